Source: an optimization exercise on an open RTL-to-GDS flow (aim: a short achievable clock period and few clock cycles). Production flows keep margins and buffers that such runs may drop.
RTL that was checked went through simulation tests only; none was proved equivalent to the original.
The runs stand in the order in which they began. Some may have run side by side, so a run need not build on the results above it, and the first need not be the original design.
The series may have gaps, and a smaller design here may also do less where the tests do not look.
Only the layout flow was run in run 2; the RTL was not checked for function there.
Power figures rest on the tool's default switching activity, not on a simulated workload.

File: design/flow/run.sh
#!/bin/bash
# synth_recipe.tcl (not shown) runs the flow's synth.tcl, then flattens the netlist and writes it again
# the make line also repeats each setting of config.mk as NAME=value (left out here)
make -C /OpenROAD-flow-scripts/flow DESIGN_CONFIG=/design/flow/config.mk WORK_HOME=/design/flow/orfs CLKGATE_MAP_FILE= SYNTH_SCRIPT=/design/flow/synth_recipe.tcl finish
File: design/flow/config.mk
export PLATFORM = sky130hd
export DESIGN_NAME = cpu_top
export DESIGN_NICKNAME = cpu_top
export VERILOG_FILES = /design/flow/design.v
export SDC_FILE = /design/flow/constraint.sdc
export NUM_CORES = 4
export LEC_CHECK = 0
export CAP_MARGIN = 20
export CORE_MARGIN = 2
export CORE_UTILIZATION = 30
export PLACE_DENSITY = 0.45
export SLEW_MARGIN = 20
File: design/flow/constraint.sdc
create_clock -name core_clock -period 12.0 [get_ports {clk}]
set_input_delay 2.4000 -clock core_clock [delete_from_list [all_inputs] [get_ports {clk}]]
set_output_delay 2.4000 -clock core_clock [all_outputs]
set_load 0.01 [all_outputs]
File: design/flow/design.v
`timescale 1ns / 1ps
module adder(
    input [31:0] data_a_i,
    input [31:0] data_b_i,
    output [31:0] data_o
    );
assign data_o = data_a_i + data_b_i;
endmodule
`timescale 1ns / 1ps
module mux2(
    input [31:0] data_a_i,
    input [31:0] data_b_i,
    output [31:0] data_o,
    input sel_i
    );
assign data_o = (~sel_i) ? data_a_i : data_b_i;
endmodule
`timescale 1ns / 1ps
module mux4(
    input [31:0] data_a_i,
    input [31:0] data_b_i,
    input [31:0] data_c_i,
    input [31:0] data_d_i,
    output [31:0] data_o,
    input [1:0] sel_i
    );
assign data_o = (sel_i == 2'b00) ? data_a_i : ((sel_i == 2'b01) ? data_b_i : ((sel_i == 2'b10) ? data_c_i : data_d_i));
endmodule
`timescale 1ns / 1ps
module register #( parameter WIDTH = 32 )
    (
    input clk,
    input rst_n,
    input wr,
    input [WIDTH - 1:0] data_i,
    output reg [WIDTH - 1:0] data_o
    );
always @(posedge clk) begin
    if (~rst_n) begin
        data_o <= {WIDTH{1'b0}};
    end else begin
        if (wr) begin
            data_o <= data_i;
        end else begin
            data_o <= data_o;
        end
    end   
end
endmodule
`timescale 1ns / 1ps
module reg_file(
    input clk,
    input rst_n,
    input [4:0] rs1_addr_i,
    input [4:0] rs2_addr_i,
    input [4:0] rd_addr_i,
    input [31:0] rd_data_i,
    input rd_wr_en_i,
    output [31:0] r1_data_o,
    output [31:0] r2_data_o
    );
reg [31:0] regs[31:0];  
integer i;
assign r1_data_o = (rd_wr_en_i && rd_addr_i != 0 && rd_addr_i == rs1_addr_i) ? rd_data_i : regs[rs1_addr_i];
assign r2_data_o = (rd_wr_en_i && rd_addr_i != 0 && rd_addr_i == rs2_addr_i) ? rd_data_i : regs[rs2_addr_i];
always @(posedge clk or negedge rst_n) begin
    if (~rst_n) begin
        for (i = 0; i < 32; i = i + 1) begin
            regs[i] <= 0;   
        end 
    end else begin
        if (rd_wr_en_i == 1 && rd_addr_i != 0) begin  
            regs[rd_addr_i] <= rd_data_i;
        end else begin
            for (i = 0; i < 32; i = i + 1) begin
                regs[i] <= regs[i];   
            end 
        end
    end
end 
endmodule
`timescale 1ns / 1ps
module imm_gen(
    input [31:0] inst_i,
    input [4:0] type_i,
    output reg signed [31:0] imm_val_o
    );
wire [31:0] I = inst_i;
always @*
begin
    casex (type_i)  
        5'b1xxxx:  
            imm_val_o = {{21{I[31]}},I[30:20]};   
        5'b01xxx:  
            imm_val_o = {{21{I[31]}},I[30:25],I[11:7]}; 
        5'b001xx:  
            imm_val_o = {{20{I[31]}},I[7],I[30:25],I[11:8],1'b0}; 
        5'b0001x:  
            imm_val_o = {{12{I[31]}},I[19:12],I[20],I[30:21],1'b0}; 
        5'b00001:  
            imm_val_o = {I[31:12],12'b0}; 
        default:
            imm_val_o = 32'd0;
    endcase
end
endmodule
`timescale 1ns / 1ps
module main_ctrl(
    input [6:0] opcode_i,
    input [2:0] funct3_i,
    input [6:0] funct7_i,
    input stall_i,
    output reg mem_read_o,
    output reg mem_to_reg_o,
    output reg mem_sign_extend_o,
    output reg [1:0] mem_trim_o,
    output [1:0] alu_op_o,
    output [4:0] imm_gen_type_o,
    output reg [3:0] mem_write_o,
    output reg [1:0] alu_a_src_o,
    output reg [1:0] alu_b_src_o,
    output reg unc_branch_o,
    output reg pc_adder_src_o,
    output reg reg_write_o
    );
wire R_TYPE        = ( opcode_i == 7'b0110011      );     
wire I_TYPE_LOAD   = ( opcode_i == 7'b0000011 );
wire I_TYPE_ARITH  = ( opcode_i == 7'b0010011);
wire I_TYPE_JUMP   = ( opcode_i == 7'b1100111 );
wire I_TYPE_CSR    = ( opcode_i == 7'b1110011  );
wire S_TYPE        = ( opcode_i == 7'b0100011      );
wire B_TYPE        = ( opcode_i == 7'b1100011      );
wire J_TYPE        = ( opcode_i == 7'b1101111      );
wire U_TYPE_LOAD   = ( opcode_i == 7'b0110111 );
wire U_TYPE_AUIPC  = ( opcode_i == 7'b0010111);
wire I_TYPE = I_TYPE_LOAD || I_TYPE_ARITH || I_TYPE_JUMP || I_TYPE_CSR;
wire U_TYPE = U_TYPE_LOAD || U_TYPE_AUIPC;
wire B_TYPE_BEQ = ( funct3_i == 'b000);
wire B_TYPE_BNQ = ( funct3_i == 'b001);
wire B_TYPE_BLT = ( funct3_i == 'b100);
wire B_TYPE_BGE = ( funct3_i == 'b101);
wire B_TYPE_BLTU = ( funct3_i == 'b110);
wire B_TYPE_BGEU = ( funct3_i == 'b111);
reg alu_op1;
reg alu_op0;
assign imm_gen_type_o = {I_TYPE,S_TYPE,B_TYPE,J_TYPE,U_TYPE};
assign alu_op_o = {alu_op1,alu_op0};
always @*
begin
    if (stall_i) begin
        mem_read_o     = 1'b0;
        mem_to_reg_o   = 1'b0;
        alu_op1        = 1'b0;
        alu_op0        = 1'b0;
        mem_write_o    = 4'b0;
        alu_a_src_o    = 2'b00;
        alu_b_src_o    = 2'b00;
        unc_branch_o   = 1'b0;
        pc_adder_src_o = 1'b0;
        reg_write_o    = 1'b0;    
        mem_sign_extend_o = 1'b0; 
        mem_trim_o     = 2'b00;  
    end else begin
        case (opcode_i)
            7'b0110011 :  
            begin
                mem_read_o     = 1'b0;
                mem_to_reg_o   = 1'b0;
                alu_op1        = 1'b1;
                alu_op0        = 1'b0;
                mem_write_o    = 4'b0;
                alu_a_src_o    = 2'b00;  
                alu_b_src_o    = 2'b00;  
                unc_branch_o   = 1'b0;
                pc_adder_src_o = 1'b0;
                reg_write_o    = 1'b1;    
                mem_sign_extend_o = 1'b0;
                mem_trim_o     = 2'b00;        
            end
            7'b0000011 :  
            begin
                mem_read_o     = 1'b1;
                mem_to_reg_o   = 1'b1;
                alu_op1        = 1'b0;
                alu_op0        = 1'b0;
                mem_write_o    = 4'b0;
                alu_a_src_o    = 2'b00;  
                alu_b_src_o    = 2'b01;  
                unc_branch_o   = 1'b0;
                pc_adder_src_o = 1'b0;
                reg_write_o    = 1'b1; 
                if (funct3_i[1]) begin  
                    mem_sign_extend_o = 1'b1; 
                    mem_trim_o        = 2'b00;                     
                end else begin
                    if (funct3_i[2]) begin  
                        mem_sign_extend_o = 1'b0; 
                    end else begin  
                        mem_sign_extend_o = 1'b1; 
                    end                
                    if (funct3_i[0]) begin  
                        mem_trim_o  = 2'b01; 
                    end else begin  
                        mem_trim_o  = 2'b10;                       
                    end
                end                          
            end
            7'b0010011 :  
            begin
                mem_read_o     = 1'b0;
                mem_to_reg_o   = 1'b0;
                alu_op1        = 1'b1;
                alu_op0        = 1'b1;
                mem_write_o    = 4'b0;
                alu_a_src_o    = 2'b00;  
                alu_b_src_o    = 2'b01;  
                unc_branch_o   = 1'b0;
                pc_adder_src_o = 1'b0;
                reg_write_o    = 1'b1;  
                mem_sign_extend_o = 1'b0; 
                mem_trim_o     = 2'b00;         
            end        
            7'b0100011 :  
            begin
                mem_read_o     = 1'b0;
                mem_to_reg_o   = 1'b0;
                alu_op1        = 1'b0;
                alu_op0        = 1'b0;
                if (funct3_i[1] == 1'b1) begin  
                    mem_write_o = 4'b1111; 
                end else if (funct3_i[0] == 1'b1) begin   
                    mem_write_o = 4'b0011; 
                end else begin 
                    mem_write_o = 4'b0001;  
                end                
                alu_a_src_o    = 2'b00;  
                alu_b_src_o    = 2'b01;  
                unc_branch_o   = 1'b0;
                pc_adder_src_o = 1'b0;
                reg_write_o    = 1'b0;
                mem_sign_extend_o = 1'b0; 
                mem_trim_o     = 2'b00; 
            end
            7'b1100011 :  
            begin
                mem_read_o     = 1'b0;
                mem_to_reg_o   = 1'b0;
                alu_op1        = 1'b0;
                alu_op0        = 1'b1;
                mem_write_o    = 4'b0;
                alu_a_src_o    = 2'b00;  
                alu_b_src_o    = 2'b00;  
                unc_branch_o   = 1'b0;
                pc_adder_src_o = 1'b0;
                reg_write_o    = 1'b0;
                mem_sign_extend_o = 1'b0;
                mem_trim_o     = 2'b00; 
            end
            7'b1101111 :  
            begin
                mem_read_o     = 1'b0;
                mem_to_reg_o   = 1'b0;
                alu_op1        = 1'b0;
                alu_op0        = 1'b0;
                mem_write_o    = 4'b0;
                alu_a_src_o    = 2'b01;  
                alu_b_src_o    = 2'b10;  
                unc_branch_o   = 1'b1;
                pc_adder_src_o = 1'b0;
                reg_write_o    = 1'b1;  
                mem_sign_extend_o = 1'b0;
                mem_trim_o     = 2'b00;                        
            end 
            7'b1100111 :  
            begin
                mem_read_o     = 1'b0;
                mem_to_reg_o   = 1'b0;
                alu_op1        = 1'b0;
                alu_op0        = 1'b0;
                mem_write_o    = 4'b0;
                alu_a_src_o    = 2'b01;  
                alu_b_src_o    = 2'b10;  
                unc_branch_o   = 1'b1;
                pc_adder_src_o = 1'b1;
                reg_write_o    = 1'b1;
                mem_sign_extend_o = 1'b0; 
                mem_trim_o     = 2'b0;                               
            end 
            7'b0110111 :  
            begin
                mem_read_o     = 1'b0;
                mem_to_reg_o   = 1'b0;
                alu_op1        = 1'b0;
                alu_op0        = 1'b0;
                mem_write_o    = 4'b0;
                alu_a_src_o    = 2'b10;  
                alu_b_src_o    = 2'b01;  
                unc_branch_o   = 1'b0;
                pc_adder_src_o = 1'b0;
                reg_write_o    = 1'b1;
                mem_sign_extend_o = 1'b0; 
                mem_trim_o     = 2'b00;                               
            end  
            7'b0010111 :  
            begin
                mem_read_o     = 1'b0;
                mem_to_reg_o   = 1'b0;
                alu_op1        = 1'b0;
                alu_op0        = 1'b0;
                mem_write_o    = 4'b0;
                alu_a_src_o    = 2'b01;  
                alu_b_src_o    = 2'b01;  
                unc_branch_o   = 1'b0;
                pc_adder_src_o = 1'b0;
                reg_write_o    = 1'b1;  
                mem_sign_extend_o = 1'b0;      
                mem_trim_o     = 2'b00;                        
            end                                                       
            default:
            begin
                mem_read_o     = 1'b0;
                mem_to_reg_o   = 1'b0;
                alu_op1        = 1'b0;
                alu_op0        = 1'b0;
                mem_write_o    = 4'b0;
                alu_a_src_o    = 2'b00;
                alu_b_src_o    = 2'b00;
                unc_branch_o   = 1'b0;
                pc_adder_src_o = 1'b0;
                reg_write_o    = 1'b0;  
                mem_sign_extend_o = 1'b0; 
                mem_trim_o     = 2'b00; 
            end
        endcase
    end
end
endmodule
`timescale 1ns / 1ps
module alu_ctrl(
    input [2:0] funct3_i,
    input [6:0] funct7_i,
    input [1:0] alu_op_i,
    output reg [3:0] alu_ctrl_o
    );
always @*
begin
    casex (alu_op_i)
        2'b00: alu_ctrl_o = 4'b0010;  
        2'b01:  
            begin
                case(funct3_i)
                    3'b000: alu_ctrl_o = 4'b1010;  
                    3'b001: alu_ctrl_o = 4'b1011;  
                    3'b100: alu_ctrl_o = 4'b1100;  
                    3'b101: alu_ctrl_o = 4'b1101;  
                    3'b110: alu_ctrl_o = 4'b1110;  
                    3'b111: alu_ctrl_o = 4'b1111;  
                    default: alu_ctrl_o = 4'b0000;
                endcase
            end
        2'b10:  
            case(funct7_i[5])
                1'b0:
                    case(funct3_i)
                        3'b000: alu_ctrl_o =    4'b0010;  
                        3'b001: alu_ctrl_o =    4'b0100;  
                        3'b010: alu_ctrl_o =    4'b1000;  
                        3'b011: alu_ctrl_o =    4'b1001;  
                        3'b100: alu_ctrl_o =    4'b0011;  
                        3'b101: alu_ctrl_o =    4'b0101;  
                        3'b110: alu_ctrl_o =    4'b0001;  
                        3'b111: alu_ctrl_o =    4'b0000;  
                        default: alu_ctrl_o =   4'b0000; 
                    endcase
                7'b1:
                    case(funct3_i[2])
                        1'b0: alu_ctrl_o =    4'b0110;  
                        1'b1: alu_ctrl_o =    4'b0111;  
                        default: alu_ctrl_o =   4'b0000; 
                    endcase
                default: alu_ctrl_o =   4'b0000;                    
            endcase
        2'b11:  
                case(funct3_i)
                    3'b000: alu_ctrl_o =    4'b0010;  
                    3'b001: alu_ctrl_o =    4'b0100;  
                    3'b010: alu_ctrl_o =    4'b1000;  
                    3'b011: alu_ctrl_o =    4'b1001;  
                    3'b100: alu_ctrl_o =    4'b0011;  
                    3'b101: 
                    begin
                        case(funct7_i[5])
                            1'b0: alu_ctrl_o =    4'b0101;  
                            1'b1: alu_ctrl_o =    4'b0111;  
                            default: alu_ctrl_o =   4'b0000; 
                        endcase     
                    end
                    3'b110: alu_ctrl_o =    4'b0001;  
                    3'b111: alu_ctrl_o =    4'b0000;  
                    default: alu_ctrl_o =   4'b0000; 
                endcase
        default: alu_ctrl_o =   4'b0000;
    endcase
end
endmodule
`timescale 1ns / 1ps
module alu(
    input [31:0] op_a_i,
    input [31:0] op_b_i,
    input [3:0] op_code_i,
    output reg [31:0] result_o,
    output reg branch_o
    );
wire signed [31:0] op_a_signed = op_a_i;
wire signed [31:0] op_b_signed = op_b_i;
always @*
begin
    case (op_code_i)
        4'b0101: begin
            result_o = op_a_i >> op_b_i[4:0]; branch_o = 1'b0; end   
        4'b0100: begin
            result_o = op_a_i << op_b_i[4:0]; branch_o = 1'b0; end   
        4'b0011: begin
            result_o = op_a_i ^ op_b_i; branch_o = 1'b0; end    
        4'b0000: begin
            result_o = op_a_i & op_b_i; branch_o = 1'b0; end           
        4'b0001: begin
            result_o = op_a_i | op_b_i; branch_o = 1'b0; end   
        4'b0010: begin
            result_o = op_a_i + op_b_i; branch_o = 1'b0; end   
        4'b0110: begin
            result_o = op_a_i - op_b_i; branch_o = 1'b0; end   
        4'b0111: begin
            result_o = op_a_signed >>> op_b_i[4:0]; branch_o = 1'b0; end   
        4'b1000: begin
            result_o = (op_a_signed < op_b_signed ? 32'b1 : 32'b0); branch_o = 1'b0; end    
        4'b1001: begin
            result_o = (op_a_i < op_b_i ? 32'b1 : 32'b0); branch_o = 1'b0; end     
        4'b1010: begin
            result_o = 32'b0; branch_o = (op_a_i == op_b_i) ? 1 : 0; end   
        4'b1011: begin
            result_o = 32'b0; branch_o = (op_a_i != op_b_i) ? 1 : 0; end           
        4'b1100: begin
            result_o = 32'b0; branch_o = (op_a_signed < op_b_signed) ? 1 : 0; end           
        4'b1101: begin
            result_o = 32'b0; branch_o = (op_a_signed >= op_b_signed) ? 1 : 0; end           
        4'b1110: begin
            result_o = 32'b0; branch_o = (op_a_i < op_b_i) ? 1 : 0; end           
        4'b1111: begin 
            result_o = 32'b0; branch_o = (op_a_i >= op_b_i) ? 1 : 0; end                 
        default: begin
            result_o = 32'd0; branch_o = 1'b0; end
    endcase
end
endmodule
`timescale 1ns / 1ps
module forwarding_unit(
    input [4:0] ID_EX_REG_RS1_ADD,
    input [4:0] ID_EX_REG_RS2_ADD,
    input [4:0] EX_MEM_REG_RD_ADD,
    input [4:0] MEM_WB_REG_RD_ADD,
    input EX_MEM_REG_WB_CTRL_RegWrite,
    input MEM_WB_REG_WB_CTRL_RegWrite,
    output [1:0] ForwardA,
    output [1:0] ForwardB
    );
assign ForwardA = (EX_MEM_REG_WB_CTRL_RegWrite && EX_MEM_REG_RD_ADD != 5'b0 && EX_MEM_REG_RD_ADD == ID_EX_REG_RS1_ADD) ? 2'b10 : 
                  ((MEM_WB_REG_WB_CTRL_RegWrite && MEM_WB_REG_RD_ADD != 5'b0 && MEM_WB_REG_RD_ADD == ID_EX_REG_RS1_ADD) ? 2'b01 : 2'b00);
assign ForwardB = (EX_MEM_REG_WB_CTRL_RegWrite && EX_MEM_REG_RD_ADD != 5'b0 && EX_MEM_REG_RD_ADD == ID_EX_REG_RS2_ADD) ? 2'b10 : 
                  ((MEM_WB_REG_WB_CTRL_RegWrite && MEM_WB_REG_RD_ADD != 5'b0 && MEM_WB_REG_RD_ADD == ID_EX_REG_RS2_ADD) ? 2'b01 : 2'b00);
endmodule
`timescale 1ns / 1ps
module hazard_detection_unit(
    input ID_EX_REG_MEM_CTRL_MemRead,
    input [4:0] ID_EX_REG_RD_ADD,
    input [4:0] IF_ID_REG_RS1_ADD,
    input [4:0] IF_ID_REG_RS2_ADD,
    output stall
    );
assign stall = (ID_EX_REG_MEM_CTRL_MemRead && (ID_EX_REG_RD_ADD == IF_ID_REG_RS1_ADD || ID_EX_REG_RD_ADD == IF_ID_REG_RS2_ADD)) ? 1'b1 : 1'b0;
endmodule
`timescale 1ns / 1ps
module sign_trim_ctrl(
    input sign_extend_i,
    input [1:0] trim_i,
    input [31:0] data_i,
    output [31:0] data_o
    );
wire [31:0] data_byte = {{24{data_i[7] && sign_extend_i}}, (data_i[7:0])};
wire [31:0] data_half = {{16{data_i[15] && sign_extend_i}}, (data_i[15:0])};
wire [31:0] data_word = data_i;
assign data_o = (trim_i == 2'b00) ? data_word : ((trim_i == 2'b01) ? data_half : ((trim_i == 2'b10) ? data_byte : data_word));
endmodule
`timescale 1ns / 1ps
module if_stage(
    input clk,
    input rst_n,
    input id_stage_stall,
    input ex_stage_flush,
    input ex_stage_branch,
    input [31:0] ex_stage_branch_address,
    input [31:0] inst_mem_data_i,
    output [31:0] inst_mem_addr_o,
    output reg [31:0] if_id_reg_pc,
    output reg [31:0] if_id_reg_inst
    );
wire        mux_pc_in_sel = ex_stage_branch;
wire [31:0] mux_pc_in_a;   
wire [31:0] mux_pc_in_b = ex_stage_branch_address; 
wire [31:0] pc_in;
wire [31:0] pc_out;
wire        pc_wr = ~id_stage_stall;
assign inst_mem_addr_o = pc_out;
always @(posedge clk, negedge rst_n)
begin
    if (~rst_n) begin
        if_id_reg_pc <= 32'b0;
        if_id_reg_inst <= 32'b0;        
    end else begin
        if (id_stage_stall) begin
            if_id_reg_pc <= if_id_reg_pc;
            if_id_reg_inst <= if_id_reg_inst;
        end else if (ex_stage_flush) begin
            if_id_reg_pc <= pc_out;
            if_id_reg_inst <= 32'h00000013;         
        end else begin
            if_id_reg_pc <= pc_out;
            if_id_reg_inst <= inst_mem_data_i;        
        end
    end
end
register #(.WIDTH(32)) pc_ins
(
	.clk(clk),
	.rst_n(rst_n),
	.data_i(pc_in),
	.data_o(pc_out),
	.wr(pc_wr)
);
mux2 mux2_pc_in(
   .data_a_i(mux_pc_in_a),
   .data_b_i(mux_pc_in_b),
   .data_o(pc_in),
   .sel_i(mux_pc_in_sel)
); 
adder adder_mux_pc_in_a(
    .data_a_i(pc_out),
    .data_b_i(32'd4),
    .data_o(mux_pc_in_a)
    );  
endmodule
`timescale 1ns / 1ps
module id_stage(
    input clk,
    input rst_n,
    input [31:0] if_id_reg_pc,
    input [31:0] if_id_reg_inst,
    output reg [31:0] id_ex_reg_rs1_data,
    output reg [31:0] id_ex_reg_rs2_data,
    output reg [31:0] id_ex_reg_imm_out,
    output reg [31:0] id_ex_reg_pc,
    output reg [4:0]  id_ex_reg_rs1_adr,
    output reg [4:0]  id_ex_reg_rs2_adr,
    output reg [4:0]  id_ex_reg_rd_adr,
    output reg [6:0]  id_ex_reg_funct7,
    output reg [2:0]  id_ex_reg_funct3,
    output reg        id_ex_reg_wb_ctrl_RegWrite,
    output reg        id_ex_reg_wb_ctrl_MemtoReg,
    output reg        id_ex_reg_wb_ctrl_MemSign,
    output reg [1:0]  id_ex_reg_wb_ctrl_MemTrim,
    output reg        id_ex_reg_mem_ctrl_MemRead,    
    output reg [3:0]  id_ex_reg_mem_ctrl_MemWrite,
    output reg [1:0]  id_ex_reg_ex_ctrl_ALU_A_Src,
    output reg [1:0]  id_ex_reg_ex_ctrl_ALU_B_Src,
    output reg [1:0]  id_ex_reg_ex_ctrl_ALUOp,
    output reg        id_ex_reg_ex_ctrl_uncBranch,
    output reg        id_ex_reg_ex_ctrl_PCAdderSrc,
    output            id_stage_stall,
    input             ex_stage_flush,
    input             wb_stage_wb_ctrl_RegWrite,
    input      [4:0]  wb_stage_rd_adr,
    input      [31:0] wb_stage_reg_file_wr_data
    );
wire [31:0] inst = ex_stage_flush ? 32'h00000013 : if_id_reg_inst;
wire [6:0] OPCODE   = inst[6:0];
wire [6:0] FUNCT7   = inst[31:25];
wire [2:0] FUNCT3   = inst[14:12];
wire [4:0] RS1_ADR   = inst[19:15];
wire [4:0] RS2_ADR   = inst[24:20];
wire [4:0] RD_ADR   = inst[11:7];
wire [4:0]  reg_file_rs1_addr_in = RS1_ADR; 
wire [4:0]  reg_file_rs2_addr_in = RS2_ADR;
wire [4:0]  reg_file_rd_addr_in  = wb_stage_rd_adr;
wire [31:0] reg_file_rd_in = wb_stage_reg_file_wr_data;
wire        reg_file_rd_wr_en_in = wb_stage_wb_ctrl_RegWrite;
wire [31:0] reg_file_rs1_out;
wire [31:0] reg_file_rs2_out;
wire [31:0] imm_gen_inst_in = inst;
wire [4:0]  imm_gen_type; 
wire [31:0] imm_out;
wire        main_ctrl_RegWrite;
wire        main_ctrl_MemtoReg;
wire        main_ctrl_MemSign;
wire [1:0]  main_ctrl_MemTrim;
wire        main_ctrl_MemRead;
wire [3:0]  main_ctrl_MemWrite;
wire [1:0]  main_ctrl_ALU_A_Src;
wire [1:0]  main_ctrl_ALU_B_Src;
wire [1:0]  main_ctrl_ALUOp;
wire        main_ctrl_uncBranch; 
wire        main_ctrl_PCAdderSrc; 
wire        hazard_stall_out;
assign id_stage_stall = hazard_stall_out;
always @(posedge clk, negedge rst_n)
begin
    if (~rst_n) begin
        id_ex_reg_rs1_data <= 32'b0;
        id_ex_reg_rs2_data <= 32'b0;
        id_ex_reg_imm_out <= 32'b0;
        id_ex_reg_pc <= 32'b0;
        id_ex_reg_rs1_adr <= 5'b0;
        id_ex_reg_rs2_adr <= 5'b0;
        id_ex_reg_rd_adr <= 5'b0;
        id_ex_reg_funct7 <= 7'b0;
        id_ex_reg_funct3 <= 3'b0;
        id_ex_reg_wb_ctrl_RegWrite <= 1'b0;
        id_ex_reg_wb_ctrl_MemtoReg <= 1'b0;
        id_ex_reg_wb_ctrl_MemSign <= 1'b0;
        id_ex_reg_wb_ctrl_MemTrim <= 2'b00;
        id_ex_reg_mem_ctrl_MemRead <= 1'b0;    
        id_ex_reg_mem_ctrl_MemWrite <= 4'b0;
        id_ex_reg_ex_ctrl_ALU_A_Src <= 2'b0;
        id_ex_reg_ex_ctrl_ALU_B_Src <= 2'b0;
        id_ex_reg_ex_ctrl_ALUOp <= 2'b0;    
        id_ex_reg_ex_ctrl_uncBranch <= 1'b0;
        id_ex_reg_ex_ctrl_PCAdderSrc <= 1'b0;
    end else begin
        id_ex_reg_rs1_data <= reg_file_rs1_out;
        id_ex_reg_rs2_data <= reg_file_rs2_out;
        id_ex_reg_imm_out <= imm_out;
        id_ex_reg_pc <= if_id_reg_pc;
        id_ex_reg_rs1_adr <= RS1_ADR;
        id_ex_reg_rs2_adr <= RS2_ADR;
        id_ex_reg_rd_adr <= RD_ADR;
        id_ex_reg_funct7 <= FUNCT7;
        id_ex_reg_funct3 <= FUNCT3;
        id_ex_reg_wb_ctrl_RegWrite <= main_ctrl_RegWrite;
        id_ex_reg_wb_ctrl_MemtoReg <= main_ctrl_MemtoReg;
        id_ex_reg_wb_ctrl_MemSign <= main_ctrl_MemSign;
        id_ex_reg_wb_ctrl_MemTrim <= main_ctrl_MemTrim;
        id_ex_reg_mem_ctrl_MemRead <= main_ctrl_MemRead;    
        id_ex_reg_mem_ctrl_MemWrite <= main_ctrl_MemWrite;
        id_ex_reg_ex_ctrl_ALU_A_Src <= main_ctrl_ALU_A_Src;
        id_ex_reg_ex_ctrl_ALU_B_Src <= main_ctrl_ALU_B_Src;
        id_ex_reg_ex_ctrl_ALUOp <= main_ctrl_ALUOp;
        id_ex_reg_ex_ctrl_uncBranch <= main_ctrl_uncBranch;
        id_ex_reg_ex_ctrl_PCAdderSrc <= main_ctrl_PCAdderSrc;
    end
end
reg_file reg_file_ins(
    .clk(clk),
    .rst_n(rst_n),
    .rs1_addr_i(reg_file_rs1_addr_in),
    .rs2_addr_i(reg_file_rs2_addr_in),
    .rd_addr_i(reg_file_rd_addr_in),
    .rd_data_i(reg_file_rd_in),
    .rd_wr_en_i(reg_file_rd_wr_en_in),
    .r1_data_o(reg_file_rs1_out),
    .r2_data_o(reg_file_rs2_out)
    );
imm_gen imm_gen_ins
(
	.inst_i(imm_gen_inst_in),
	.type_i(imm_gen_type),
	.imm_val_o(imm_out)
);
main_ctrl main_ctrl_ins(
    .opcode_i(OPCODE),
    .funct3_i(FUNCT3),
    .funct7_i(FUNCT7),
    .stall_i(hazard_stall_out),
    .mem_read_o(main_ctrl_MemRead),
    .mem_to_reg_o(main_ctrl_MemtoReg),
    .mem_sign_extend_o(main_ctrl_MemSign),
    .mem_trim_o(main_ctrl_MemTrim),
    .alu_op_o(main_ctrl_ALUOp),
    .imm_gen_type_o(imm_gen_type),
    .mem_write_o(main_ctrl_MemWrite),
    .alu_a_src_o(main_ctrl_ALU_A_Src),
    .alu_b_src_o(main_ctrl_ALU_B_Src),
    .unc_branch_o(main_ctrl_uncBranch),
    .pc_adder_src_o(main_ctrl_PCAdderSrc),
    .reg_write_o(main_ctrl_RegWrite)
    );   
hazard_detection_unit hazard_i(
    .ID_EX_REG_MEM_CTRL_MemRead(id_ex_reg_mem_ctrl_MemRead),
    .ID_EX_REG_RD_ADD(id_ex_reg_rd_adr),
    .IF_ID_REG_RS1_ADD(RS1_ADR),
    .IF_ID_REG_RS2_ADD(RS2_ADR),
    .stall(hazard_stall_out)
    );
endmodule
`timescale 1ns / 1ps
module ex_stage(
    input clk,
    input rst_n,
    input [31:0] id_ex_reg_rs1_data,
    input [31:0] id_ex_reg_rs2_data,
    input [31:0] id_ex_reg_imm_out,
    input [31:0] id_ex_reg_pc,
    input [4:0]  id_ex_reg_rs1_adr,
    input [4:0]  id_ex_reg_rs2_adr,
    input [4:0]  id_ex_reg_rd_adr,
    input [6:0]  id_ex_reg_funct7,
    input [2:0]  id_ex_reg_funct3,
    input        id_ex_reg_wb_ctrl_RegWrite,
    input        id_ex_reg_wb_ctrl_MemtoReg,
    input        id_ex_reg_wb_ctrl_MemSign,
    input [1:0]  id_ex_reg_wb_ctrl_MemTrim,
    input        id_ex_reg_mem_ctrl_MemRead,    
    input [3:0]  id_ex_reg_mem_ctrl_MemWrite,
    input [1:0]  id_ex_reg_ex_ctrl_ALU_A_Src,
    input [1:0]  id_ex_reg_ex_ctrl_ALU_B_Src,
    input [1:0]  id_ex_reg_ex_ctrl_ALUOp,
    input        id_ex_reg_ex_ctrl_PCAdderSrc,
    input        id_ex_reg_ex_ctrl_uncBranch,
    input [4:0]  mem_wb_reg_rd_adr,
    input        mem_wb_reg_wb_ctrl_RegWrite,
    output reg [31:0] ex_mem_reg_alu_result,
    output reg [31:0] ex_mem_reg_rs2_data,
    output reg [4:0]  ex_mem_reg_rd_adr,
    output reg        ex_mem_reg_wb_ctrl_RegWrite,
    output reg        ex_mem_reg_wb_ctrl_MemtoReg,
    output reg        ex_mem_reg_wb_ctrl_MemSign,
    output reg [1:0]  ex_mem_reg_wb_ctrl_MemTrim,
    output reg        ex_mem_reg_mem_ctrl_MemRead,    
    output reg [3:0]  ex_mem_reg_mem_ctrl_MemWrite,
    output            ex_stage_flush,
    output            ex_stage_branch,
    output     [31:0] ex_stage_branch_address,
    input      [31:0] wb_stage_reg_file_wr_data,
    input      [31:0] mem_stage_alu_result 
    );
wire [2:0] alu_ctrl_funct3 = id_ex_reg_funct3;
wire [6:0] alu_ctrl_funct7 = id_ex_reg_funct7;
wire [1:0] alu_ctrl_op = id_ex_reg_ex_ctrl_ALUOp;
wire [3:0] alu_ctrl_out; 
wire [31:0] mux4_level_2_alu_op_a_in_a = id_ex_reg_rs1_data;
wire [31:0] mux4_level_2_alu_op_a_in_b = wb_stage_reg_file_wr_data;
wire [31:0] mux4_level_2_alu_op_a_in_c = mem_stage_alu_result;
wire [31:0] mux4_level_2_alu_op_a_in_d = 32'b0;
wire [31:0] mux4_level_2_alu_op_a_out;
wire [1:0]  mux4_level_2_alu_op_a_sel;
wire [31:0] mux4_level_2_alu_op_b_in_a = id_ex_reg_rs2_data;
wire [31:0] mux4_level_2_alu_op_b_in_b = wb_stage_reg_file_wr_data;
wire [31:0] mux4_level_2_alu_op_b_in_c = mem_stage_alu_result;
wire [31:0] mux4_level_2_alu_op_b_in_d = 32'b0;
wire [31:0] mux4_level_2_alu_op_b_out;
wire [1:0]  mux4_level_2_alu_op_b_sel;
wire [31:0] mux4_level_1_alu_op_a_in_a = mux4_level_2_alu_op_a_out;
wire [31:0] mux4_level_1_alu_op_a_in_b = id_ex_reg_pc;
wire [31:0] mux4_level_1_alu_op_a_in_c = 32'b0;
wire [31:0] mux4_level_1_alu_op_a_in_d = 32'b0;  
wire [1:0]  mux4_level_1_alu_op_a_sel = id_ex_reg_ex_ctrl_ALU_A_Src;
wire [31:0] mux4_level_1_alu_op_a_out;
wire [31:0] mux4_level_1_alu_op_b_in_a = mux4_level_2_alu_op_b_out;
wire [31:0] mux4_level_1_alu_op_b_in_b = id_ex_reg_imm_out;
wire [31:0] mux4_level_1_alu_op_b_in_c = 32'd4;
wire [31:0] mux4_level_1_alu_op_b_in_d = 32'd0;  
wire [1:0]  mux4_level_1_alu_op_b_sel = id_ex_reg_ex_ctrl_ALU_B_Src;
wire [31:0] mux4_level_1_alu_op_b_out;
wire [31:0] alu_op_a_in = mux4_level_1_alu_op_a_out;
wire [31:0] alu_op_b_in = mux4_level_1_alu_op_b_out;
wire [31:0] alu_result;
wire con_branch;
wire [31:0] mux2_level_1_adder_pc_sum_in_a_a = id_ex_reg_pc;
wire [31:0] mux2_level_1_adder_pc_sum_in_a_b = mux4_level_2_alu_op_a_out;
wire [31:0] mux2_level_1_adder_pc_sum_in_a_out;
wire        mux2_level_1_adder_pc_sum_in_a_sel = id_ex_reg_ex_ctrl_PCAdderSrc;
wire [31:0] adder_pc_sum_in_a = mux2_level_1_adder_pc_sum_in_a_out;
wire [31:0] adder_pc_sum_in_b = id_ex_reg_imm_out;
wire [31:0] adder_pc_sum_out;
assign ex_stage_branch_address = {adder_pc_sum_out[31:1], 1'b0};
assign ex_stage_branch = con_branch || id_ex_reg_ex_ctrl_uncBranch;
assign ex_stage_flush = ex_stage_branch;
always @(posedge clk, negedge rst_n)
begin
    if (~rst_n) begin
        ex_mem_reg_alu_result <= 32'b0;
        ex_mem_reg_rs2_data <= 32'b0;    
        ex_mem_reg_rd_adr <= 5'b0;
        ex_mem_reg_wb_ctrl_RegWrite <= 1'b0;
        ex_mem_reg_wb_ctrl_MemtoReg <= 1'b0;
        ex_mem_reg_wb_ctrl_MemSign <= 1'b0;
        ex_mem_reg_wb_ctrl_MemTrim <= 2'b00;
        ex_mem_reg_mem_ctrl_MemRead <= 1'b0;    
        ex_mem_reg_mem_ctrl_MemWrite <= 1'b0;     
    end else begin
        ex_mem_reg_alu_result <= alu_result;
        ex_mem_reg_rs2_data <= mux4_level_2_alu_op_b_out;    
        ex_mem_reg_rd_adr <= id_ex_reg_rd_adr;
        ex_mem_reg_wb_ctrl_RegWrite <= id_ex_reg_wb_ctrl_RegWrite;
        ex_mem_reg_wb_ctrl_MemtoReg <= id_ex_reg_wb_ctrl_MemtoReg;
        ex_mem_reg_wb_ctrl_MemSign <= id_ex_reg_wb_ctrl_MemSign;
        ex_mem_reg_wb_ctrl_MemTrim <= id_ex_reg_wb_ctrl_MemTrim;
        ex_mem_reg_mem_ctrl_MemRead <= id_ex_reg_mem_ctrl_MemRead;    
        ex_mem_reg_mem_ctrl_MemWrite <= id_ex_reg_mem_ctrl_MemWrite; 
    end
end
alu_ctrl alu_ctrl_ins(
    .funct3_i(alu_ctrl_funct3),
    .funct7_i(alu_ctrl_funct7),
    .alu_op_i(alu_ctrl_op),
    .alu_ctrl_o(alu_ctrl_out)
    );
alu alu_ins(
    .op_a_i(alu_op_a_in),
    .op_b_i(alu_op_b_in),
    .op_code_i(alu_ctrl_out),    
    .result_o(alu_result),
    .branch_o(con_branch)
);
mux4 mux_alu_op_a_level_1(
   .data_a_i(mux4_level_1_alu_op_a_in_a),
   .data_b_i(mux4_level_1_alu_op_a_in_b),
   .data_c_i(mux4_level_1_alu_op_a_in_c),
   .data_d_i(mux4_level_1_alu_op_a_in_d),
   .data_o(mux4_level_1_alu_op_a_out),
   .sel_i(mux4_level_1_alu_op_a_sel)
); 
mux4 mux_alu_op_b_level_1(
   .data_a_i(mux4_level_1_alu_op_b_in_a),
   .data_b_i(mux4_level_1_alu_op_b_in_b),
   .data_c_i(mux4_level_1_alu_op_b_in_c),
   .data_d_i(mux4_level_1_alu_op_b_in_d),
   .data_o(mux4_level_1_alu_op_b_out),
   .sel_i(mux4_level_1_alu_op_b_sel)
); 
mux4 mux_alu_op_a_level_2(
   .data_a_i(mux4_level_2_alu_op_a_in_a),
   .data_b_i(mux4_level_2_alu_op_a_in_b),
   .data_c_i(mux4_level_2_alu_op_a_in_c),
   .data_d_i(mux4_level_2_alu_op_a_in_d),
   .data_o(mux4_level_2_alu_op_a_out),
   .sel_i(mux4_level_2_alu_op_a_sel)
); 
mux4 mux_alu_op_b_level_2(
   .data_a_i(mux4_level_2_alu_op_b_in_a),
   .data_b_i(mux4_level_2_alu_op_b_in_b),
   .data_c_i(mux4_level_2_alu_op_b_in_c),
   .data_d_i(mux4_level_2_alu_op_b_in_d),
   .data_o(mux4_level_2_alu_op_b_out),
   .sel_i(mux4_level_2_alu_op_b_sel)
); 
forwarding_unit forwarding_i(
    .ID_EX_REG_RS1_ADD(id_ex_reg_rs1_adr),
    .ID_EX_REG_RS2_ADD(id_ex_reg_rs2_adr),
    .EX_MEM_REG_RD_ADD(ex_mem_reg_rd_adr),
    .MEM_WB_REG_RD_ADD(mem_wb_reg_rd_adr),
    .EX_MEM_REG_WB_CTRL_RegWrite(ex_mem_reg_wb_ctrl_RegWrite),
    .MEM_WB_REG_WB_CTRL_RegWrite(mem_wb_reg_wb_ctrl_RegWrite),
    .ForwardA(mux4_level_2_alu_op_a_sel),
    .ForwardB(mux4_level_2_alu_op_b_sel)
    );
adder adder_pc(
    .data_a_i(mux2_level_1_adder_pc_sum_in_a_out),
    .data_b_i(adder_pc_sum_in_b),
    .data_o(adder_pc_sum_out)
    );
mux2 mux_adder_pc_a_level_1(
   .data_a_i(mux2_level_1_adder_pc_sum_in_a_a),
   .data_b_i(mux2_level_1_adder_pc_sum_in_a_b),
   .data_o(mux2_level_1_adder_pc_sum_in_a_out),
   .sel_i(mux2_level_1_adder_pc_sum_in_a_sel)
);
endmodule
`timescale 1ns / 1ps
module mem_stage(
    input clk,
    input rst_n,
    output [31:0] data_mem_data_o,
    input  [31:0] data_mem_data_i,
    output [31:0] data_mem_addr_i,
    output data_mem_we_i,
    output [3:0] data_mem_wstrb_i,
    output data_mem_re_i,
    input [31:0] ex_mem_reg_alu_result,
    input [31:0] ex_mem_reg_rs2_data,
    input [4:0] ex_mem_reg_rd_adr,
    input ex_mem_reg_wb_ctrl_RegWrite,
    input ex_mem_reg_wb_ctrl_MemtoReg,
    input ex_mem_reg_wb_ctrl_MemSign,
    input [1:0] ex_mem_reg_wb_ctrl_MemTrim,
    input ex_mem_reg_mem_ctrl_MemRead,    
    input [3:0] ex_mem_reg_mem_ctrl_MemWrite,
    output reg [31:0] mem_wb_reg_alu_result,
    output reg [31:0] mem_wb_reg_data_mem_out, 
    output reg [4:0]  mem_wb_reg_rd_adr,
    output reg        mem_wb_reg_wb_ctrl_RegWrite,
    output reg        mem_wb_reg_wb_ctrl_MemtoReg,
    output reg        mem_wb_reg_wb_ctrl_MemSign,
    output reg [1:0]  mem_wb_reg_wb_ctrl_MemTrim,
    output     [31:0] mem_stage_alu_result  
    );
assign mem_stage_alu_result = ex_mem_reg_alu_result;
assign data_mem_we_i = ex_mem_reg_mem_ctrl_MemWrite[3] || ex_mem_reg_mem_ctrl_MemWrite[2] || ex_mem_reg_mem_ctrl_MemWrite[1] || ex_mem_reg_mem_ctrl_MemWrite[0];
assign data_mem_wstrb_i = ex_mem_reg_mem_ctrl_MemWrite << ex_mem_reg_alu_result[1:0];
assign data_mem_re_i = ex_mem_reg_mem_ctrl_MemRead;
assign data_mem_addr_i = ex_mem_reg_alu_result;
assign data_mem_data_o = ex_mem_reg_rs2_data << {ex_mem_reg_alu_result[1:0], 3'b000};
always @(posedge clk, negedge rst_n)
begin
    if (~rst_n) begin
        mem_wb_reg_rd_adr <= 5'b0;
        mem_wb_reg_data_mem_out <= 32'b0;
        mem_wb_reg_alu_result <= 32'b0;
        mem_wb_reg_wb_ctrl_RegWrite <= 1'b0;
        mem_wb_reg_wb_ctrl_MemtoReg <= 1'b0; 
        mem_wb_reg_wb_ctrl_MemSign <= 1'b0;  
        mem_wb_reg_wb_ctrl_MemTrim <= 2'b00;      
    end else begin
        mem_wb_reg_rd_adr <= ex_mem_reg_rd_adr;
        mem_wb_reg_data_mem_out <= data_mem_data_i;
        mem_wb_reg_alu_result <= ex_mem_reg_alu_result;
        mem_wb_reg_wb_ctrl_RegWrite <= ex_mem_reg_wb_ctrl_RegWrite;
        mem_wb_reg_wb_ctrl_MemtoReg <= ex_mem_reg_wb_ctrl_MemtoReg;  
        mem_wb_reg_wb_ctrl_MemSign <= ex_mem_reg_wb_ctrl_MemSign;
        mem_wb_reg_wb_ctrl_MemTrim <= ex_mem_reg_wb_ctrl_MemTrim;
    end
end
endmodule
`timescale 1ns / 1ps
module wb_stage(
    input clk,
    input rst_n,
    input [31:0] mem_wb_reg_alu_result,
    input [31:0] mem_wb_reg_data_mem_out, 
    input [4:0]  mem_wb_reg_rd_adr,
    input        mem_wb_reg_wb_ctrl_RegWrite,
    input        mem_wb_reg_wb_ctrl_MemtoReg,  
    input        mem_wb_reg_wb_ctrl_MemSign,
    input [1:0]  mem_wb_reg_wb_ctrl_MemTrim,
    output             wb_stage_wb_ctrl_RegWrite,
    output      [4:0]  wb_stage_rd_adr,
    output      [31:0] wb_stage_reg_file_wr_data
    );
wire [31:0] sign_trim_data_mem_out; 
wire [31:0] mux_reg_file_wr_data_in_a = mem_wb_reg_alu_result;
wire [31:0] mux_reg_file_wr_data_in_b = sign_trim_data_mem_out;
wire [31:0] mux_reg_file_wr_data_out; 
wire mux_reg_file_wr_data_sel = mem_wb_reg_wb_ctrl_MemtoReg; 
assign wb_stage_wb_ctrl_RegWrite = mem_wb_reg_wb_ctrl_RegWrite;
assign wb_stage_rd_adr = mem_wb_reg_rd_adr;
assign wb_stage_reg_file_wr_data = mux_reg_file_wr_data_out;
mux2 mux_reg_file_wr_data(
   .data_a_i(mux_reg_file_wr_data_in_a),
   .data_b_i(mux_reg_file_wr_data_in_b),
   .data_o(mux_reg_file_wr_data_out),
   .sel_i(mux_reg_file_wr_data_sel)
);
sign_trim_ctrl sign_trim_ctrl_i(
    .sign_extend_i(mem_wb_reg_wb_ctrl_MemSign),
    .trim_i(mem_wb_reg_wb_ctrl_MemTrim),
    .data_i(mem_wb_reg_data_mem_out >> {mem_wb_reg_alu_result[1:0], 3'b000}),
    .data_o(sign_trim_data_mem_out)
);
endmodule
`timescale 1ns / 1ps
module cpu_top
    (
    input clk,
    input rst_n,
    input [31:0] inst_mem_data_i,
    output [31:0] inst_mem_addr_o,
    output [31:0] data_mem_data_o,
    input [31:0] data_mem_data_i,
    output [31:0] data_mem_addr_i,
    output data_mem_we_i,
    output [3:0] data_mem_wstrb_i,
    output data_mem_re_i
    );
wire [31:0] if_id_reg_pc;
wire [31:0] if_id_reg_inst;
wire [31:0] id_stage_pc_sum;
wire        id_stage_PCSrc;
wire [31:0] id_ex_reg_pc;
wire [31:0] id_ex_reg_rs1_data;
wire [31:0] id_ex_reg_rs2_data;
wire [31:0] id_ex_reg_imm_out;
wire [31:0] id_ex_reg_pc_sum;
wire [4:0]  id_ex_reg_rs1_adr;
wire [4:0]  id_ex_reg_rs2_adr;
wire [4:0]  id_ex_reg_rd_adr;
wire [6:0]  id_ex_reg_funct7;
wire [2:0]  id_ex_reg_funct3;
wire        id_ex_reg_wb_ctrl_RegWrite;
wire        id_ex_reg_wb_ctrl_MemtoReg;
wire        id_ex_reg_wb_ctrl_MemSign;
wire [1:0]  id_ex_reg_wb_ctrl_MemTrim;
wire [5:0]  id_ex_reg_mem_ctrl_Branch;
wire        id_ex_reg_mem_ctrl_MemRead;    
wire [3:0]  id_ex_reg_mem_ctrl_MemWrite;
wire [1:0]  id_ex_reg_ex_ctrl_ALU_A_Src;
wire [1:0]  id_ex_reg_ex_ctrl_ALU_B_Src;
wire        id_ex_reg_ex_ctrl_PCAdderSrc;
wire        id_ex_reg_ex_ctrl_uncBranch;
wire [1:0]  id_ex_reg_ex_ctrl_ALUOp;
wire        wb_stage_wb_ctrl_RegWrite;
wire [4:0]  wb_stage_rd_adr;
wire [31:0] wb_stage_reg_file_wr_data;
wire [31:0] ex_mem_reg_pc_imm_sum;
wire [31:0] ex_mem_reg_alu_result;
wire        ex_mem_reg_alu_equal;
wire        ex_mem_reg_alu_lessthan;
wire        ex_mem_reg_alu_lessthanu;
wire [31:0] ex_mem_reg_rs2_data;
wire [4:0]  ex_mem_reg_rd_adr;
wire        ex_mem_reg_wb_ctrl_RegWrite;
wire        ex_mem_reg_wb_ctrl_MemtoReg;
wire        ex_mem_reg_wb_ctrl_MemSign;
wire [1:0]  ex_mem_reg_wb_ctrl_MemTrim;
wire [5:0]  ex_mem_reg_mem_ctrl_Branch;
wire        ex_mem_reg_mem_ctrl_MemRead;    
wire [3:0]  ex_mem_reg_mem_ctrl_MemWrite;
wire        ex_stage_branch;
wire [31:0] ex_stage_branch_address;
wire        ex_stage_flush;
wire [31:0] mem_wb_reg_alu_result;
wire [31:0] mem_wb_reg_data_mem_out; 
wire [4:0]  mem_wb_reg_rd_adr;
wire        mem_wb_reg_wb_ctrl_RegWrite;
wire        mem_wb_reg_wb_ctrl_MemtoReg; 
wire        mem_wb_reg_wb_ctrl_MemSign; 
wire [1:0]  mem_wb_reg_wb_ctrl_MemTrim; 
wire [31:0] mem_stage_alu_result;
wire id_stage_stall;
wire id_stage_flush;
if_stage if_stage_i(
    .clk(clk),
    .rst_n(rst_n),
    .id_stage_stall(id_stage_stall),
    .ex_stage_flush(ex_stage_flush),
    .ex_stage_branch(ex_stage_branch),
    .ex_stage_branch_address(ex_stage_branch_address),
    .inst_mem_data_i(inst_mem_data_i),
    .inst_mem_addr_o(inst_mem_addr_o),
    .if_id_reg_pc(if_id_reg_pc),
    .if_id_reg_inst(if_id_reg_inst)
    );
id_stage id_stage_i(
    .clk(clk),
    .rst_n(rst_n),
    .if_id_reg_pc(if_id_reg_pc),
    .if_id_reg_inst(if_id_reg_inst),
    .id_ex_reg_rs1_data(id_ex_reg_rs1_data),
    .id_ex_reg_rs2_data(id_ex_reg_rs2_data),
    .id_ex_reg_imm_out(id_ex_reg_imm_out),
    .id_ex_reg_pc(id_ex_reg_pc),
    .id_ex_reg_rs1_adr(id_ex_reg_rs1_adr),
    .id_ex_reg_rs2_adr(id_ex_reg_rs2_adr),
    .id_ex_reg_rd_adr(id_ex_reg_rd_adr),
    .id_ex_reg_funct7(id_ex_reg_funct7),
    .id_ex_reg_funct3(id_ex_reg_funct3),
    .id_ex_reg_wb_ctrl_RegWrite(id_ex_reg_wb_ctrl_RegWrite),
    .id_ex_reg_wb_ctrl_MemtoReg(id_ex_reg_wb_ctrl_MemtoReg),
    .id_ex_reg_wb_ctrl_MemSign(id_ex_reg_wb_ctrl_MemSign),
    .id_ex_reg_wb_ctrl_MemTrim(id_ex_reg_wb_ctrl_MemTrim),
    .id_ex_reg_mem_ctrl_MemRead(id_ex_reg_mem_ctrl_MemRead),    
    .id_ex_reg_mem_ctrl_MemWrite(id_ex_reg_mem_ctrl_MemWrite),
    .id_ex_reg_ex_ctrl_ALU_A_Src(id_ex_reg_ex_ctrl_ALU_A_Src),
    .id_ex_reg_ex_ctrl_ALU_B_Src(id_ex_reg_ex_ctrl_ALU_B_Src),
    .id_ex_reg_ex_ctrl_ALUOp(id_ex_reg_ex_ctrl_ALUOp),
    .id_ex_reg_ex_ctrl_PCAdderSrc(id_ex_reg_ex_ctrl_PCAdderSrc),
    .id_ex_reg_ex_ctrl_uncBranch(id_ex_reg_ex_ctrl_uncBranch),
    .id_stage_stall(id_stage_stall),
    .ex_stage_flush(ex_stage_flush),
    .wb_stage_wb_ctrl_RegWrite(wb_stage_wb_ctrl_RegWrite),
    .wb_stage_rd_adr(wb_stage_rd_adr),
    .wb_stage_reg_file_wr_data(wb_stage_reg_file_wr_data)    
    );
ex_stage ex_stage_i(
    .clk(clk),
    .rst_n(rst_n),
    .id_ex_reg_rs1_data(id_ex_reg_rs1_data),
    .id_ex_reg_rs2_data(id_ex_reg_rs2_data),
    .id_ex_reg_imm_out(id_ex_reg_imm_out),
    .id_ex_reg_pc(id_ex_reg_pc),
    .id_ex_reg_rs1_adr(id_ex_reg_rs1_adr),
    .id_ex_reg_rs2_adr(id_ex_reg_rs2_adr),
    .id_ex_reg_rd_adr(id_ex_reg_rd_adr),
    .id_ex_reg_funct7(id_ex_reg_funct7),
    .id_ex_reg_funct3(id_ex_reg_funct3),
    .id_ex_reg_wb_ctrl_RegWrite(id_ex_reg_wb_ctrl_RegWrite),
    .id_ex_reg_wb_ctrl_MemtoReg(id_ex_reg_wb_ctrl_MemtoReg),
    .id_ex_reg_wb_ctrl_MemSign(id_ex_reg_wb_ctrl_MemSign),
    .id_ex_reg_wb_ctrl_MemTrim(id_ex_reg_wb_ctrl_MemTrim),
    .id_ex_reg_mem_ctrl_MemRead(id_ex_reg_mem_ctrl_MemRead),    
    .id_ex_reg_mem_ctrl_MemWrite(id_ex_reg_mem_ctrl_MemWrite),
    .id_ex_reg_ex_ctrl_ALU_A_Src(id_ex_reg_ex_ctrl_ALU_A_Src),
    .id_ex_reg_ex_ctrl_ALU_B_Src(id_ex_reg_ex_ctrl_ALU_B_Src),
    .id_ex_reg_ex_ctrl_ALUOp(id_ex_reg_ex_ctrl_ALUOp),
    .id_ex_reg_ex_ctrl_PCAdderSrc(id_ex_reg_ex_ctrl_PCAdderSrc),
    .id_ex_reg_ex_ctrl_uncBranch(id_ex_reg_ex_ctrl_uncBranch),
    .mem_wb_reg_rd_adr(mem_wb_reg_rd_adr),
    .mem_wb_reg_wb_ctrl_RegWrite(mem_wb_reg_wb_ctrl_RegWrite),
    .ex_mem_reg_alu_result(ex_mem_reg_alu_result),
    .ex_mem_reg_rs2_data(ex_mem_reg_rs2_data),
    .ex_mem_reg_rd_adr(ex_mem_reg_rd_adr),
    .ex_mem_reg_wb_ctrl_RegWrite(ex_mem_reg_wb_ctrl_RegWrite),
    .ex_mem_reg_wb_ctrl_MemtoReg(ex_mem_reg_wb_ctrl_MemtoReg),
    .ex_mem_reg_wb_ctrl_MemSign(ex_mem_reg_wb_ctrl_MemSign),
    .ex_mem_reg_wb_ctrl_MemTrim(ex_mem_reg_wb_ctrl_MemTrim),
    .ex_mem_reg_mem_ctrl_MemRead(ex_mem_reg_mem_ctrl_MemRead),    
    .ex_mem_reg_mem_ctrl_MemWrite(ex_mem_reg_mem_ctrl_MemWrite),
    .ex_stage_branch(ex_stage_branch),
    .ex_stage_branch_address(ex_stage_branch_address),
    .ex_stage_flush(ex_stage_flush),
    .wb_stage_reg_file_wr_data(wb_stage_reg_file_wr_data), 
    .mem_stage_alu_result(mem_stage_alu_result)
    );
mem_stage mem_stage_i(
    .clk(clk),
    .rst_n(rst_n),
    .data_mem_data_o(data_mem_data_o),
    .data_mem_data_i(data_mem_data_i),
    .data_mem_addr_i(data_mem_addr_i),
    .data_mem_we_i(data_mem_we_i),
    .data_mem_wstrb_i(data_mem_wstrb_i),
    .data_mem_re_i(data_mem_re_i),
    .ex_mem_reg_alu_result(ex_mem_reg_alu_result),
    .ex_mem_reg_rs2_data(ex_mem_reg_rs2_data),
    .ex_mem_reg_rd_adr(ex_mem_reg_rd_adr),
    .ex_mem_reg_wb_ctrl_RegWrite(ex_mem_reg_wb_ctrl_RegWrite),
    .ex_mem_reg_wb_ctrl_MemtoReg(ex_mem_reg_wb_ctrl_MemtoReg),
    .ex_mem_reg_wb_ctrl_MemSign(ex_mem_reg_wb_ctrl_MemSign),
    .ex_mem_reg_wb_ctrl_MemTrim(ex_mem_reg_wb_ctrl_MemTrim),
    .ex_mem_reg_mem_ctrl_MemRead(ex_mem_reg_mem_ctrl_MemRead),    
    .ex_mem_reg_mem_ctrl_MemWrite(ex_mem_reg_mem_ctrl_MemWrite),
    .mem_wb_reg_alu_result(mem_wb_reg_alu_result),
    .mem_wb_reg_data_mem_out(mem_wb_reg_data_mem_out), 
    .mem_wb_reg_rd_adr(mem_wb_reg_rd_adr),
    .mem_wb_reg_wb_ctrl_RegWrite(mem_wb_reg_wb_ctrl_RegWrite),
    .mem_wb_reg_wb_ctrl_MemtoReg(mem_wb_reg_wb_ctrl_MemtoReg),
    .mem_wb_reg_wb_ctrl_MemSign(mem_wb_reg_wb_ctrl_MemSign),
    .mem_wb_reg_wb_ctrl_MemTrim(mem_wb_reg_wb_ctrl_MemTrim),
    .mem_stage_alu_result(mem_stage_alu_result)
    );
wb_stage wb_stage_i(
    .clk(clk),
    .rst_n(rst_n),
    .mem_wb_reg_alu_result(mem_wb_reg_alu_result),
    .mem_wb_reg_data_mem_out(mem_wb_reg_data_mem_out), 
    .mem_wb_reg_rd_adr(mem_wb_reg_rd_adr),
    .mem_wb_reg_wb_ctrl_RegWrite(mem_wb_reg_wb_ctrl_RegWrite),
    .mem_wb_reg_wb_ctrl_MemtoReg(mem_wb_reg_wb_ctrl_MemtoReg),  
    .mem_wb_reg_wb_ctrl_MemSign(mem_wb_reg_wb_ctrl_MemSign),
    .mem_wb_reg_wb_ctrl_MemTrim(mem_wb_reg_wb_ctrl_MemTrim),
    .wb_stage_wb_ctrl_RegWrite(wb_stage_wb_ctrl_RegWrite),
    .wb_stage_rd_adr(wb_stage_rd_adr),
    .wb_stage_reg_file_wr_data(wb_stage_reg_file_wr_data)
    );
endmodule
==> summary.md, run 1 <==
| Metric | Value |
|---|---|
| DRT iter0 DRCs | 11,615 |
| CTS tree | built |
| Max-slew violations | 0 |
| Netlist Area Pre-Place | 79,500 µm² |
| Clk pin slew, worst setup/hold paths | 0.06 ns |
| Final setup violating endpoints | 0 |
| Synth async-reset ratio | 0.978 |
| Area growth from synthesis to layout | 16.1% |
| Hold Fails Final Rpt | 0 |
| Vias | 80,461 |
| Setup TNS | 0 ns |
| Main flop type after synthesis | dfrtp_1 |
| Slew margin rel. | 0.0944 |
| Clock sink total | 1,430 |
| Yosys warns | 11 |
| Worst reg-to-reg path cell count | 26 |
| Crit Path Category | reg2reg |
| Crit path required time | 12.75 ns |
| Post-synth EDFFs | 0 |
| CTS H-Tree Depth | 4 |
| Total CTS buffers | 179 |
| # IOs | 168 |
| Final nets | 9,184 |
| Layout cells sized above 1 | 0.113 |
| Fin worst setup slack | 1.77 ns |
| Share of the synthesized area in the top cell type | 0.440 |
| Slew @ Worst Pin | 1.35 ns |
| GP Congestion | 1.04 |
| Number of cells produced by synthesis | 9,097 |
| Post-synthesis cell type count | 106 |
| Drt first pass iters | 9 |
| CTS resizes | 0 |
| GR Util met1 | 0.463 |
| Final period util | 0.853 |
| Die W | 519 µm |
| Max Buffers Root-to-Sink | 3 |
| Top Usage Layer GRT | met2 |
| Total grt overflow | 0 |
| FMAX | 97.7 MHz |
| Arr. time, crit path | 10.98 ns |
| Worst setup SP type | flop |
| Tmin final | 10.23 ns |
| Worst-Skew Late Latency | 0.86 ns |
| Largest net degree at the start of global routing | 143 |
| Layout Skew | 0.0806 ns |
| Vias in the first global route | 75,222 |
| Max VDD drop | 0.000155 V |
| CP Max Fanout | 37 |
| Avg Cell Area, Syn | 8.74 µm² |
| Sequential-to-total area share from yosys stat | 0.448 |
| Hold depth | 0 |
| RSZ-0062 raised after global routing | false |
| Routed WL per cell | 40.8 µm |
| Commonest cells in the synthesized netlist | nand2_1, dfrtp_1, o21ai_0, clkbuf_1, nor2_1 |
| Clock Tree Root | clkbuf_16 |
| Most numerous cell in the Yosys netlist | nand2_1 |
| M2 GR Usage | 0.565 |
| Ranking of synthesized cells by area | dfrtp_1, o21ai_0, nand2_1 |
| Setup repair bufs after CTS | 0 |
| First-pass GRT wire length | 694,000 µm |
| Post-DP HPWL | 363,000 µm |
| # hold bufs at CTS | 0 |
| # port buffers | 166 |
| Post-Route WL | 519,000 µm |
| Dominant cell type by area after synthesis | dfrtp_1 |
| GR Util All Layers | 0.374 |
| Placeable Area | 264,000 µm² |
| Max-Cap Viols | 0 |
| Core Rows | 189 |
| Die height | 519 µm |
| DIE AREA | 269,000 µm² |
| Initial Util | 0.301 |
| Via-to-Cell Ratio | 6.33 |
| Synth Register Bits | 1,430 |
| Crit. End Element | flop |
| LEAKAGE | 0.0383 µW |
| Setup WS pre-CTS | 2.19 ns |
| PwrDens | 177 nW/µm² |
| Antenna-violating nets left | 0 |
| Hold Path Class | reg2reg |
| DRC | 0 |
| Initial antenna violation count | 52 |
| Status | timing/DRC/antenna clean |
| M3 GR Usage | 0.106 |
## path summary, 6_finish.rpt
check	startpoint	to	slack (ns)
worst min register to register	id_stage_i.id_ex_reg_wb_ctrl_RegWrite	ex_stage_i.ex_mem_reg_wb_ctrl_RegWrite	0.35
worst min-delay path	id_stage_i.id_ex_reg_wb_ctrl_RegWrite	ex_stage_i.ex_mem_reg_wb_ctrl_RegWrite	0.35
worst max register to register	mem_stage_i.mem_wb_reg_alu_result[0]	id_stage_i.id_ex_reg_rs2_data[12]	1.77
min in group asynchronous	rst_n	id_stage_i.reg_file_ins.regs[6][4]	1.55
max in group asynchronous	rst_n	ex_stage_i.ex_mem_reg_mem_ctrl_MemWrite[1]	7.67
worst max-delay path	mem_stage_i.mem_wb_reg_alu_result[0]	id_stage_i.id_ex_reg_rs2_data[12]	1.77
## cell type report
class	count	area [µm²]
diodes	40	100
clock buffers	257	5270
clock inverters	69	915
fillers	27483	172000
inverters	192	722
multi-input cells	6659	40500
flip-flops and latches	1430	35700
well taps	3533	4420
repair buffers	525	4650
## stage by stage
step                      std cells  power, µW  instance area [µm²]   util  hold WS [ns]
final                         12705      16300                92300  0.349         0.346
after CTS                     12661      16200                92100  0.348         0.346
after detailed placement      12335      10400                85900  0.325         0.335
after global routing          12686      16700                92200  0.349         0.366
after global placement        12333      10400                85900  0.325         0.332
after floorplan                9097       7860                79500      -         0.331
## cells by family after synthesis
| family | after synthesis | synth area share |
|---|---|---|
| other | 1 | 0.0000472 |
| adders and majority gates | 131 | 0.0209 |
| and+or+nand+nor | 2818 | 0.157 |
| xor gates and xnor gates | 64 | 0.00705 |
| DFF | 1430 | 0.448 |
| buffers and inverters | 1008 | 0.0519 |
| muxes | 326 | 0.0453 |
| AOI/OAI and AO/OA | 3319 | 0.269 |
## layout by cell type (no fill, tap or decap), types with 63 or more instances in the layout
cell	netlist	routed
ha_1	128	128
nor2_1	487	462
a221oi_1	180	177
nand4_1	94	94
nand2_1	1594	1567
nor3_1	128	116
clkdlybuf4s50_1	0	165
a31oi_1	71	64
o21ai_0	1359	1354
dfrtp_1	1399	1380
inv_1	185	183
mux2i_1	209	205
clkbuf_16	0	182
o22ai_1	79	79
a22o_1	133	133
nand3_1	133	125
buf_4	25	334
a211oi_1	76	76
a21oi_1	442	434
mux2_2	100	100
nor2b_1	63	63
a22oi_1	430	430
## critical path, stage by stage (launching register included)
cell and delay, ns:
dfrtp_2 0.88, mux4_2 0.71, a21o_1 0.37, a22o_1 0.31
nand2_1 0.09, buf_4 0.42, nor2_1 0.08, a21oi_1 0.67
o21ai_0 0.52, buf_4 0.29, mux2i_1 0.13, nor2_1 0.12
ha_1 0.45, nor4b_1 0.64, nand4_1 0.45, or4_4 0.58
mux2i_1 0.17, a21o_1 0.29, o31a_2 0.60, buf_12 0.32
nor3_4 0.62, buf_4 0.59, buf_4 0.30, a22oi_1 0.09
nand4_1 0.11, nor2_1 0.06, a221oi_2 0.23
## metal layers
layer  up-vias  wire, µm
li1      32952         -
met1     40320    199000
met2      5580    224000
met3      1579     52900
met4        30     42800
met5         -       222
## state kept, by name, indices dropped and copies added (netlist names), 3 cells and up
name                                     flops
mem_stage_i.mem_wb_reg_rd_adr                5
id_stage_i.id_ex_reg_rd_adr                  5
id_stage_i.id_ex_reg_mem_ctrl_MemWrite       3
id_stage_i.id_ex_reg_imm_out                32
id_stage_i.id_ex_reg_rs2_adr                 5
mem_stage_i.mem_wb_reg_data_mem_out         32
id_stage_i.id_ex_reg_rs2_data               32
if_stage_i.pc_ins.data_o                    31
id_stage_i.id_ex_reg_rs1_adr                 5
id_stage_i.id_ex_reg_pc                     31
ex_stage_i.ex_mem_reg_rs2_data              32
id_stage_i.reg_file_ins.regs              1024
ex_stage_i.ex_mem_reg_mem_ctrl_MemWrite      3
ex_stage_i.ex_mem_reg_rd_adr                 5
ex_stage_i.ex_mem_reg_alu_result            32
id_stage_i.id_ex_reg_funct3                  3
mem_stage_i.mem_wb_reg_alu_result           32
if_stage_i.if_id_reg_inst                   32
id_stage_i.id_ex_reg_rs1_data               32
if_stage_i.if_id_reg_pc                     31
## report_power, final
part	total [µW]	internal (µW)	switching, µW	leakage (µW)
Sequential	6180	5310	875	0.0193
Combinational	4390	1200	3190	0.0159
Clock	5770	3380	2390	0.00305
Total	16300	9890	6460	0.0383
Testbench counts, summed over its fixed seeds: cycles 34,955.
==> run 2, diff against run 1 <==
==> design/flow/design.v (replaced) <==
`timescale 1ns / 1ps
module cpu_top
    (
    input clk,
    input rst_n,
    input [31:0] inst_mem_data_i,
    output [31:0] inst_mem_addr_o,
    output [31:0] data_mem_data_o,
    input [31:0] data_mem_data_i,
    output [31:0] data_mem_addr_i,
    output data_mem_we_i,
    output [3:0] data_mem_wstrb_i,
    output data_mem_re_i
    );
reg [31:2] pc_f;
reg        d_valid;
reg [31:0] d_inst;
reg [31:2] d_pc;
reg        e_rw, e_load, e_store, e_jalr;
reg        e_c_eq, e_c_ne, e_c_lt, e_c_ge, e_c_ltu, e_c_geu;
reg        e_s_add, e_s_sub, e_s_slt, e_s_sltu, e_s_xor, e_s_or, e_s_and,
           e_s_sll, e_s_srl, e_s_sra, e_s_link;
reg        e_fa_e, e_fa_m, e_fa_w;
reg        e_fb_e, e_fb_m, e_fb_w, e_fb_i;
reg        e_fs_e, e_fs_m, e_fs_w;
reg [31:0] e_rs1v, e_rs2v, e_imm, e_link;
reg [4:0]  e_rd;
reg [2:0]  e_f3;
reg        m_rw, m_load, m_we;
reg [31:0] m_res, m_wdata;
reg [3:0]  m_wstrb;
reg [4:0]  m_rd;
reg [2:0]  m_f3;
reg        w_rw;
reg [31:0] w_res;
reg [4:0]  w_rd;
reg [31:0] regs [1:31];
wire [31:0] inst = d_inst;
wire [4:0]  op   = inst[6:2];
wire [4:0]  rd   = inst[11:7];
wire [2:0]  f3   = inst[14:12];
wire [4:0]  rs1  = inst[19:15];
wire [4:0]  rs2  = inst[24:20];
wire        f7b5 = inst[30];
wire is_lui   = (op == 5'b01101);
wire is_auipc = (op == 5'b00101);
wire is_jal   = (op == 5'b11011);
wire is_jalr  = (op == 5'b11001);
wire is_br    = (op == 5'b11000);
wire is_load  = (op == 5'b00000);
wire is_store = (op == 5'b01000);
wire is_opimm = (op == 5'b00100);
wire is_op    = (op == 5'b01100);
wire [31:0] imm_i = {{20{inst[31]}}, inst[31:20]};
wire [31:0] imm_s = {{20{inst[31]}}, inst[31:25], inst[11:7]};
wire [31:0] imm_b = {{20{inst[31]}}, inst[7], inst[30:25], inst[11:8], 1'b0};
wire [31:0] imm_u = {inst[31:12], 12'b0};
wire [31:0] imm_j = {{12{inst[31]}}, inst[19:12], inst[20], inst[30:21], 1'b0};
wire uses_rs1 = is_jalr | is_br | is_load | is_store | is_opimm | is_op;
wire uses_rs2 = is_br | is_store | is_op;
wire rd_nz    = (rd != 5'd0);
wire d_rw     = (is_lui | is_auipc | is_jal | is_jalr | is_load | is_opimm | is_op) & rd_nz;
wire same_rs   = (rs1 == rs2);
wire br_eqtype = (f3 == 3'b000) | (f3 == 3'b101) | (f3 == 3'b111);  
wire br_off4   = (imm_b == 32'd4);
wire jal_off4  = (imm_j == 32'd4);
wire br_known  = same_rs | br_off4;                  
wire br_known_taken = same_rs & br_eqtype & ~br_off4;
wire br_pred_taken  = br_known ? br_known_taken : imm_b[31];
wire br_check  = is_br & ~br_known;                  
wire [31:2] pc_plus4_d = d_pc + 30'd1;
wire [31:0] d_tgt = {d_pc, 2'b00} + (is_jal ? imm_j : imm_b);
wire d_redirect_raw = (is_jal & ~jal_off4) | (is_br & br_pred_taken);
wire [31:0] auipc_v = {d_pc[31:12] + inst[31:12], d_pc[11:2], 2'b00};
wire [31:0] link_v  = is_lui   ? imm_u :
                      is_auipc ? auipc_v :
                      is_br    ? (br_pred_taken ? {pc_plus4_d, 2'b00} : d_tgt) :
                                 {pc_plus4_d, 2'b00};
wire stall = d_valid & e_load & ((uses_rs1 & (e_rd == rs1)) | (uses_rs2 & (e_rd == rs2)));
wire a_from_e = e_rw & (e_rd == rs1);
wire a_from_m = m_rw & (m_rd == rs1);
wire b_from_e = e_rw & (e_rd == rs2);
wire b_from_m = m_rw & (m_rd == rs2);
wire a_nz = uses_rs1 & (rs1 != 5'd0);
wire b_nz = uses_rs2 & (rs2 != 5'd0);
wire fa_m = a_nz & a_from_e;
wire fa_w = a_nz & ~a_from_e & a_from_m;
wire fa_e = a_nz & ~a_from_e & ~a_from_m;
wire fs_m = b_nz & b_from_e;
wire fs_w = b_nz & ~b_from_e & b_from_m;
wire fs_e = b_nz & ~b_from_e & ~b_from_m;
wire b_imm = is_opimm | is_load | is_store | is_jalr;
wire [31:0] rf1 = (w_rw & (w_rd == rs1)) ? w_res : regs[rs1];
wire [31:0] rf2 = (w_rw & (w_rd == rs2)) ? w_res : regs[rs2];
wire alu_r  = is_op;
wire alu_i  = is_opimm;
wire alu_ri = alu_r | alu_i;
wire s_add  = (alu_ri & (f3 == 3'b000) & ~(alu_r & f7b5)) | is_load | is_store;
wire s_sub  = alu_r & (f3 == 3'b000) & f7b5;
wire s_sll  = alu_ri & (f3 == 3'b001);
wire s_slt  = alu_ri & (f3 == 3'b010);
wire s_sltu = alu_ri & (f3 == 3'b011);
wire s_xor  = alu_ri & (f3 == 3'b100);
wire s_srl  = alu_ri & (f3 == 3'b101) & ~f7b5;
wire s_sra  = alu_ri & (f3 == 3'b101) & f7b5;
wire s_or   = alu_ri & (f3 == 3'b110);
wire s_and  = alu_ri & (f3 == 3'b111);
wire s_link = is_lui | is_auipc | is_jal | is_jalr;
wire [2:0] bf = f3;
wire c_eq  = br_check & ((bf == 3'b000) ? ~br_pred_taken : (bf == 3'b001) ?  br_pred_taken : 1'b0);
wire c_ne  = br_check & ((bf == 3'b001) ? ~br_pred_taken : (bf == 3'b000) ?  br_pred_taken : 1'b0);
wire c_lt  = br_check & ((bf == 3'b100) ? ~br_pred_taken : (bf == 3'b101) ?  br_pred_taken : 1'b0);
wire c_ge  = br_check & ((bf == 3'b101) ? ~br_pred_taken : (bf == 3'b100) ?  br_pred_taken : 1'b0);
wire c_ltu = br_check & ((bf == 3'b110) ? ~br_pred_taken : (bf == 3'b111) ?  br_pred_taken : 1'b0);
wire c_geu = br_check & ((bf == 3'b111) ? ~br_pred_taken : (bf == 3'b110) ?  br_pred_taken : 1'b0);
wire [31:0] m_fwd = m_res;
wire [31:0] w_fwd = w_res;
wire [31:0] opa = ({32{e_fa_e}} & e_rs1v) | ({32{e_fa_m}} & m_fwd) | ({32{e_fa_w}} & w_fwd);
wire [31:0] opb = ({32{e_fb_e}} & e_rs2v) | ({32{e_fb_m}} & m_fwd) | ({32{e_fb_w}} & w_fwd) |
                  ({32{e_fb_i}} & e_imm);
wire [31:0] sdat = ({32{e_fs_e}} & e_rs2v) | ({32{e_fs_m}} & m_fwd) | ({32{e_fs_w}} & w_fwd);
wire [31:0] sum  = opa + opb;
wire [31:0] diff = opa - opb;
wire        eq   = (opa == opb);
wire        ltu  = (opa < opb);
wire        lt   = ($signed(opa) < $signed(opb));
wire [31:0] sll  = opa << opb[4:0];
wire [31:0] srl  = opa >> opb[4:0];
wire [31:0] sra  = $signed(opa) >>> opb[4:0];
wire [31:0] alu_res =
      ({32{e_s_add}}  & sum)
    | ({32{e_s_sub}}  & diff)
    | ({32{e_s_slt}}  & {31'b0, lt})
    | ({32{e_s_sltu}} & {31'b0, ltu})
    | ({32{e_s_xor}}  & (opa ^ opb))
    | ({32{e_s_or}}   & (opa | opb))
    | ({32{e_s_and}}  & (opa & opb))
    | ({32{e_s_sll}}  & sll)
    | ({32{e_s_srl}}  & srl)
    | ({32{e_s_sra}}  & sra)
    | ({32{e_s_link}} & e_link);
wire ex_redirect = e_jalr | (e_c_eq & eq) | (e_c_ne & ~eq) | (e_c_lt & lt) | (e_c_ge & ~lt) |
                   (e_c_ltu & ltu) | (e_c_geu & ~ltu);
wire [31:2] ex_tgt = e_jalr ? sum[31:2] : e_link[31:2];
wire [1:0]  alo = opa[1:0] + e_imm[1:0];
wire [3:0]  smask = (e_f3[1:0] == 2'b00) ? 4'b0001 : (e_f3[1:0] == 2'b01) ? 4'b0011 : 4'b1111;
wire [3:0]  st_strb = smask << alo;
wire [31:0] st_data = sdat << {alo, 3'b000};
assign data_mem_addr_i  = m_res;
assign data_mem_data_o  = m_wdata;
assign data_mem_we_i    = m_we;
assign data_mem_wstrb_i = m_wstrb;
assign data_mem_re_i    = m_load;
wire [31:0] ld_sh = data_mem_data_i >> {m_res[1:0], 3'b000};
wire [31:0] ld_v  = (m_f3[1:0] == 2'b00) ? {{24{ld_sh[7]  & ~m_f3[2]}}, ld_sh[7:0]} :
                    (m_f3[1:0] == 2'b01) ? {{16{ld_sh[15] & ~m_f3[2]}}, ld_sh[15:0]} :
                                           ld_sh;
wire [31:0] m_final = m_load ? ld_v : m_res;
assign inst_mem_addr_o = {pc_f, 2'b00};
wire d_redirect = d_valid & d_redirect_raw & ~stall;
wire d_go = d_valid & ~stall & ~ex_redirect;    
always @(posedge clk or negedge rst_n) begin
    if (~rst_n) begin
        pc_f    <= 30'd0;
        d_valid <= 1'b0;
    end else begin
        if (ex_redirect) begin
            pc_f    <= ex_tgt;
            d_valid <= 1'b0;
        end else if (!stall) begin
            if (d_redirect) begin
                pc_f    <= d_tgt[31:2];
                d_valid <= 1'b0;
            end else begin
                pc_f    <= pc_f + 30'd1;
                d_valid <= 1'b1;
            end
        end
    end
end
always @(posedge clk) begin
    if (!stall) begin
        d_inst <= inst_mem_data_i;
        d_pc   <= pc_f;
    end
end
always @(posedge clk or negedge rst_n) begin
    if (~rst_n) begin
        e_rw <= 1'b0; e_load <= 1'b0; e_store <= 1'b0; e_jalr <= 1'b0;
        e_c_eq <= 1'b0; e_c_ne <= 1'b0; e_c_lt <= 1'b0; e_c_ge <= 1'b0; e_c_ltu <= 1'b0; e_c_geu <= 1'b0;
    end else begin
        e_rw    <= d_go & d_rw;
        e_load  <= d_go & is_load;
        e_store <= d_go & is_store;
        e_jalr  <= d_go & is_jalr;
        e_c_eq  <= d_go & c_eq;
        e_c_ne  <= d_go & c_ne;
        e_c_lt  <= d_go & c_lt;
        e_c_ge  <= d_go & c_ge;
        e_c_ltu <= d_go & c_ltu;
        e_c_geu <= d_go & c_geu;
    end
end
always @(posedge clk) begin
    e_s_add <= s_add; e_s_sub <= s_sub; e_s_slt <= s_slt; e_s_sltu <= s_sltu;
    e_s_xor <= s_xor; e_s_or <= s_or; e_s_and <= s_and;
    e_s_sll <= s_sll; e_s_srl <= s_srl; e_s_sra <= s_sra; e_s_link <= s_link;
    e_fa_e <= fa_e; e_fa_m <= fa_m; e_fa_w <= fa_w;
    e_fb_e <= fs_e & ~b_imm; e_fb_m <= fs_m & ~b_imm; e_fb_w <= fs_w & ~b_imm; e_fb_i <= b_imm;
    e_fs_e <= fs_e; e_fs_m <= fs_m; e_fs_w <= fs_w;
    e_rs1v <= rf1;
    e_rs2v <= rf2;
    e_imm  <= is_store ? imm_s : imm_i;
    e_link <= link_v;
    e_rd   <= rd;
    e_f3   <= f3;
end
always @(posedge clk or negedge rst_n) begin
    if (~rst_n) begin
        m_rw <= 1'b0; m_load <= 1'b0; m_we <= 1'b0;
    end else begin
        m_rw   <= e_rw;
        m_load <= e_load;
        m_we   <= e_store;
    end
end
always @(posedge clk) begin
    m_res   <= alu_res;
    m_wdata <= st_data;
    m_wstrb <= st_strb;
    m_rd    <= e_rd;
    m_f3    <= e_f3;
end
always @(posedge clk or negedge rst_n) begin
    if (~rst_n) w_rw <= 1'b0;
    else        w_rw <= m_rw;
end
always @(posedge clk) begin
    w_res <= m_final;
    w_rd  <= m_rd;
end
always @(posedge clk) begin
    if (w_rw) regs[w_rd] <= w_res;
end
endmodule
--- a/design/flow/config.mk
+++ b/design/flow/config.mk
@@ -5,8 +5,10 @@
 export SDC_FILE = /design/flow/constraint.sdc
 export NUM_CORES = 4
 export LEC_CHECK = 0
+export ABC_CLOCK_PERIOD_IN_PS = 4000
 export CAP_MARGIN = 20
 export CORE_MARGIN = 2
 export CORE_UTILIZATION = 30
 export PLACE_DENSITY = 0.45
+export SETUP_SLACK_MARGIN = 5
 export SLEW_MARGIN = 20
==> run 2 against run 1 <==
Critical path depth is 9 lower. Via count is 33% lower. Global-route usage is 12 points lower. Clock-buffer cell count is 65 lower. Wire length is 40% lower. Still clean on timing, DRC and antenna. Largest power group unchanged. Critical endpoint is now pc_f[17]. Sequential share of layout area is 5.6 points higher.
==> summary.md, run 2 <==
| Metric | Value |
|---|---|
| Biggest register | regs |
| Ranking of synthesized cells by area | edfxtp_1, mux4_2, mux2i_1 |
| Final nets | 5,923 (-36%) |
| # hold bufs at CTS | 0 (unchanged) |
| Setup TNS | 0 ns (unchanged) |
| Design area | 82,900 µm² (-10%) |
| CTS H-Tree Depth | 4 (unchanged) |
| Yosys warns | 1 (-10) |
| Initial antenna violation count | 11 (-79%) |
| Cell Area, Placed | 76,500 µm² (-11%) |
| Register Area | 36,700 µm² (+2.8%) |
| Hold EP | m_rd[2] |
| DRC | 0 (unchanged) |
| Vias in the first global route | 51,943 (-31%) |
| Slew @ Worst Pin | 1.16 ns (-0.188 ns) |
| Share of the synthesized area in the top cell type | 0.446 (+0.00567) |
| Status | timing/DRC/antenna clean |
| Post-synthesis cell type count | 95 (-10%) |
| Area growth from synthesis to layout | 17.0% |
| Total grt overflow | 0 (unchanged) |
| R2r setup slk | 5.09 ns (+3.32 ns) |
| Tmin final | 6.91 ns (-3.32 ns) |
| GP Congestion | 1.00 (-3.9%) |
| Most frequent cells in the layout | edfxtp_1, mux2i_1, mux4_2 |
| Post-DP HPWL | 198,000 µm (-46%) |
| Crit path max-delay family | compound AO/OA/AOI/OAI gates |
| Total CTS buffers | 150 (-16%) |
| DIE AREA | 240,000 µm² (-11%) |
| Netlist Area Pre-Place | 70,800 µm² (-11%) |
| Commonest cells in the synthesized netlist | edfxtp_1, mux2i_1, nor2_1, mux4_2, nand2_1 |
| Layout cells sized above 1 | 0.184 (+0.0709) |
| Drt first pass iters | 9 (unchanged) |
| Main flop type after synthesis | edfxtp_1 |
| Hold Path Class | reg2reg |
| Clock Tree Root | clkbuf_16 |
| CP max stage cell | ha_2 |
| Crit. End Element | flop |
| Hold Fails Final Rpt | 0 (unchanged) |
| Routed WL per cell | 34.4 µm (-16%) |
| CP Cell Sequence | buf_16 -> buf_6 -> mux4_2 -> mux4_2 -> mux2i_1 -> o2111ai_1 -> ha_2 -> inv_1 -> a221o_1 -> a221o_1 -> a221oi_4 -> xnor2_1 -> mux2i_2 -> and4b_4 -> buf_4 -> nor3b_1 -> a221o_1 |
| GR Util All Layers | 0.249 (-0.125) |
| Max reg flops | 992 (-3.1%) |
| Vias | 53,530 (-33%) |
| Via-to-Cell Ratio | 5.96 (-5.9%) |
| # port buffers | 163 (-1.8%) |
| Final hold slack | 0.396 ns (+0.0501 ns) |
| Final setup violating endpoints | 0 (unchanged) |
| Fillers | 22,834 (-17%) |
| Multi-input gate area | 32,500 µm² (-20%) |
| Most numerous cell in the Yosys netlist | edfxtp_1 |
| Avg Cell Area, Syn | 12.7 µm² (+46%) |
| LEAKAGE | 0.0289 µW (-25%) |
| Largest net degree at the start of global routing | 65 (-55%) |
| Clk pin slew, worst setup/hold paths | 0.06 ns (about the same) |
| DRT iter0 DRCs | 6,790 (-42%) |
| Initial Util | 0.301 (+0.000730) |
| Crit-path max cell delay | 0.72 ns (-0.16 ns) |
| Max VDD drop | 0.000148 V (-4.7%) |
| PnR Total Power | 13,200 µW (-19%) |
| CP Max Fanout | 34 (-8.1%) |
| PwrDens | 160 nW/µm² (-9.8%) |
| Placeable Area | 235,000 µm² (-11%) |
| First-pass GRT wire length | 424,000 µm (-39%) |
| Hold_sp | e_rd[2] |
| Die height | 490 µm (-5.6%) |
| Worst setup SP type | flop |
| RR Endpoint | pc_f[17] |
| CTS tree | built |
| Crit Path Category | reg2reg |
| Max Buffers Root-to-Sink | 3 (unchanged) |
| Slew margin rel. | 0.224 (+0.129) |
| Max-slew violations | 0 (unchanged) |
| CP most frequent cell | a221o_1 |
| Placed cells | 8,661 (-30%) |
| Arr. time, crit path | 7.59 ns (-3.39 ns) |
| Die W | 490 µm (-5.6%) |
| Antenna-violating nets left | 0 (unchanged) |
| Number of cells produced by synthesis | 5,564 (-39%) |
| Crit path buf inv count | 4 (-1) |
| FMAX | 145 MHz (+48%) |
| Crit path required time | 12.68 ns (-0.07 ns) |
| Worst reg-to-reg path cell count | 17 (-35%) |
| Synth async-reset ratio | 0.0348 (-0.943) |
| Commonest non-fill, non-tap cell in the layout | edfxtp_1 |
| Post-synth EDFFs | 1,052 (+1,052) |
| Final period util | 0.576 (-0.277) |
| Layout Skew | 0.0632 ns (-0.0174 ns) |
| # IOs | 168 (unchanged) |
| Clock sink total | 1,292 (-9.7%) |
| Worst-Skew Late Latency | 0.85 ns (about the same) |
| Core Rows | 178 (-5.8%) |
| Final cell count without fillers | 8,985 (-29%) |
| Max-Cap Viols | 0 (unchanged) |
| Hold depth | 0 (unchanged) |
| Post-Route WL | 309,000 µm (-40%) |
| RSZ-0062 raised after global routing | true |
| Dominant cell type by area after synthesis | edfxtp_1 |
| Synth Register Bits | 1,292 (-9.7%) |
| Sequential-to-total area share from yosys stat | 0.517 (+0.0689) |
run 2: cell count changes after synthesis, moves of 66 or more:
cell      change
dfrtp_1    -1354
nand2_1    -1210
o21ai_0    -1126
edfxtp_1   +1052
mux4_2      +394
a22oi_1     -363
clkbuf_1    -341
mux2i_1     +295
dfxtp_1     +164
a221oi_1    -153
a21oi_1     -129
a22o_1      -123
mux2_2       -68
nor3_1       -66
run 2: worst register-to-register path, cell delays in order, from the launching register on:
cell       delay [ns]
dfxtp_4          0.61
buf_16           0.35
buf_6            0.42
mux4_2           0.38
mux4_2           0.52
mux2i_1          0.30
o2111ai_1        0.60
ha_2             0.73
inv_1            0.12
a221o_1          0.36
a221o_1          0.46
a221oi_4         0.41
xnor2_1          0.22
mux2i_2          0.37
and4b_4          0.33
buf_4            0.27
nor3b_1          0.09
a221o_1          0.27
run 2: power breakdown:
part	internal [µW]	leakage [µW]	total (µW)	switching (µW)
Sequential	5200	0.0119	5680	478
Combinational	1060	0.0144	2700	1640
Clock	2840	0.00253	4860	2020
Total	9090	0.0289	13200	4140
run 2: repair_timing:
item	4_1_cts	5_1_grt
buffers inserted	24	4
endpoints found under the setup margin	61	47
pin swaps	1	2
gates cloned	9	2
resized for setup	78	36
run 2: how the worst max path moves through the flow:
stage	from	endpoint	slack (ns)	cells past startpoint
global route	flop	pc_f[17]	4.93	21
global placement	flop	pc_f[17]	3.52	18
CTS	flop	m_res[31]	5.00	18
finish	flop	pc_f[17]	5.09	17
detailed placement	flop	pc_f[17]	3.53	18
floorplan	flop	e_load	5.32	24
run 2: cells by family after synthesis:
logic type,Yosys count,synth area share
other,1,0.0000529
AO/OA/AOI/OAI,1274,0.121
buffers and inverters,547,0.0332
flip-flops,1292,0.517
XOR/XNOR,120,0.0148
adder cells (fa/ha/maj),154,0.0276
AND/OR/NAND/NOR,1221,0.0780
multiplexers,955,0.209
run 2: final cells by class:
type,instances,share of cell area
Sequential cell,1292,0.443
Multi-Input combinational cell,3728,0.392
Clock buffer,192,0.0496
Timing Repair Buffer,399,0.0486
Tap cell,3150,0.0476
Clock inverter,86,0.0132
Inverter,132,0.00609
Antenna cell,6,0.000181
run 2: per-layer routing:
layer | vias to the layer above | wire length, µm | global-route usage
met5 | - | 34 | 0
met4 | 6 | 14400 | 0.111
met3 | 528 | 25500 | 0.0498
met2 | 2774 | 143000 | 0.395
met1 | 27960 | 126000 | 0.330
li1 | 22262 | - | -
run 2: stage by stage:
step / setup slack, ns / utilization
after floorplan: 5.32 / -
after global placement: 3.52 / 0.326
after detailed placement: 3.53 / 0.326
after CTS: 5.00 / 0.351
after global routing: 4.93 / 0.353
final: 5.09 / 0.353
==> run 3, diff against run 2 <==
--- a/design/flow/design.v
+++ b/design/flow/design.v
@@ -34,7 +34,18 @@
 reg        w_rw;
 reg [31:0] w_res;
 reg [4:0]  w_rd;
-reg [31:0] regs [1:31];
+wire [31:0] regs [0:31];
+assign regs[0] = 32'd0;
+genvar gi;
+generate
+    for (gi = 1; gi < 32; gi = gi + 1) begin : rf
+        reg [31:0] q;
+        always @(posedge clk) begin
+            if (w_rw && (w_rd == gi)) q <= w_res;
+        end
+        assign regs[gi] = q;
+    end
+endgenerate
 wire [31:0] inst = d_inst;
 wire [4:0]  op   = inst[6:2];
 wire [4:0]  rd   = inst[11:7];
@@ -123,10 +134,12 @@
 wire [31:0] diff = opa - opb;
 wire        eq   = (opa == opb);
 wire        ltu  = (opa < opb);
-wire        lt   = ($signed(opa) < $signed(opb));
+wire signed [31:0] opa_s = opa;
+wire signed [31:0] opb_s = opb;
+wire        lt   = (opa_s < opb_s);
 wire [31:0] sll  = opa << opb[4:0];
 wire [31:0] srl  = opa >> opb[4:0];
-wire [31:0] sra  = $signed(opa) >>> opb[4:0];
+wire [31:0] sra  = opa_s >>> opb[4:0];
 wire [31:0] alu_res =
       ({32{e_s_add}}  & sum)
     | ({32{e_s_sub}}  & diff)
@@ -239,7 +252,4 @@
     w_res <= m_final;
     w_rd  <= m_rd;
 end
-always @(posedge clk) begin
-    if (w_rw) regs[w_rd] <= w_res;
-end
 endmodule
==> run 3 against run 2 <==
Clock power increased by 1%. First-iteration DRC count is 83% higher. Critical path depth down 3. Clock skew is 0.0049 ns higher. Setup slack gained 0.83 ns. Cell area decreased by 4.0%. Non-clock buffer count rose by 16. Worst hold slack got worse by 0.038 ns. Wire length grew 23%. Die area is 3.9% lower. Global-route usage increased by 6.7 points. Sequential share of layout area rose by 3.2 points. Still clean.
==> summary.md, run 3 <==
| Metric | Value |
|---|---|
| Combinational power share | 0.197 (-0.007) |
| Dominant cell type by area after synthesis | edfxtp_1 |
| Via-to-Cell Ratio | 6.65 (+12%) |
| Fillers | 22,331 (-2.2%) |
| Post-DP HPWL | 227,000 µm (+15%) |
| Max reg flops | 992 (unchanged) |
| FMAX | 164 MHz (+14%) |
| CP Cell Sequence | buf_4 -> nand2_1 -> buf_4 -> nand4_1 -> ha_1 -> nor4_2 -> nand3_1 -> nor3_1 -> nand2_1 -> o211ai_2 -> nor2_1 -> o211ai_1 -> or2_2 -> mux2_2 |
| Crit. End Element | flop |
| Netlist Area Pre-Place | 68,000 µm² (-3.9%) |
| Total grt overflow | 0 (unchanged) |
| Yosys warns | 1 (unchanged) |
| Slew @ Worst Pin | 1.27 ns (+0.106 ns) |
| First-pass GRT wire length | 504,000 µm (+19%) |
| Register Area | 37,700 µm² (+2.8%) |
| Commonest cells in the synthesized netlist | edfxtp_1, nand2_1, a22oi_1, nor2_1, clkbuf_1 |
| Most frequent cells in the layout | edfxtp_1, nand2_1, a22oi_1 |
| Commonest non-fill, non-tap cell in the layout | edfxtp_1 |
| Clk pin slew, worst setup/hold paths | 0.06 ns (about the same) |
| Worst setup SP type | flop |
| Most numerous cell in the Yosys netlist | edfxtp_1 |
| # port buffers | 163 (unchanged) |
| GP Congestion | 1.01 (+0.28%) |
| Final period util | 0.507 (-0.0689) |
| Int Pwr | 9170 µW (+0.82%) |
| Max Buffers Root-to-Sink | 3 (unchanged) |
| DRT iter0 DRCs | 12,435 (+83%) |
| P_sw | 4230 µW (+2.2%) |
| Max VDD drop | 0.000156 V (+5.6%) |
| CTS H-Tree Depth | 4 (unchanged) |
| CTS resizes | 0 (-100%) |
| Total CTS buffers | 152 (+1.3%) |
| Crit path required time | 12.70 ns (+0.02 ns) |
| Flop pwr share | 0.436 (+0.007) |
| Final hold slack | 0.359 ns (-0.0376 ns) |
| LEAKAGE | 0.0270 µW (-6.4%) |
| Layout Skew | 0.0681 ns (+0.00494 ns) |
| Core Util, Final | 0.353 (+0.000633) |
| Main flop type after synthesis | edfxtp_1 |
| Routed WL per cell | 40.9 µm (+19%) |
| CP Max Fanout | 31 (-8.8%) |
| Switching share of power | 0.316 (+0.00303) |
| Largest net degree at the start of global routing | 68 (+4.6%) |
| DIE AREA | 231,000 µm² (-3.9%) |
| Post-Route WL | 380,000 µm (+23%) |
| Final setup violating endpoints | 0 (unchanged) |
| Clock sink total | 1,346 (+4.2%) |
| Post-synthesis cell type count | 99 (+4.2%) |
| Multi-input gate area | 28,800 µm² (-11%) |
| Setup repair bufs after CTS | 0 (-100%) |
| PwrDens | 168 nW/µm² (+5.5%) |
| Max-slew violations | 0 (unchanged) |
| # hold bufs at CTS | 0 (unchanged) |
| Number of cells produced by synthesis | 6,038 (+8.5%) |
| Biggest register | rf.q |
| Hold Fails Final Rpt | 0 (unchanged) |
| Layout cells sized above 1 | 0.110 (-0.0733) |
| Max-Cap Viols | 0 (unchanged) |
| Initial antenna violation count | 27 (+16) |
| Synth async-reset ratio | 0.0334 (-0.00140) |
| Ranking of synthesized cells by area | edfxtp_1, dfxtp_1, a22oi_1 |
| Vias in the first global route | 57,555 (+11%) |
| Placeable Area | 225,000 µm² (-4.2%) |
| Vias | 61,679 (+15%) |
| Drt first pass iters | 9 (unchanged) |
| Final nets | 6,371 (+7.6%) |
| Hold Path Class | reg2reg |
| RSZ-0062 raised after global routing | false |
| Post-synth EDFFs | 1,052 (unchanged) |
| Crit-path max cell delay | 0.83 ns (+0.11 ns) |
| Core Rows | 174 (-2.2%) |
| Tmin final | 6.08 ns (-0.827 ns) |
| CP max stage cell | or2_2 |
| Die W | 480 µm (-2.0%) |
| Share of the synthesized area in the top cell type | 0.464 (+0.0183) |
| Clock power share | 0.367 (about the same) |
| Die height | 480 µm (-2.0%) |
| CTS tree | built |
| Crit path max-delay family | simple AND/OR/NAND/NOR gates |
| DRC | 0 (unchanged) |
| Clock Tree Root | clkbuf_16 |
| Crit path buf inv count | 2 (-2) |
| Avg Cell Area, Syn | 11.3 µm² (-11%) |
| Status | timing/DRC/antenna clean |
| Area growth from synthesis to layout | 16.9% (about the same) |
| Antenna-violating nets left | 0 (unchanged) |
| Initial Util | 0.302 (+0.000782) |
| Crit Path Category | reg2reg |
| Setup TNS | 0 ns (unchanged) |
| Worst-Skew Late Latency | 0.85 ns (about the same) |
| Arr. time, crit path | 6.78 ns (-0.81 ns) |
| Sequential-to-total area share from yosys stat | 0.554 (+0.0371) |
| Slew margin rel. | 0.148 (-0.0752) |
| GR Util All Layers | 0.316 (+0.0672) |
| Synth Register Bits | 1,346 (+4.2%) |
| # IOs | 168 (unchanged) |
[run 3: cell types whose count changed after synthesis, moves of 73 or more]
cell,delta
nand3_1,+105
mux2i_1,-338
nor2_1,-79
a222oi_1,+74
a221oi_1,+249
clkbuf_1,+90
nand4_1,+120
nand2_1,+73
a22oi_1,+369
mux4_2,-404
a22o_1,+250
[run 3: path summary, 6_finish.rpt]
path                       startpoint  endpoint  slack (ns)  cells after the start
min in group asynchronous       rst_n   pc_f[2]        1.67                      2
max                            e_fb_i   pc_f[7]        5.92                     14
min reg2reg                   e_store      m_we        0.36                      0
max in group asynchronous       rst_n    m_load        9.79                      2
min                           e_store      m_we        0.36                      0
max reg2reg                    e_fb_i   pc_f[7]        5.92                     14
[run 3: cells by family after synthesis]
logic type,after synthesis,share of synthesized area
and+or+nand+nor,1517,0.106
DFF,1346,0.554
buffers and inverters,590,0.0344
muxes,204,0.0319
adders and majority gates,154,0.0288
AOI/OAI and AO/OA,2096,0.228
other,1,0.0000551
xor gates and xnor gates,130,0.0169
[run 3: metrics by stage]
stage                     setup WS [ns]  instance area, µm²  power (µW)  cells
after floorplan                    7.41               68000        7270   6039
after global placement             6.05               74200        8500   8986
after detailed placement           6.06               74200        8500   8986
after CTS                          6.06               79400       13300   9266
after global routing               5.65               79500       13800   9273
final                              5.92               79500       13400   9282
[run 3: area by class of cell]
cell class                 count  area share
antenna                       13    0.000409
timing repair buffer         415      0.0443
multi-input combinational   4103       0.363
tap                         2992      0.0471
clock inverter                77      0.0122
sequential                  1346       0.474
clock buffer                 203      0.0529
inverter                     133     0.00629
[run 3: power groups by stage]
| stage | clock network (µW) | registers [µW] | logic, µW |
|---|---|---|---|
| global route | 5130 | 5870 | 2820 |
| CTS | 4930 | 5840 | 2580 |
| finish | 4910 | 5840 | 2650 |
| floorplan | 0 | 5820 | 1450 |
| detailed placement | 0 | 5930 | 2570 |
| global placement | 0 | 5930 | 2570 |
[run 3: metal layers]
layer / wire length (µm) / part of all wire / GRT usage / up-vias
met5: 531 / 0.0014 / 0.00973 / -
met4: 25300 / 0.067 / 0.177 / 28
met3: 48700 / 0.13 / 0.105 / 1303
met2: 163000 / 0.43 / 0.473 / 5178
met1: 142000 / 0.38 / 0.400 / 30801
li1: - / - / - / 24369
Testbench counts for the RTL of run 3, summed over its fixed seeds: cycles 33,149.
==> run 4, diff against run 3 <==
==> design/flow/flow/run.sh (new file) <==
#!/bin/bash
set -euo pipefail
bash standard.sh SETUP_SLACK_MARGIN=8 finish > standard_flow.log 2>&1
==> design/flow/standard.sh (new file) <==
#!/bin/bash
# synth_recipe.tcl (not shown) runs the flow's synth.tcl, then flattens the netlist and writes it again
# the make line also repeats each setting of config.mk as NAME=value (left out here)
make -C /OpenROAD-flow-scripts/flow DESIGN_CONFIG=/design/flow/config.mk WORK_HOME=/design/flow/orfs CLKGATE_MAP_FILE= SYNTH_SCRIPT=/design/flow/synth_recipe.tcl "${@:-finish}"
==> design/flow/config.mk (replaced) <==
export PLATFORM = sky130hd
export DESIGN_NAME = cpu_top
export DESIGN_NICKNAME = cpu_top
export VERILOG_FILES = /design/flow/design.v
export SDC_FILE = /design/flow/constraint.sdc
export NUM_CORES = 4
export LEC_CHECK = 0
export ABC_CLOCK_PERIOD_IN_PS = 3500
export CAP_MARGIN = 20
export CORE_MARGIN = 2
export CORE_UTILIZATION = 40
export PLACE_DENSITY = 0.6
export SLEW_MARGIN = 20
removed: design/flow/run.sh
==> run 4 against run 3 <==
Cell area rose by 4.3%. Clock power fell by 4.1%. Via count rose by 5.2%. Sequential cell count did not move. Final cell count fell by 5.6%. Critical path depth rose by 3. Synthesized cell count did not move. Die area fell by 25%. Largest cell class unchanged. Largest power group unchanged.
==> summary.md, run 4 <==
| Metric | Value |
|---|---|
| Netlist Area Pre-Place | 68,000 µm² (unchanged) |
| Area growth from synthesis to layout | 21.9% |
| CTS H-Tree Depth | 4 (unchanged) |
| LEAKAGE | 0.0290 µW (+7.2%) |
| Avg Cell Area, Syn | 11.3 µm² (unchanged) |
| Hold Fails Final Rpt | 0 (unchanged) |
| Max VDD drop | 0.000147 V (-5.9%) |
| Setup TNS | 0 ns (unchanged) |
| GR Util met1 | 0.468 (+0.0679) |
| Status | timing/DRC/antenna clean |
| Number of cells produced by synthesis | 6,038 (unchanged) |
| Max Buffers Root-to-Sink | 3 (unchanged) |
| DRC | 0 (unchanged) |
| Synth async-reset ratio | 0.0334 (unchanged) |
| Antenna-violating nets left | 0 (unchanged) |
| Post-Route WL | 364,000 µm (-4.1%) |
| DIE AREA | 173,000 µm² (-25%) |
| Vias | 64,870 (+5.2%) |
| Crit Path Category | reg2reg |
| Max-slew violations | 0 (unchanged) |
| # port buffers | 163 (unchanged) |
| Main flop type after synthesis | edfxtp_1 |
| Largest net degree at the start of global routing | 65 (-4.4%) |
| Top Usage Layer GRT | met2 |
| M2 GR Usage | 0.575 (+0.102) |
| Commonest cells in the synthesized netlist | edfxtp_1, nand2_1, a22oi_1, nor2_1, clkbuf_1 |
| Core Rows | 151 (-13%) |
| Slew margin rel. | 0.113 (-0.0358) |
| Worst setup SP type | flop |
| Share of the synthesized area in the top cell type | 0.464 (unchanged) |
| Slew @ Worst Pin | 1.32 ns (+0.0533 ns) |
| Yosys warns | 1 (unchanged) |
| Layout cells sized above 1 | 0.189 (+0.0783) |
| Max-Cap Viols | 0 (unchanged) |
| Post-synthesis cell type count | 99 (unchanged) |
| Tmin final | 4.40 ns (-1.68 ns) |
| Placeable Area | 169,000 µm² (-25%) |
| Design area | 82,900 µm² (+4.3%) |
| RSZ-0062 raised after global routing | true |
| Worst-Skew Late Latency | 0.88 ns (+0.03 ns) |
| Final setup violating endpoints | 0 (unchanged) |
| Clock Tree Root | clkbuf_16 |
| Post-DP HPWL | 208,000 µm (-8.7%) |
| Layout Skew | 0.0890 ns (+0.0208 ns) |
| Vias in the first global route | 60,413 (+5.0%) |
| First-pass GRT wire length | 488,000 µm (-3.2%) |
| Initial Util | 0.402 (+0.100) |
| Cell Area, Placed | 73,100 µm² (-1.5%) |
| FMAX | 227 MHz (+38%) |
| Synth Register Bits | 1,346 (unchanged) |
| Max reg flops | 992 (unchanged) |
| Final nets | 6,625 (+4.0%) |
| Sequential-to-total area share from yosys stat | 0.554 (unchanged) |
| # IOs | 168 (unchanged) |
| Die height | 416 µm (-13%) |
| CTS tree | built |
| Most numerous cell in the Yosys netlist | edfxtp_1 |
| Die W | 416 µm (-13%) |
| Clk pin slew, worst setup/hold paths | 0.06 ns (about the same) |
| Routed WL per cell | 41.6 µm (+1.7%) |
| Total grt overflow | 0 (unchanged) |
| Crit. End Element | flop |
| # hold bufs at CTS | 0 (unchanged) |
| Drt first pass iters | 11 (+2) |
| Via-to-Cell Ratio | 7.41 (+11%) |
| GP Congestion | 1.06 (+5.1%) |
| Commonest non-fill, non-tap cell in the layout | edfxtp_1 |
| CP Max Fanout | 5 (-84%) |
| Total CTS buffers | 147 (-3.3%) |
| Crit path required time | 12.73 ns (+0.03 ns) |
| Post-synth EDFFs | 1,052 (unchanged) |
| PwrDens | 164 nW/µm² (-2.5%) |
| Biggest register | rf.q |
| Hold Path Class | reg2reg |
| Most frequent cells in the layout | edfxtp_1, nand2_1, buf_4 |
| Initial antenna violation count | 26 (-3.7%) |
| DRT iter0 DRCs | 13,735 (+10%) |
| Dominant cell type by area after synthesis | edfxtp_1 |
| Clock sink total | 1,346 (unchanged) |
| Ranking of synthesized cells by area | edfxtp_1, dfxtp_1, a22oi_1 |
| Arr. time, crit path | 5.13 ns (-1.65 ns) |
| GR Util All Layers | 0.404 (+0.0878) |
| Final period util | 0.367 (-0.140) |
| M3 GR Usage | 0.176 (+0.0705) |
[run 4: cell count changes in the layout (fill, tap and decap cells not counted), sizes merged]
cell and change:
buf +245, bufbuf +12, clkbuf -6, clkdlybuf4s15 +8
clkdlybuf4s50 -100, clkinv -6, clkinvlp +5, diode +5
dlygate4sd2 +89, inv -2
[run 4: logic make-up after synthesis]
group,after synthesis,share of synthesized area
DFF,1346,0.554
AOI/OAI and AO/OA,2096,0.228
adders and majority gates,154,0.0288
muxes,204,0.0319
other,1,0.0000551
and+or+nand+nor,1517,0.106
buffers and inverters,590,0.0344
xor gates and xnor gates,130,0.0169
[run 4: layout make-up]
cell class | count | area [µm²]
Inverter | 133 | 532
Multi-Input combinational cell | 4103 | 30500
Clock buffer | 192 | 3960
Clock inverter | 74 | 960
Timing Repair Buffer | 674 | 6240
Fill cell | 15052 | 86200
Sequential cell | 1346 | 37900
Antenna cell | 18 | 45.0
Tap cell | 2218 | 2780
[run 4: critical path, cell delays in order (launching register included)]
cell and delay, ns:
dfxtp_4 0.39, buf_12 0.16, buf_4 0.14, a222oi_1 0.48
buf_4 0.29, inv_4 0.06, ha_4 0.25, a211o_1 0.31
a311oi_4 0.31, a211o_1 0.25, and3b_2 0.25, o31ai_4 0.08
buf_12 0.15, o41ai_4 0.26, a31o_2 0.27, buf_12 0.13
mux2_4 0.31, a32oi_1 0.19
[run 4: path summary, 6_finish.rpt]
kind	startpoint	endpoint	slack, ns	cells past startpoint
min in group asynchronous	rst_n	pc_f[3]	1.68	2
min reg2reg	e_store	m_we	0.36	0
min	e_store	m_we	0.36	0
max	e_fa_m	pc_f[31]	7.60	17
max reg2reg	e_fa_m	pc_f[31]	7.60	17
max in group asynchronous	rst_n	pc_f[20]	9.79	2
[run 4: where the power goes]
| group | internal (µW) | switching [µW] | leakage, µW |
|---|---|---|---|
| Sequential | 5440 | 426 | 0.0124 |
| Clock | 2660 | 2050 | 0.00236 |
| Combinational | 1140 | 1920 | 0.0142 |
[run 4: per-layer routing]
metal	routed length, µm	part of all wire
met1	119000	0.33
met2	148000	0.41
met3	57400	0.16
met4	39200	0.11
met5	365	0.0010
[run 4: through the flow]
step / instances / worst slack, ns / hold WS, ns / power [µW] / utilization
6_report: 8758 / 7.60 / 0.359 / 13600 / 0.490
3_3_place_gp: 8193 / 6.20 / 0.352 / 8440 / 0.433
3_5_place_dp: 8193 / 6.21 / 0.340 / 8450 / 0.433
4_1_cts: 8651 / 7.76 / 0.362 / 13300 / 0.482
2_1_floorplan: 6039 / 8.00 / 0.310 / 7270 / -
5_1_grt: 8740 / 7.54 / 0.373 / 13900 / 0.490
[run 4: repair_timing]
action / 4_1_cts / 5_1_grt
cloned: 17 / 2
pin swaps: 95 / 105
setup endpoints to repair: 233 / 107
resized for setup: 499 / 140
buffers inserted: 175 / 85
==> run 5, diff against run 4 <==
==> design/flow/design.v (replaced) <==
`timescale 1ns / 1ps
module cpu_top
    (
    input clk,
    input rst_n,
    input [31:0] inst_mem_data_i,
    output [31:0] inst_mem_addr_o,
    output [31:0] data_mem_data_o,
    input [31:0] data_mem_data_i,
    output [31:0] data_mem_addr_i,
    output data_mem_we_i,
    output [3:0] data_mem_wstrb_i,
    output data_mem_re_i
    );
reg [31:2] pc_f;
reg        d_valid;
reg        d_btb;       
reg [31:0] d_inst;
reg [31:2] d_pc;
reg        x_kill;      
reg        e_rw, e_load, e_store, e_jalr;
reg        e_c_eq, e_c_ne, e_c_lt, e_c_ge, e_c_ltu, e_c_geu;
reg        e_s_add, e_s_sub, e_s_slt, e_s_sltu, e_s_xor, e_s_or, e_s_and,
           e_s_sll, e_s_srl, e_s_sra, e_s_link;
reg        e_fa_m, e_fb_m;
reg        e_p_ee, e_p_em, e_p_me;
reg        e_bad;       
reg [31:2] e_tgt;       
reg [31:0] e_rs1v, e_rs2v, e_imm, e_link;    
reg [4:0]  e_rd;
reg [2:0]  e_f3;
reg        m_rw, m_load, m_we, m_jalr;
reg [31:0] m_res, m_addr, m_wdata;
reg [31:2] m_jtgt;
reg [3:0]  m_wstrb;
reg [4:0]  m_rd;
reg [2:0]  m_f3;
reg        w_rw;
reg [31:0] w_res;
reg [4:0]  w_rd;
wire [31:0] regs [0:31];
assign regs[0] = 32'd0;
genvar gi;
generate
    for (gi = 1; gi < 32; gi = gi + 1) begin : rf
        reg [31:0] q;
        always @(posedge clk) begin
            if (w_rw && (w_rd == gi)) q <= w_res;
        end
        assign regs[gi] = q;
    end
endgenerate
wire m_redirect = m_jalr;                  
wire e_ok = ~x_kill & ~m_redirect;         
wire ex_redirect;                          
wire e_bad_v = e_bad & e_ok;               
wire [31:0] inst = d_inst;
wire [4:0]  op   = inst[6:2];
wire [4:0]  rd   = inst[11:7];
wire [2:0]  f3   = inst[14:12];
wire [4:0]  rs1  = inst[19:15];
wire [4:0]  rs2  = inst[24:20];
wire        f7b5 = inst[30];
wire is_lui   = (op == 5'b01101);
wire is_auipc = (op == 5'b00101);
wire is_jal   = (op == 5'b11011);
wire is_jalr  = (op == 5'b11001);
wire is_br    = (op == 5'b11000);
wire is_load  = (op == 5'b00000);
wire is_store = (op == 5'b01000);
wire is_opimm = (op == 5'b00100);
wire is_op    = (op == 5'b01100);
wire [31:0] imm_i = {{20{inst[31]}}, inst[31:20]};
wire [31:0] imm_s = {{20{inst[31]}}, inst[31:25], inst[11:7]};
wire [31:0] imm_b = {{20{inst[31]}}, inst[7], inst[30:25], inst[11:8], 1'b0};
wire [31:0] imm_u = {inst[31:12], 12'b0};
wire [31:0] imm_j = {{12{inst[31]}}, inst[19:12], inst[20], inst[30:21], 1'b0};
wire uses_rs1 = is_jalr | is_br | is_load | is_store | is_opimm | is_op;
wire uses_rs2 = is_br | is_store | is_op;
wire rd_nz    = (rd != 5'd0);
wire d_rw     = (is_lui | is_auipc | is_jal | is_jalr | is_load | is_opimm | is_op) & rd_nz;
wire e_rw_v   = e_rw & e_ok;
wire e_load_v = e_load & e_ok;
wire same_rs   = (rs1 == rs2);
wire br_eqtype = (f3 == 3'b000) | (f3 == 3'b101) | (f3 == 3'b111);  
wire br_off4   = (imm_b == 32'd4);
wire jal_off4  = (imm_j == 32'd4);
wire br_known  = same_rs | br_off4;                  
wire br_known_taken = same_rs & br_eqtype & ~br_off4;
wire br_pred_taken  = br_known ? br_known_taken : imm_b[31];
wire br_check  = is_br & ~br_known;                  
wire [31:2] pc_plus4_d = d_pc + 30'd1;
wire jalr_x0    = (rs1 == 5'd0);
wire jalr_fuse  = is_jalr & (jalr_x0 | (e_rw_v & e_s_link & (e_rd == rs1)));
wire jalr_late  = is_jalr & ~jalr_fuse;
wire [31:0] tgt_j  = {d_pc, 2'b00} + imm_j;
wire [31:0] tgt_b  = {d_pc, 2'b00} + imm_b;
wire [31:0] tgt_r  = (jalr_x0 ? 32'd0 : e_link) + imm_i;
wire [31:0] d_tgt  = is_jal ? tgt_j : is_br ? tgt_b : {tgt_r[31:1], 1'b0};
wire d_taken = (is_jal & ~jal_off4) | (is_br & br_pred_taken) | jalr_fuse;
wire [31:0] auipc_v = {d_pc[31:12] + inst[31:12], d_pc[11:2], 2'b00};
wire [31:0] link_v  = is_lui   ? imm_u :
                      is_auipc ? auipc_v :
                      is_br    ? (br_pred_taken ? {pc_plus4_d, 2'b00} : tgt_b) :
                                 {pc_plus4_d, 2'b00};
wire stall = d_valid & e_load_v & ((uses_rs1 & (e_rd == rs1)) | (uses_rs2 & (e_rd == rs2)));
wire a_from_e = e_rw_v & (e_rd == rs1);
wire a_from_m = m_rw & (m_rd == rs1);
wire a_from_w = w_rw & (w_rd == rs1);
wire b_from_e = e_rw_v & (e_rd == rs2);
wire b_from_m = m_rw & (m_rd == rs2);
wire b_from_w = w_rw & (w_rd == rs2);
wire fa_m = a_from_e;
wire fb_m = uses_rs2 & b_from_e;
wire [31:0] m_final;
wire [31:0] byp1 = a_from_m ? m_final : w_res;
wire [31:0] byp2 = is_opimm ? imm_i : b_from_m ? m_final : w_res;
wire [31:0] rf1  = (a_from_m | a_from_w) ? byp1 : regs[rs1];
wire [31:0] rf2  = (is_opimm | b_from_m | b_from_w) ? byp2 : regs[rs2];
wire alu_r  = is_op;
wire alu_i  = is_opimm;
wire alu_ri = alu_r | alu_i;
wire s_add  = alu_ri & (f3 == 3'b000) & ~(alu_r & f7b5);
wire s_sub  = alu_r & (f3 == 3'b000) & f7b5;
wire s_sll  = alu_ri & (f3 == 3'b001);
wire s_slt  = alu_ri & (f3 == 3'b010);
wire s_sltu = alu_ri & (f3 == 3'b011);
wire s_xor  = alu_ri & (f3 == 3'b100);
wire s_srl  = alu_ri & (f3 == 3'b101) & ~f7b5;
wire s_sra  = alu_ri & (f3 == 3'b101) & f7b5;
wire s_or   = alu_ri & (f3 == 3'b110);
wire s_and  = alu_ri & (f3 == 3'b111);
wire s_link = is_lui | is_auipc | is_jal | is_jalr;
wire [2:0] bf = f3;
wire c_eq  = br_check & ((bf == 3'b000) ? ~br_pred_taken : (bf == 3'b001) ?  br_pred_taken : 1'b0);
wire c_ne  = br_check & ((bf == 3'b001) ? ~br_pred_taken : (bf == 3'b000) ?  br_pred_taken : 1'b0);
wire c_lt  = br_check & ((bf == 3'b100) ? ~br_pred_taken : (bf == 3'b101) ?  br_pred_taken : 1'b0);
wire c_ge  = br_check & ((bf == 3'b101) ? ~br_pred_taken : (bf == 3'b100) ?  br_pred_taken : 1'b0);
wire c_ltu = br_check & ((bf == 3'b110) ? ~br_pred_taken : (bf == 3'b111) ?  br_pred_taken : 1'b0);
wire c_geu = br_check & ((bf == 3'b111) ? ~br_pred_taken : (bf == 3'b110) ?  br_pred_taken : 1'b0);
wire [31:0] opa  = e_fa_m ? m_res : e_rs1v;
wire [31:0] opb  = e_fb_m ? m_res : e_rs2v;
wire [31:0] sdat = opb;
wire [31:0] addr = opa + e_imm;       
wire signed [31:0] opa_s = opa;
wire signed [31:0] opb_s = opb;
wire [31:0] sum  = opa + opb;
wire [31:0] diff = opa - opb;
wire        ltu  = (opa < opb);
wire        lt   = (opa_s < opb_s);
wire [31:0] sll  = opa << opb[4:0];
wire [31:0] srl  = opa >> opb[4:0];
wire [31:0] sra  = opa_s >>> opb[4:0];
wire [31:0] alu_res =
      ({32{e_s_add}}  & sum)
    | ({32{e_s_sub}}  & diff)
    | ({32{e_s_slt}}  & {31'b0, lt})
    | ({32{e_s_sltu}} & {31'b0, ltu})
    | ({32{e_s_xor}}  & (opa ^ opb))
    | ({32{e_s_or}}   & (opa | opb))
    | ({32{e_s_and}}  & (opa & opb))
    | ({32{e_s_sll}}  & sll)
    | ({32{e_s_srl}}  & srl)
    | ({32{e_s_sra}}  & sra)
    | ({32{e_s_link}} & e_link);
wire signed [31:0] e_rs1v_s = e_rs1v;
wire signed [31:0] e_rs2v_s = e_rs2v;
wire signed [31:0] m_res_s  = m_res;
wire eq_ee = (e_rs1v == e_rs2v), lt_ee = (e_rs1v_s < e_rs2v_s), ltu_ee = (e_rs1v < e_rs2v);
wire eq_em = (e_rs1v == m_res),  lt_em = (e_rs1v_s < m_res_s),  ltu_em = (e_rs1v < m_res);
wire eq_me = (m_res == e_rs2v),  lt_me = (m_res_s < e_rs2v_s),  ltu_me = (m_res < e_rs2v);
wire b_eq  = (e_p_ee & eq_ee) | (e_p_em & eq_em) | (e_p_me & eq_me);
wire b_lt  = (e_p_ee & lt_ee) | (e_p_em & lt_em) | (e_p_me & lt_me);
wire b_ltu = (e_p_ee & ltu_ee) | (e_p_em & ltu_em) | (e_p_me & ltu_me);
wire k_eq = e_c_eq & e_ok, k_ne = e_c_ne & e_ok, k_lt = e_c_lt & e_ok, k_ge = e_c_ge & e_ok,
     k_ltu = e_c_ltu & e_ok, k_geu = e_c_geu & e_ok;
assign ex_redirect = (k_eq & b_eq) | (k_ne & ~b_eq) | (k_lt & b_lt) | (k_ge & ~b_lt) |
                     (k_ltu & b_ltu) | (k_geu & ~b_ltu);
wire [1:0]  alo = addr[1:0];
wire [3:0]  smask = (e_f3[1:0] == 2'b00) ? 4'b0001 : (e_f3[1:0] == 2'b01) ? 4'b0011 : 4'b1111;
wire [3:0]  st_strb = smask << alo;
wire [31:0] st_data = sdat << {alo, 3'b000};
assign data_mem_addr_i  = m_addr;
assign data_mem_data_o  = m_wdata;
assign data_mem_we_i    = m_we;
assign data_mem_wstrb_i = m_wstrb;
assign data_mem_re_i    = m_load;
wire [31:0] ld_sh = data_mem_data_i >> {m_addr[1:0], 3'b000};
wire [31:0] ld_v  = (m_f3[1:0] == 2'b00) ? {{24{ld_sh[7]  & ~m_f3[2]}}, ld_sh[7:0]} :
                    (m_f3[1:0] == 2'b01) ? {{16{ld_sh[15] & ~m_f3[2]}}, ld_sh[15:0]} :
                                           ld_sh;
assign m_final = m_load ? ld_v : m_res;
assign inst_mem_addr_o = {pc_f, 2'b00};
localparam BTB_N = 16;
reg [BTB_N-1:0] btb_v;
reg [13:6]      btb_tag [0:BTB_N-1];
reg [15:2]      btb_tgt [0:BTB_N-1];    
wire [3:0]  f_idx  = pc_f[5:2];
wire        f_hit  = btb_v[f_idx] & (btb_tag[f_idx] == pc_f[13:6]);
wire [31:2] f_tgt  = {pc_f[31:16], btb_tgt[f_idx]};
wire d_fix = d_btb ? (~d_taken & ~jalr_late) : d_taken;
wire d_bad = d_btb & d_taken & (pc_f != d_tgt[31:2]);
wire d_redirect = d_valid & d_fix & ~stall;
wire [31:2] d_next = d_taken ? d_tgt[31:2] : pc_plus4_d;
wire [3:0]  d_idx  = d_pc[5:2];
wire d_go = d_valid & ~stall;    
always @(posedge clk or negedge rst_n) begin
    if (~rst_n) begin
        pc_f    <= 30'd0;
        d_valid <= 1'b0;
        d_btb   <= 1'b0;
    end else begin
        if (m_redirect) begin
            pc_f    <= m_jtgt;
            d_valid <= 1'b0;
        end else if (ex_redirect) begin
            pc_f    <= e_link[31:2];
            d_valid <= 1'b0;
        end else if (e_bad_v) begin
            pc_f    <= e_tgt;
            d_valid <= 1'b0;
        end else if (!stall) begin
            if (d_redirect) begin
                pc_f    <= d_next;
                d_valid <= 1'b0;
            end else begin
                pc_f    <= f_hit ? f_tgt : pc_f + 30'd1;
                d_valid <= 1'b1;
            end
        end
        if (!stall) d_btb <= f_hit;
    end
end
always @(posedge clk or negedge rst_n) begin
    if (~rst_n) begin
        btb_v <= {BTB_N{1'b0}};
    end else begin
        if (d_valid & ~jalr_late)
            btb_v[d_idx] <= d_taken ? 1'b1 : (d_btb ? 1'b0 : btb_v[d_idx]);
    end
end
always @(posedge clk) begin
    if (d_valid & d_taken) begin
        btb_tag[d_idx] <= d_pc[13:6];
        btb_tgt[d_idx] <= d_tgt[15:2];
    end
end
always @(posedge clk) begin
    if (!stall) begin
        d_inst <= inst_mem_data_i;
        d_pc   <= pc_f;
    end
end
always @(posedge clk or negedge rst_n) begin
    if (~rst_n) begin
        x_kill <= 1'b0;
        e_bad  <= 1'b0;
        e_rw <= 1'b0; e_load <= 1'b0; e_store <= 1'b0; e_jalr <= 1'b0;
        e_c_eq <= 1'b0; e_c_ne <= 1'b0; e_c_lt <= 1'b0; e_c_ge <= 1'b0; e_c_ltu <= 1'b0; e_c_geu <= 1'b0;
    end else begin
        x_kill  <= ex_redirect | m_redirect | e_bad_v;
        e_bad   <= d_go & d_bad;
        e_rw    <= d_go & d_rw;
        e_load  <= d_go & is_load;
        e_store <= d_go & is_store;
        e_jalr  <= d_go & jalr_late;
        e_c_eq  <= d_go & c_eq;
        e_c_ne  <= d_go & c_ne;
        e_c_lt  <= d_go & c_lt;
        e_c_ge  <= d_go & c_ge;
        e_c_ltu <= d_go & c_ltu;
        e_c_geu <= d_go & c_geu;
    end
end
always @(posedge clk) begin
    e_s_add <= s_add; e_s_sub <= s_sub; e_s_slt <= s_slt; e_s_sltu <= s_sltu;
    e_s_xor <= s_xor; e_s_or <= s_or; e_s_and <= s_and;
    e_s_sll <= s_sll; e_s_srl <= s_srl; e_s_sra <= s_sra; e_s_link <= s_link;
    e_fa_m <= fa_m; e_fb_m <= fb_m;
    e_p_ee <= is_br & ~fa_m & ~fb_m; e_p_em <= is_br & ~fa_m & fb_m; e_p_me <= is_br & fa_m & ~fb_m;
    e_rs1v <= rf1;
    e_rs2v <= rf2;
    e_imm  <= is_store ? imm_s : imm_i;
    e_link <= link_v;
    e_tgt  <= d_tgt[31:2];
    e_rd   <= rd;
    e_f3   <= f3;
end
always @(posedge clk or negedge rst_n) begin
    if (~rst_n) begin
        m_rw <= 1'b0; m_load <= 1'b0; m_we <= 1'b0; m_jalr <= 1'b0;
    end else begin
        m_rw   <= e_rw & e_ok;
        m_load <= e_load & e_ok;
        m_we   <= e_store & e_ok;
        m_jalr <= e_jalr & e_ok;
    end
end
always @(posedge clk) begin
    m_res   <= alu_res;
    m_addr  <= addr;
    m_jtgt  <= addr[31:2];
    m_wdata <= st_data;
    m_wstrb <= st_strb;
    m_rd    <= e_rd;
    m_f3    <= e_f3;
end
always @(posedge clk or negedge rst_n) begin
    if (~rst_n) w_rw <= 1'b0;
    else        w_rw <= m_rw;
end
always @(posedge clk) begin
    w_res <= m_final;
    w_rd  <= m_rd;
end
endmodule
==> run 5 against run 4 <==
Still clean on timing, DRC and antenna. Worst hold slack lost 0.030 ns. First-iteration DRC count grew 18%. Clock-buffer cell count grew 30. Wire length grew 19%. Clock skew grew 0.018 ns. Combinational power grew to 2.8 times the previous value. Sequential power grew 44%. Total power grew 69%. Setup slack lost 0.46 ns. Sequential cell count grew 429. Sequential share of layout area shrank 0.17 points. Area after synthesis grew 34%. Critical path type unchanged.
==> summary.md, run 5 <==
| Metric | Value |
|---|---|
| Dominant cell type by area after synthesis | edfxtp_1 |
| Hold Path Class | reg2reg |
| # port buffers | 163 (unchanged) |
| Main flop type after synthesis | edfxtp_1 |
| Number of cells produced by synthesis | 7,968 (+32%) |
| Biggest register | rf.q |
| Share of the synthesized area in the top cell type | 0.463 (-0.00163) |
| Total grt overflow | 0 (unchanged) |
| Worst-Skew Late Latency | 0.91 ns (+0.03 ns) |
| Synth Register Bits | 1,775 (+32%) |
| PnR Total Power | 23,000 µW (+69%) |
| Design area | 110,000 µm² (+33%) |
| Max-slew violations | 0 (unchanged) |
| Ranking of synthesized cells by area | edfxtp_1, dfxtp_1, ha_1 |
| DRC | 0 (unchanged) |
| Crit path required time | 12.69 ns (-0.04 ns) |
| Crit path buf inv count | 2 (-4) |
| Final cell count without fillers | 11,517 (+32%) |
| Placed cells | 10,858 (+33%) |
| Crit. End Element | flop |
| Avg Cell Area, Syn | 11.4 µm² (+1.5%) |
| GR Util All Layers | 0.356 (-0.0485) |
| LEAKAGE | 0.0384 µW (+32%) |
| Clk pin slew, worst setup/hold paths | 0.06 ns (about the same) |
| Post-synth EDFFs | 1,404 (+33%) |
| Most numerous cell in the Yosys netlist | edfxtp_1 |
| Netlist Area Pre-Place | 91,100 µm² (+34%) |
| Tmin final | 4.86 ns (+0.456 ns) |
| Cell Area, Placed | 97,400 µm² (+33%) |
| Post-DP HPWL | 258,000 µm (+24%) |
| RSZ-0062 raised after global routing | true |
| Clock Tree Root | clkbuf_16 |
| DIE AREA | 232,000 µm² (+34%) |
| Placeable Area | 227,000 µm² (+34%) |
| Hold Fails Final Rpt | 0 (unchanged) |
| Area growth from synthesis to layout | 20.8% |
| CTS tree | built |
| Final period util | 0.405 (+0.0380) |
| Via-to-Cell Ratio | 7.09 (-4.2%) |
| PwrDens | 209 nW/µm² (+27%) |
| FMAX | 206 MHz (-9.4%) |
| Biggest regs | rf.q x992, btb_tgt x224, btb_tag x128 |
| Slew @ Worst Pin | 1.27 ns (-0.0466 ns) |
| CP most frequent cell | nand4_1 |
| Die height | 481 µm (+16%) |
| Max VDD drop | 0.000193 V (+31%) |
| Post-synthesis cell type count | 94 (-5.1%) |
| CP Cell Sequence | buf_8 -> and3b_2 -> nand2_2 -> buf_4 -> o221ai_1 -> a221o_4 -> or2_0 -> a21oi_1 -> nand4_1 -> or4_4 -> nor4_4 -> nand4_1 -> nor3_4 -> nor4b_1 |
| Most frequent cells in the layout | edfxtp_1, nand2_1, a22oi_1 |
| DRT iter0 DRCs | 16,157 (+18%) |
| Post-Route WL | 432,000 µm (+19%) |
| Antenna-violating nets left | 0 (unchanged) |
| Fillers | 20,105 (+34%) |
| Status | timing/DRC/antenna clean |
| CP max stage cell | or4_4 |
| CTS H-Tree Depth | 4 (unchanged) |
| Max Buffers Root-to-Sink | 3 (unchanged) |
| Synth async-reset ratio | 0.0366 (+0.00319) |
| Layout cells sized above 1 | 0.197 (+0.00859) |
| Clock sink total | 1,775 (+32%) |
| Worst setup SP type | flop |
| Commonest cells in the synthesized netlist | edfxtp_1, nor2_1, nand2_1, a22oi_1, clkbuf_1 |
| Total CTS buffers | 188 (+28%) |
| Largest net degree at the start of global routing | 66 (+1.5%) |
| # IOs | 168 (unchanged) |
| Core Rows | 175 (+16%) |
| Arr. time, crit path | 5.55 ns (+0.42 ns) |
| Max reg flops | 992 (unchanged) |
| Final hold slack | 0.329 ns (-0.0300 ns) |
| Final setup violating endpoints | 0 (unchanged) |
| Setup TNS | 0 ns (unchanged) |
| GP Congestion | 1.01 (-4.8%) |
| Sequential-to-total area share from yosys stat | 0.548 (-0.00637) |
| Routed WL per cell | 37.5 µm (-9.8%) |
| CP Max Fanout | 46 (+41) |
| Initial Util | 0.402 (-0.000662) |
| Max-Cap Viols | 0 (unchanged) |
| Slew margin rel. | 0.143 (+0.0300) |
| Drt first pass iters | 11 (unchanged) |
| Yosys warns | 1 (unchanged) |
| # hold bufs at CTS | 0 (unchanged) |
| Vias in the first global route | 75,985 (+26%) |
| Crit-path max cell delay | 0.64 ns (+0.16 ns) |
| Crit Path Category | reg2reg |
| Final nets | 8,704 (+31%) |
| First-pass GRT wire length | 585,000 µm (+20%) |
| Crit path max-delay family | simple AND/OR/NAND/NOR gates |
| Initial antenna violation count | 34 (+31%) |
| Layout Skew | 0.107 ns (+0.0184 ns) |
| Die W | 481 µm (+16%) |
| Commonest non-fill, non-tap cell in the layout | edfxtp_1 |
| Vias | 81,699 (+26%) |
[run 5: cell count changes in the layout (fill, tap and decap cells not counted), moves of 78 or more]
cell / before / now
o21ai_0: 222 / 365
edfxtp_1: 1052 / 1404
ha_1: 112 / 246
mux4_2: 7 / 85
nor2_1: 254 / 424
inv_1: 107 / 199
[run 5: worst paths after layout]
check,start,end,slack (ns),cells after the start
max in group asynchronous,rst_n,m_load,9.37,2
min reg2reg,e_f3[2],m_f3[2],0.33,0
max reg2reg,d_inst[5],e_bad,7.14,14
max,d_inst[5],e_bad,7.14,14
min,e_f3[2],m_f3[2],0.33,0
min in group asynchronous,rst_n,pc_f[14],1.43,1
[run 5: power breakdown]
part           internal, µW  switching, µW  leakage, µW
Sequential             7600            849       0.0163
Clock                  3380           2680      0.00309
Combinational          3310           5180       0.0190
Total                 14300           8720       0.0384
[run 5: worst register-to-register path, stage by stage (launching register included)]
cell	delay, ns
edfxtp_1	0.39
buf_8	0.21
and3b_2	0.41
nand2_2	0.24
buf_4	0.45
o221ai_1	0.47
a221o_4	0.53
or2_0	0.23
a21oi_1	0.16
nand4_1	0.16
or4_4	0.64
nor4_4	0.24
nand4_1	0.20
nor3_4	0.33
nor4b_1	0.10
[run 5: logic make-up (layout without fill, tap and decap cells)]
| group | Yosys count | count (layout) | share of synthesized area |
|---|---|---|---|
| adders and majority gates | 319 | 319 | 0.0444 |
| xor gates and xnor gates | 239 | 239 | 0.0232 |
| other | 1 | 27 | 0.0000412 |
| buffers and inverters | 783 | 1291 | 0.0329 |
| DFF | 1775 | 1775 | 0.548 |
| and+or+nand+nor | 1967 | 1970 | 0.103 |
| AOI/OAI and AO/OA | 2568 | 2571 | 0.202 |
| muxes | 316 | 316 | 0.0470 |
[run 5: final cells by class]
type                    count  area (µm²)  area share
multi-input cells        5417       42000       0.382
flip-flops and latches   1775       50100       0.455
well taps                3009        3760      0.0342
clock inverters           132        1560      0.0142
inverters                 245         980     0.00890
repair buffers            692        6730      0.0611
clock buffers             222        4860      0.0442
diodes                     25        62.6    0.000568
[run 5: metal layers]
| metal | global-route usage | wire length [µm] | up-vias |
|---|---|---|---|
| li1 | - | - | 32246 |
| met2 | 0.508 | 177000 | 7551 |
| met5 | 0.00186 | 274 | - |
| met3 | 0.131 | 64900 | 2071 |
| met4 | 0.242 | 37900 | 32 |
| met1 | 0.447 | 152000 | 39799 |
[run 5: through the flow]
step	utilization	worst slack, ns
after CTS	0.475	7.29
after detailed placement	0.429	5.56
final	0.485	7.14
after global routing	0.485	7.11
after global placement	0.429	5.64
after floorplan	-	7.62
[run 5: repair_timing]
action | CTS | global route
gates cloned | 21 | 11
setup endpoints to repair | 693 | 238
setup buffers | 169 | 79
pin swaps | 88 | 95
resized for setup | 705 | 290
Testbench counts for the RTL of run 5, summed over its fixed seeds: cycles 31,675.
==> run 6, diff against run 5 <==
==> design/flow/flow/run.sh (replaced) <==
#!/bin/bash
set -euo pipefail
bash standard.sh SETUP_SLACK_MARGIN=8.7 finish > standard_flow.log 2>&1
==> run 6 against run 5 <==
Still clean. Clock-buffer cell count increased by 6. Wire length rose by 6.8%. Setup slack better by 0.044 ns. Clock skew is essentially flat. Sequential cell count unchanged. Utilization increased by 3.4 points. Critical endpoint unchanged. Largest cell class unchanged.
==> summary.md, run 6 <==
| Metric | Value |
|---|---|
| First-pass GRT wire length | 617,000 µm (+5.5%) |
| Final setup violating endpoints | 0 (unchanged) |
| Die height | 481 µm (unchanged) |
| Crit Path Category | reg2reg |
| Initial Util | 0.402 (unchanged) |
| DRC | 0 (unchanged) |
| PnR Total Power | 24,500 µW (+6.3%) |
| Vias in the first global route | 78,834 (+3.7%) |
| Max reg flops | 992 (unchanged) |
| Setup TNS | 0 ns (unchanged) |
| Fillers | 19,377 (-3.6%) |
| Clock Tree Root | clkbuf_16 |
| Clock sink total | 1,775 (unchanged) |
| PwrDens | 207 nW/µm² (-0.76%) |
| Clk pin slew, worst setup/hold paths | 0.06 ns (about the same) |
| Arr. time, crit path | 5.51 ns (-0.04 ns) |
| Largest net degree at the start of global routing | 67 (+1.5%) |
| CTS tree | built |
| GP Congestion | 1.03 (+2.0%) |
| Slew @ Worst Pin | 1.22 ns (-0.0533 ns) |
| Core Rows | 175 (unchanged) |
| Synth Register Bits | 1,775 (unchanged) |
| CTS H-Tree Depth | 4 (unchanged) |
| Max-Cap Viols | 0 (unchanged) |
| Tmin final | 4.82 ns (-0.0442 ns) |
| Vias | 84,357 (+3.3%) |
| Post-synthesis cell type count | 94 (unchanged) |
| Post-DP HPWL | 264,000 µm (+2.5%) |
| Max-slew violations | 0 (unchanged) |
| DIE AREA | 232,000 µm² (unchanged) |
| Yosys warns | 1 (unchanged) |
| Number of cells produced by synthesis | 7,968 (unchanged) |
| Total grt overflow | 0 (unchanged) |
| Crit path required time | 12.70 ns (about the same) |
| FMAX | 208 MHz (+0.92%) |
| Worst-Skew Late Latency | 0.89 ns (-0.02 ns) |
| Biggest regs | rf.q x992, btb_tgt x224, btb_tag x128 |
| Commonest non-fill, non-tap cell in the layout | edfxtp_1 |
| Final nets | 9,091 (+4.4%) |
| Core Util, Final | 0.520 (+0.0345) |
| Biggest register | rf.q |
| Final period util | 0.401 (-0.00368) |
| Hold Fails Final Rpt | 0 (unchanged) |
| Avg Cell Area, Syn | 11.4 µm² (unchanged) |
| Final hold slack | 0.401 ns (+0.0716 ns) |
| LEAKAGE | 0.0413 µW (+7.7%) |
| Worst setup SP type | flop |
| # port buffers | 163 (unchanged) |
| Netlist Area Pre-Place | 91,100 µm² (unchanged) |
| Sequential-to-total area share from yosys stat | 0.548 (unchanged) |
| Max VDD drop | 0.000168 V (-13%) |
| Ranking of synthesized cells by area | edfxtp_1, dfxtp_1, ha_1 |
| Routed WL per cell | 38.8 µm (+3.4%) |
| Antenna-violating nets left | 0 (unchanged) |
| Die W | 481 µm (unchanged) |
| Drt first pass iters | 11 (unchanged) |
| Status | timing/DRC/antenna clean |
| Layout cells sized above 1 | 0.293 (+0.0952) |
| Post-Route WL | 461,000 µm (+6.8%) |
| Area growth from synthesis to layout | 29.4% |
| Synth async-reset ratio | 0.0366 (unchanged) |
| Dominant cell type by area after synthesis | edfxtp_1 |
| DRT iter0 DRCs | 15,763 (-2.4%) |
| GR Util All Layers | 0.378 (+0.0225) |
| Slew margin rel. | 0.185 (+0.0423) |
| Most numerous cell in the Yosys netlist | edfxtp_1 |
| Crit. End Element | flop |
| # IOs | 168 (unchanged) |
| # hold bufs at CTS | 0 (unchanged) |
| Max Buffers Root-to-Sink | 3 (unchanged) |
| Placeable Area | 227,000 µm² (unchanged) |
| Main flop type after synthesis | edfxtp_1 |
| Commonest cells in the synthesized netlist | edfxtp_1, nor2_1, nand2_1, a22oi_1, clkbuf_1 |
| Post-synth EDFFs | 1,404 (unchanged) |
| Most frequent cells in the layout | edfxtp_1, buf_4, nand2_1 |
| RSZ-0062 raised after global routing | true |
| Layout Skew | 0.107 ns (-0.000424 ns) |
| CP Max Fanout | 7 (-85%) |
| Hold Path Class | reg2reg |
| Total CTS buffers | 187 (-0.53%) |
| Initial antenna violation count | 26 (-24%) |
| Share of the synthesized area in the top cell type | 0.463 (unchanged) |
| Via-to-Cell Ratio | 7.10 (about the same) |
## run 6: cells by family after synthesis
family / after synthesis / share of synthesized area
flops: 1775 / 0.548
mux: 316 / 0.0470
compound gates: 2568 / 0.202
fa+ha+maj: 319 / 0.0444
simple gates: 1967 / 0.103
other cells: 1 / 0.0000412
xor+xnor: 239 / 0.0232
buf+inv: 783 / 0.0329
## run 6: final cells by class
cell class	instances	area, µm²	area share
antenna	13	32.5	0.000276
clock buffer	228	5020	0.0426
clock inverter	121	1470	0.0125
inverter	245	1030	0.00874
multi-input combinational	5449	45300	0.384
sequential	1775	50200	0.426
tap	3009	3760	0.0319
timing repair buffer	1048	11100	0.0942
## run 6: timing repair
item	4_1_cts	5_1_grt
endpoints found under the setup margin	946	750
resized for setup	1565	567
buffers inserted	430	174
gates cloned	50	20
pin swaps	250	253
## run 6: path summary, 6_finish.rpt
check	start	end	slack, ns	cells past startpoint
max	d_inst[18]	e_bad	7.18	18
max in group asynchronous	rst_n	m_we	9.37	2
min	m_rd[4]	w_rd[4]	0.40	0
min in group asynchronous	rst_n	pc_f[16]	1.42	1
max reg2reg	d_inst[18]	e_bad	7.18	18
min reg2reg	m_rd[4]	w_rd[4]	0.40	0
## run 6: routing by layer
metal | track usage | routed length [µm]
met2 | 0.542 | 188000
met4 | 0.285 | 45600
met5 | 0.00290 | 469
met1 | 0.458 | 157000
met3 | 0.147 | 70000
## run 6: stage by stage
step	std cells	area (µm²)	setup WS [ns]
6_report	11888	118000	7.18
2_1_floorplan	7969	92700	7.63
4_1_cts	11680	114000	7.47
5_1_grt	11875	118000	7.22
3_5_place_dp	10851	98300	5.37
3_3_place_gp	10849	98200	5.42
## run 6: report_power, final
part           internal [µW]  switching [µW]
combinational           4040            5780
clock                   3470            2700
sequential              7620             840
total                  15100            9320
## run 6: worst max-delay path: stages (launching register included)
cell and delay (ns):
edfxtp_1 0.41, buf_6 0.15, nor3_4 0.24, buf_4 0.16
buf_8 0.14, nand2b_4 0.09, and2_4 0.18, ha_4 0.32
and3_4 0.30, nand3_4 0.10, o311ai_4 0.40, a21oi_1 0.21
o211ai_1 0.37, o221a_2 0.25, nand4_1 0.24, nor4_4 0.48
nand4_1 0.21, nor3_4 0.34, nor4b_1 0.10
==> run 7, diff against run 6 <==
--- a/design/flow/design.v
+++ b/design/flow/design.v
@@ -17,19 +17,22 @@
 reg        d_btb;       
 reg [31:0] d_inst;
 reg [31:2] d_pc;
+reg [31:0] d_rs1_oh, d_rs2_oh;    
 reg        x_kill;      
 reg        e_rw, e_load, e_store, e_jalr;
 reg        e_c_eq, e_c_ne, e_c_lt, e_c_ge, e_c_ltu, e_c_geu;
-reg        e_s_add, e_s_sub, e_s_slt, e_s_sltu, e_s_xor, e_s_or, e_s_and,
+reg        e_s_slt, e_s_sltu, e_s_xor, e_s_or, e_s_and,
            e_s_sll, e_s_srl, e_s_sra, e_s_link;
 reg        e_fa_m, e_fb_m;
 reg        e_p_ee, e_p_em, e_p_me;
-reg        e_bad;       
+reg        e_add_ee, e_add_em, e_add_me, e_add_mm, e_sub_ee, e_sub_em, e_sub_me;
+reg        e_chk;       
 reg [31:2] e_tgt;       
+reg [31:2] e_fpc;       
 reg [31:0] e_rs1v, e_rs2v, e_imm, e_link;    
 reg [4:0]  e_rd;
 reg [2:0]  e_f3;
-reg        m_rw, m_load, m_we, m_jalr;
+reg        m_rw, m_load, m_we, m_redir;
 reg [31:0] m_res, m_addr, m_wdata;
 reg [31:2] m_jtgt;
 reg [3:0]  m_wstrb;
@@ -50,10 +53,9 @@
         assign regs[gi] = q;
     end
 endgenerate
-wire m_redirect = m_jalr;                  
+wire m_redirect = m_redir;                 
 wire e_ok = ~x_kill & ~m_redirect;         
 wire ex_redirect;                          
-wire e_bad_v = e_bad & e_ok;               
 wire [31:0] inst = d_inst;
 wire [4:0]  op   = inst[6:2];
 wire [4:0]  rd   = inst[11:7];
@@ -95,8 +97,8 @@
 wire jalr_late  = is_jalr & ~jalr_fuse;
 wire [31:0] tgt_j  = {d_pc, 2'b00} + imm_j;
 wire [31:0] tgt_b  = {d_pc, 2'b00} + imm_b;
-wire [31:0] tgt_r  = (jalr_x0 ? 32'd0 : e_link) + imm_i;
-wire [31:0] d_tgt  = is_jal ? tgt_j : is_br ? tgt_b : {tgt_r[31:1], 1'b0};
+wire [31:0] tgt_r  = e_link + imm_i;
+wire [31:0] d_tgt  = is_jal ? tgt_j : is_br ? tgt_b : jalr_x0 ? {imm_i[31:1], 1'b0} : {tgt_r[31:1], 1'b0};
 wire d_taken = (is_jal & ~jal_off4) | (is_br & br_pred_taken) | jalr_fuse;
 wire [31:0] auipc_v = {d_pc[31:12] + inst[31:12], d_pc[11:2], 2'b00};
 wire [31:0] link_v  = is_lui   ? imm_u :
@@ -115,8 +117,18 @@
 wire [31:0] m_final;
 wire [31:0] byp1 = a_from_m ? m_final : w_res;
 wire [31:0] byp2 = is_opimm ? imm_i : b_from_m ? m_final : w_res;
-wire [31:0] rf1  = (a_from_m | a_from_w) ? byp1 : regs[rs1];
-wire [31:0] rf2  = (is_opimm | b_from_m | b_from_w) ? byp2 : regs[rs2];
+reg  [31:0] rd1, rd2;
+integer ri;
+always @* begin
+    rd1 = 32'd0;
+    rd2 = 32'd0;
+    for (ri = 1; ri < 32; ri = ri + 1) begin
+        rd1 = rd1 | ({32{d_rs1_oh[ri]}} & regs[ri]);
+        rd2 = rd2 | ({32{d_rs2_oh[ri]}} & regs[ri]);
+    end
+end
+wire [31:0] rf1  = (a_from_m | a_from_w) ? byp1 : rd1;
+wire [31:0] rf2  = (is_opimm | b_from_m | b_from_w) ? byp2 : rd2;
 wire alu_r  = is_op;
 wire alu_i  = is_opimm;
 wire alu_ri = alu_r | alu_i;
@@ -144,25 +156,16 @@
 wire [31:0] addr = opa + e_imm;       
 wire signed [31:0] opa_s = opa;
 wire signed [31:0] opb_s = opb;
-wire [31:0] sum  = opa + opb;
-wire [31:0] diff = opa - opb;
-wire        ltu  = (opa < opb);
-wire        lt   = (opa_s < opb_s);
+wire [31:0] sum_ee  = e_rs1v + e_rs2v;
+wire [31:0] sum_em  = e_rs1v + m_res;
+wire [31:0] sum_me  = m_res + e_rs2v;
+wire [31:0] sum_mm  = {m_res[30:0], 1'b0};
+wire [31:0] diff_ee = e_rs1v - e_rs2v;
+wire [31:0] diff_em = e_rs1v - m_res;
+wire [31:0] diff_me = m_res - e_rs2v;
 wire [31:0] sll  = opa << opb[4:0];
 wire [31:0] srl  = opa >> opb[4:0];
 wire [31:0] sra  = opa_s >>> opb[4:0];
-wire [31:0] alu_res =
-      ({32{e_s_add}}  & sum)
-    | ({32{e_s_sub}}  & diff)
-    | ({32{e_s_slt}}  & {31'b0, lt})
-    | ({32{e_s_sltu}} & {31'b0, ltu})
-    | ({32{e_s_xor}}  & (opa ^ opb))
-    | ({32{e_s_or}}   & (opa | opb))
-    | ({32{e_s_and}}  & (opa & opb))
-    | ({32{e_s_sll}}  & sll)
-    | ({32{e_s_srl}}  & srl)
-    | ({32{e_s_sra}}  & sra)
-    | ({32{e_s_link}} & e_link);
 wire signed [31:0] e_rs1v_s = e_rs1v;
 wire signed [31:0] e_rs2v_s = e_rs2v;
 wire signed [31:0] m_res_s  = m_res;
@@ -172,6 +175,23 @@
 wire b_eq  = (e_p_ee & eq_ee) | (e_p_em & eq_em) | (e_p_me & eq_me);
 wire b_lt  = (e_p_ee & lt_ee) | (e_p_em & lt_em) | (e_p_me & lt_me);
 wire b_ltu = (e_p_ee & ltu_ee) | (e_p_em & ltu_em) | (e_p_me & ltu_me);
+wire [31:0] alu_res =
+      ({32{e_add_ee}} & sum_ee)
+    | ({32{e_add_em}} & sum_em)
+    | ({32{e_add_me}} & sum_me)
+    | ({32{e_add_mm}} & sum_mm)
+    | ({32{e_sub_ee}} & diff_ee)
+    | ({32{e_sub_em}} & diff_em)
+    | ({32{e_sub_me}} & diff_me)
+    | ({32{e_s_slt}}  & {31'b0, b_lt})
+    | ({32{e_s_sltu}} & {31'b0, b_ltu})
+    | ({32{e_s_xor}}  & (opa ^ opb))
+    | ({32{e_s_or}}   & (opa | opb))
+    | ({32{e_s_and}}  & (opa & opb))
+    | ({32{e_s_sll}}  & sll)
+    | ({32{e_s_srl}}  & srl)
+    | ({32{e_s_sra}}  & sra)
+    | ({32{e_s_link}} & e_link);
 wire k_eq = e_c_eq & e_ok, k_ne = e_c_ne & e_ok, k_lt = e_c_lt & e_ok, k_ge = e_c_ge & e_ok,
      k_ltu = e_c_ltu & e_ok, k_geu = e_c_geu & e_ok;
 assign ex_redirect = (k_eq & b_eq) | (k_ne & ~b_eq) | (k_lt & b_lt) | (k_ge & ~b_lt) |
@@ -199,7 +219,6 @@
 wire        f_hit  = btb_v[f_idx] & (btb_tag[f_idx] == pc_f[13:6]);
 wire [31:2] f_tgt  = {pc_f[31:16], btb_tgt[f_idx]};
 wire d_fix = d_btb ? (~d_taken & ~jalr_late) : d_taken;
-wire d_bad = d_btb & d_taken & (pc_f != d_tgt[31:2]);
 wire d_redirect = d_valid & d_fix & ~stall;
 wire [31:2] d_next = d_taken ? d_tgt[31:2] : pc_plus4_d;
 wire [3:0]  d_idx  = d_pc[5:2];
@@ -216,9 +235,6 @@
         end else if (ex_redirect) begin
             pc_f    <= e_link[31:2];
             d_valid <= 1'b0;
-        end else if (e_bad_v) begin
-            pc_f    <= e_tgt;
-            d_valid <= 1'b0;
         end else if (!stall) begin
             if (d_redirect) begin
                 pc_f    <= d_next;
@@ -247,19 +263,21 @@
 end
 always @(posedge clk) begin
     if (!stall) begin
-        d_inst <= inst_mem_data_i;
-        d_pc   <= pc_f;
+        d_inst   <= inst_mem_data_i;
+        d_pc     <= pc_f;
+        d_rs1_oh <= 32'd1 << inst_mem_data_i[19:15];
+        d_rs2_oh <= 32'd1 << inst_mem_data_i[24:20];
     end
 end
 always @(posedge clk or negedge rst_n) begin
     if (~rst_n) begin
         x_kill <= 1'b0;
-        e_bad  <= 1'b0;
+        e_chk  <= 1'b0;
         e_rw <= 1'b0; e_load <= 1'b0; e_store <= 1'b0; e_jalr <= 1'b0;
         e_c_eq <= 1'b0; e_c_ne <= 1'b0; e_c_lt <= 1'b0; e_c_ge <= 1'b0; e_c_ltu <= 1'b0; e_c_geu <= 1'b0;
     end else begin
-        x_kill  <= ex_redirect | m_redirect | e_bad_v;
-        e_bad   <= d_go & d_bad;
+        x_kill  <= ex_redirect | m_redirect;
+        e_chk   <= d_go & d_btb & d_taken;
         e_rw    <= d_go & d_rw;
         e_load  <= d_go & is_load;
         e_store <= d_go & is_store;
@@ -273,33 +291,38 @@
     end
 end
 always @(posedge clk) begin
-    e_s_add <= s_add; e_s_sub <= s_sub; e_s_slt <= s_slt; e_s_sltu <= s_sltu;
+    e_s_slt <= s_slt; e_s_sltu <= s_sltu;
     e_s_xor <= s_xor; e_s_or <= s_or; e_s_and <= s_and;
     e_s_sll <= s_sll; e_s_srl <= s_srl; e_s_sra <= s_sra; e_s_link <= s_link;
     e_fa_m <= fa_m; e_fb_m <= fb_m;
-    e_p_ee <= is_br & ~fa_m & ~fb_m; e_p_em <= is_br & ~fa_m & fb_m; e_p_me <= is_br & fa_m & ~fb_m;
+    e_p_ee <= ~fa_m & ~fb_m; e_p_em <= ~fa_m & fb_m; e_p_me <= fa_m & ~fb_m;
+    e_add_ee <= s_add & ~fa_m & ~fb_m; e_add_em <= s_add & ~fa_m & fb_m;
+    e_add_me <= s_add & fa_m & ~fb_m;  e_add_mm <= s_add & fa_m & fb_m;
+    e_sub_ee <= s_sub & ~fa_m & ~fb_m; e_sub_em <= s_sub & ~fa_m & fb_m;
+    e_sub_me <= s_sub & fa_m & ~fb_m;   
     e_rs1v <= rf1;
     e_rs2v <= rf2;
     e_imm  <= is_store ? imm_s : imm_i;
     e_link <= link_v;
     e_tgt  <= d_tgt[31:2];
+    e_fpc  <= pc_f;
     e_rd   <= rd;
     e_f3   <= f3;
 end
 always @(posedge clk or negedge rst_n) begin
     if (~rst_n) begin
-        m_rw <= 1'b0; m_load <= 1'b0; m_we <= 1'b0; m_jalr <= 1'b0;
+        m_rw <= 1'b0; m_load <= 1'b0; m_we <= 1'b0; m_redir <= 1'b0;
     end else begin
         m_rw   <= e_rw & e_ok;
         m_load <= e_load & e_ok;
         m_we   <= e_store & e_ok;
-        m_jalr <= e_jalr & e_ok;
+        m_redir <= (e_jalr | (e_chk & (e_tgt != e_fpc) & ~ex_redirect)) & e_ok;
     end
 end
 always @(posedge clk) begin
     m_res   <= alu_res;
     m_addr  <= addr;
-    m_jtgt  <= addr[31:2];
+    m_jtgt  <= e_jalr ? addr[31:2] : e_tgt;
     m_wdata <= st_data;
     m_wstrb <= st_strb;
     m_rd    <= e_rd;
==> design/flow/flow/run.sh (replaced) <==
#!/bin/bash
set -euo pipefail
bash standard.sh SETUP_SLACK_MARGIN=8.7 "BUFFER_PORTS_ARGS=-buffer_cell sky130_fd_sc_hd__buf_4" finish > standard_flow.log 2>&1
==> run 7 against run 6 <==
Utilization is 1.2 points lower. Clock skew up 0.024 ns. Total power up 13%. Sequential cell count rose by 127. Final cell count is 9.7% higher. Non-clock buffer count is the same. Worst hold slack lost 0.059 ns. Largest power group unchanged. Largest cell class unchanged. Clock-buffer cell count increased by 25.
==> summary.md, run 7 <==
| Metric | Value |
|---|---|
| Max reg flops | 992 (unchanged) |
| CP Max Fanout | 7 (unchanged) |
| Fillers | 21,329 (+10%) |
| Crit path required time | 12.74 ns (+0.04 ns) |
| Vias | 91,379 (+8.3%) |
| Synth async-reset ratio | 0.0342 (-0.00245) |
| GR Util All Layers | 0.365 (-0.0130) |
| # IOs | 168 (unchanged) |
| Vias in the first global route | 84,906 (+7.7%) |
| Max VDD drop | 0.000160 V (-4.9%) |
| Clock Tree Root | clkbuf_16 |
| Post-Route WL | 490,000 µm (+6.3%) |
| Main flop type after synthesis | edfxtp_1 |
| Number of cells produced by synthesis | 8,813 (+11%) |
| Crit path launch | pc_f[2] |
| # hold bufs at CTS | 0 (unchanged) |
| Final cell count without fillers | 13,041 (+9.7%) |
| Slew margin rel. | 0.156 (-0.0289) |
| Placeable Area | 248,000 µm² (+9.5%) |
| Setup TNS | 0 ns (unchanged) |
| Most frequent cells in the layout | edfxtp_1, buf_4, nand2_1 |
| Slew @ Worst Pin | 1.26 ns (+0.0403 ns) |
| Largest net degree at the start of global routing | 73 (+9.0%) |
| Register Area | 53,500 µm² (+6.4%) |
| Post-synth EDFFs | 1,466 (+4.4%) |
| Max-slew violations | 0 (unchanged) |
| Initial antenna violation count | 32 (+23%) |
| Crit path to | pc_f[26] |
| Worst-Skew Late Latency | 0.96 ns (+0.07 ns) |
| Core Rows | 183 (+4.6%) |
| First-pass GRT wire length | 663,000 µm (+7.4%) |
| Share of the synthesized area in the top cell type | 0.441 (-0.0220) |
| Layout cells sized above 1 | 0.280 (-0.0124) |
| Synth Register Bits | 1,902 (+7.2%) |
| Placed cells | 11,973 (+10%) |
| Total grt overflow | 0 (unchanged) |
| Worst reg-to-reg path cell count | 14 (-4) |
| Hold depth | 0 (unchanged) |
| Die height | 504 µm (+4.7%) |
| # port buffers | 163 (unchanged) |
| Final setup violating endpoints | 0 (unchanged) |
| DRC | 0 (unchanged) |
| GP Congestion | 1.00 (-2.3%) |
| Clock sink total | 1,902 (+7.2%) |
| FMAX | 244 MHz (+18%) |
| Commonest non-fill, non-tap cell in the layout | edfxtp_1 |
| Area growth from synthesis to layout | 26.2% |
| Crit. End Element | flop |
| Commonest cells in the synthesized netlist | edfxtp_1, nor2_1, nand2_1, a21oi_1, clkbuf_1 |
| R2r setup slk | 7.91 ns (+0.72 ns) |
| Final nets | 9,948 (+9.4%) |
| Max Buffers Root-to-Sink | 3 (unchanged) |
| Antenna-violating nets left | 0 (unchanged) |
| Yosys warns | 1 (unchanged) |
| Drt first pass iters | 12 (+1) |
| Die W | 504 µm (+4.7%) |
| Arr. time, crit path | 4.83 ns (-0.68 ns) |
| Clk pin slew, worst setup/hold paths | 0.07 ns (about the same) |
| Via-to-Cell Ratio | 7.01 (-1.3%) |
| Layout Skew | 0.131 ns (+0.0244 ns) |
| Biggest register | rf.q |
| Dominant cell type by area after synthesis | edfxtp_1 |
| Max-Cap Viols | 0 (unchanged) |
| Design area | 126,000 µm² (+6.9%) |
| Hold Fails Final Rpt | 0 (unchanged) |
| CTS tree | built |
| Hold Path Class | reg2reg |
| Avg Cell Area, Syn | 11.3 µm² (-0.87%) |
| PnR Total Power | 27,700 µW (+13%) |
| Final period util | 0.341 (-0.0604) |
| DIE AREA | 254,000 µm² (+9.6%) |
| Worst setup SP type | flop |
| Initial Util | 0.402 (+0.000450) |
| Multi-input gate area | 50,000 µm² (+10%) |
| Crit Path Category | reg2reg |
| Post-synthesis cell type count | 115 (+22%) |
| Core Util, Final | 0.508 (-0.0124) |
| Post-DP HPWL | 287,000 µm (+8.6%) |
| Tmin final | 4.09 ns (-0.724 ns) |
| Netlist Area Pre-Place | 99,900 µm² (+9.6%) |
| RSZ-0062 raised after global routing | true |
| Most numerous cell in the Yosys netlist | edfxtp_1 |
| Worst r2r src | pc_f[2] |
| Routed WL per cell | 37.6 µm (-3.1%) |
| CTS H-Tree Depth | 4 (unchanged) |
| PwrDens | 220 nW/µm² (+5.9%) |
| Sequential-to-total area share from yosys stat | 0.531 (-0.0165) |
| LEAKAGE | 0.0451 µW (+9.2%) |
| Biggest regs | rf.q x992, btb_tgt x224, btb_tag x128 |
| DRT iter0 DRCs | 17,923 (+14%) |
| Cell Area, Placed | 106,000 µm² (+7.8%) |
| Total CTS buffers | 201 (+7.5%) |
| Ranking of synthesized cells by area | edfxtp_1, dfxtp_1, ha_1 |
| Status | timing/DRC/antenna clean |
| RR Endpoint | pc_f[26] |
run 7: cell count changes after synthesis, moves of 47 or more:
cell | previous run | this run
edfxtp_1 | 1404 | 1466
nor2_1 | 539 | 597
a22oi_1 | 450 | 400
nand2_1 | 488 | 537
ha_1 | 312 | 373
a21oi_1 | 385 | 492
nand3_1 | 248 | 193
and2_1 | 79 | 31
mux2_2 | 43 | 91
inv_1 | 238 | 289
nor3_1 | 142 | 191
dfxtp_1 | 306 | 371
buf_2 | 14 | 61
xnor2_1 | 152 | 210
run 7: how the worst min path moves through the flow:
stage	start	end
2_1_floorplan	e_f3[2]	m_f3[2]
3_3_place_gp	e_f3[2]	m_f3[2]
3_5_place_dp	e_f3[2]	m_f3[2]
4_1_cts	e_f3[2]	m_f3[2]
5_1_grt	e_f3[2]	m_f3[2]
6_report	e_f3[2]	m_f3[2]
run 7: kinds of logic (layout without fill, tap and decap cells):
family,count (synthesis),after routing,synth area share
other,1,38,0.0000375
and+or+nand+nor,2090,2103,0.0995
muxes,388,388,0.0504
xor gates and xnor gates,334,334,0.0293
AOI/OAI and AO/OA,2835,2837,0.206
adders and majority gates,384,384,0.0489
DFF,1902,1902,0.531
buffers and inverters,879,1725,0.0350
run 7: power breakdown:
group / total (µW) / switching [µW] / internal (µW) / leakage [µW]
combinational: 11700 / 6870 / 4820 / 0.0242
sequential: 9370 / 1060 / 8310 / 0.0176
clock: 6630 / 2950 / 3680 / 0.00340
run 7: metrics by stage:
step                hold WS [ns]  setup slack (ns)
global placement           0.320              6.58
global route               0.354              7.88
finish                     0.342              7.91
floorplan                  0.310              7.56
CTS                        0.342              7.91
detailed placement         0.319              6.52
run 7: layer usage:
layer / vias up / GRT usage / part of all wire
met3: 2186 / 0.130 / 0.15
met1: 44538 / 0.466 / 0.35
met2: 8468 / 0.525 / 0.41
li1: 36165 / - / -
met4: 22 / 0.231 / 0.083
met5: - / 0.00131 / 0.00049
run 7: layout make-up:
| type | count | area share |
|---|---|---|
| inverter | 295 | 0.00940 |
| timing repair inverter | 2 | 0.0000992 |
| clock buffer | 253 | 0.0435 |
| clock inverter | 127 | 0.0122 |
| multi-input combinational | 6048 | 0.396 |
| tap | 3330 | 0.0330 |
| antenna | 36 | 0.000714 |
| sequential | 1902 | 0.424 |
| timing repair buffer | 1048 | 0.0808 |
run 7: repair_timing:
action                     in CTS  in global routing
setup endpoints to repair     964                740
gates cloned                   40                 10
pin swaps                     220                272
setup buffers                 416                185
resized for setup            1182                486
run 7: critical path: stages (launching register included):
cell	delay, ns
dfrtp_4	0.47
buf_6	0.13
buf_12	0.13
buf_16	0.16
mux4_2	0.53
mux4_2	0.60
xnor2_2	0.24
nand3_1	0.10
or4_4	0.55
buf_12	0.20
nand3_4	0.12
nor2_2	0.08
a2111oi_4	0.34
o31a_1	0.20
o21ai_1	0.08
Testbench counts for the RTL of run 7, summed over its fixed seeds: cycles 31,675.
==> run 8, diff against run 7 <==
--- a/design/flow/design.v
+++ b/design/flow/design.v
@@ -18,6 +18,7 @@
 reg [31:0] d_inst;
 reg [31:2] d_pc;
 reg [31:0] d_rs1_oh, d_rs2_oh;    
+reg [31:2] d_pc4;       
 reg        x_kill;      
 reg        e_rw, e_load, e_store, e_jalr;
 reg        e_c_eq, e_c_ne, e_c_lt, e_c_ge, e_c_ltu, e_c_geu;
@@ -32,7 +33,10 @@
 reg [31:0] e_rs1v, e_rs2v, e_imm, e_link;    
 reg [4:0]  e_rd;
 reg [2:0]  e_f3;
-reg        m_rw, m_load, m_we, m_redir;
+reg        m_rw, m_load, m_we;
+reg        m_jr;        
+reg        m_bad;       
+reg        m_exr;       
 reg [31:0] m_res, m_addr, m_wdata;
 reg [31:2] m_jtgt;
 reg [3:0]  m_wstrb;
@@ -53,7 +57,7 @@
         assign regs[gi] = q;
     end
 endgenerate
-wire m_redirect = m_redir;                 
+wire m_redirect = m_jr | (m_bad & ~m_exr);  
 wire e_ok = ~x_kill & ~m_redirect;         
 wire ex_redirect;                          
 wire [31:0] inst = d_inst;
@@ -91,7 +95,7 @@
 wire br_known_taken = same_rs & br_eqtype & ~br_off4;
 wire br_pred_taken  = br_known ? br_known_taken : imm_b[31];
 wire br_check  = is_br & ~br_known;                  
-wire [31:2] pc_plus4_d = d_pc + 30'd1;
+wire [31:2] pc_plus4_d = d_pc4;
 wire jalr_x0    = (rs1 == 5'd0);
 wire jalr_fuse  = is_jalr & (jalr_x0 | (e_rw_v & e_s_link & (e_rd == rs1)));
 wire jalr_late  = is_jalr & ~jalr_fuse;
@@ -216,38 +220,40 @@
 reg [13:6]      btb_tag [0:BTB_N-1];
 reg [15:2]      btb_tgt [0:BTB_N-1];    
 wire [3:0]  f_idx  = pc_f[5:2];
-wire        f_hit  = btb_v[f_idx] & (btb_tag[f_idx] == pc_f[13:6]);
-wire [31:2] f_tgt  = {pc_f[31:16], btb_tgt[f_idx]};
+reg         f_hit;
+reg  [15:2] f_tgt_lo;
+integer bi;
+always @* begin
+    f_hit    = 1'b0;
+    f_tgt_lo = 14'd0;
+    for (bi = 0; bi < BTB_N; bi = bi + 1) begin
+        if (btb_v[bi] && (f_idx == bi) && (btb_tag[bi] == pc_f[13:6])) begin
+            f_hit    = 1'b1;
+            f_tgt_lo = f_tgt_lo | btb_tgt[bi];
+        end
+    end
+end
+wire [31:2] f_tgt  = {pc_f[31:16], f_tgt_lo};
 wire d_fix = d_btb ? (~d_taken & ~jalr_late) : d_taken;
 wire d_redirect = d_valid & d_fix & ~stall;
 wire [31:2] d_next = d_taken ? d_tgt[31:2] : pc_plus4_d;
 wire [3:0]  d_idx  = d_pc[5:2];
 wire d_go = d_valid & ~stall;    
-always @(posedge clk or negedge rst_n) begin
+wire [31:2] pc_other = m_redirect ? m_jtgt : stall ? pc_f : d_redirect ? d_next :
+                       f_hit ? f_tgt : pc_f + 30'd1;
+wire d_valid_other   = m_redirect ? 1'b0 : stall ? d_valid : ~d_redirect;
+always @(posedge clk) begin
     if (~rst_n) begin
         pc_f    <= 30'd0;
         d_valid <= 1'b0;
         d_btb   <= 1'b0;
     end else begin
-        if (m_redirect) begin
-            pc_f    <= m_jtgt;
-            d_valid <= 1'b0;
-        end else if (ex_redirect) begin
-            pc_f    <= e_link[31:2];
-            d_valid <= 1'b0;
-        end else if (!stall) begin
-            if (d_redirect) begin
-                pc_f    <= d_next;
-                d_valid <= 1'b0;
-            end else begin
-                pc_f    <= f_hit ? f_tgt : pc_f + 30'd1;
-                d_valid <= 1'b1;
-            end
-        end
+        pc_f    <= ex_redirect ? e_link[31:2] : pc_other;
+        d_valid <= ~ex_redirect & d_valid_other;
         if (!stall) d_btb <= f_hit;
     end
 end
-always @(posedge clk or negedge rst_n) begin
+always @(posedge clk) begin
     if (~rst_n) begin
         btb_v <= {BTB_N{1'b0}};
     end else begin
@@ -267,9 +273,10 @@
         d_pc     <= pc_f;
         d_rs1_oh <= 32'd1 << inst_mem_data_i[19:15];
         d_rs2_oh <= 32'd1 << inst_mem_data_i[24:20];
+        d_pc4    <= pc_f + 30'd1;
     end
 end
-always @(posedge clk or negedge rst_n) begin
+always @(posedge clk) begin
     if (~rst_n) begin
         x_kill <= 1'b0;
         e_chk  <= 1'b0;
@@ -309,14 +316,16 @@
     e_rd   <= rd;
     e_f3   <= f3;
 end
-always @(posedge clk or negedge rst_n) begin
+always @(posedge clk) begin
     if (~rst_n) begin
-        m_rw <= 1'b0; m_load <= 1'b0; m_we <= 1'b0; m_redir <= 1'b0;
+        m_rw <= 1'b0; m_load <= 1'b0; m_we <= 1'b0; m_jr <= 1'b0; m_bad <= 1'b0; m_exr <= 1'b0;
     end else begin
         m_rw   <= e_rw & e_ok;
         m_load <= e_load & e_ok;
         m_we   <= e_store & e_ok;
-        m_redir <= (e_jalr | (e_chk & (e_tgt != e_fpc) & ~ex_redirect)) & e_ok;
+        m_jr  <= e_jalr & e_ok;
+        m_bad <= e_chk & (e_tgt != e_fpc) & e_ok;
+        m_exr <= ex_redirect;
     end
 end
 always @(posedge clk) begin
@@ -328,7 +337,7 @@
     m_rd    <= e_rd;
     m_f3    <= e_f3;
 end
-always @(posedge clk or negedge rst_n) begin
+always @(posedge clk) begin
     if (~rst_n) w_rw <= 1'b0;
     else        w_rw <= m_rw;
 end
==> run 8 against run 7 <==
Utilization down 0.55 points. First-iteration DRC count down 8.0%. Clock-buffer cell count up 1. Wire length down 1.7%. Area after synthesis down 0.35%. Critical path type is now reg2out. Critical endpoint is now inst_mem_addr_o[2]. Largest cell class unchanged. Largest power group is now registers.
==> summary.md, run 8 <==
| Metric | Value |
|---|---|
| Status | timing/DRC/antenna clean |
| CP max stage cell | dfxtp_4 |
| Avg Cell Area, Syn | 11.2 µm² (-1.4%) |
| LEAKAGE | 0.0439 µW (-2.7%) |
| Final period util | 0.327 (-0.0140) |
| Crit Path Category | reg2out |
| Largest net degree at the start of global routing | 76 (+4.1%) |
| CP Cell Sequence | buf_12 -> buf_6 |
| Synth async-reset ratio | 0 (-0.0342) |
| Slew margin rel. | 0.133 (-0.0232) |
| GP Congestion | 1.02 (+1.5%) |
| DRT iter0 DRCs | 16,489 (-8.0%) |
| Crit path required time | 9.60 ns (-3.14 ns) |
| PwrDens | 168 nW/µm² (-23%) |
| Total grt overflow | 0 (unchanged) |
| Yosys warns | 1 (unchanged) |
| Most frequent cells in the layout | edfxtp_1, buf_4, nor2_1 |
| Ranking of synthesized cells by area | edfxtp_1, dfxtp_1, ha_1 |
| Clock Tree Root | clkbuf_16 |
| RSZ-0062 raised after global routing | true |
| Initial Util | 0.401 (-0.000675) |
| Final setup violating endpoints | 0 (unchanged) |
| Die W | 503 µm (-0.17%) |
| Fillers | 21,611 (+1.3%) |
| Post-synthesis cell type count | 119 (+3.5%) |
| Hold Fails Final Rpt | 0 (unchanged) |
| Vias | 90,121 (-1.4%) |
| Max Buffers Root-to-Sink | 3 (unchanged) |
| DIE AREA | 253,000 µm² (-0.35%) |
| Netlist Area Pre-Place | 99,600 µm² (-0.35%) |
| Post-synth EDFFs | 1,496 (+2.0%) |
| Most numerous cell in the Yosys netlist | edfxtp_1 |
| Hold Path Class | reg2reg |
| Crit. End Element | primary output |
| Crit path max-delay family | flip-flops |
| Initial antenna violation count | 23 (-28%) |
| Clk pin slew, worst setup/hold paths | 0.06 ns (about the same) |
| Cell Area, Placed | 106,000 µm² (-0.20%) |
| FMAX | 255 MHz (+4.3%) |
| Routed WL per cell | 37.1 µm (-1.3%) |
| Core Util, Final | 0.502 (-0.00554) |
| Layout Skew | 0.117 ns (-0.0140 ns) |
| CTS H-Tree Depth | 4 (unchanged) |
| Main flop type after synthesis | edfxtp_1 |
| Vias in the first global route | 83,821 (-1.3%) |
| Core Rows | 183 (unchanged) |
| Share of the synthesized area in the top cell type | 0.451 (+0.0106) |
| Final nets | 9,921 (-0.27%) |
| Biggest register | rf.q |
| Tmin final | 3.92 ns (-0.168 ns) |
| Max VDD drop | 0.000169 V (+5.3%) |
| Worst setup SP type | flop |
| Commonest cells in the synthesized netlist | edfxtp_1, nor2_1, a21oi_1, nand2_1, dfxtp_1 |
| Drt first pass iters | 9 (-3) |
| Slew @ Worst Pin | 1.29 ns (+0.0295 ns) |
| CP Max Fanout | 2 (-5) |
| GR Util All Layers | 0.364 (-0.000643) |
| Max-slew violations | 0 (unchanged) |
| First-pass GRT wire length | 653,000 µm (-1.5%) |
| Die height | 503 µm (-0.17%) |
| Sequential-to-total area share from yosys stat | 0.539 (+0.00806) |
| Via-to-Cell Ratio | 6.94 (-1.0%) |
| Layout cells sized above 1 | 0.253 (-0.0270) |
| Number of cells produced by synthesis | 8,903 (+1.0%) |
| Clock sink total | 1,934 (+1.7%) |
| Max-Cap Viols | 0 (unchanged) |
| Worst-Skew Late Latency | 0.94 ns (-0.02 ns) |
| Dominant cell type by area after synthesis | edfxtp_1 |
| Crit path buf inv count | 2 (-2) |
| Placeable Area | 248,000 µm² (-0.18%) |
| Commonest non-fill, non-tap cell in the layout | edfxtp_1 |
| PnR Total Power | 20,900 µW (-24%) |
| Max reg flops | 992 (unchanged) |
| Antenna-violating nets left | 0 (unchanged) |
| Setup TNS | 0 ns (unchanged) |
| Total CTS buffers | 201 (unchanged) |
| Arr. time, crit path | 1.52 ns (-3.31 ns) |
| Biggest regs | rf.q x992, btb_tgt x224, btb_tag x128 |
| # hold bufs at CTS | 0 (unchanged) |
| Synth Register Bits | 1,934 (+1.7%) |
| Crit-path max cell delay | 0.36 ns (-0.24 ns) |
| Post-DP HPWL | 286,000 µm (-0.34%) |
| Area growth from synthesis to layout | 25.0% |
| Post-Route WL | 482,000 µm (-1.7%) |
| # IOs | 168 (unchanged) |
| # port buffers | 163 (unchanged) |
| Design area | 124,000 µm² (-1.3%) |
| CTS tree | built |
| DRC | 0 (unchanged) |
==> run 8: changes by cell type after synthesis, moves of 67 or more <==
cell     previous run  this run
xnor2_1           210       315
a21oi_1           492       559
nor2_1            597       665
o21ai_0           374       276
mux2i_1           215       139
mux4_2             80         5
dfxtp_1           371       438
==> run 8: cells by family after synthesis <==
| logic type | synth area share |
|---|---|
| adders and majority gates | 0.0495 |
| other | 0.0000377 |
| and+or+nand+nor | 0.105 |
| buffers and inverters | 0.0340 |
| muxes | 0.0240 |
| xor gates and xnor gates | 0.0370 |
| DFF | 0.539 |
| AOI/OAI and AO/OA | 0.212 |
==> run 8: cell type report <==
class / count / area [µm²] / area share
diodes: 22 / 55.1 / 0.000442
multi-input cells: 6115 / 48700 / 0.391
repair buffers: 924 / 9060 / 0.0728
clock buffers: 254 / 5380 / 0.0433
inverters: 292 / 1150 / 0.00923
well taps: 3330 / 4170 / 0.0335
flip-flops and latches: 1934 / 54100 / 0.435
clock inverters: 124 / 1840 / 0.0148
==> run 8: metrics by stage <==
| step | instances | setup WS, ns | hold WS (ns) |
|---|---|---|---|
| floorplan | 8904 | 4.40 | 0.310 |
| global placement | 12079 | 6.67 | 0.316 |
| detailed placement | 12079 | 6.61 | 0.313 |
| CTS | 12824 | 8.02 | 0.334 |
| global route | 12980 | 8.00 | 0.341 |
| finish | 12995 | 8.08 | 0.334 |
==> run 8: routing by layer <==
| metal | track usage | vias up | routed length (µm) |
|---|---|---|---|
| li1 | - | 36087 | - |
| met1 | 0.468 | 43895 | 173000 |
| met2 | 0.528 | 8043 | 201000 |
| met3 | 0.112 | 2072 | 68300 |
| met4 | 0.239 | 24 | 39300 |
| met5 | 0.00400 | - | 298 |
==> run 8: power breakdown <==
part / internal [µW] / total, µW / switching, µW
clock: 3920 / 6860 / 2940
combinational: 2270 / 5700 / 3430
sequential: 7760 / 8390 / 630
total: 13900 / 20900 / 7000
==> run 8: worst paths after layout <==
path,from,endpoint,slack [ns],cells past startpoint
worst max-delay path,pc_f[2],inst_mem_addr_o[2],8.08,2
worst min-delay path,e_f3[2],m_f3[2],0.33,0
worst max register to register,e_fa_m,m_jtgt[29],8.11,20
worst min register to register,e_f3[2],m_f3[2],0.33,0
==> run 8: what timing repair did <==
item | in CTS | in global routing
pin swaps | 220 | 236
buffers inserted | 333 | 146
gates resized for setup | 1085 | 483
endpoints found under the setup margin | 915 | 686
cloned | 34 | 2
Testbench counts for the RTL of run 8, summed over its fixed seeds: cycles 31,675.
==> run 9, diff against run 8 <==
--- a/design/flow/design.v
+++ b/design/flow/design.v
@@ -157,7 +157,9 @@
 wire [31:0] opa  = e_fa_m ? m_res : e_rs1v;
 wire [31:0] opb  = e_fb_m ? m_res : e_rs2v;
 wire [31:0] sdat = opb;
-wire [31:0] addr = opa + e_imm;       
+wire [31:0] addr_e = e_rs1v + e_imm;
+wire [31:0] addr_m = m_res + e_imm;
+wire [31:0] addr   = e_fa_m ? addr_m : addr_e;
 wire signed [31:0] opa_s = opa;
 wire signed [31:0] opb_s = opb;
 wire [31:0] sum_ee  = e_rs1v + e_rs2v;
==> run 9 against run 8 <==
Clock power down 3%. Combinational power down 0.9%. Area after synthesis about the same. Non-clock buffer count up 92. Synthesized cell count down 0.95%. Wire length up 1.5%. Sequential cell count unchanged. Worst hold slack better by 0.055 ns. Total power down 1.9%. Sequential power down 2%. First-iteration DRC count up 6.6%. Critical path type is now reg2reg. Critical endpoint is now pc_f[11].
==> summary.md, run 9 <==
| Metric | Value |
|---|---|
| Status | timing/DRC/antenna clean |
| Worst setup SP type | flop |
| # hold bufs at CTS | 0 (unchanged) |
| DRC | 0 (unchanged) |
| Most frequent cells in the layout | edfxtp_1, buf_4, nand2_1 |
| CTS tree | built |
| Worst r2r src | e_rs2v[26] |
| R2r setup slk | 8.11 ns (about the same) |
| Worst-Skew Late Latency | 0.95 ns (about the same) |
| Final nets | 9,940 (+0.19%) |
| Avg Cell Area, Syn | 11.3 µm² (+0.92%) |
| Via-to-Cell Ratio | 6.97 (+0.47%) |
| # port buffers | 163 (unchanged) |
| Met3 wire len | 71,200 µm (+4.2%) |
| Final setup violating endpoints | 0 (unchanged) |
| Max VDD drop | 0.000196 V (+16%) |
| Biggest register | rf.q |
| Switching share of power | 0.333 (-0.00158) |
| DRT iter0 DRCs | 17,573 (+6.6%) |
| Post-synthesis cell type count | 113 (-5.0%) |
| RSZ-0062 raised after global routing | true |
| Total grt overflow | 0 (unchanged) |
| Crit path launch | e_rs2v[26] |
| Routed WL per cell | 37.6 µm (+1.3%) |
| Placeable Area | 248,000 µm² (unchanged) |
| Uppermost routed layer | met5 |
| Slew @ Worst Pin | 1.32 ns (+0.0246 ns) |
| Final cell count without fillers | 13,013 (+0.14%) |
| Sequential-to-total area share from yosys stat | 0.540 (about the same) |
| CP most frequent cell | buf_6 |
| Largest net degree at the start of global routing | 85 (+12%) |
| Crit Path Category | reg2reg |
| Crit path to | pc_f[11] |
| Design area | 125,000 µm² (+0.66%) |
| Antenna-violating nets left | 0 (unchanged) |
| CP Max Fanout | 7 (+5) |
| Area growth from synthesis to layout | 25.9% |
| Layout cells sized above 1 | 0.274 (+0.0210) |
| Total CTS buffers | 207 (+3.0%) |
| Initial Util | 0.401 (about the same) |
| DIE AREA | 253,000 µm² (about the same) |
| Ranking of synthesized cells by area | edfxtp_1, dfxtp_1, ha_1 |
| Setup TNS | 0 ns (unchanged) |
| Number of cells produced by synthesis | 8,818 (-0.95%) |
| Synth Register Bits | 1,934 (unchanged) |
| Initial antenna violation count | 29 (+26%) |
| Crit-path max cell delay | 0.43 ns (+0.07 ns) |
| PwrDens | 164 nW/µm² (-2.6%) |
| Drt first pass iters | 13 (+4) |
| Dominant cell type by area after synthesis | edfxtp_1 |
| Register Area | 54,100 µm² (about the same) |
| # IOs | 168 (unchanged) |
| Vias | 90,674 (+0.61%) |
| Metal2 WL | 202,000 µm (+0.45%) |
| Yosys warns | 1 (unchanged) |
| Post-DP HPWL | 291,000 µm (+1.8%) |
| Multi-input gate area | 49,000 µm² (+0.51%) |
| Main flop type after synthesis | edfxtp_1 |
| CTS H-Tree Depth | 4 (unchanged) |
| Vias in the first global route | 83,471 (-0.42%) |
| Post-synth EDFFs | 1,496 (unchanged) |
| RR Endpoint | pc_f[11] |
| Clock Tree Root | clkbuf_16 |
| CP Cell Sequence | inv_2 -> ha_2 -> o21ai_2 -> a21oi_2 -> a221oi_2 -> o21ai_4 -> a211oi_4 -> buf_6 -> xor2_4 -> o221ai_4 -> mux2i_4 -> a21o_4 -> buf_6 -> buf_16 -> o211ai_1 -> o211a_1 |
| Hold Path Class | reg2reg |
| Synth async-reset ratio | 0 (unchanged) |
| Slew margin rel. | 0.117 (-0.0161) |
| Tmin final | 3.89 ns (-0.0381 ns) |
| Max Buffers Root-to-Sink | 3 (unchanged) |
| Layout Skew | 0.126 ns (+0.00885 ns) |
| Cell Area, Placed | 105,000 µm² (-0.34%) |
| Netlist Area Pre-Place | 99,500 µm² (about the same) |
| Most numerous cell in the Yosys netlist | edfxtp_1 |
| Share of the synthesized area in the top cell type | 0.451 (about the same) |
| Post-Route WL | 489,000 µm (+1.5%) |
| Commonest cells in the synthesized netlist | edfxtp_1, nor2_1, nand2_1, a21oi_1, a221oi_1 |
| Biggest regs | rf.q x992, btb_tgt x224, btb_tag x128 |
| Crit path required time | 12.80 ns (+3.20 ns) |
| Commonest non-fill, non-tap cell in the layout | edfxtp_1 |
| Placed cells | 11,983 (-0.79%) |
| Fillers | 21,415 (-0.91%) |
| Final period util | 0.324 (-0.00317) |
| GR Util All Layers | 0.368 (+0.00345) |
| Crit. End Element | flop |
| Metal1 wirelength | 173,000 µm (-0.29%) |
| Clock sink total | 1,934 (unchanged) |
| Max-slew violations | 0 (unchanged) |
| LEAKAGE | 0.0444 µW (+1.0%) |
| GP Congestion | 1.03 (+1.3%) |
| P_sw | 6830 µW (-2.4%) |
| FMAX | 257 MHz (+0.98%) |
| Arr. time, crit path | 4.69 ns (+3.17 ns) |
| Die height | 503 µm (about the same) |
| Core Rows | 183 (unchanged) |
| Int Pwr | 13,700 µW (-1.7%) |
| CP max stage cell | o221ai_4 |
| Worst reg-to-reg path cell count | 16 (-20%) |
| Max-Cap Viols | 0 (unchanged) |
| First-pass GRT wire length | 658,000 µm (+0.80%) |
| Max reg flops | 992 (unchanged) |
| Clock power share | 0.325 (-0.002) |
| Flop pwr share | 0.400 (about the same) |
| Die W | 503 µm (about the same) |
| Hold Fails Final Rpt | 0 (unchanged) |
| Combinational power share | 0.275 (+0.003) |
| Clk pin slew, worst setup/hold paths | 0.06 ns (about the same) |
-- run 9: timing repair --
action	4_1_cts	5_1_grt
gates resized for setup	1238	587
cloned	43	10
endpoints found under the setup margin	954	681
pin swaps	207	270
buffers inserted	374	199
-- run 9: cell families (layout without fill, tap and decap cells) --
group | count (synthesis) | after routing | share of synthesized area
and+or+nand+nor | 2027 | 2054 | 0.0983
DFF | 1934 | 1934 | 0.540
AOI/OAI and AO/OA | 2912 | 2912 | 0.214
xor gates and xnor gates | 436 | 436 | 0.0384
buffers and inverters | 892 | 1716 | 0.0355
other | 1 | 15 | 0.0000377
adders and majority gates | 386 | 386 | 0.0494
muxes | 230 | 230 | 0.0252
-- run 9: per-layer routing --
metal	vias to the layer above	global-route usage
li1	36095	-
met1	44088	0.467
met2	8287	0.531
met3	2186	0.119
met4	18	0.251
met5	-	0.00190
-- run 9: worst max-delay path, delay by kind of cell, from the launching register on --
family / cells / cell delay, ns
adder cells (fa/ha/maj): 1 / 0.35
multiplexers: 1 / 0.43
AO/OA/AOI/OAI: 9 / 1.99
flip-flops: 1 / 0.35
buffers and inverters: 4 / 0.58
XOR/XNOR: 1 / 0.07
-- run 9: layout make-up --
| class | count | area share |
|---|---|---|
| Antenna cell | 13 | 0.000260 |
| Tap cell | 3330 | 0.0333 |
| Inverter | 308 | 0.0100 |
| Sequential cell | 1934 | 0.432 |
| Timing Repair Buffer | 1016 | 0.0768 |
| Clock inverter | 130 | 0.0120 |
| Multi-Input combinational cell | 6020 | 0.391 |
| Clock buffer | 261 | 0.0446 |
| Timing Repair inverter | 1 | 0.000130 |
-- run 9: per-stage QoR --
step	total power, µW	utilization	hold slack, ns	setup slack, ns
2_1_floorplan	10600	-	0.310	8.09
3_3_place_gp	12200	0.425	0.384	6.62
3_5_place_dp	12300	0.425	0.384	6.54
4_1_cts	19800	0.488	0.390	8.08
5_1_grt	21000	0.505	0.401	8.09
6_report	20500	0.505	0.389	8.11
-- run 9: worst min path at each step --
| stage | slack [ns] | from | cells past startpoint | endpoint |
|---|---|---|---|---|
| floorplan | 0.31 | e_f3[2] | 0 | m_f3[2] |
| global placement | 0.38 | m_rd[0] | 0 | w_rd[0] |
| detailed placement | 0.38 | e_rd[3] | 0 | m_rd[3] |
| CTS | 0.39 | m_rd[0] | 0 | w_rd[0] |
| global route | 0.40 | m_rd[4] | 0 | w_rd[4] |
| finish | 0.39 | m_rd[1] | 0 | w_rd[1] |
-- run 9: power groups by stage --
stage,sequential [µW],clock (µW),combinational (µW)
4_1_cts,8180,6660,4940
6_report,8230,6670,5650
5_1_grt,8240,6920,5880
2_1_floorplan,8110,0,2500
3_3_place_gp,8280,0,3940
3_5_place_dp,8290,0,3960
Testbench counts for the RTL of run 9, summed over its fixed seeds: cycles 31,675.

static timing again, ports no longer ideal:
How much do the figures lean on ideal ports? The routed layouts below were timed once more, with nothing changed but the port constraints.
Step 1 sets driving cells, clkbuf_16 on the clock port and buf_2 on the other inputs (assumed; they add their load-dependent delay and slew).
Step 2 moves the port delays by t, midway between the first and last clock arrival at a register: inputs arrive t later, outputs are due t later. That takes back most of the time a late clock gives input paths.
Three values: ideal ports, drivers, drivers and shift; two values: the first two.
run	shift t [ns]	setup slack, ns	latest minus earliest clock arrival (ns)	worst register clock-pin slew, ns	cell pins on the clock port's net
run 1	0.927	1.767 / 1.767 / 1.767	0.082 / 0.081	0.07 / 0.07	1
run 2	0.907	5.089 / 5.089 / 5.089	0.063 / 0.063	0.07 / 0.07	1
run 3	0.909	5.916 / 5.916 / 5.916	0.072 / 0.072	0.07 / 0.07	1
run 4	0.917	7.596 / 7.596 / 7.296	0.099 / 0.099	0.07 / 0.07	1
run 5	0.958	7.140 / 7.140 / 7.140	0.128 / 0.128	0.07 / 0.07	1
run 6	0.952	7.184 / 7.184 / 7.184	0.110 / 0.110	0.07 / 0.07	1
run 7	0.975	7.909 / 7.834 / 7.715	0.151 / 0.151	0.08 / 0.08	1
run 8	0.967	8.076 / 7.984 / 7.616	0.139 / 0.139	0.08 / 0.08	1
run 9	0.968	8.114 / 8.030 / 7.588	0.147 / 0.147	0.07 / 0.07	1
After both steps every run listed still meets setup and hold. For run 9, which loses most, drivers alone change the setup slack by -0.084 ns; drivers and shift together by -0.526 ns.
